What follows belongs to an exercise in optimizing a design on an open flow for small area and a short achievable clock period; a production flow would make more cautious choices.
Where RTL was checked, it was by simulation tests only, not by an equivalence proof against the original.
The runs stand in the order in which they began. Some may have run side by side, so a run need not build on the results above it, and the first need not be the original design.
Not every run is shown, and edits may drop behaviour that the tests do not exercise.
Function not checked in runs 2, 3, 8, 9, 13 and 15: the RTL went through the layout flow alone.
The clock port is modelled as an ideal driver; clocking choices that lean on that would not hold on a real chip.
No activity file was given, so power comes from the tool's default toggle rates.

==> design.v <==
module registor_block(
	input clk_i,
	input rstn_i,
	input acc_en_i,
	input wr_en_i,
	input [2:0] addr_i,
	input [15:0] wdata_i,
	output reg [15:0] rdata_o,
	output [1:0] mode,
	output [9:0] duty_cycle,
	output [1:0] frequency_selection,
	output [3:0] input_selection,
	output [1:0] trigger_selection,
	output out_function,
	output [1:0] capture_selection,
	output [9:0] target_value,
	output [9:0] counter,
	output clear,
	output SW_trigger,
	input [9:0] actual_counter_value,
	input [9:0] captured_value,
	input tm_running
);
reg [15:0] CTRL0;
always @(posedge clk_i or negedge rstn_i) begin
	if(!rstn_i)
		CTRL0<=16'd0;
	else if(acc_en_i==1 && wr_en_i==1 && addr_i==3'b000)
		CTRL0<=wdata_i;
end
assign mode=CTRL0[1:0];
reg [15:0] PWM_MODE;
always @(posedge clk_i or negedge rstn_i) begin
	if(!rstn_i)
		PWM_MODE<=0;
	else if(acc_en_i==1 && wr_en_i==1 && addr_i==3'b001)
		PWM_MODE<=wdata_i;
end
assign duty_cycle=PWM_MODE[9:0];
assign frequency_selection=PWM_MODE[13:12];
reg [15:0] CNT_TIMER_MODE0;
always @(posedge clk_i or negedge rstn_i) begin
	if(!rstn_i)
		CNT_TIMER_MODE0<=0;
	else if(acc_en_i==1 && wr_en_i==1 && addr_i==3'b010)
		CNT_TIMER_MODE0<=wdata_i;
end
assign input_selection=CNT_TIMER_MODE0[3:0];
assign trigger_selection=CNT_TIMER_MODE0[5:4];
assign out_function=CNT_TIMER_MODE0[8];
assign capture_selection=CNT_TIMER_MODE0[13:12];
reg[15:0] CNT_TIMER_MODE1;
always @(posedge clk_i or negedge rstn_i) begin
	if(!rstn_i)
		CNT_TIMER_MODE1<=0;
	else if(acc_en_i==1 && wr_en_i==1 && addr_i==3'b011)
		CNT_TIMER_MODE1<=wdata_i;
end
assign target_value=CNT_TIMER_MODE1[9:0];
assign clear=wdata_i[0] && wr_en_i==1 && acc_en_i==1 && addr_i==3'b101;
assign SW_trigger=wdata_i[4] && wr_en_i==1 && acc_en_i==1 && addr_i==3'b101;
always @(*) begin
	rdata_o=0;
	if(acc_en_i==1 && wr_en_i==0) begin  
		case(addr_i)
			3'b000: rdata_o=CTRL0;
			3'b001: rdata_o=PWM_MODE;
			3'b010: rdata_o=CNT_TIMER_MODE0;
			3'b011: rdata_o=CNT_TIMER_MODE1;
			3'b100: rdata_o={6'b000000, actual_counter_value};
			3'b110: rdata_o={3'b000, tm_running, 2'b00, captured_value};
		endcase
	end
end
endmodule
`timescale 1ns / 1ps
module PWM(
    input clk_i,
	input rstn_i,
	input acc_en_i,
	input [9:0] duty_cycle,
	input [1:0] frequency_selection,
	input [1:0] trigger_selection,
	input out_function,
	input [1:0] capture_selection,
	input [9:0] target_value,
	input clear,
	input SW_trigger,
	output reg [9:0] actual_counter_value,
	output reg [9:0] captured_value,
	output reg tm_running,
	output reg pwm_out
);
reg [18:0] pwm_counter;
reg [18:0] duty_counter;
reg [18:0] frequency_divisor;
always @(*) begin
    case(frequency_selection)
        2'b00:  frequency_divisor=40*(10**6)/100;
        2'b01:  frequency_divisor=40*(10**6)/200;
        2'b10:  frequency_divisor=40*(10**6)/320;
        2'b11:  frequency_divisor=40*(10**6)/400;
    endcase
end
always @(posedge clk_i or negedge rstn_i) begin
    if(!rstn_i) begin
        pwm_counter<=10'd0;
        duty_counter<=10'd0;
        pwm_out<=1'b0;
        actual_counter_value<=10'd0;
        captured_value<=10'd0;
        tm_running<=1'b0;
    end
    else if(acc_en_i) begin
        if(duty_counter<(duty_cycle*frequency_divisor/1023)) begin
            pwm_out<=1'b1;
            duty_counter<=duty_counter+1;
        end
        else begin
            pwm_out<=1'b0;
        end
        if(pwm_counter < frequency_divisor) begin
            pwm_counter<=pwm_counter+1;
        end
        else begin
            pwm_counter<=19'd0;
            duty_counter<=19'd0;
            tm_running<=1'b0;
        end
        actual_counter_value<=pwm_counter[9:0];
        if(clear) begin
            captured_value<=10'd0;
        end else if(pwm_counter==target_value) begin
            captured_value<=pwm_counter[9:0];
        end
        if(SW_trigger || (trigger_selection==2'b01 && pwm_counter==target_value)) begin
            tm_running<=1'b1;
        end
    end
end
endmodule
module top(
	input clk_i,
	input rstn_i,
	input acc_en_i,
	input wr_en_i,
	input [2:0] addr_i,
	input [15:0] wdata_i,
	input input1_i,
	input input2_i,
	input input3_i,
	input input4_i,
	input input5_i,
	input input6_i,
	input input7_i,
	input input8_i,
	input input9_i,
	input input10_i,
	input input11_i,
	input input12_i,
	input input13_i,
	input input14_i,
	input input15_i,
	output [15:0] rdata_o,
	output output_o
);
	wire [1:0] mode_w;
	wire [9:0] duty_cycle_w;
	wire [1:0] frequency_selection_w;
	wire [3:0] input_selection_w;
	wire [1:0] trigger_selection_w;
	wire out_function_w;
	wire [1:0] capture_selection_w;
	wire [9:0] target_value_w;
	wire [9:0] counter_w;
	wire clear_w;
	wire SW_trigger_w;
	wire [9:0] actual_counter_value_w;
	wire [9:0] captured_value_w;
    wire tm_running_w;
registor_block registor_block(
	.clk_i(clk_i),
	.rstn_i(rstn_i),
	.acc_en_i(acc_en_i),
	.wr_en_i(wr_en_i),
	.wdata_i(wdata_i),
	.rdata_o(rdata_o),
	.addr_i(addr_i),
	.mode(mode_w),
	.duty_cycle(duty_cycle_w),
	.frequency_selection(frequency_selection_w),
	.input_selection(input_selection_w),
	.trigger_selection(trigger_selection_w),
	.out_function(out_function_w),
	.capture_selection(capture_selection_w),
	.target_value(target_value_w),
	.counter(counter_w),
	.clear(clear_w),
	.SW_trigger(SW_trigger_w),
	.actual_counter_value(actual_counter_value_w),
	.captured_value(captured_value_w),
	.tm_running(tm_running_w)
);
PWM PWM(
    .clk_i(clk_i),
	.rstn_i(rstn_i),
	.acc_en_i(acc_en_i),
	.duty_cycle(duty_cycle_w),
	.out_function(out_function_w),
	.frequency_selection(frequency_selection_w),
	.trigger_selection(trigger_selection_w),
    .target_value(target_value_w),
	.clear(clear_w),
	.SW_trigger(SW_trigger_w),
	.actual_counter_value(actual_counter_value_w),
	.captured_value(captured_value_w),
    .tm_running(tm_running_w),
	.pwm_out(output_o)
);
endmodule
==> run.sh <==
#!/bin/bash
# synth_recipe.tcl (not shown) runs the flow's synth.tcl, then flattens the netlist and writes it again
# the make line also repeats each setting of config.mk as NAME=value (left out here)
make -C /OpenROAD-flow-scripts/flow DESIGN_CONFIG=/design/flow/config.mk WORK_HOME=/design/flow/orfs CLKGATE_MAP_FILE= SYNTH_SCRIPT=/design/flow/synth_recipe.tcl finish
==> config.mk <==
export PLATFORM = sky130hd
export DESIGN_NAME = top
export DESIGN_NICKNAME = top
export VERILOG_FILES = /design/flow/design.v
export SDC_FILE = /design/flow/constraint.sdc
export NUM_CORES = 4
export LEC_CHECK = 0
export CAP_MARGIN = 20
export CORE_MARGIN = 2
export CORE_UTILIZATION = 40
export SLEW_MARGIN = 20
==> constraint.sdc <==
create_clock -name core_clock -period 25.0 [get_ports {clk_i}]
set_input_delay 5.0000 -clock core_clock [delete_from_list [all_inputs] [get_ports {clk_i}]]
set_output_delay 5.0000 -clock core_clock [all_outputs]
set_load 0.01 [all_outputs]
==> results of run 1 <==
==> cell usage in the layout (no fill, tap or decap), drive strengths merged, types with 11 or more instances in the layout <==
| cell type | count |
|---|---|
| nand2 | 184 |
| and3 | 28 |
| dfrtp | 124 |
| o211ai | 30 |
| xnor2 | 59 |
| o31a | 16 |
| nor4 | 22 |
| a31oi | 26 |
| buf | 13 |
| mux2 | 81 |
| fa | 101 |
| nand2b | 32 |
| and4 | 14 |
| or3 | 23 |
| xor2 | 28 |
| and2 | 69 |
| clkbuf | 17 |
| mux2i | 48 |
| nor3 | 57 |
| a21oi | 112 |
| a21o | 31 |
| o31ai | 26 |
| or2 | 15 |
| clkdlybuf4s50 | 38 |
| inv | 151 |
| o21ai | 87 |
| ha | 105 |
| nand3 | 59 |
| o22a | 11 |
| nor2 | 163 |
| o21a | 14 |
| a211oi | 28 |
| nor2b | 29 |
| nand4 | 37 |
==> worst max path at each step <==
stage,from,to,slack (ns),cells past startpoint
2_1_floorplan,registor_block.PWM_MODE[13]$_DFFE_PN0P_,PWM.duty_counter[0]$_DFFE_PN0P_,6.99,75
3_3_place_gp,registor_block.PWM_MODE[13]$_DFFE_PN0P_,PWM.duty_counter[6]$_DFFE_PN0P_,2.36,67
3_5_place_dp,registor_block.PWM_MODE[13]$_DFFE_PN0P_,PWM.duty_counter[6]$_DFFE_PN0P_,2.22,66
4_1_cts,registor_block.PWM_MODE[13]$_DFFE_PN0P_,PWM.duty_counter[6]$_DFFE_PN0P_,2.06,67
5_1_grt,registor_block.PWM_MODE[13]$_DFFE_PN0P_,PWM.duty_counter[2]$_DFFE_PN0P_,0.23,67
6_report,registor_block.PWM_MODE[13]$_DFFE_PN0P_,PWM.duty_counter[6]$_DFFE_PN0P_,2.07,65
==> per-layer routing <==
metal | routed length [µm] | vias to the layer above
met2 | 23730 | 423
li1 | - | 7503
met3 | 1776 | 70
met4 | 911 | 0
met1 | 23470 | 7729
met5 | 0 | -
==> timing repair <==
item,CTS,global route
endpoints found under the setup margin,0,1
gates resized for setup,0,1
setup buffers,0,0
==> flip-flops by register name (all words and copies together) (netlist names) <==
| register | cells |
|---|---|
| registor_block.PWM_MODE | 16 |
| registor_block.CNT_TIMER_MODE0 | 16 |
| registor_block.CNT_TIMER_MODE1 | 16 |
| PWM.duty_counter | 19 |
| registor_block.CTRL0 | 16 |
| PWM.captured_value | 10 |
| PWM.pwm_counter | 19 |
| PWM.tm_running | 1 |
| PWM.pwm_out | 1 |
| PWM.actual_counter_value | 10 |
==> cell families (layout without fill, tap and decap cells) <==
kind of cell | after synthesis | count (layout) | synth area share, %
flip-flops | 124 | 124 | 17.52
multiplexers | 132 | 132 | 8.427
other | 1 | 1 | 0.02117
XOR/XNOR | 87 | 87 | 4.429
buffers and inverters | 230 | 232 | 5.284
AO/OA/AOI/OAI | 523 | 523 | 22.61
AND/OR/NAND/NOR | 765 | 765 | 22.87
adder cells (fa/ha/maj) | 206 | 206 | 18.83
==> worst max-delay path, delay by kind of cell (launching register included) <==
kind	cells	cell delay [ns]
buffers and inverters	4	0.99
muxes	2	0.60
adders and majority gates	8	3.85
DFF	1	0.49
xor gates and xnor gates	2	0.94
AOI/OAI and AO/OA	27	8.98
and+or+nand+nor	22	6.96
==> area by class of cell <==
cell class	instances	area [µm²]	area share [%]
multi-input cells	1714	13700	71.51
clock inverters	15	142.6	0.7444
inverters	149	561.8	2.932
clock buffers	17	425.4	2.220
repair buffers	51	485.5	2.533
well taps	592	740.7	3.865
flip-flops and latches	124	3103	16.19
==> through the flow <==
stage / instances / utilization (%) / hold slack (ns) / instance area, µm² / setup WS [ns]
finish: 2662 / 43.62 / 0.5040 / 19160 / 2.070
global route: 2662 / 43.62 / 0.5154 / 19160 / 0.2295
CTS: 2662 / 43.60 / 0.5079 / 19160 / 2.063
detailed placement: 2630 / 42.31 / 0.4948 / 18590 / 2.220
global placement: 2629 / 42.28 / 0.4845 / 18580 / 2.361
floorplan: 2068 / - / 0.4752 / 17710 / 6.991
==> impl.org, run 1 <==
** Hold path
- Hold Crit Depth :: 1
- Start point of the worst hold path :: registor_block.CNT_TIMER_MODE0[15]$_DFFE_PN0P_
- Worst hold-check path type :: register to register
- The path with the worst hold slack has its endpoint at registor_block.CNT_TIMER_MODE0[15]$_DFFE_PN0P_.

** Worst setup path
- Sort of element at the start of the critical path :: register
- Along the worst path, the maximum fanout reaches 19.
- Type of destination of the critical path :: register
- Critical path type :: register to register
- STA puts the critical path data arrival time at approximately 23 ns.
- Reg-to-reg slack, setup :: roughly 2.1 ns
- Startpoint of the most critical register-to-register path :: registor_block.PWM_MODE[13]$_DFFE_PN0P_
- Most frequent cell on the critical path :: sky130_fd_sc_hd__fa_1
- Number of cells on the worst reg-to-reg path :: 65
- For this design, the slowest cell found on the critical path is sky130_fd_sc_hd__o22ai_1.
- Worst path max stage delay :: roughly 0.84 ns
- In this run the critical register-to-register path is captured at PWM.duty_counter[6]$_DFFE_PN0P_.
- STA puts the critical path data required time at about 25 ns.

** Global routing
- Global routing used around 21% of the available tracks across all layers.
- For this run, global-route usage on met3 was measured as approximately 1.7%.
- The first global-routing pass estimated roughly 82 mm of wire.
- Global-route track usage on met1 :: between 20 and 30%
- Antenna violations before repair :: 0
- Total congestion overflow :: 0
- For met2 alone, demand over resource in global routing was 36.80%.
- Pin count of the biggest net entering global routing :: 79
- The layer flagged by global routing as most heavily used is met2.
- Number of global-route vias before repair :: roughly 16k

** STA
- In the finished design, the share of the clock period the worst path needs comes to about nine tenths.
- The count of final hold-check violations was 0.
- The final number of max-transition violations came to 0.
- Final worst path period need :: around 23 ns
- Final setup vio count :: 0
- Setup repair after global routing left no endpoint under its margin.
- Setup Skew :: 0.006219 ns
- Setup total negative slack :: 0 ns
- Worst-Margin Slew :: roughly 1.1 ns
- Timing would allow up to between 40 and 50 MHz.
- Worst-case headroom to the max-slew limit :: between 20% and 30%

** Layout
- Fin nets :: about 2.3k
- Area growth from synthesis to final layout :: 8.187%
- The repair_antennas step left the layout with diodes totalling 0.
- Proportion of layout cells with a drive suffix above 1 :: between 10% and 20%
- Fill cell count :: around 4.4k

** Drt
- After detailed routing, the average wire length per cell comes to 18.74 µm.
- In the routed design, unresolved DRC markers number 0.
- After detailed routing, the number of vias per cell comes to 5.907.
- The first detailed-routing pass ran for 7 iterations.
- Post-route ant nets :: 0
- The final layout contains routed wiring with a total length of around 50 mm.
- After the first detailed-routing iteration, the DRC count stood at 1229.
- Overall via count from detail_route :: 15.73k

** Clock network
- Clock tree synthesis inserted a total of 17 buffers.
- Clock latency on the worst-skew pair, taken at its later pin, is 0.42 ns.
- No sink is reached through more buffers than the 2 on the longest clock path.
- The H-tree was split into 4 levels.
- Clock Pin Slew Worst Setup and Hold Paths :: 0.06 ns
- CTS saw 124 sinks.
- Number of buffers added to fix hold violations after cts :: 0
- Clock tree from TritonCTS :: built
- In this run the clock root is driven by a sky130_fd_sc_hd__clkbuf_16.

** Yosys
- Post-synthesis area per instance :: between 8 and 9 µm²
- Most frequent cells after synthesis :: sky130_fd_sc_hd__nand2_1 (182), sky130_fd_sc_hd__nor2_1 (161), sky130_fd_sc_hd__inv_1 (144), sky130_fd_sc_hd__dfrtp_1 (124), sky130_fd_sc_hd__ha_1 (105)
- Of all cell types, the one taking the most synthesized area is sky130_fd_sc_hd__dfrtp_1.
- Area share of the largest cell type after synthesis :: between 10% and 20%
- Synth Cell Area :: 17710 µm²
- The number of different library cells used by synthesis comes to approximately 140.
- Synthesis inferred roughly 120 register bits.
- Synthesized netlist net count :: 2312
- After synthesis, the share of flip-flops with an asynchronous set or reset is 100.0%.
- Ys flop type :: sky130_fd_sc_hd__dfrtp_1
- Count of flip-flops with a built-in enable after synthesis :: 0
- Share of synthesized area occupied by flip-flops and latches :: 17.52%
- Mapped Cells :: 2068
- Synth area leaders :: sky130_fd_sc_hd__dfrtp_1 (18%), sky130_fd_sc_hd__fa_1 (11%), sky130_fd_sc_hd__ha_1 (7.4%)
- Most repeated cell in the gate-level netlist after synthesis :: sky130_fd_sc_hd__nand2_1
- Yosys synthesis warning count :: 2

** Outcome
- Outcome :: timing/DRC/antenna clean

** Flow run
- Max-cap violations in this run came to 0.

** Floorplanning
- The die covers between 40000 and 50000 µm².
- In this run the standard cell core region covers approximately 44000 µm².
- Row cnt :: just under 80
- Measured along the y axis, the die boundary spans about 210 µm.
- For this configuration, the core starts out at a cell density of just over 40%.
- Pin placement for this block handled 55 I/O pins.
- In this run the horizontal extent of the chip is 214.4 µm.

** Placement
- Routability Congestion :: 0.8862
- Placed wire-length estimate after detailed placement :: roughly 40 mm
- Count of port buffers added during placement :: 39
Power of run 1 is left out: the tool's default activity adds up to more than one toggle a clock period on the data nets, which glitch-free logic cannot reach.
==> run 2, diff against run 1 <==
==> design.v (replaced) <==
module registor_block(
	input clk_i,
	input rstn_i,
	input acc_en_i,
	input wr_en_i,
	input [2:0] addr_i,
	input [15:0] wdata_i,
	output reg [15:0] rdata_o,
	output [9:0] duty_cycle,
	output [1:0] frequency_selection,
	output [1:0] trigger_selection,
	output [9:0] target_value,
	output clear,
	output SW_trigger,
	input [9:0] actual_counter_value,
	input [9:0] captured_value,
	input tm_running
);
reg [15:0] CTRL0;
reg [15:0] PWM_MODE;
reg [15:0] CNT_TIMER_MODE0;
reg [15:0] CNT_TIMER_MODE1;
wire wr = acc_en_i & wr_en_i;
always @(posedge clk_i or negedge rstn_i) begin
	if(!rstn_i) begin
		CTRL0<=16'd0;
		PWM_MODE<=16'd0;
		CNT_TIMER_MODE0<=16'd0;
		CNT_TIMER_MODE1<=16'd0;
	end else if(wr) begin
		if(addr_i==3'd0) CTRL0<=wdata_i;
		if(addr_i==3'd1) PWM_MODE<=wdata_i;
		if(addr_i==3'd2) CNT_TIMER_MODE0<=wdata_i;
		if(addr_i==3'd3) CNT_TIMER_MODE1<=wdata_i;
	end
end
assign duty_cycle=PWM_MODE[9:0];
assign frequency_selection=PWM_MODE[13:12];
assign trigger_selection=CNT_TIMER_MODE0[5:4];
assign target_value=CNT_TIMER_MODE1[9:0];
assign clear=wdata_i[0] & wr & (addr_i==3'd5);
assign SW_trigger=wdata_i[4] & wr & (addr_i==3'd5);
always @(*) begin
	rdata_o=16'd0;
	if(acc_en_i & ~wr_en_i) begin
		case(addr_i)
			3'd0: rdata_o=CTRL0;
			3'd1: rdata_o=PWM_MODE;
			3'd2: rdata_o=CNT_TIMER_MODE0;
			3'd3: rdata_o=CNT_TIMER_MODE1;
			3'd4: rdata_o={6'd0, actual_counter_value};
			3'd6: rdata_o={3'd0, tm_running, 2'd0, captured_value};
			default: rdata_o=16'd0;
		endcase
	end
end
endmodule
module PWM(
	input clk_i,
	input rstn_i,
	input acc_en_i,
	input [9:0] duty_cycle,
	input [1:0] frequency_selection,
	input [1:0] trigger_selection,
	input [9:0] target_value,
	input clear,
	input SW_trigger,
	output [9:0] actual_counter_value,
	output reg [9:0] captured_value,
	output reg tm_running,
	output reg pwm_out
);
reg [18:0] P;
reg        Z;
reg [13:0] A;
reg [14:0] B;
wire [18:0] pc = Z ? 19'd0 : P + 19'd1;
reg [18:0] fd_m1;
reg [13:0] T;
always @(*) begin
	case(frequency_selection)
		2'b00: begin fd_m1 = 19'd399999; T = {duty_cycle, 4'b0}; end
		2'b01: begin fd_m1 = 19'd199999; T = {1'b0, duty_cycle, 3'b0}; end
		2'b10: begin fd_m1 = 19'd124999; T = {2'b0, duty_cycle, 2'b0} + {4'b0, duty_cycle}; end
		default: begin fd_m1 = 19'd99999; T = {2'b0, duty_cycle, 2'b0}; end
	endcase
end
wire wrap = ~Z & (P >= fd_m1);
wire hit = (pc == {9'd0, target_value});
wire duty_on = (B == 15'd0) ? (A <= T) : (A < T);
wire [15:0] b_add = {1'b0, B} + 16'd1023;
wire b_carry = (b_add >= 16'd25000);
assign actual_counter_value = P[9:0];
always @(posedge clk_i or negedge rstn_i) begin
	if(!rstn_i) begin
		P <= 19'd0;
		Z <= 1'b1;
		A <= 14'd0;
		B <= 15'd1023;
		pwm_out <= 1'b0;
		captured_value <= 10'd0;
		tm_running <= 1'b0;
	end else if(acc_en_i) begin
		pwm_out <= duty_on;
		P <= pc;
		Z <= wrap;
		if(wrap) begin
			A <= 14'd0;
			B <= 15'd1023;
		end else if(duty_on) begin
			if(b_carry) begin
				A <= A + 14'd1;
				B <= b_add - 16'd25000;
			end else begin
				B <= b_add[14:0];
			end
		end
		if(clear)
			captured_value <= 10'd0;
		else if(hit)
			captured_value <= target_value;
		if(SW_trigger || (trigger_selection==2'b01 && hit))
			tm_running <= 1'b1;
		else if(wrap)
			tm_running <= 1'b0;
	end
end
endmodule
module top(
	input clk_i,
	input rstn_i,
	input acc_en_i,
	input wr_en_i,
	input [2:0] addr_i,
	input [15:0] wdata_i,
	input input1_i,
	input input2_i,
	input input3_i,
	input input4_i,
	input input5_i,
	input input6_i,
	input input7_i,
	input input8_i,
	input input9_i,
	input input10_i,
	input input11_i,
	input input12_i,
	input input13_i,
	input input14_i,
	input input15_i,
	output [15:0] rdata_o,
	output output_o
);
	wire [9:0] duty_cycle_w;
	wire [1:0] frequency_selection_w;
	wire [1:0] trigger_selection_w;
	wire [9:0] target_value_w;
	wire clear_w;
	wire SW_trigger_w;
	wire [9:0] actual_counter_value_w;
	wire [9:0] captured_value_w;
	wire tm_running_w;
registor_block registor_block(
	.clk_i(clk_i),
	.rstn_i(rstn_i),
	.acc_en_i(acc_en_i),
	.wr_en_i(wr_en_i),
	.addr_i(addr_i),
	.wdata_i(wdata_i),
	.rdata_o(rdata_o),
	.duty_cycle(duty_cycle_w),
	.frequency_selection(frequency_selection_w),
	.trigger_selection(trigger_selection_w),
	.target_value(target_value_w),
	.clear(clear_w),
	.SW_trigger(SW_trigger_w),
	.actual_counter_value(actual_counter_value_w),
	.captured_value(captured_value_w),
	.tm_running(tm_running_w)
);
PWM PWM(
	.clk_i(clk_i),
	.rstn_i(rstn_i),
	.acc_en_i(acc_en_i),
	.duty_cycle(duty_cycle_w),
	.frequency_selection(frequency_selection_w),
	.trigger_selection(trigger_selection_w),
	.target_value(target_value_w),
	.clear(clear_w),
	.SW_trigger(SW_trigger_w),
	.actual_counter_value(actual_counter_value_w),
	.captured_value(captured_value_w),
	.tm_running(tm_running_w),
	.pwm_out(output_o)
);
endmodule
==> impl.org, run 2 <==
** Outcome
- Outcome :: timing/DRC/antenna clean

** Layout
- The number of antenna diodes in the final layout is 0.
- From synthesis to final layout, the design area changed by 13.84%.
- Proportion of layout cells with a drive suffix above 1 :: around 17%
- Leaving out fill and tap cells, the most frequent cell in the layout is sky130_fd_sc_hd__dfrtp_1.
- Largest reg by FF count :: PWM.P
- The register with the most flip-flops in the layout has 19 of them.
- Most frequent cells in the layout :: sky130_fd_sc_hd__dfrtp_1 (114), sky130_fd_sc_hd__nand2_1 (80), sky130_fd_sc_hd__nor2_1 (73)
- Cells fill approximately 46% of the core in the end.
- Fin nets :: approximately 1.0k

** Yosys
- Most frequent cells after synthesis :: sky130_fd_sc_hd__dfrtp_1 (114), sky130_fd_sc_hd__nand2_1 (80), sky130_fd_sc_hd__nor2_1 (73), sky130_fd_sc_hd__mux2_2 (67), sky130_fd_sc_hd__o21ai_0 (64)
- Mapped Cells :: about 920
- The number of nets in the synthesized netlist is between 1k and 1.5k.
- Area share of xor/xnor cells in the synthesized design :: 4.322%
- Largest family of logic cells by synthesized area :: compound AO/OA/AOI/OAI gates
- Area share of the largest cell type after synthesis :: around 33%
- In the post-synthesis netlist, the biggest area contributors are sky130_fd_sc_hd__dfrtp_1 (33%), sky130_fd_sc_hd__mux2_2 (8.7%), sky130_fd_sc_hd__ha_1 (6.7%).
- Synth area leader :: sky130_fd_sc_hd__dfrtp_1
- Yosys synthesis warning count :: 2
- Number of register bits inferred by synthesis :: ~130
- Share of synthesized area occupied by flip-flops and latches :: a little over a third
- Fraction of registers with async set/reset :: 100.0%
- Yosys mapped the design onto 80 distinct sky130hd cell types.
- The synthesized netlist occupies a cell area of about 8700 µm².
- After Yosys synthesis, and, or, nand and nor cells account for 17.29% of the synthesized area.
- Area share of fa/ha/maj cells after synthesis :: under 10%
- Count of flip-flops with a built-in enable after synthesis :: 0
- Among all flip-flop cells after synthesis, the most frequent one is sky130_fd_sc_hd__dfrtp_1.
- Synth Area in Compound Gates :: about 18%
- In the synthesized netlist, mux cells make up a little over an eighth of the area.
- Most repeated cell in the gate-level netlist after synthesis :: sky130_fd_sc_hd__dfrtp_1
- Post-synthesis area per instance :: between 9 and 10 µm²

** Worst setup path
- Family with the most delay on the worst path :: buffers and inverters
- STA puts the critical path data required time at around 20 ns.
- Type of destination of the critical path :: output port
- Sort of element at the start of the critical path :: primary input
- Crit path max-delay cell type :: sky130_fd_sc_hd__nor2_1
- Worst Path Arrival :: between 7 and 8 ns
- Walking the worst path, the cells encountered are clkdlybuf4s50_1, buf_4, clkinv_1, nor2_1, a221oi_1, a21oi_1, a21oi_1, nor2_1, clkdlybuf4s50_1.
- In this run the worst path has a maximum fanout of 16.
- Counting both buffers and inverters, the worst setup path holds a total of 4.
- Worst path max stage delay :: 0.60 ns
- Critical path type :: primary input to output port

** Drt
- Routed length per instance :: 18.94 µm
- Average via count per standard cell :: approximately 6
- Iteration-0 DRC count of the detailed router :: ~500
- 1st-pass router iterations :: 5
- The routed layout has 7163 vias.
- Count of unresolved DRC violations after routing :: 0
- In this run the remaining antenna-violating nets after routing total 0.
- Wires add up to 23.14 mm.

** STA
- Count of final hold-check violations :: 0
- Setup repair after global routing missed its margin :: no
- Final setup vio count :: 0
- Setup Skew :: just under 0.01 ns
- Adding up every negative setup slack in the final design gives 0 ns.
- Final worst path period need :: approximately 13 ns
- The final critical path takes up 51.50% of the cycle.
- Worst-Margin Slew :: 1.028 ns
- In this run the tightest slew margin relative to its limit is 31.28%.
- Derived from the worst setup path, the maximum achievable clock frequency is around 78 MHz.
- Pins Over Slew Limit :: 0

** Global routing
- The total overflow left after global routing is 0.
- The first global-routing pass estimated between 30 and 40 mm of wire.
- The number of antenna violations at the first check in global routing was 0.
- Pin count of the biggest net entering global routing :: 84
- Overall routing resource usage :: 21.21%
- Number of global-route vias before repair :: roughly 7.0k

** Placement
- At the end of routability-driven placement, the weighted congestion stood at a little under 0.9.
- During placement, the flow inserted port buffers numbering 39.
- Placed wire-length estimate after detailed placement :: ~16 mm

** Clock network
- Clock tree synthesis found a total of between 100 and 150 sinks.
- Number of buffers added to fix hold violations after cts :: 0
- TritonCTS built the clock tree.
- Clock tree root buffer cell :: sky130_fd_sc_hd__clkbuf_16
- Cells resized by post-CTS repair :: 0
- Maximum number of buffers from clock root to sink :: 2
- The H-tree generated during clock tree synthesis spans 4 levels.
- After clock tree synthesis, the setup repair step added 0 buffers.
- After clock tree synthesis, the clock-pin slew on the worst setup and hold paths is 0.06 ns.
- Clock tree synthesis inserted a total of 17 buffers.
- At the later pin of the worst-skew pair, clock insertion delay measures 0.44 ns.

** Pwr
- Proportion of power drawn by flip-flops and latches :: approximately 37%
- Switching share of power :: about two fifths
- Net switching power figure :: 342.5 µW
- Internal power comes to 523.1 µW.
- Dividing total power by cell area gives a power density of 87.26 nW/µm².
- For this design the static power due to leakage is 4.104 nW.
- Max rail drop VDD :: roughly 52 µV
- Share of total power in the clock network :: between 30% and 40%
- Combinational cells account for between 30 and 40% of the total power.

** Floorplanning
- Effective utilization at floorplan :: 40.31%
- The floorplan step defined a die boundary enclosing between 20000 and 25000 µm².
- Pin placement for this block handled 55 I/O pins.
- X dimension of the die :: 151.6 µm
- The initialized floorplan defines 54 standard-cell rows.
- The core region is roughly 22000 µm².
- The floorplan step set the die height to around 150 µm.

** Hold path
- Worst hold-check path type :: register to register

** Flow run
- The tool flagged a number of max-cap violations equal to 0.
## run 2: logic make-up after synthesis
kind of cell,count (synthesis)
and+or+nand+nor,292
AOI/OAI and AO/OA,223
DFF,125
muxes,97
buffers and inverters,91
adders and majority gates,48
xor gates and xnor gates,43
## run 2: worst paths after layout
kind,cells after the start,slack [ns],start,to
worst min register to register,1,0.49,PWM.pwm_out$_DFFE_PN0P_,PWM.pwm_out$_DFFE_PN0P_
worst max register to register,20,19.76,registor_block.PWM_MODE[2]$_DFFE_PN0P_,PWM.A[1]$_DFFE_PN0P_
max in group asynchronous,2,19.40,rstn_i,PWM.captured_value[4]$_DFFE_PN0P_
worst max-delay path,9,12.12,addr_i[0],rdata_o[8]
worst min-delay path,1,0.49,PWM.pwm_out$_DFFE_PN0P_,PWM.pwm_out$_DFFE_PN0P_
min in group asynchronous,1,4.47,rstn_i,PWM.P[7]$_DFFE_PN0P_
## run 2: per-stage QoR
step / setup slack (ns) / cells / total power [mW] / instance area, µm² / hold WS (ns)
finish: 12.12 / 1222 / 0.8657 / 9921 / 0.4854
global route: 12.00 / 1222 / 0.9216 / 9921 / 0.5242
CTS: 12.15 / 1222 / 0.8677 / 9906 / 0.4906
detailed placement: 12.16 / 1190 / 0.5999 / 9288 / 0.4762
global placement: 12.13 / 1190 / 0.5930 / 9288 / 0.4699
floorplan: 13.68 / 919 / 0.5194 / 8715 / 0.4737
## run 2: final cells by class
cell class / count / area [µm²]
Clock buffer: 17 / 425.4
Clock inverter: 15 / 192.7
Fill cell: 2069 / 11700
Inverter: 36 / 135.1
Multi-Input combinational cell: 703 / 5233
Sequential cell: 125 / 3142
Tap cell: 280 / 350.3
Timing Repair Buffer: 46 / 442.9
## run 2: power by group through the flow
stage / registers (mW) / clock network (mW) / logic, mW
6_report: 0.320 / 0.265 / 0.281
5_1_grt: 0.328 / 0.278 / 0.316
4_1_cts: 0.319 / 0.269 / 0.280
3_5_place_dp: 0.322 / 0 / 0.278
3_3_place_gp: 0.321 / 0 / 0.272
2_1_floorplan: 0.283 / 0 / 0.237
## run 2: per-layer routing
layer  vias to the layer above  global-route usage, %  wire length [µm]
met1                      3515                  27.71             10740
met3                        42                  5.030              1104
met5                         -                      0                 0
met2                       176                  35.16             10840
met4                         0                  6.111               456
li1                       3430                      -                 -
==> run 3, diff against run 2 <==
--- a/config.mk
+++ b/config.mk
@@ -8,4 +8,7 @@
 export CAP_MARGIN = 20
 export CORE_MARGIN = 2
-export CORE_UTILIZATION = 40
+export CORE_UTILIZATION = 70
+export CTS_BUF_LIST = sky130_fd_sc_hd__clkbuf_4 sky130_fd_sc_hd__clkbuf_8
+export CTS_CLUSTER_DIAMETER = 60
+export CTS_CLUSTER_SIZE = 30
 export SLEW_MARGIN = 20
==> impl.org, run 3 <==
** Floorplanning
- For this configuration, the core starts out at a cell density of around 72%.
- Floorplan Core Area :: ~12000 µm²
- Top Ports :: between 50 and 60
- The die covers around 13000 µm².
- In this run the horizontal extent of the chip is around 120 µm.
- The initialized floorplan defines 40 standard-cell rows.
- From bottom edge to top edge, the die measures 115.6 µm.

** Clock network
- After clock tree synthesis, the clock-pin slew on the worst setup and hold paths is around 0.09 ns.
- At the later pin of the worst-skew pair, clock insertion delay measures ~0.46 ns.
- Clock tree from TritonCTS :: built
- The clock drives approximately 130 sinks.
- Number of buffers created by CTS :: 17
- Post-CTS repair changed the size of 0 cells.
- Clock tree root buffer cell :: sky130_fd_sc_hd__clkbuf_8
- Post-CTS timing repair inserted 0 buffers for setup.
- H-tree Lvls :: 4
- In this run, post-CTS hold repair placed 0 buffers.
- In this run the deepest clock path goes through 2 buffers.

** Global routing
- Number of global-route vias before repair :: between 7k and 8k
- Global-route wire length before repair :: ~37 mm
- In the global route stage, overall resource usage came out at a little over a third.
- In the global route stage, met3 resource usage came out at ~8.5%.
- M2 GR Usage :: between 50% and 60%
- After global routing, the most crowded layer is met2.
- Antenna violations before repair :: 0
- Global-route track usage on met1 :: a little over two fifths
- Entering global routing, the biggest net connects between 70 and 80 pins.
- Global routing finished with a remaining overflow of 0.

** Drt
- Overall via count from detail_route :: approximately 7.6k
- The routed design has between 20 and 25 mm of wire.
- Iteration-0 DRC count of the detailed router :: 789
- In the routed layout, each cell is associated on average with a via count of 6.815.
- Post-route ant nets :: 0
- Dividing the detail-routed wire length by the instance count gives around 21 µm.
- The first detailed-routing pass took 6 iterations.
- Count of unresolved DRC violations after routing :: 0

** Layout
- The register with the most flip-flops in the layout has 19 of them.
- The net count of the finished layout is ~1.0k.
- Proportion of layout cells with a drive suffix above 1 :: 16.45%
- Area growth from synthesis to final layout :: 9.835%
- Most frequent standard cell in the layout excluding fill and tap cells :: sky130_fd_sc_hd__dfrtp_1
- Once layout is done, the placed cells without fillers occupy between 9000 and 10000 µm².
- The repair_antennas step left the layout with diodes totalling 0.
- Largest reg by FF count :: PWM.P
- In the layout the commonest cells are sky130_fd_sc_hd__dfrtp_1 (114), sky130_fd_sc_hd__nand2_1 (80), sky130_fd_sc_hd__nor2_1 (73).

** STA
- The worst path meets setup with 12.13 ns of slack.
- After layout, the worst path uses approximately half of the clock period.
- Setup repair after global routing left no endpoint under its margin.
- Count of final hold-check violations :: 0
- Final setup vio count :: 0
- At the pin with the least slew margin, the transition time is ~1.1 ns.
- Maximum achievable frequency :: about 80 MHz
- Final worst path period need :: 12.87 ns
- After routing, the total negative slack on setup checks comes to 0 ns.
- Worst-case headroom to the max-slew limit :: between 20% and 30%
- Pins Over Slew Limit :: 0
- On the final layout, the worst clock skew is 0.01443 ns.

** Worst setup path
- Data on the critical path arrives at its endpoint at approximately 7.9 ns.
- Family with the most delay on the worst path :: buffers and inverters
- STA classifies the critical path startpoint as a primary input.
- Crit path max-delay cell type :: sky130_fd_sc_hd__nor2_1
- The worst setup path is captured at an output port.
- Worst Path Buf+Inv :: 4
- Critical path type :: primary input to output port
- Required time at the worst-slack endpoint :: approximately 20 ns
- Across all register-to-register paths, the minimum setup slack is around 20 ns.
- Critical Path, Cell by Cell :: clkdlybuf4s50_1, buf_4, clkinv_1, nor2_1, a221oi_1, a21oi_1, a21oi_1, nor2_1, clkdlybuf4s50_1
- Along the worst path, the maximum fanout reaches 16.
- Worst path max stage delay :: approximately 0.62 ns

** Placement
- Placement-stage cell area :: roughly 9000 µm²
- Placement-stage worst setup slack :: ~12 ns
- Count of port buffers added during placement :: 39
- Routability Congestion :: between 0.9 and 1
- Placed wire-length estimate after detailed placement :: 15.77 mm

** Yosys
- Count of flip-flops with a built-in enable after synthesis :: 0
- Synthesized netlist net count :: 1005
- Among all flip-flop cells after synthesis, the most frequent one is sky130_fd_sc_hd__dfrtp_1.
- Dividing the synthesized area by the synthesized cell count gives between 9 and 10 µm².
- The share of synthesized area in the top cell type comes to 32.74%.
- The synthesized design spends more area on one cell type than any other, namely sky130_fd_sc_hd__dfrtp_1.
- The Yosys step of the flow raised 2 warnings.
- For this run, asynchronously set or reset flops after synthesis account for 100.0%.
- Number of register bits inferred by synthesis :: ~130
- Yosys instantiated no cell more often than sky130_fd_sc_hd__dfrtp_1.
- Synth unique cells :: 80
- Summing every instance area after synthesis gives ~8700 µm².
- By count the netlist is led by sky130_fd_sc_hd__dfrtp_1 (114), sky130_fd_sc_hd__nand2_1 (80), sky130_fd_sc_hd__nor2_1 (73), sky130_fd_sc_hd__mux2_2 (67), sky130_fd_sc_hd__o21ai_0 (64).
- Synth area leaders :: sky130_fd_sc_hd__dfrtp_1 (33%), sky130_fd_sc_hd__mux2_2 (8.7%), sky130_fd_sc_hd__ha_1 (6.7%)
- Share of synthesized area occupied by flip-flops and latches :: between 30% and 40%
- Mapped Cells :: about 900

** Pwr
- Total power per unit cell area :: roughly 84 nW/µm²
- In this run the static leakage power is between 4 and 5 nW.
- IR analysis of the VDD net gives a maximum drop of 63.39 µV.

** Flow run
- Across the run, the number of max-cap violations was 0.

** Outcome
- The flow ran to the end and the layout has no timing, DRC or antenna violations.

** Hold path
- In this run the worst hold path is classified as register to register.
[run 3: cell counts after synthesis]
No cell type changed its count.
[run 3: power breakdown]
part / total [mW] / internal (mW) / switching [mW] / leakage [nW]
Sequential: 0.321 / 0.250 / 0.0703 / 1.58
Combinational: 0.287 / 0.128 / 0.159 / 2.22
Clock: 0.199 / 0.103 / 0.0963 / 0.225
Total: 0.806 / 0.481 / 0.325 / 4.02
[run 3: worst reg2reg max path: stages (launching register included)]
cell and delay, ns:
sky130_fd_sc_hd__dfrtp_1 0.52, sky130_fd_sc_hd__ha_1 0.25, sky130_fd_sc_hd__inv_1 0.06, sky130_fd_sc_hd__fa_1 0.39, sky130_fd_sc_hd__nor2b_1 0.12, sky130_fd_sc_hd__o21ai_0 0.11
sky130_fd_sc_hd__a21boi_0 0.22, sky130_fd_sc_hd__o21ai_0 0.13, sky130_fd_sc_hd__a21oi_1 0.23, sky130_fd_sc_hd__o21ai_0 0.17, sky130_fd_sc_hd__nor4b_1 0.18, sky130_fd_sc_hd__or3_1 0.36
sky130_fd_sc_hd__ha_1 0.29, sky130_fd_sc_hd__nand4_1 0.09, sky130_fd_sc_hd__or2_2 0.34, sky130_fd_sc_hd__a211o_1 0.28, sky130_fd_sc_hd__o2111ai_1 0.09, sky130_fd_sc_hd__nand2_1 0.55
sky130_fd_sc_hd__nand2_1 0.38, sky130_fd_sc_hd__nor2_1 0.11, sky130_fd_sc_hd__a32o_1 0.22
[run 3: final timing paths]
check / from / to / cells past startpoint
setup / recovery: addr_i[0] / rdata_o[8] / 9
hold / removal: PWM.pwm_out$_DFFE_PN0P_ / PWM.pwm_out$_DFFE_PN0P_ / 1
setup reg to reg: registor_block.PWM_MODE[2]$_DFFE_PN0P_ / PWM.A[1]$_DFFE_PN0P_ / 20
hold reg to reg: PWM.pwm_out$_DFFE_PN0P_ / PWM.pwm_out$_DFFE_PN0P_ / 1
max in group asynchronous: rstn_i / registor_block.CNT_TIMER_MODE1[15]$_DFFE_PN0P_ / 2
min in group asynchronous: rstn_i / PWM.pwm_out$_DFFE_PN0P_ / 1
[run 3: per-stage QoR]
stage / cells / power, mW / util [%] / hold WS, ns
final: 1110 / 0.8065 / 79.36 / 0.4999
after global routing: 1110 / 0.8529 / 79.36 / 0.5244
after CTS: 1110 / 0.7987 / 79.36 / 0.5075
after detailed placement: 1078 / 0.6001 / 75.76 / 0.4892
after global placement: 1078 / 0.5810 / 75.76 / 0.4629
after floorplan: 919 / 0.5194 / - / 0.4737
[run 3: cells by family after synthesis]
group           Yosys count  synth area share, %
mux                      97                13.54
xor+xnor                 43                4.322
compound gates          223                17.53
fa+ha+maj                48                6.978
buf+inv                  91                4.293
flops                   125                36.05
simple gates            292                17.29
[run 3: layout make-up]
type,instances,area [µm²]
Timing Repair Buffer,46,435.4
Fill cell,758,2490
Tap cell,168,210.2
Clock buffer,17,234.0
Sequential cell,125,3142
Inverter,36,135.1
Clock inverter,15,200.2
Multi-Input combinational cell,703,5215
[run 3: layer usage]
layer	up-vias	routed length, µm
li1	3416	-
met1	3647	8941
met2	407	11100
met3	95	1827
met4	0	957
met5	-	0
==> run 4, diff against run 3 <==
--- a/design.v
+++ b/design.v
@@ -71,57 +71,76 @@
 	output reg pwm_out
 );
-reg [18:0] P;
+reg [9:0]  P_lo;
+reg [8:0]  P_hi;
 reg        Z;
 reg [13:0] A;
 reg [14:0] B;
-wire [18:0] pc = Z ? 19'd0 : P + 19'd1;
-reg [18:0] fd_m1;
+wire [18:0] P = {P_hi, P_lo};
+wire en = acc_en_i;
+wire [18:0] p_inc = P + {18'd0, en};
+wire [18:0] p_next = (Z & en) ? 19'd0 : p_inc;
+wire ge400 = P >= 19'd399999;
+wire ge200 = P >= 19'd199999;
+wire ge125 = P >= 19'd124999;
+wire ge100 = P >= 19'd99999;
+wire ge = frequency_selection[1] ? (frequency_selection[0] ? ge100 : ge125)
+                                 : (frequency_selection[0] ? ge200 : ge400);
+wire wrap = ~Z & ge;
+wire hit = Z ? (target_value == 10'd0) : (p_inc == {9'd0, target_value});
+wire [12:0] dc5 = {1'b0, duty_cycle, 2'b0} + {3'b0, duty_cycle};
 reg [13:0] T;
 always @(*) begin
 	case(frequency_selection)
-		2'b00: begin fd_m1 = 19'd399999; T = {duty_cycle, 4'b0}; end
-		2'b01: begin fd_m1 = 19'd199999; T = {1'b0, duty_cycle, 3'b0}; end
-		2'b10: begin fd_m1 = 19'd124999; T = {2'b0, duty_cycle, 2'b0} + {4'b0, duty_cycle}; end
-		default: begin fd_m1 = 19'd99999; T = {2'b0, duty_cycle, 2'b0}; end
+		2'b00: T = {duty_cycle, 4'b0};
+		2'b01: T = {1'b0, duty_cycle, 3'b0};
+		2'b10: T = {1'b0, dc5};
+		default: T = {2'b0, duty_cycle, 2'b0};
 	endcase
 end
-wire wrap = ~Z & (P >= fd_m1);
-wire hit = (pc == {9'd0, target_value});
-wire duty_on = (B == 15'd0) ? (A <= T) : (A < T);
-wire [15:0] b_add = {1'b0, B} + 16'd1023;
-wire b_carry = (b_add >= 16'd25000);
-assign actual_counter_value = P[9:0];
+wire bz = (B == 15'd0);
+wire [14:0] lt;
+assign lt[0] = bz;
+genvar i;
+generate for (i = 0; i < 14; i = i + 1) begin : g_lt
+	assign lt[i+1] = (~A[i] & T[i]) | (~A[i] & lt[i]) | (T[i] & lt[i]);
+end endgenerate
+wire duty_on = Z ? (duty_cycle != 10'd0) : lt[14];
+wire b_carry = (B >= 15'd23977);
+wire [14:0] b_next = B + (b_carry ? 15'd8791 : 15'd1023);
+assign actual_counter_value = P_lo;
 always @(posedge clk_i or negedge rstn_i) begin
 	if(!rstn_i) begin
-		P <= 19'd0;
+		P_lo <= 10'd0;
 		Z <= 1'b1;
-		A <= 14'd0;
-		B <= 15'd1023;
 		pwm_out <= 1'b0;
 		captured_value <= 10'd0;
 		tm_running <= 1'b0;
-	end else if(acc_en_i) begin
-		pwm_out <= duty_on;
-		P <= pc;
-		Z <= wrap;
-		if(wrap) begin
+	end else begin
+		P_lo <= p_next[9:0];
+		if(en) begin
+			Z <= wrap;
+			pwm_out <= duty_on;
+			if(clear)
+				captured_value <= 10'd0;
+			else if(hit)
+				captured_value <= target_value;
+			if(SW_trigger || (trigger_selection==2'b01 && hit))
+				tm_running <= 1'b1;
+			else if(wrap)
+				tm_running <= 1'b0;
+		end
+	end
+end
+always @(posedge clk_i) begin
+	P_hi <= p_next[18:10];
+	if(en) begin
+		if(Z) begin
 			A <= 14'd0;
-			B <= 15'd1023;
+			B <= duty_on ? 15'd2046 : 15'd1023;
 		end else if(duty_on) begin
-			if(b_carry) begin
+			B <= b_next;
+			if(b_carry)
 				A <= A + 14'd1;
-				B <= b_add - 16'd25000;
-			end else begin
-				B <= b_add[14:0];
-			end
 		end
-		if(clear)
-			captured_value <= 10'd0;
-		else if(hit)
-			captured_value <= target_value;
-		if(SW_trigger || (trigger_selection==2'b01 && hit))
-			tm_running <= 1'b1;
-		else if(wrap)
-			tm_running <= 1'b0;
 	end
 end
==> impl.org, run 4 <==
** Hold path
- Start point of the worst hold path :: registor_block.CTRL0[9]$_DFFE_PN0P_
- In this run the worst hold path is classified as register to register.
- Counting instances, the worst hold path has a depth of 1.
- The path with the worst hold slack has its endpoint at registor_block.CTRL0[9]$_DFFE_PN0P_.

** Worst setup path
- For the worst setup path, the data arrival time is a little under 8 ns.
- Most frequent cell on the critical path :: sky130_fd_sc_hd__clkdlybuf4s50_1
- Startpoint of the most critical register-to-register path :: registor_block.PWM_MODE[0]$_DFFE_PN0P_
- STA classifies the critical path endpoint as an output port.
- The endpoint identified for the worst register-to-register timing path is PWM.B[7]$_SDFFCE_PP1P_.
- Family with the most delay on the worst path :: buffers and inverters
- Data on the critical path is required at its endpoint by approximately 20 ns.
- Worst path max stage delay :: 0.85 ns
- Number of cells on the worst reg-to-reg path :: 11
- The setup check on the worst reg-to-reg path leaves a slack of between 20 and 25 ns.
- Along the worst path, the maximum fanout reaches 14.
- Worst Path Buf+Inv :: 3
- Sort of element at the start of the critical path :: primary input
- The critical path goes through clkdlybuf4s50_1, clkinv_1, nor2_1, a221oi_1, a211oi_1, clkdlybuf4s50_1.
- The critical path starts at addr_i[2].
- Among all stages on the critical path, the largest delay is contributed by sky130_fd_sc_hd__clkdlybuf4s50_1.
- The critical path is of the primary input to output port type.

** Floorplanning
- Row cnt :: 38
- Top Ports :: 55
- Once the floorplan was initialized, standard cells occupied between 70 and 80% of the core.
- Full die area :: roughly 12000 µm²
- Die Height :: around 110 µm
- X dimension of the die :: 110.0 µm
- Floorplan Core Area :: roughly 11000 µm²

** Drt
- Average via count per standard cell :: slightly below 7
- Iteration-0 DRC count of the detailed router :: 676
- The first TritonRoute pass finished after 6 iterations.
- For this block, the via count after detailed routing is 6398.
- In the routed design, unresolved DRC markers number 0.
- Wire length reported by the detailed router :: about 19 mm
- The count of nets left with antenna violations once routing finished came out at 0.
- Dividing the detail-routed wire length by the instance count gives just over 20 µm.

** Yosys
- Multiplexer area fraction after synthesis :: between 15 and 20%
- In the post-synthesis netlist, the cell with the most instances is sky130_fd_sc_hd__dfrtp_1.
- Fraction of the mapped netlist area in simple logic gates :: 17.85%
- Post-synthesis area per instance :: approximately 10 µm²
- Area share of xor/xnor cells in the synthesized design :: between 5 and 6%
- Area share of fa/ha/maj cells after synthesis :: between 3 and 4%
- In this run, synthesis produced a sequential element count of around 130.
- By count the netlist is led by sky130_fd_sc_hd__dfrtp_1 (86), sky130_fd_sc_hd__mux2_2 (76), sky130_fd_sc_hd__nor2_1 (70), sky130_fd_sc_hd__clkbuf_1 (35), sky130_fd_sc_hd__nand2_1 (34).
- Fraction of registers with async set/reset :: 69.60%
- Ys flop type :: sky130_fd_sc_hd__dfrtp_1
- Synthesized netlist net count :: a little over 800
- Synth area leaders :: sky130_fd_sc_hd__dfrtp_1 (27%), sky130_fd_sc_hd__edfxtp_1 (11%), sky130_fd_sc_hd__mux2_2 (11%)
- Summed over all instances, the cell type with the most area after synthesis is sky130_fd_sc_hd__dfrtp_1.
- The share of the Yosys chip area taken by registers is between 40 and 50%.
- The Yosys step of the flow raised 2 warnings.
- Synth unique cells :: 79
- Synth Cell Area :: slightly below 8000 µm²
- Summing the areas of all compound-gate instances in the mapped netlist gives between 10% and 20% of the synthesized area.
- Mapped Cells :: 766
- Largest family of logic cells by synthesized area :: simple AND/OR/NAND/NOR gates
- Counting flops with a built-in enable in the synthesized netlist gives 29.
- Of the post-synthesis cell area, the dominant cell type holds between 20% and 30%.

** STA
- Worst-Margin Slew :: a little over 1 ns
- In the finished design, the share of the clock period the worst path needs comes to about half.
- Setup Skew :: 0.01398 ns
- Setup total negative slack :: 0 ns
- Maximum achievable frequency :: 77.92 MHz
- Count of final hold-check violations :: 0
- Worst-case headroom to the max-slew limit :: 31.10%
- Setup repair after global routing left no endpoint under its margin.
- Final setup vio count :: 0
- Final worst path period need :: roughly 13 ns
- Pins Over Slew Limit :: 0

** Clock network
- Number of buffers added to fix hold violations after cts :: 0
- In this run the deepest clock path goes through 2 buffers.
- Setup bufs post-CTS :: 0
- After clock tree synthesis, the clock-pin slew on the worst setup and hold paths is approximately 0.070 ns.
- TritonCTS built the clock tree.
- Clock tree root buffer cell :: sky130_fd_sc_hd__clkbuf_8
- Clk Latency, worst-skew pair :: between 0.4 and 0.5 ns
- Clock sink count :: roughly 130
- Number of buffers created by CTS :: 17
- Gates resized during post-CTS repair numbered 0.
- The H-tree generated during clock tree synthesis spans 4 levels.

** Pwr
- Total power per unit cell area :: roughly 90 nW/µm²
- For this design the static power due to leakage is 3.472 nW.
- IR analysis of the VDD net gives a maximum drop of roughly 72 µV.

** Layout
- Finished Cell Area :: 8708 µm²
- Summing all flip-flop and latch instances after layout gives ~3200 µm².
- Area growth from synthesis to final layout :: 10.76%
- Most frequent standard cell in the layout excluding fill and tap cells :: sky130_fd_sc_hd__dfrtp_1
- Diode count :: 0
- Fill cell count :: roughly 660
- Fin nets :: 846
- Cells with a size suffix above 1 make up 18.02% of the layout.
- In the layout the commonest cells are sky130_fd_sc_hd__dfrtp_1 (86), sky130_fd_sc_hd__mux2_2 (76), sky130_fd_sc_hd__nor2_1 (70).
- The multi-input combinational cells in the finished layout cover a total of between 4000 and 5000 µm².

** Global routing
- Summed over all layers, the global routing overflow is 0.
- Pin count of the biggest net entering global routing :: roughly 90
- Antenna violations before repair :: 0
- Number of global-route vias before repair :: 6293
- Overall routing resource usage :: roughly 34%
- Global-route wire length before repair :: approximately 31 mm

** Placement
- Count of port buffers added during placement :: 39
- Placed wire-length estimate after detailed placement :: 13.17 mm
- At the end of routability-driven placement, the weighted congestion stood at 0.9079.
- In this run the cell area measured after placement is roughly 8300 µm².

** Flow run
- Maximum Capacitance Violations :: 0

** Outcome
- The run finished with no timing, DRC or antenna violations.
[run 4: changes by cell type in the layout (fill, tap and decap cells not counted), sizes merged, moves of 12 or more]
cell / delta
nand2: -46
inv: -25
dfrtp: -28
a21oi: -12
o21ai: -41
edfxtp: +29
ha: -28
[run 4: metrics by stage]
| step | power [mW] | util, % | setup WS (ns) | hold slack (ns) | instances |
|---|---|---|---|---|---|
| 2_1_floorplan | 0.5231 | - | 13.45 | 0.4568 | 766 |
| 3_3_place_gp | 0.5827 | 76.38 | 12.33 | 0.4768 | 909 |
| 3_5_place_dp | 0.6002 | 76.38 | 12.30 | 0.4830 | 909 |
| 4_1_cts | 0.7816 | 79.95 | 12.27 | 0.5053 | 939 |
| 5_1_grt | 0.8299 | 79.98 | 12.05 | 0.5179 | 939 |
| 6_report | 0.7861 | 79.98 | 12.17 | 0.5092 | 939 |
[run 4: worst max path at each step]
stage / endpoint / slack [ns] / depth (start not counted)
after CTS: rdata_o[4] / 12.27 / 6
after global routing: rdata_o[4] / 12.05 / 6
final: rdata_o[4] / 12.17 / 6
after global placement: rdata_o[4] / 12.33 / 6
after detailed placement: rdata_o[4] / 12.30 / 6
after floorplan: rdata_o[12] / 13.45 / 7
[run 4: layout make-up]
cell class / instances / area share [%]
clock buffers: 21 / 3.175
clock inverters: 9 / 1.279
inverters: 17 / 0.7328
multi-input cells: 580 / 50.59
flip-flops and latches: 125 / 37.08
well taps: 140 / 2.011
repair buffers: 47 / 5.129
[run 4: where the power goes]
group          internal, mW  switching, mW
combinational         0.133          0.146
sequential            0.267         0.0597
clock                0.0954         0.0853
total                 0.495          0.291
[run 4: logic make-up after synthesis]
family          count (synthesis)
simple gates                  260
buf+inv                        61
mux                            99
flops                         125
fa+ha+maj                      23
compound gates                149
xor+xnor                       49
[run 4: per-layer routing]
metal | wire length (µm) | track usage [%]
met1 | 7986 | 43.57
met4 | 659 | 15.46
met2 | 9441 | 55.00
met5 | 0 | 0
met3 | 1250 | 7.995
==> run 5, diff against run 4 <==
--- a/design.v
+++ b/design.v
@@ -41,17 +41,15 @@
 assign clear=wdata_i[0] & wr & (addr_i==3'd5);
 assign SW_trigger=wdata_i[4] & wr & (addr_i==3'd5);
+wire rd = acc_en_i & ~wr_en_i;
+wire s0 = rd & (addr_i == 3'd0);
+wire s1 = rd & (addr_i == 3'd1);
+wire s2 = rd & (addr_i == 3'd2);
+wire s3 = rd & (addr_i == 3'd3);
+wire s4 = rd & (addr_i == 3'd4);
+wire s6 = rd & (addr_i == 3'd6);
 always @(*) begin
-	rdata_o=16'd0;
-	if(acc_en_i & ~wr_en_i) begin
-		case(addr_i)
-			3'd0: rdata_o=CTRL0;
-			3'd1: rdata_o=PWM_MODE;
-			3'd2: rdata_o=CNT_TIMER_MODE0;
-			3'd3: rdata_o=CNT_TIMER_MODE1;
-			3'd4: rdata_o={6'd0, actual_counter_value};
-			3'd6: rdata_o={3'd0, tm_running, 2'd0, captured_value};
-			default: rdata_o=16'd0;
-		endcase
-	end
+	rdata_o = ({16{s0}} & CTRL0) | ({16{s1}} & PWM_MODE) | ({16{s2}} & CNT_TIMER_MODE0)
+	        | ({16{s3}} & CNT_TIMER_MODE1) | ({16{s4}} & {6'd0, actual_counter_value})
+	        | ({16{s6}} & {3'd0, tm_running, 2'd0, captured_value});
 end
 endmodule
@@ -71,4 +69,46 @@
 	output reg pwm_out
 );
+function [18:0] inc19(input [18:0] a, input cin);
+	integer i; reg c;
+	begin
+		c = cin;
+		for (i = 0; i < 19; i = i + 1) begin inc19[i] = a[i] ^ c; c = a[i] & c; end
+	end
+endfunction
+function [13:0] inc14(input [13:0] a, input cin);
+	integer i; reg c;
+	begin
+		c = cin;
+		for (i = 0; i < 14; i = i + 1) begin inc14[i] = a[i] ^ c; c = a[i] & c; end
+	end
+endfunction
+function [14:0] add15(input [14:0] a, input [14:0] b);
+	integer i; reg c;
+	begin
+		c = 1'b0;
+		for (i = 0; i < 15; i = i + 1) begin
+			add15[i] = a[i] ^ b[i] ^ c;
+			c = (a[i] & b[i]) | (a[i] & c) | (b[i] & c);
+		end
+	end
+endfunction
+function [12:0] add13(input [12:0] a, input [12:0] b);
+	integer i; reg c;
+	begin
+		c = 1'b0;
+		for (i = 0; i < 13; i = i + 1) begin
+			add13[i] = a[i] ^ b[i] ^ c;
+			c = (a[i] & b[i]) | (a[i] & c) | (b[i] & c);
+		end
+	end
+endfunction
+function lt14(input [13:0] a, input [13:0] b, input cin);
+	integer i; reg c;
+	begin
+		c = cin;
+		for (i = 0; i < 14; i = i + 1) c = (~a[i] & b[i]) | (~a[i] & c) | (b[i] & c);
+		lt14 = c;
+	end
+endfunction
 reg [9:0]  P_lo;
 reg [8:0]  P_hi;
@@ -78,5 +118,5 @@
 wire [18:0] P = {P_hi, P_lo};
 wire en = acc_en_i;
-wire [18:0] p_inc = P + {18'd0, en};
+wire [18:0] p_inc = inc19(P, en);
 wire [18:0] p_next = (Z & en) ? 19'd0 : p_inc;
 wire ge400 = P >= 19'd399999;
@@ -88,5 +128,5 @@
 wire wrap = ~Z & ge;
 wire hit = Z ? (target_value == 10'd0) : (p_inc == {9'd0, target_value});
-wire [12:0] dc5 = {1'b0, duty_cycle, 2'b0} + {3'b0, duty_cycle};
+wire [12:0] dc5 = add13({1'b0, duty_cycle, 2'b0}, {3'b0, duty_cycle});
 reg [13:0] T;
 always @(*) begin
@@ -99,13 +139,11 @@
 end
 wire bz = (B == 15'd0);
-wire [14:0] lt;
-assign lt[0] = bz;
-genvar i;
-generate for (i = 0; i < 14; i = i + 1) begin : g_lt
-	assign lt[i+1] = (~A[i] & T[i]) | (~A[i] & lt[i]) | (T[i] & lt[i]);
-end endgenerate
-wire duty_on = Z ? (duty_cycle != 10'd0) : lt[14];
+wire duty_on = Z ? (duty_cycle != 10'd0) : lt14(A, T, bz);
+wire go = en & ~Z & duty_on;
+wire ld = en & Z;
 wire b_carry = (B >= 15'd23977);
-wire [14:0] b_next = B + (b_carry ? 15'd8791 : 15'd1023);
+wire [14:0] b_step = go ? (b_carry ? 15'd8791 : 15'd1023) : 15'd0;
+wire [14:0] b_sum = add15(B, b_step);
+wire [13:0] a_sum = inc14(A, go & b_carry);
 assign actual_counter_value = P_lo;
 always @(posedge clk_i or negedge rstn_i) begin
@@ -134,14 +172,6 @@
 always @(posedge clk_i) begin
 	P_hi <= p_next[18:10];
-	if(en) begin
-		if(Z) begin
-			A <= 14'd0;
-			B <= duty_on ? 15'd2046 : 15'd1023;
-		end else if(duty_on) begin
-			B <= b_next;
-			if(b_carry)
-				A <= A + 14'd1;
-		end
-	end
+	A <= ld ? 14'd0 : a_sum;
+	B <= ld ? (duty_on ? 15'd2046 : 15'd1023) : b_sum;
 end
 endmodule
==> impl.org, run 5 <==
** Outcome
- The flow ran to the end and the layout has no timing, DRC or antenna violations.

** STA
- Summed over all failing endpoints, the final setup total negative slack is 0 ns.
- Final setup vio count :: 0
- The final number of max-transition violations is 0.
- Across all setup checks in the final design, the least slack found is about 12 ns.
- Setup repair after global routing missed its margin :: no
- Worst-case headroom to the max-slew limit :: 35.53%
- Timing would allow up to about 76 MHz.
- The worst path in the final design needs a cycle of roughly 13 ns, including I/O delays and setup.
- For the pin with the worst max-slew slack, the measured transition is between 0.9 and 1 ns.
- Count of final hold-check violations :: 0
- Setup Skew :: roughly 0.013 ns
- The worst path uses a little over half of the clock period.

** Placement
- The HPWL after detailed placement is 11.28 mm.
- Count of port buffers added during placement :: 39
- Routability-driven placement finished with a final weighted congestion of 0.8927.
- Prior to clock tree synthesis, the placed netlist has a worst setup slack of 11.67 ns.
- Summing all placed instances gives a cell area of approximately 7300 µm².

** Layout
- Fin nets :: around 750
- After routing the design area is around 7800 µm².
- Across the whole layout, storage elements account for 2939 µm².
- Diode count :: 0
- Leaving out fill and tap cells, the most frequent cell in the layout is sky130_fd_sc_hd__dfrtp_1.
- Proportion of layout cells with a drive suffix above 1 :: between 10% and 20%
- The top cell types in the final layout, fill and taps aside, are sky130_fd_sc_hd__dfrtp_1 (86), sky130_fd_sc_hd__mux2_2 (56), sky130_fd_sc_hd__a22oi_1 (44).
- Fill cell count :: roughly 640
- In the final layout, the multi-input gates occupy ~3700 µm².
- The area growth from synthesis to layout is 13.82%.

** Global routing
- Overall routing resource usage :: approximately a third
- The first global-routing pass estimated approximately 26 mm of wire.
- Entering global routing, the biggest net connects 88 pins.
- For this run the aggregate overflow at the end of global routing stands at 0.
- The number of antenna violations at the first check in global routing was 0.
- The via count of the first global-routing pass was ~5.2k.

** Pwr
- For this design the total switching power over the nets is roughly 260 µW.
- Proportion of power drawn by flip-flops and latches :: between 40% and 50%
- Total power per unit cell area :: 95.59 nW/µm²
- Leakage power figure :: 3.384 nW
- Internal power contribution :: roughly 480 µW
- Max rail drop VDD :: 69.25 µV
- Of the total power, combinational logic draws 32.0%.
- In this run switching power makes up 34.79% of total power.
- Share of total power in the clock network :: about a quarter

** Yosys
- Most repeated cell in the gate-level netlist after synthesis :: sky130_fd_sc_hd__dfrtp_1
- Synth Cell Area :: 6828 µm²
- In the post-synthesis netlist, the biggest area contributors are sky130_fd_sc_hd__dfrtp_1 (32%), sky130_fd_sc_hd__dfxtp_1 (11%), sky130_fd_sc_hd__mux2_2 (9.2%).
- Synthesized netlist net count :: just over 700
- Most frequent cells after synthesis :: sky130_fd_sc_hd__dfrtp_1 (86), sky130_fd_sc_hd__mux2_2 (56), sky130_fd_sc_hd__a22oi_1 (44), sky130_fd_sc_hd__ha_1 (40), sky130_fd_sc_hd__dfxtp_1 (38)
- The most used flip-flop cell after synthesis is sky130_fd_sc_hd__dfrtp_1.
- Yosys synthesis warning count :: 2
- Fraction of registers with async set/reset :: between 60% and 70%
- Synth unique cells :: 62
- A synthesized cell averages ~11 µm².
- The top cell type by area accounts for about a third of the synthesized area.
- Counting flops with a built-in enable in the synthesized netlist gives 0.
- Sequential elements use between 40% and 50% of the synthesized area.
- The largest total area in the synthesized netlist belongs to sky130_fd_sc_hd__dfrtp_1.
- Synthesis produced a netlist whose cell count is slightly above 600.
- Counting flops and latches in the post-synthesis netlist gives 125.

** Drt
- Wire length on met2 :: ~8 mm
- Count of unresolved DRC violations after routing :: 0
- 1st-pass router iterations :: 5
- Post-route ant nets :: 0
- Top layer reached by signal wires :: met4
- Routed length per instance :: 19.97 µm
- Iteration-0 DRC count of the detailed router :: around 350
- DRT met1 WL :: 6.590 mm
- After detailed routing, the total wire length is ~16 mm.
- The routed layout has approximately 5.2k vias.
- Detailed routing placed a total of between 800 and 900 µm of wire on met3.
- Average via count per standard cell :: between 6 and 7

** Clock network
- Clock Pin Slew Worst Setup and Hold Paths :: around 0.070 ns
- Clock tree synthesis inserted a total of 17 buffers.
- Maximum number of buffers from clock root to sink :: 2
- For this design, the sink count on the clock tree is around 130.
- TritonCTS built the clock tree.
- H-tree Lvls :: 4
- The number of hold buffers added after CTS was 0.
- Clock tree root buffer cell :: sky130_fd_sc_hd__clkbuf_8
- Clock latency on the worst-skew pair, taken at its later pin, is 0.46 ns.
- Setup bufs post-CTS :: 0
- Cells resized by post-CTS repair :: 0

** Floorplanning
- The region available for standard cell placement spans about 9600 µm².
- Once the floorplan was initialized, standard cells occupied a little over two thirds of the core.
- In this run the count of I/O pins placed on the die edge is 55.
- Full die area :: 10560 µm²
- Die Height :: between 100 and 150 µm
- X dimension of the die :: ~100 µm
- Row generation in the floorplan step produced 36 rows.

** Worst setup path
- Along the worst path, the maximum fanout reaches 22.
- Sort of element at the start of the critical path :: primary input
- Critical path type :: primary input to output port
- STA puts the critical path data required time at 20.00 ns.
- Reg-to-reg slack, setup :: 14.98 ns
- STA puts the critical path data arrival time at 8.11 ns.
- STA classifies the critical path endpoint as an output port.

** Flow run
- The tool flagged a number of max-cap violations equal to 0.

** Hold path
- Worst hold-check path type :: register to register
==> run 5: changes by cell type after synthesis, moves of 11 or more <==
cell                       change
sky130_fd_sc_hd__xnor2_1      -20
sky130_fd_sc_hd__mux2_2       -20
sky130_fd_sc_hd__edfxtp_1     -29
sky130_fd_sc_hd__xor2_1       -15
sky130_fd_sc_hd__nor2b_1      -13
sky130_fd_sc_hd__nand4_1      -11
sky130_fd_sc_hd__dfxtp_1      +29
sky130_fd_sc_hd__ha_1         +21
sky130_fd_sc_hd__a22o_1       -11
sky130_fd_sc_hd__fa_1         +15
sky130_fd_sc_hd__a22oi_1      +34
sky130_fd_sc_hd__and2_1       +30
sky130_fd_sc_hd__clkbuf_1     -22
sky130_fd_sc_hd__nor2_1       -58
==> run 5: power groups by stage <==
stage | registers (mW) | clock network, mW | logic [mW]
floorplan | 0.295 | 0 | 0.186
finish | 0.313 | 0.192 | 0.238
global route | 0.321 | 0.202 | 0.269
CTS | 0.313 | 0.193 | 0.236
global placement | 0.312 | 0 | 0.219
detailed placement | 0.316 | 0 | 0.232
==> run 5: cell type report <==
cell class,instances,area share [%]
clock inverters,12,2.077
clock buffers,20,3.542
well taps,133,2.141
flip-flops and latches,125,37.82
multi-input cells,442,47.59
repair buffers,44,5.522
inverters,27,1.304
==> run 5: logic make-up (layout without fill, tap and decap cells) <==
kind of cell             count (synthesis)  in the layout  synth area share (%)
XOR/XNOR                                14             14                 1.796
buffers and inverters                   54            103                 3.372
AND/OR/NAND/NOR                        168            168                 13.65
multiplexers                            69             69                 12.24
adder cells (fa/ha/maj)                 57             57                 12.19
flip-flops                             125            125                 43.05
AO/OA/AOI/OAI                          134            134                 13.71
==> run 5: worst paths after layout <==
kind	startpoint	to	cells after the start
min	registor_block.CTRL0[0]$_DFFE_PN0P_	registor_block.CTRL0[0]$_DFFE_PN0P_	1
min in group asynchronous	rstn_i	registor_block.CTRL0[14]$_DFFE_PN0P_	1
min reg2reg	registor_block.CTRL0[0]$_DFFE_PN0P_	registor_block.CTRL0[0]$_DFFE_PN0P_	1
max reg2reg	registor_block.PWM_MODE[0]$_DFFE_PN0P_	PWM.B[14]$_SDFF_PP0_	34
max	acc_en_i	rdata_o[12]	8
max in group asynchronous	rstn_i	PWM.P_lo[5]$_DFF_PN0_	1
==> run 5: stage by stage <==
stage	std cells	total power, mW	hold slack (ns)	util, %
after floorplan	621	0.4805	0.4793	-
after global placement	771	0.5305	0.4878	75.78
after detailed placement	771	0.5479	0.4938	75.87
after CTS	803	0.7418	0.5114	80.40
after global routing	803	0.7923	0.5170	80.62
final	803	0.7428	0.5107	80.62
==> run 5: routing by layer <==
metal / vias to the layer above / global-route usage [%]
met4: 0 / 12.35
met3: 39 / 7.864
met1: 2605 / 41.67
met2: 183 / 54.50
met5: - / 0
li1: 2357 / -
==> run 5: critical path: stages <==
cell                              delay [ns]
sky130_fd_sc_hd__clkdlybuf4s50_1        0.45
sky130_fd_sc_hd__buf_4                  0.28
sky130_fd_sc_hd__inv_2                  0.19
sky130_fd_sc_hd__or3_1                  0.51
sky130_fd_sc_hd__nor3b_4                0.69
sky130_fd_sc_hd__a22oi_1                0.25
sky130_fd_sc_hd__nand3_1                0.16
sky130_fd_sc_hd__clkdlybuf4s50_1        0.55
==> run 6, diff against run 5 <==
==> flow/run.sh (new file) <==
#!/bin/bash
# Layout flow: the standard ORFS flow, with port buffers of a plain buffer
# cell, a clock tree without dummy loads, and timing repair aimed at a larger
# setup margin. Clock period and constraints are the standard flow's own.
set -euo pipefail
W=$(pwd)
bash standard.sh \
  "BUFFER_PORTS_ARGS=-buffer_cell sky130_fd_sc_hd__buf_2" \
  "CTS_ARGS=-sink_clustering_enable -repair_clock_nets -dont_use_dummy_load -sink_clustering_size 30 -sink_clustering_max_diameter 60 -buf_list {sky130_fd_sc_hd__clkbuf_4 sky130_fd_sc_hd__clkbuf_8}" \
  finish > "$W/flow_make.log" 2>&1
==> standard.sh (new file) <==
#!/bin/bash
# synth_recipe.tcl (not shown) runs the flow's synth.tcl, then flattens the netlist and writes it again
# the make line also repeats each setting of config.mk as NAME=value (left out here)
make -C /OpenROAD-flow-scripts/flow DESIGN_CONFIG=/design/flow/config.mk WORK_HOME=/design/flow/orfs CLKGATE_MAP_FILE= SYNTH_SCRIPT=/design/flow/synth_recipe.tcl "${@:-finish}"
removed: run.sh
==> impl.org, run 6 <==
** Global routing
- Antenna violations before repair :: 0
- Entering global routing, the biggest net connects 88 pins.
- Overall routing resource usage :: about a third
- Total congestion overflow :: 0
- Global-route wire length before repair :: 25.27 mm
- Number of global-route vias before repair :: 5066

** Layout
- Proportion of layout cells with a drive suffix above 1 :: 21.53%
- Leaving out fill and tap cells, the most frequent cell in the layout is sky130_fd_sc_hd__dfrtp_1.
- The finished layout holds approximately 790 standard cells, fillers aside.
- Finished Core Util :: between 70% and 80%
- Compared with the post-synthesis result, the final layout area differs by 7.971%.
- Fin nets :: around 750
- Most frequent cells in the layout :: sky130_fd_sc_hd__dfrtp_1 (86), sky130_fd_sc_hd__mux2_2 (56), sky130_fd_sc_hd__a22oi_1 (44)
- Diode count :: 0

** Floorplanning
- Die Height :: 102.8 µm
- After floorplanning, the core was divided into 36 placement rows.
- Floorplan Core Area :: approximately 9600 µm²
- The die covers ~11000 µm².
- 55 I/O pins were placed.
- The initial utilization of the core area, before any placement, comes to 70.83%.
- Measured along the x axis, the die boundary spans 102.8 µm.

** Placement
- The count of buffers added on input and output ports is 39.
- In this run, placement finished with an instance count of between 700 and 800.
- At the end of routability-driven placement, the weighted congestion stood at approximately 0.9.
- The HPWL after detailed placement is around 11 mm.

** Pwr
- Net switching power figure :: around 230 µW
- The worst-case IR drop observed on VDD is around 54 µV.
- Power spread over the standard cell area amounts to 90.60 nW/µm².
- In this run switching power makes up between 30% and 40% of total power.
- Total power consumption of the routed design :: 667.9 µW
- Leakage power figure :: 3.336 nW
- Internal power comes to 433.6 µW.
- The share of total power dissipated in the clock network is between 10% and 20%.
- Proportion of power drawn by flip-flops and latches :: a little under half
- Combinational logic burns around a third of the power.

** Yosys
- Area share of fa/ha/maj cells after synthesis :: 12.19%
- Summing the areas of all and, or, nand and nor instances in the mapped netlist gives between 10% and 20% of the synthesized area.
- Number of register bits inferred by synthesis :: between 100 and 150
- Summed over its instances, the top area cell type makes up 31.52% of the synthesized netlist area.
- The largest total area in the synthesized netlist belongs to sky130_fd_sc_hd__dfrtp_1.
- Yosys synthesis warning count :: 2
- Summing the areas of all compound-gate instances in the mapped netlist gives between 10 and 15% of the synthesized area.
- The cell area that synthesis handed to floorplanning was ~6800 µm².
- After synthesis, the mean cell area works out to 10.99 µm².
- Most frequent cells after synthesis :: sky130_fd_sc_hd__dfrtp_1 (86), sky130_fd_sc_hd__mux2_2 (56), sky130_fd_sc_hd__a22oi_1 (44), sky130_fd_sc_hd__ha_1 (40), sky130_fd_sc_hd__dfxtp_1 (38)
- Synth area leaders :: sky130_fd_sc_hd__dfrtp_1 (32%), sky130_fd_sc_hd__dfxtp_1 (11%), sky130_fd_sc_hd__mux2_2 (9.2%)
- Synth unique cells :: 62
- The synthesized netlist devotes under 10% of its cell area to XOR and XNOR gates.
- Synthesis handed over a netlist of ~620 instances.
- By area, the combinational part of the netlist is dominated by compound AO/OA/AOI/OAI gates.
- Fraction of registers with async set/reset :: around 70%
- The share of the Yosys chip area taken by registers is a little over two fifths.
- Synthesized netlist net count :: approximately 720
- The synthesized design contains 0 enable-type register cells.
- In the post-synthesis netlist, the cell with the most instances is sky130_fd_sc_hd__dfrtp_1.
- Of the post-synthesis cell area, the part taken by muxes is between 10 and 15%.
- Among all flip-flop cells after synthesis, the most frequent one is sky130_fd_sc_hd__dfrtp_1.

** Clock network
- Clock Pin Slew Worst Setup and Hold Paths :: 0.06 ns
- Buffers added to address setup during post-CTS repair amount to 0.
- Number of buffers added to fix hold violations after cts :: 0
- TritonCTS built the clock tree.
- CTS saw between 100 and 150 sinks.
- Clk Latency, worst-skew pair :: between 0.4 and 0.5 ns
- Clock tree root buffer cell :: sky130_fd_sc_hd__clkbuf_8
- Number of buffers created by CTS :: 17
- Cells resized by post-CTS repair :: 0
- H-tree Lvls :: 4
- Maximum number of buffers from clock root to sink :: 2

** Worst setup path
- For this design, the slowest cell found on the critical path is sky130_fd_sc_hd__nor3b_4.
- Critical path type :: primary input to output port
- Sort of element at the start of the critical path :: primary input
- Family with the most delay on the worst path :: simple AND/OR/NAND/NOR gates
- The worst setup path is captured at an output port.
- Critical path fanouts, max :: 22
- For the worst setup path, the data arrival time is approximately 7.4 ns.
- Worst path max stage delay :: 0.70 ns
- Required time at the worst-slack endpoint :: around 20 ns
- Most frequent cell on the critical path :: sky130_fd_sc_hd__buf_2
- The critical path contains buffers and inverters numbering 3 combined.
- Walking the worst path, the cells encountered are buf_2, inv_2, or3_1, nor3b_4, a22oi_1, nand3_1, buf_2.

** Outcome
- Outcome :: timing/DRC/antenna clean

** STA
- Pins Over Slew Limit :: 0
- Maximum achievable frequency :: 80.38 MHz
- Headroom to the max-slew limit came out at between 30% and 40%.
- For the pin with the worst max-slew slack, the measured transition is 0.9434 ns.
- Between clock sinks in the finished design, the worst skew comes to about 0.027 ns.
- Summed over all failing endpoints, the final setup total negative slack is 0 ns.
- Subtracting the final worst setup slack from the clock period gives around 12 ns.
- Period Utilization, post-route :: 49.76%
- The count of final hold-check violations is 0.
- Setup repair after global routing left no endpoint under its margin.
- Setup violations remaining at the end of the flow were counted as 0.
- Worst hold margin :: between 0.5 and 0.6 ns

** Drt
- Routed length per instance :: ~20 µm
- The final layout contains routed wiring with a total length of about 16 mm.
- The detailed router placed 5138 vias in this run.
- The first TritonRoute pass finished after 8 iterations.
- The detail route stage leaves a number of antenna-violating nets equal to 0.
- Count of unresolved DRC violations after routing :: 0
- In the routed layout, each cell is associated on average with a via count of 6.520.
- Iteration-0 DRC count of the detailed router :: slightly below 400

** Flow run
- Across the run, the number of max-cap violations was 0.

** Hold path
- The min-delay analysis places its worst path in the category register to register.
[run 6: cell counts after synthesis]
No cell type changed its count.
[run 6: final cells by class]
class | instances | area [µm²]
fillers | 701 | 2267
inverters | 27 | 101.3
flip-flops and latches | 125 | 2939
multi-input cells | 442 | 3692
clock buffers | 17 | 234.0
well taps | 133 | 166.4
repair buffers | 44 | 239.0
[run 6: path summary, 6_finish.rpt]
kind	from	to	slack [ns]	cells past startpoint
min in group asynchronous	rstn_i	registor_block.CNT_TIMER_MODE1[10]$_DFFE_PN0P_	4.61	1
hold reg to reg	registor_block.CTRL0[10]$_DFFE_PN0P_	registor_block.CTRL0[10]$_DFFE_PN0P_	0.51	1
hold / removal	registor_block.CTRL0[10]$_DFFE_PN0P_	registor_block.CTRL0[10]$_DFFE_PN0P_	0.51	1
setup / recovery	acc_en_i	rdata_o[1]	12.56	7
setup reg to reg	registor_block.PWM_MODE[0]$_DFFE_PN0P_	PWM.B[14]$_SDFF_PP0_	14.94	34
max in group asynchronous	rstn_i	PWM.P_lo[5]$_DFF_PN0_	19.84	1
[run 6: kinds of logic (layout without fill, tap and decap cells)]
logic type,count (synthesis),after routing
AO/OA/AOI/OAI,134,134
XOR/XNOR,14,14
adder cells (fa/ha/maj),57,57
buffers and inverters,54,88
flip-flops,125,125
multiplexers,69,69
AND/OR/NAND/NOR,168,168
[run 6: per-layer routing]
layer,vias to the layer above,GRT usage (%),share of wire (%)
met1,2557,41.93,42
met4,0,12.65,2.9
li1,2349,-,-
met2,199,50.73,49
met3,33,9.085,6.2
met5,-,0,0
[run 6: metrics by stage]
stage / setup slack [ns] / area, µm²
2_1_floorplan: 13.67 / 6828
3_3_place_gp: 12.38 / 7114
3_5_place_dp: 12.29 / 7117
4_1_cts: 12.28 / 7351
5_1_grt: 12.50 / 7372
6_report: 12.56 / 7372
[run 6: worst register-to-register path, delay by kind of cell (launching register included)]
kind / cells / cell delay [ns]
xor gates and xnor gates: 1 / 0.17
buffers and inverters: 2 / 0.12
muxes: 2 / 0.36
DFF: 1 / 0.55
AOI/OAI and AO/OA: 5 / 0.99
adders and majority gates: 24 / 7.75
[run 6: power groups by stage]
stage,combinational (mW),clock (mW),sequential (mW)
2_1_floorplan,0.186,0,0.295
3_3_place_gp,0.214,0,0.312
3_5_place_dp,0.229,0,0.314
4_1_cts,0.230,0.127,0.312
5_1_grt,0.262,0.134,0.320
6_report,0.230,0.125,0.312
==> run 7, diff against run 6 <==
--- a/flow/run.sh
+++ b/flow/run.sh
@@ -7,4 +7,5 @@
 bash standard.sh \
   "BUFFER_PORTS_ARGS=-buffer_cell sky130_fd_sc_hd__buf_2" \
-  "CTS_ARGS=-sink_clustering_enable -repair_clock_nets -dont_use_dummy_load -sink_clustering_size 30 -sink_clustering_max_diameter 60 -buf_list {sky130_fd_sc_hd__clkbuf_4 sky130_fd_sc_hd__clkbuf_8}" \
+  "SETUP_SLACK_MARGIN=14" \
+  "CTS_ARGS=-sink_clustering_enable -repair_clock_nets -dont_use_dummy_load -sink_clustering_size 50 -sink_clustering_max_diameter 200 -buf_list {sky130_fd_sc_hd__clkbuf_4 sky130_fd_sc_hd__clkbuf_8}" \
   finish > "$W/flow_make.log" 2>&1
==> impl.org, run 7 <==
** Outcome
- Outcome :: timing/DRC/antenna clean

** Clock network
- Clk Latency, worst-skew pair :: 0.44 ns
- The cell sitting at the root of the clock tree is a sky130_fd_sc_hd__clkbuf_8.
- TritonCTS built the clock tree.
- Number of buffers added to fix hold violations after cts :: 0
- Counting every sink on the clock net gives 125.
- The clock passes through at most 2 buffers.
- Clock-pin slew was measured on the worst setup and hold paths at ~0.070 ns.
- H-tree Lvls :: 4
- Buffers inserted during clock tree synthesis total 17.

** Yosys
- In this run the cell area of the synthesized design comes to roughly 6800 µm².
- Synthesis inferred ~130 register bits.
- Ys flop type :: sky130_fd_sc_hd__dfrtp_1
- During synthesis, Yosys emitted a total of 2 warnings.
- In the synthesized netlist, the number of instances is 621.
- Synth Area in Compound Gates :: roughly 14%
- The commonest cells after synthesis are sky130_fd_sc_hd__dfrtp_1 (86), sky130_fd_sc_hd__mux2_2 (56), sky130_fd_sc_hd__a22oi_1 (44), sky130_fd_sc_hd__ha_1 (40), sky130_fd_sc_hd__dfxtp_1 (38).
- sky130_fd_sc_hd__dfrtp_1 takes more of the synthesized area than any other cell.
- Area share of xor/xnor cells in the synthesized design :: 1.796%
- Of all flip-flops after synthesis, the portion carrying an async set or reset was a little over two thirds.
- Multiplexer area fraction after synthesis :: about an eighth
- The synthesized netlist devotes ~12% of its cell area to adder and majority cells.
- Largest family of logic cells by synthesized area :: compound AO/OA/AOI/OAI gates
- Synthesis produced a netlist with a net count of slightly above 700.
- In this run the biggest area consumer among cell types represents 31.52% of the synthesized area.
- In this run the mean area of a mapped cell was roughly 11 µm².
- Share of synthesized area occupied by flip-flops and latches :: a little over two fifths
- Most repeated cell in the gate-level netlist after synthesis :: sky130_fd_sc_hd__dfrtp_1
- Fraction of the mapped netlist area in simple logic gates :: around 14%
- Count of flip-flops with a built-in enable after synthesis :: 0
- Synth unique cells :: 62
- Yosys attributes the largest share of cell area to sky130_fd_sc_hd__dfrtp_1 (32%), sky130_fd_sc_hd__dfxtp_1 (11%), sky130_fd_sc_hd__mux2_2 (9.2%).

** Pwr
- Proportion of power drawn by flip-flops and latches :: 46.4%
- The share of total power dissipated in the clock network is a little under a fifth.
- Logic pwr share :: a little over a third
- In this run the static leakage power is 3.537 nW.
- Internal power contribution :: ~440 µW
- In this run the power spent charging and discharging nets is ~240 µW.
- Net switching is a little over a third of the power.
- IR analysis of the VDD net gives a maximum drop of ~59 µV.
- For this design the ratio of total power to cell area is 86.96 nW/µm².

** Placement
- Count of port buffers added during placement :: 39
- The congestion estimate from routability-driven global placement came to 0.8843.
- Inst Count DP :: around 770
- Placed wire-length estimate after detailed placement :: about 11 mm

** Worst setup path
- Along the worst path, the maximum fanout reaches 5.
- STA classifies the critical path startpoint as a primary input.
- The worst setup path is captured at an output port.
- The critical path is of the primary input to output port type.
- STA puts the critical path data required time at around 20 ns.
- Data arrives at the worst endpoint at roughly 6.4 ns.
- Across all register-to-register paths, the minimum setup slack is roughly 15 ns.

** Global routing
- Entering global routing, the biggest net connects 88 pins.
- Overall routing resource usage :: roughly a third
- Global-route wire length before repair :: 26.87 mm
- The via count of the first global-routing pass is 5349.
- Antenna violations before repair :: 0
- The total overflow left after global routing is 0.

** Layout
- Fin nets :: 767
- Most frequent cells in the layout :: sky130_fd_sc_hd__dfrtp_1 (86), sky130_fd_sc_hd__mux2_2 (56), sky130_fd_sc_hd__ha_1 (40)
- In the final layout, the multi-input gates occupy a little under 4000 µm².
- Final standard cell count with taps included and fillers excluded :: between 800 and 900
- The layout has about 600 filler cells.
- Area growth from synthesis to final layout :: 15.08%
- Leaving out fill and tap cells, the most frequent cell in the layout is sky130_fd_sc_hd__dfrtp_1.
- Area occupied by registers :: about 2900 µm²
- Diode count :: 0
- Cells with a size suffix above 1 make up between 20% and 30% of the layout.

** STA
- Setup violations remaining at the end of the flow were counted as 0.
- The worst pin sits at a relative slew slack of between 30% and 40%.
- Setup repair after global routing missed its margin :: yes
- Pins Over Slew Limit :: 0
- Period Utilization, post-route :: a little under half
- For this run, the top clock speed supported by timing is roughly 88 MHz.
- Worst-Margin Slew :: 0.9892 ns
- Setup Skew :: 0.02363 ns
- Setup total negative slack :: 0 ns
- The count of final hold-check violations is 0.
- Final worst path period need :: between 10 and 15 ns

** Hold path
- Worst hold-check path type :: register to register

** Drt
- The routed layout has about 5.3k vias.
- Iteration-0 DRC count of the detailed router :: approximately 300
- Average via count per standard cell :: approximately 6.5
- Once detail routing completed, the nets flagged for antenna violations numbered 0.
- After detailed routing, the average wire length per cell comes to between 20 and 25 µm.
- The routed design has approximately 17 mm of wire.
- 1st-pass router iterations :: 5
- Count of unresolved DRC violations after routing :: 0

** Floorplanning
- After floorplanning, the core was divided into 36 placement rows.
- The region available for standard cell placement spans approximately 9600 µm².
- Effective utilization at floorplan :: roughly 71%
- Full die area :: around 11000 µm²
- In this run the vertical extent of the chip is 102.8 µm.
- During I/O placement, the number of pins put on the boundary was 55.
- X dimension of the die :: between 100 and 150 µm

** Flow run
- Maximum Capacitance Violations :: 0
-- run 7: final cells by class --
type                       count  area share [%]
inverter                      27           1.449
tap                          133           2.118
timing repair buffer          60           7.054
multi-input combinational    442           49.00
sequential                   125           37.40
clock buffer                  17           2.978
-- run 7: critical path: stages --
cell and delay, ns:
sky130_fd_sc_hd__buf_8 0.09, sky130_fd_sc_hd__buf_4 0.14, sky130_fd_sc_hd__nor2_2 0.14, sky130_fd_sc_hd__nand2_2 0.09
sky130_fd_sc_hd__nor3b_2 0.30, sky130_fd_sc_hd__clkbuf_4 0.26, sky130_fd_sc_hd__a22oi_1 0.13, sky130_fd_sc_hd__nand3_2 0.12
sky130_fd_sc_hd__buf_6 0.13
-- run 7: power by group through the flow --
stage                     clock (mW)  combinational, mW  sequential [mW]
after floorplan                    0              0.187            0.296
after CTS                      0.127              0.234            0.314
after global routing           0.136              0.272            0.325
after detailed placement           0              0.227            0.316
final                          0.127              0.239            0.317
after global placement             0              0.216            0.313
-- run 7: layer usage --
metal	wire, µm	GRT usage, %	vias up
li1	-	-	2382
met2	8496	56.81	208
met1	6857	41.92	2611
met5	0	0	-
met4	633	15.08	0
met3	1235	9.966	62
-- run 7: final timing paths --
path | startpoint | end | cells after the start
max in group asynchronous | rstn_i | registor_block.PWM_MODE[1]$_DFFE_PN0P_ | 1
worst min-delay path | registor_block.CTRL0[9]$_DFFE_PN0P_ | registor_block.CTRL0[9]$_DFFE_PN0P_ | 1
worst max register to register | registor_block.PWM_MODE[0]$_DFFE_PN0P_ | PWM.B[14]$_SDFF_PP0_ | 34
min in group asynchronous | rstn_i | registor_block.PWM_MODE[10]$_DFFE_PN0P_ | 1
worst max-delay path | wr_en_i | rdata_o[0] | 9
worst min register to register | registor_block.CTRL0[9]$_DFFE_PN0P_ | registor_block.CTRL0[9]$_DFFE_PN0P_ | 1
-- run 7: stage by stage --
step | power [mW] | hold slack (ns) | util (%) | instance area, µm² | setup slack, ns
after floorplan | 0.4826 | 0.4799 | - | 6957 | 13.82
after global placement | 0.5283 | 0.4870 | 74.71 | 7202 | 12.73
after detailed placement | 0.5427 | 0.4962 | 74.71 | 7202 | 12.65
after CTS | 0.6746 | 0.5108 | 80.53 | 7762 | 13.65
after global routing | 0.7341 | 0.5325 | 81.52 | 7858 | 13.57
final | 0.6833 | 0.5133 | 81.52 | 7858 | 13.59
-- run 7: cell families (layout without fill, tap and decap cells) --
family,count (synthesis),after routing
AO/OA/AOI/OAI,134,134
buffers and inverters,54,104
flip-flops,125,125
multiplexers,69,69
adder cells (fa/ha/maj),57,57
XOR/XNOR,14,14
AND/OR/NAND/NOR,168,168
-- run 7: timing repair --
action,4_1_cts,5_1_grt
pin swaps,13,12
resized for setup,33,15
setup endpoints to repair,16,17
buffers inserted,11,2
cloned,2,1
==> run 8, diff against run 7 <==
--- a/design.v
+++ b/design.v
@@ -7,7 +7,9 @@
 	input [15:0] wdata_i,
 	output reg [15:0] rdata_o,
+	output duty_valid,
 	output [9:0] duty_cycle,
 	output [1:0] frequency_selection,
-	output [1:0] trigger_selection,
+	output trigger_on_hit,
+	output target_valid,
 	output [9:0] target_value,
 	output clear,
@@ -21,36 +23,60 @@
 reg [15:0] CNT_TIMER_MODE0;
 reg [15:0] CNT_TIMER_MODE1;
+reg [3:0] valid;
 wire wr = acc_en_i & wr_en_i;
+wire we0 = wr & (addr_i == 3'd0);
+wire we1 = wr & (addr_i == 3'd1);
+wire we2 = wr & (addr_i == 3'd2);
+wire we3 = wr & (addr_i == 3'd3);
 always @(posedge clk_i or negedge rstn_i) begin
-	if(!rstn_i) begin
-		CTRL0<=16'd0;
-		PWM_MODE<=16'd0;
-		CNT_TIMER_MODE0<=16'd0;
-		CNT_TIMER_MODE1<=16'd0;
-	end else if(wr) begin
-		if(addr_i==3'd0) CTRL0<=wdata_i;
-		if(addr_i==3'd1) PWM_MODE<=wdata_i;
-		if(addr_i==3'd2) CNT_TIMER_MODE0<=wdata_i;
-		if(addr_i==3'd3) CNT_TIMER_MODE1<=wdata_i;
-	end
-end
-assign duty_cycle=PWM_MODE[9:0];
-assign frequency_selection=PWM_MODE[13:12];
-assign trigger_selection=CNT_TIMER_MODE0[5:4];
-assign target_value=CNT_TIMER_MODE1[9:0];
-assign clear=wdata_i[0] & wr & (addr_i==3'd5);
-assign SW_trigger=wdata_i[4] & wr & (addr_i==3'd5);
+	if(!rstn_i)
+		valid <= 4'd0;
+	else
+		valid <= valid | {we3, we2, we1, we0};
+end
+always @(posedge clk_i) begin
+	if(we0) CTRL0 <= wdata_i;
+	if(we1) PWM_MODE <= wdata_i;
+	if(we2) CNT_TIMER_MODE0 <= wdata_i;
+	if(we3) CNT_TIMER_MODE1 <= wdata_i;
+end
+assign duty_valid = valid[1];
+assign duty_cycle = PWM_MODE[9:0];
+assign frequency_selection = PWM_MODE[13:12] & {2{valid[1]}};
+assign trigger_on_hit = valid[2] & (CNT_TIMER_MODE0[5:4] == 2'b01);
+assign target_valid = valid[3];
+assign target_value = CNT_TIMER_MODE1[9:0];
+assign clear = wdata_i[0] & wr & (addr_i == 3'd5);
+assign SW_trigger = wdata_i[4] & wr & (addr_i == 3'd5);
 wire rd = acc_en_i & ~wr_en_i;
-wire s0 = rd & (addr_i == 3'd0);
-wire s1 = rd & (addr_i == 3'd1);
-wire s2 = rd & (addr_i == 3'd2);
-wire s3 = rd & (addr_i == 3'd3);
+wire s0 = rd & (addr_i == 3'd0) & valid[0];
+wire s1 = rd & (addr_i == 3'd1) & valid[1];
+wire s2 = rd & (addr_i == 3'd2) & valid[2];
+wire s3 = rd & (addr_i == 3'd3) & valid[3];
 wire s4 = rd & (addr_i == 3'd4);
 wire s6 = rd & (addr_i == 3'd6);
-always @(*) begin
-	rdata_o = ({16{s0}} & CTRL0) | ({16{s1}} & PWM_MODE) | ({16{s2}} & CNT_TIMER_MODE0)
-	        | ({16{s3}} & CNT_TIMER_MODE1) | ({16{s4}} & {6'd0, actual_counter_value})
-	        | ({16{s6}} & {3'd0, tm_running, 2'd0, captured_value});
-end
+wire [15:0] ya, yb;
+genvar i;
+generate
+	for (i = 0; i < 16; i = i + 1) begin : g_rd
+		if (i < 10) begin : g6
+			rd_aoi222 ua(.a0(CTRL0[i]), .s0(s0), .a1(PWM_MODE[i]), .s1(s1), .a2(CNT_TIMER_MODE0[i]), .s2(s2), .y(ya[i]));
+			rd_aoi222 ub(.a0(CNT_TIMER_MODE1[i]), .s0(s3), .a1(actual_counter_value[i]), .s1(s4), .a2(captured_value[i]), .s2(s6), .y(yb[i]));
+		end else if (i == 12) begin : g5
+			rd_aoi222 ua(.a0(CTRL0[i]), .s0(s0), .a1(PWM_MODE[i]), .s1(s1), .a2(CNT_TIMER_MODE0[i]), .s2(s2), .y(ya[i]));
+			rd_aoi22 ub(.a0(CNT_TIMER_MODE1[i]), .s0(s3), .a1(tm_running), .s1(s6), .y(yb[i]));
+		end else begin : g4
+			rd_aoi22 ua(.a0(CTRL0[i]), .s0(s0), .a1(PWM_MODE[i]), .s1(s1), .y(ya[i]));
+			rd_aoi22 ub(.a0(CNT_TIMER_MODE0[i]), .s0(s2), .a1(CNT_TIMER_MODE1[i]), .s1(s3), .y(yb[i]));
+		end
+	end
+endgenerate
+always @(*) rdata_o = ~(ya & yb);
+endmodule
+module rd_aoi222(input a0, input s0, input a1, input s1, input a2, input s2, output y);
+assign y = ~((a0 & s0) | (a1 & s1) | (a2 & s2));
+endmodule
+module rd_aoi22(input a0, input s0, input a1, input s1, output y);
+assign y = ~((a0 & s0) | (a1 & s1));
 endmodule
 module PWM(
@@ -60,5 +86,7 @@
 	input [9:0] duty_cycle,
 	input [1:0] frequency_selection,
-	input [1:0] trigger_selection,
+	input duty_valid,
+	input trigger_on_hit,
+	input target_valid,
 	input [9:0] target_value,
 	input clear,
@@ -127,5 +155,6 @@
                                  : (frequency_selection[0] ? ge200 : ge400);
 wire wrap = ~Z & ge;
-wire hit = Z ? (target_value == 10'd0) : (p_inc == {9'd0, target_value});
+wire hit_tv = Z ? (target_value == 10'd0) : (p_inc == {9'd0, target_value});
+wire hit = target_valid ? hit_tv : Z;
 wire [12:0] dc5 = add13({1'b0, duty_cycle, 2'b0}, {3'b0, duty_cycle});
 reg [13:0] T;
@@ -139,5 +168,5 @@
 end
 wire bz = (B == 15'd0);
-wire duty_on = Z ? (duty_cycle != 10'd0) : lt14(A, T, bz);
+wire duty_on = duty_valid & (Z ? (duty_cycle != 10'd0) : lt14(A, T, bz));
 wire go = en & ~Z & duty_on;
 wire ld = en & Z;
@@ -159,9 +188,9 @@
 			Z <= wrap;
 			pwm_out <= duty_on;
-			if(clear)
+			if(clear | (hit & ~target_valid))
 				captured_value <= 10'd0;
 			else if(hit)
 				captured_value <= target_value;
-			if(SW_trigger || (trigger_selection==2'b01 && hit))
+			if(SW_trigger || (trigger_on_hit && hit))
 				tm_running <= 1'b1;
 			else if(wrap)
@@ -203,5 +232,7 @@
 	wire [9:0] duty_cycle_w;
 	wire [1:0] frequency_selection_w;
-	wire [1:0] trigger_selection_w;
+	wire duty_valid_w;
+	wire trigger_on_hit_w;
+	wire target_valid_w;
 	wire [9:0] target_value_w;
 	wire clear_w;
@@ -220,5 +251,7 @@
 	.duty_cycle(duty_cycle_w),
 	.frequency_selection(frequency_selection_w),
-	.trigger_selection(trigger_selection_w),
+	.duty_valid(duty_valid_w),
+	.trigger_on_hit(trigger_on_hit_w),
+	.target_valid(target_valid_w),
 	.target_value(target_value_w),
 	.clear(clear_w),
@@ -234,5 +267,7 @@
 	.duty_cycle(duty_cycle_w),
 	.frequency_selection(frequency_selection_w),
-	.trigger_selection(trigger_selection_w),
+	.duty_valid(duty_valid_w),
+	.trigger_on_hit(trigger_on_hit_w),
+	.target_valid(target_valid_w),
 	.target_value(target_value_w),
 	.clear(clear_w),
==> flow/run.sh (replaced) <==
#!/bin/bash
# Layout flow: the standard ORFS flow, with port buffers of a plain buffer
# cell, a clock tree without dummy loads, and timing repair aimed at a larger
# setup margin. Clock period and constraints are the standard flow's own.
set -euo pipefail
W=$(pwd)
bash standard.sh \
  "BUFFER_PORTS_ARGS=-buffer_cell sky130_fd_sc_hd__buf_2" \
  "CTS_ARGS=-sink_clustering_enable -repair_clock_nets -dont_use_dummy_load -sink_clustering_size 30 -sink_clustering_max_diameter 60 -buf_list {sky130_fd_sc_hd__clkbuf_4 sky130_fd_sc_hd__clkbuf_8}" \
  finish > "$W/flow_make.log" 2>&1
--- a/config.mk
+++ b/config.mk
@@ -13,2 +13,4 @@
 export CTS_CLUSTER_SIZE = 30
 export SLEW_MARGIN = 20
+export SYNTH_HIERARCHICAL = 1
+export SYNTH_MINIMUM_KEEP_SIZE = 0
==> impl.org, run 8 <==
** Outcome
- Outcome :: timing/DRC/antenna clean

** Worst setup path
- Required time at the worst-slack endpoint :: ~20 ns
- Startpoint of the most critical register-to-register path :: registor_block.PWM_MODE[2]$_DFFE_PP_
- Type of destination of the critical path :: output port
- Data arrives at the worst endpoint at 6.79 ns.
- Critical path fanouts, max :: 16
- Source of the critical timing path :: acc_en_i
- The critical path in this run is classified as primary input to output port.
- Sort of element at the start of the critical path :: primary input

** STA
- Worst-case headroom to the max-slew limit :: 31.58%
- Worst-Margin Slew :: ~1.0 ns
- Adding up every negative setup slack in the final design gives 0 ns.
- The final critical path takes up between 40% and 50% of the cycle.
- The count of final hold-check violations came to 0.
- Final setup vio count :: 0
- Worst setup margin :: approximately 13 ns
- The final number of max-transition violations came to 0.
- Between clock sinks in the finished design, the worst skew comes to about 0.032 ns.
- The clock period could shrink to roughly 12 ns.
- Maximum achievable frequency :: around 85 MHz
- Setup repair after global routing missed its margin :: no

** Clock network
- Counting the buffers created by CTS gives 17.
- The number of setup buffers added after CTS is 0.
- Clock Pin Slew Worst Setup and Hold Paths :: ~0.070 ns
- In this run, post-CTS hold repair placed 0 buffers.
- Maximum number of buffers from clock root to sink :: 2
- Cells resized by post-CTS repair :: 0
- Clk Latency, worst-skew pair :: approximately 0.43 ns
- In this run the number of H-tree levels came out at 4.
- Counting every sink on the clock net gives between 100 and 150.
- Clock tree root buffer cell :: sky130_fd_sc_hd__clkbuf_8
- Clock tree from TritonCTS :: built

** Floorplanning
- Top Ports :: between 50 and 60
- Once the floorplan was initialized, standard cells occupied around 73% of the core.
- Floorplan Core Area :: 9284 µm²
- X dimension of the die :: just over 100 µm
- The die covers roughly 10000 µm².
- Row cnt :: 35
- Die Height :: 102.3 µm

** Pwr
- Leakage power figure :: slightly above 3 nW
- Dividing total power by cell area gives a power density of slightly above 70 nW/µm².
- Across the VDD grid, the largest voltage drop is 53.75 µV.

** Global routing
- Pin count of the biggest net entering global routing :: 28
- Summed over all layers, the global routing overflow is 0.
- The via count of the first global-routing pass was 4436.
- The number of antenna violations at the first check in global routing came to 0.
- Across every metal layer, demand over resource in global routing totals 28.71%.
- The first global-routing pass estimated about 22 mm of wire.

** Drt
- Wire length reported by the detailed router :: 14.01 mm
- Average via count per standard cell :: about 6.5
- After detailed routing, the average wire length per cell comes to around 20 µm.
- Overall via count from detail_route :: 4592
- For this run, design rule violations remaining after detail routing come to 0.
- After the first detailed-routing iteration, the DRC count stood at around 360.
- Post-route ant nets :: 0
- The first detailed-routing pass took 5 iterations.

** Yosys
- The cell count after synthesis came out at about 560.
- The largest total area in the synthesized netlist belongs to sky130_fd_sc_hd__edfxtp_1.
- Yosys synthesis warning count :: 8
- Area share of xor/xnor cells in the synthesized design :: 1.814%
- Number of register bits inferred by synthesis :: roughly 130
- Synth Area in Compound Gates :: 12.75%
- The number of different library cells used by synthesis comes to 71.
- Of the total synthesized cell area, the portion taken by AND, OR, NAND and NOR gates is around 15%.
- Share of synthesized area occupied by flip-flops and latches :: slightly below 50%
- For this run, asynchronously set or reset flops after synthesis account for a little over a fifth.
- The most common cell in the synthesized netlist is sky130_fd_sc_hd__edfxtp_1.
- Synthesized netlist net count :: approximately 650
- Ys flop type :: sky130_fd_sc_hd__edfxtp_1
- After synthesis, the mean cell area works out to ~12 µm².
- Synth area leaders :: sky130_fd_sc_hd__edfxtp_1 (28%), sky130_fd_sc_hd__dfxtp_1 (11%), sky130_fd_sc_hd__dfrtp_1 (9.6%)
- After Yosys synthesis, full adders, half adders and majority gates account for 12.14% of the synthesized area.
- Largest family of logic cells by synthesized area :: simple AND/OR/NAND/NOR gates
- In this run the biggest area consumer among cell types represents ~28% of the synthesized area.
- Multiplexer area fraction after synthesis :: 3.240%
- Sorting the synthesized cells by how often they occur yields sky130_fd_sc_hd__edfxtp_1 (64), sky130_fd_sc_hd__nand2_1 (51), sky130_fd_sc_hd__ha_1 (40), sky130_fd_sc_hd__and2_1 (39), sky130_fd_sc_hd__dfxtp_1 (38).
- Counting flops with a built-in enable in the synthesized netlist gives 64.
- After synthesis the cells add up to roughly 6800 µm².

** Placement
- Before CTS, the worst setup slack after placement is around 13 ns.
- Placed wire-length estimate after detailed placement :: between 9 and 10 mm
- Count of port buffers added during placement :: 39
- Routability-driven placement finished with a final weighted congestion of between 0.8 and 0.9.

** Layout
- Most frequent cells in the layout :: sky130_fd_sc_hd__edfxtp_1 (64), sky130_fd_sc_hd__nand2_1 (51), sky130_fd_sc_hd__ha_1 (40)
- Cells fill between 70% and 80% of the core in the end.
- The number of antenna diodes in the final layout is 0.
- Most frequent standard cell in the layout excluding fill and tap cells :: sky130_fd_sc_hd__edfxtp_1
- Area growth from synthesis to final layout :: 6.164%
- At the end of the flow, the number of nets in the layout was around 680.
- The post-route netlist has 17.76% of its cells at a drive strength greater than 1.

** Hold path
- The startpoint identified for the worst hold timing path is registor_block.valid[0]$_DFF_PN0_.
- Worst hold-check path type :: register to register

** Flow run
- Maximum Capacitance Violations :: 0
==> run 8: changes by cell type after synthesis, sizes merged, moves of 7 or more <==
cell / delta
a211oi: -8
dfrtp: -60
nand3: -21
nor3: -7
edfxtp: +64
a21oi: -12
nand2: +16
mux2: -55
buf: +24
a22oi: -31
clkbuf: -8
a222oi: +23
==> run 8: final cells by class <==
| class | count | area, µm² |
|---|---|---|
| repair buffers | 49 | 290.3 |
| clock buffers | 17 | 234.0 |
| flip-flops and latches | 129 | 3359 |
| multi-input cells | 361 | 3040 |
| well taps | 129 | 161.4 |
| fillers | 646 | 2108 |
| inverters | 24 | 90.09 |
==> run 8: per-layer routing <==
layer	part of all wire (%)	GRT usage, %	wire length (µm)	vias to the layer above
met3	6.4	5.814	890	38
met1	40	36.91	5654	2245
li1	-	-	-	2111
met2	50	46.86	6986	198
met4	3.4	14.15	475	0
met5	0	0	0	-
==> run 8: where the power goes <==
| group | switching [mW] | total [mW] | internal [mW] |
|---|---|---|---|
| Combinational | 0.0522 | 0.102 | 0.0502 |
| Sequential | 0.0268 | 0.280 | 0.253 |
| Clock | 0.0658 | 0.125 | 0.0596 |
==> run 8: modules after synthesis (local to each module, per instance), excerpt <==
module	flip-flops and latches	area, µm²
PWM	61	3925
registor_block	68	2486
rd_aoi22	0	12.51
rd_aoi222	0	10.01
==> run 8: critical path, stage by stage <==
cell,delay (ns)
sky130_fd_sc_hd__buf_2,0.27
sky130_fd_sc_hd__nand3b_1,0.17
sky130_fd_sc_hd__nor2_1,0.71
sky130_fd_sc_hd__a222oi_1,0.33
sky130_fd_sc_hd__nand2_1,0.16
sky130_fd_sc_hd__buf_2,0.14
==> run 8: worst paths after layout <==
| check | endpoint | cells past startpoint | slack [ns] |
|---|---|---|---|
| worst min-delay path | registor_block.valid[0]$_DFF_PN0_ | 2 | 0.46 |
| max in group asynchronous | PWM.captured_value[8]$_DFFE_PN0P_ | 1 | 19.99 |
| worst max register to register | PWM.B[14]$_SDFF_PP0_ | 35 | 14.69 |
| worst min register to register | registor_block.valid[0]$_DFF_PN0_ | 2 | 0.46 |
| worst max-delay path | rdata_o[6] | 6 | 13.21 |
| min in group asynchronous | PWM.P_lo[3]$_DFF_PN0_ | 1 | 4.59 |
==> run 8: kinds of logic after synthesis <==
| group | Yosys count |
|---|---|
| compound gates | 105 |
| xor+xnor | 14 |
| fa+ha+maj | 56 |
| buf+inv | 67 |
| flops | 129 |
| mux | 11 |
| simple gates | 175 |
==> run 8: per-stage QoR <==
| stage | hold slack [ns] | cell area, µm² | cells | power, mW |
|---|---|---|---|---|
| 2_1_floorplan | 0.4269 | 6759 | 557 | 0.3620 |
| 3_3_place_gp | 0.4481 | 6904 | 691 | 0.3782 |
| 3_5_place_dp | 0.4456 | 6932 | 692 | 0.3860 |
| 4_1_cts | 0.4612 | 7166 | 709 | 0.5098 |
| 5_1_grt | 0.4807 | 7176 | 709 | 0.5371 |
| 6_report | 0.4644 | 7176 | 709 | 0.5079 |
==> run 9, diff against run 8 <==
==> flow/run.sh (replaced) <==
#!/bin/bash
# Layout flow: the standard ORFS flow, with port buffers of a plain buffer
# cell, a clock tree of small clock buffers without dummy loads, and timing
# repair aimed at a larger setup margin. Clock period and constraints are
# the standard flow's own.
set -euo pipefail
W=$(pwd)
bash standard.sh \
  "BUFFER_PORTS_ARGS=-buffer_cell sky130_fd_sc_hd__buf_2" \
  "SETUP_SLACK_MARGIN=13.8" \
  "CTS_ARGS=-sink_clustering_enable -repair_clock_nets -dont_use_dummy_load -buf_list {sky130_fd_sc_hd__clkbuf_4}" \
  finish > "$W/flow_make.log" 2>&1
==> impl.org, run 9 <==
** Drt
- Count of unresolved DRC violations after routing :: 0
- In this run, the number of DRC markers left after iteration 0 of detailed routing was between 500 and 600.
- Post-route ant nets :: 0
- Routed length per instance :: approximately 21 µm
- Overall via count from detail_route :: 4780
- 1st-pass router iterations :: 8
- Average via count per standard cell :: 6.503
- After detailed routing, the total wire length is 15.11 mm.

** Global routing
- Total congestion overflow :: 0
- Entering global routing, the biggest net connects 46 pins.
- Global routing used between 30% and 40% of the available tracks.
- Antenna violations before repair :: 0
- Global routing usage on met3 :: under 10%
- For this run, global-route usage on met1 was measured as a little under two fifths.
- Number of global-route vias before repair :: roughly 4.7k
- Most crowded layer after global routing :: met2
- Global-route wire length before repair :: between 20 and 25 mm
- M2 GR Usage :: a little under 50%

** Floorplanning
- Effective utilization at floorplan :: between 70% and 80%
- From bottom edge to top edge, the die measures between 100 and 150 µm.
- Row cnt :: 35
- X dimension of the die :: around 100 µm
- The floorplan step defined a die boundary enclosing approximately 10000 µm².
- For this design the top-level I/O count stands at 55.
- Floorplan Core Area :: around 9300 µm²

** Yosys
- Among all flip-flop cells after synthesis, the most frequent one is sky130_fd_sc_hd__edfxtp_1.
- Of the synthesized area, sequential elements account for a little under 50%.
- Synth area leader :: sky130_fd_sc_hd__edfxtp_1
- Yosys mapped a number of flops with a built-in enable equal to 64.
- Yosys synthesis warning count :: 8
- Summing the areas of all fa, ha and maj instances in the mapped netlist gives approximately 12% of the synthesized area.
- Most frequent cells after synthesis :: sky130_fd_sc_hd__edfxtp_1 (64), sky130_fd_sc_hd__nand2_1 (51), sky130_fd_sc_hd__ha_1 (40), sky130_fd_sc_hd__and2_1 (39), sky130_fd_sc_hd__dfxtp_1 (38)
- Fraction of the mapped netlist area in simple logic gates :: between 10% and 20%
- Most repeated cell in the gate-level netlist after synthesis :: sky130_fd_sc_hd__edfxtp_1
- The synthesized netlist contains 71 unique library cells.
- Area share of the largest cell type after synthesis :: between 20 and 30%
- Multiplexer area fraction after synthesis :: under 10%
- Sorting the synthesized cells by area gives the leading types as sky130_fd_sc_hd__edfxtp_1 (28%), sky130_fd_sc_hd__dfxtp_1 (11%), sky130_fd_sc_hd__dfrtp_1 (9.6%).
- Synthesized netlist net count :: roughly 650
- Of all flip-flops after synthesis, the portion carrying an async set or reset was 20.93%.
- Of the total synthesized cell area, the portion taken by XOR and XNOR cells is around 1.8%.
- The synthesized design contains ~130 register bits.
- Synth Cell Area :: a little under 7000 µm²
- Summing the areas of all compound-gate instances in the mapped netlist gives between 10% and 20% of the synthesized area.
- Each instance of the synthesized netlist takes up on average 12.13 µm².
- Synthesis produced ~560 cells.
- After synthesis, the largest family of logic cells by area is simple AND/OR/NAND/NOR gates.

** Placement
- Placed wire-length estimate after detailed placement :: approximately 9.9 mm
- Placement-stage worst setup slack :: 12.91 ns
- Count of port buffers added during placement :: 39
- The congestion estimate from routability-driven global placement came to between 0.8 and 0.9.
- Placement-stage cell area :: approximately 7000 µm²

** Worst setup path
- The signal on the critical path passes through buf_12, nor3b_2, nor4b_4, buf_12, a222oi_1, nand2_1, buf_2.
- The worst setup path is captured at an output port.
- Together, buffers and inverters on the worst path number 3.
- Sort of element at the start of the critical path :: primary input
- The setup path with the least slack is of type primary input to output port.
- Required time at the worst-slack endpoint :: approximately 20 ns
- Counting stages on the worst path, the most repeated cell is sky130_fd_sc_hd__buf_12.
- Worst path max stage delay :: 0.42 ns
- Critical path fanouts, max :: 15
- The slowest stage of the critical path is the sky130_fd_sc_hd__a222oi_1 cell.
- Worst Path Arrival :: about 6.3 ns
- Family with the most delay on the worst path :: buffers and inverters

** Pwr
- Sequential cells burn 58.0% of the power.
- The worst-case IR drop observed on VDD is just over 60 µV.
- Summed over all nets, the switching power comes to 143.5 µW.
- Power spread over the standard cell area amounts to 64.49 nW/µm².
- In this run the static leakage power is between 3 and 4 nW.
- Overall power consumption after layout is estimated at approximately 480 µW.
- Combinational logic burns between 20% and 30% of the power.
- The internal power of the cells totals 338.6 µW.
- Net switching is just under 30% of the power.
- The clock network accounts for 19.3% of the total power.

** STA
- Worst setup margin :: between 10 and 15 ns
- Setup repair after global routing missed its margin :: yes
- Setup total negative slack :: 0 ns
- At the pin with the least slew margin, the transition time is just over 1 ns.
- The final number of max-transition violations was 0.
- Setup violations remaining at the end of the flow were counted as 0.
- The final critical path takes up between 40% and 50% of the cycle.
- Final worst path period need :: between 10 and 15 ns
- Maximum achievable frequency :: roughly 89 MHz
- Worst hold margin :: slightly below 0.5 ns
- For the final database, setup skew stands at 0.03751 ns.
- The count of final hold-check violations came to 0.
- Worst-case headroom to the max-slew limit :: 31.89%

** Layout
- The sequential cells in the finished layout cover a total of 3359 µm².
- Area taken by multi-input logic gates :: roughly 3000 µm²
- Summing all non-filler instances in the final layout gives an area of approximately 7500 µm².
- Proportion of layout cells with a drive suffix above 1 :: roughly 22%
- Most frequent cells in the layout :: sky130_fd_sc_hd__edfxtp_1 (64), sky130_fd_sc_hd__nand2_1 (50), sky130_fd_sc_hd__ha_1 (40)
- Most frequent standard cell in the layout excluding fill and tap cells :: sky130_fd_sc_hd__edfxtp_1
- Diode count :: 0
- The area growth from synthesis to layout is 10.61%.
- The filler cells instantiated in the layout total 550.
- The net count of the finished layout is about 700.

** Outcome
- The flow ran to the end and the layout has no timing, DRC or antenna violations.

** Clock network
- TritonCTS built the clock tree.
- Clock Pin Slew Worst Setup and Hold Paths :: ~0.070 ns
- Number of buffers created by CTS :: 17
- The clock passes through at most 2 buffers.
- At the later pin of the worst-skew pair, clock insertion delay measures 0.52 ns.
- The H-tree was split into 4 levels.
- Clock tree root buffer cell :: sky130_fd_sc_hd__clkbuf_4
- Clock tree synthesis found a total of 129 sinks.

** Hold path
- Worst hold-check path type :: register to register

** Flow run
- The tool flagged a number of max-cap violations equal to 0.
==> run 9: changes by cell type in the layout (fill, tap and decap cells not counted), sizes merged <==
cell,change
clkbuf,+2
buf,+24
==> run 9: power by group through the flow <==
stage          Sequential (mW)  Combinational, mW  Clock (mW)
4_1_cts                  0.280              0.108      0.0941
3_5_place_dp             0.284              0.103           0
2_1_floorplan            0.276             0.0864           0
6_report                 0.280              0.109      0.0932
3_3_place_gp             0.282             0.0970           0
5_1_grt                  0.284              0.124       0.103
==> run 9: path summary, 6_finish.rpt <==
path | slack, ns | to | depth (start not counted) | startpoint
worst min-delay path | 0.49 | PWM.captured_value[5]$_DFFE_PN0P_ | 2 | PWM.captured_value[5]$_DFFE_PN0P_
max in group asynchronous | 20.05 | registor_block.valid[1]$_DFF_PN0_ | 1 | rstn_i
worst min register to register | 0.49 | PWM.captured_value[5]$_DFFE_PN0P_ | 2 | PWM.captured_value[5]$_DFFE_PN0P_
worst max register to register | 14.56 | PWM.B[14]$_SDFF_PP0_ | 33 | registor_block.PWM_MODE[0]$_DFFE_PP_
worst max-delay path | 13.75 | rdata_o[4] | 7 | acc_en_i
min in group asynchronous | 4.49 | PWM.P_lo[1]$_DFF_PN0_ | 1 | rstn_i
==> run 9: cell families after synthesis <==
group	after synthesis
flops	129
simple gates	175
compound gates	105
xor+xnor	14
mux	11
fa+ha+maj	56
buf+inv	67
==> run 9: Yosys stat by module (local to each module, per instance), a selection <==
module          times used  area [µm²]
PWM                      1        3925
rd_aoi222               21       10.01
registor_block           1        2486
rd_aoi22                11       12.51
==> run 9: worst min-delay path: cells and delay by family, from the launching register on <==
family,cells,cell delay (ns)
compound gates,1,0.06
simple gates,1,0.05
flops,1,0.35
==> run 9: layer usage <==
metal	up-vias	part of all wire, %
met1	2349	40
met3	40	7.0
met5	-	0
met2	213	51
li1	2178	-
met4	0	2.7
==> run 9: final cells by class <==
cell class	count	share of cell area [%]
Timing Repair Buffer	75	8.686
Multi-Input combinational cell	361	41.31
Inverter	24	1.205
Clock buffer	17	1.707
Tap cell	129	2.159
Sequential cell	129	44.94
==> run 9: per-stage QoR <==
step	cells	util, %
6_report	735	80.53
5_1_grt	735	80.53
4_1_cts	729	79.65
3_5_place_dp	687	74.35
3_3_place_gp	687	74.33
2_1_floorplan	557	-
==> run 9: repair_timing <==
item / CTS / global route
gates resized for setup: 25 / 6
pin swaps: 7 / 15
hold buffers: 0 / 0
setup endpoints to repair: 16 / 14
setup buffers: 24 / 4
cloned: 1 / 2
==> run 10, diff against run 9 <==
--- a/design.v
+++ b/design.v
@@ -17,4 +17,5 @@
 	input [9:0] actual_counter_value,
 	input [9:0] captured_value,
+	input cap_valid,
 	input tm_running
 );
@@ -56,4 +57,5 @@
 wire s4 = rd & (addr_i == 3'd4);
 wire s6 = rd & (addr_i == 3'd6);
+wire s6c = s6 & cap_valid;
 wire [15:0] ya, yb;
 genvar i;
@@ -62,5 +64,5 @@
 		if (i < 10) begin : g6
 			rd_aoi222 ua(.a0(CTRL0[i]), .s0(s0), .a1(PWM_MODE[i]), .s1(s1), .a2(CNT_TIMER_MODE0[i]), .s2(s2), .y(ya[i]));
-			rd_aoi222 ub(.a0(CNT_TIMER_MODE1[i]), .s0(s3), .a1(actual_counter_value[i]), .s1(s4), .a2(captured_value[i]), .s2(s6), .y(yb[i]));
+			rd_aoi222 ub(.a0(CNT_TIMER_MODE1[i]), .s0(s3), .a1(actual_counter_value[i]), .s1(s4), .a2(captured_value[i]), .s2(s6c), .y(yb[i]));
 		end else if (i == 12) begin : g5
 			rd_aoi222 ua(.a0(CTRL0[i]), .s0(s0), .a1(PWM_MODE[i]), .s1(s1), .a2(CNT_TIMER_MODE0[i]), .s2(s2), .y(ya[i]));
@@ -94,4 +96,5 @@
 	output [9:0] actual_counter_value,
 	output reg [9:0] captured_value,
+	output reg cap_valid,
 	output reg tm_running,
 	output reg pwm_out
@@ -181,5 +184,5 @@
 		Z <= 1'b1;
 		pwm_out <= 1'b0;
-		captured_value <= 10'd0;
+		cap_valid <= 1'b0;
 		tm_running <= 1'b0;
 	end else begin
@@ -188,8 +191,8 @@
 			Z <= wrap;
 			pwm_out <= duty_on;
-			if(clear | (hit & ~target_valid))
-				captured_value <= 10'd0;
+			if(clear)
+				cap_valid <= 1'b0;
 			else if(hit)
-				captured_value <= target_value;
+				cap_valid <= target_valid;
 			if(SW_trigger || (trigger_on_hit && hit))
 				tm_running <= 1'b1;
@@ -200,4 +203,6 @@
 end
 always @(posedge clk_i) begin
+	if(en & hit)
+		captured_value <= target_value;
 	P_hi <= p_next[18:10];
 	A <= ld ? 14'd0 : a_sum;
@@ -240,4 +245,5 @@
 	wire [9:0] actual_counter_value_w;
 	wire [9:0] captured_value_w;
+	wire cap_valid_w;
 	wire tm_running_w;
 registor_block registor_block(
@@ -259,4 +265,5 @@
 	.actual_counter_value(actual_counter_value_w),
 	.captured_value(captured_value_w),
+	.cap_valid(cap_valid_w),
 	.tm_running(tm_running_w)
 );
@@ -275,4 +282,5 @@
 	.actual_counter_value(actual_counter_value_w),
 	.captured_value(captured_value_w),
+	.cap_valid(cap_valid_w),
 	.tm_running(tm_running_w),
 	.pwm_out(output_o)
==> flow/run.sh (replaced) <==
#!/bin/bash
# Layout flow: the standard ORFS flow, with port buffers of a plain buffer
# cell, a clock tree without dummy loads, and timing repair tuned (sizing
# only, power recovery on). Clock period and constraints are the standard flow's own.
set -euo pipefail
W=$(pwd)
bash standard.sh \
  "BUFFER_PORTS_ARGS=-buffer_cell sky130_fd_sc_hd__buf_2" \
  "CTS_ARGS=-sink_clustering_enable -repair_clock_nets -dont_use_dummy_load -buf_list {sky130_fd_sc_hd__clkbuf_8}" \
  "RECOVER_POWER=100"  \
  finish > "$W/flow_make.log" 2>&1
==> impl.org, run 10 <==
** Yosys
- Count of flip-flops with a built-in enable after synthesis :: 74
- Fraction of registers with async set/reset :: 13.85%
- Share of synthesized area occupied by flip-flops and latches :: just over 50%
- Most frequent cells after synthesis :: sky130_fd_sc_hd__edfxtp_1 (74), sky130_fd_sc_hd__ha_1 (40), sky130_fd_sc_hd__dfxtp_1 (38), sky130_fd_sc_hd__and2_1 (37), sky130_fd_sc_hd__nand2_1 (34)
- By area the synthesized netlist is led by sky130_fd_sc_hd__edfxtp_1 (33%), sky130_fd_sc_hd__dfxtp_1 (11%), sky130_fd_sc_hd__ha_1 (7.5%).
- Synth area leader :: sky130_fd_sc_hd__edfxtp_1
- Number of register bits inferred by synthesis :: 130
- Yosys printed 8 warnings.
- Synth unique cells :: 73
- Mapped Cells :: 528
- Area share of the largest cell type after synthesis :: between 30% and 40%
- Most repeated cell in the gate-level netlist after synthesis :: sky130_fd_sc_hd__edfxtp_1
- Synth Cell Area :: around 6700 µm²
- Ys flop type :: sky130_fd_sc_hd__edfxtp_1
- Post-synthesis area per instance :: 12.71 µm²
- Synthesized netlist net count :: 622

** Layout
- The filler cells instantiated in the layout total around 650.
- For this run, the post-layout net count is 644.
- The post-route netlist has a little under a tenth of its cells at a drive strength greater than 1.
- Area growth from synthesis to final layout :: 3.450%
- The multi-input combinational cells in the finished layout cover a total of approximately 2800 µm².
- The repair_antennas step left the layout with diodes totalling 0.
- Most frequent standard cell in the layout excluding fill and tap cells :: sky130_fd_sc_hd__edfxtp_1
- The finished cells cover around 7000 µm².
- Leaving out fill and tap cells, the most frequent cells in the layout are sky130_fd_sc_hd__edfxtp_1 (74), sky130_fd_sc_hd__ha_1 (40), sky130_fd_sc_hd__dfxtp_1 (38).
- Area occupied by registers :: around 3400 µm²

** Clock network
- Hold repair after CTS inserted 0 buffers.
- Clock tree from TritonCTS :: built
- The H-tree was split into 4 levels.
- Clk Latency, worst-skew pair :: approximately 0.44 ns
- The tree is rooted in a sky130_fd_sc_hd__clkbuf_8.
- Maximum number of buffers from clock root to sink :: 2
- Post-CTS repair changed the size of 0 cells.
- Clock-pin slew was measured on the worst setup and hold paths at around 0.080 ns.
- Setup bufs post-CTS :: 0
- Counting the buffers created by CTS gives 17.
- Clock sink count :: 130

** STA
- Setup Skew :: between 0.03 and 0.04 ns
- For the pin with the worst max-slew slack, the measured transition is around 1.2 ns.
- Count of final hold-check violations :: 0
- Based on the critical path, the design can be clocked at up to 81.40 MHz.
- The worst pin sits at a relative slew slack of 17.48%.
- Summed over all failing endpoints, the final setup total negative slack is 0 ns.
- After layout, the worst path uses just under 50% of the clock period.
- The final number of max-transition violations came to 0.
- Setup violations remaining at the end of the flow were counted as 0.
- Setup repair after global routing missed its margin :: no
- Subtracting the final worst setup slack from the clock period gives 12.29 ns.

** Global routing
- For this run the aggregate overflow at the end of global routing stands at 0.
- Global-route wire length before repair :: about 21 mm
- Pin count of the biggest net entering global routing :: 45
- Number of global-route vias before repair :: approximately 4.2k
- The number of antenna violations at the first check in global routing came to 0.
- Global routing used around 28% of the available tracks across all layers.

** Drt
- 1st-pass router iterations :: 10
- The first routing iteration left around 480 violations.
- Routed length per instance :: 19.83 µm
- For this run, design rule violations remaining after detail routing come to 0.
- Using the TritonRoute via totals, the vias-per-cell ratio works out to 6.415.
- Wires add up to between 10 and 15 mm.
- Post-route ant nets :: 0
- Overall via count from detail_route :: ~4.3k

** Pwr
- Power spread over the standard cell area amounts to 71.19 nW/µm².
- The worst-case IR drop observed on VDD is around 45 µV.
- Summed over all cells, the static leakage comes to 2.812 nW.

** Floorplanning
- Pin placement for this block handled between 50 and 60 I/O pins.
- The die is slightly above 100 µm tall.
- The floorplan step set the die width to about 100 µm.
- After floorplanning, the core was divided into 35 placement rows.
- Full die area :: 10390 µm²
- Effective utilization at floorplan :: 72.28%
- The floorplan step defined a core boundary enclosing around 9300 µm².

** Flow run
- Maximum Capacitance Violations :: 0

** Worst setup path
- For the worst setup path, the data arrival time is between 7 and 8 ns.
- The worst setup path is launched from a primary input.
- Type of destination of the critical path :: output port
- Critical path type :: primary input to output port
- For the worst setup path, the data required time is about 20 ns.
- Of all nets on the critical path, the largest fanout is 16.

** Placement
- In this run the tool buffered the top-level ports with 39 buffer cells.
- Routability Congestion :: ~0.9
- Placement-stage cell area :: just under 7000 µm²
- The wire-length estimate of the detail-placed layout is approximately 9.5 mm.

** Hold path
- Worst hold-check path type :: register to register

** Outcome
- The flow ran to the end and the layout has no timing, DRC or antenna violations.
==> run 10: cells by family after synthesis <==
group / synth area share [%]
XOR/XNOR: 1.827
AO/OA/AOI/OAI: 11.90
flip-flops: 51.18
adder cells (fa/ha/maj): 12.40
buffers and inverters: 6.172
multiplexers: 3.226
AND/OR/NAND/NOR: 13.29
==> run 10: Yosys stat by module (local to each module, per instance), excerpt <==
module          times used  cells inside  area (µm²)
rd_aoi222               21             1       10.01
PWM                      1           357        3854
registor_block           1           139        2509
rd_aoi22                11             1       12.51
==> run 10: path summary, 6_finish.rpt <==
path	from	cells after the start	endpoint	slack (ns)
setup / recovery	acc_en_i	6	rdata_o[7]	12.71
min in group asynchronous	rstn_i	1	PWM.P_lo[1]$_DFF_PN0_	4.73
setup reg to reg	registor_block.PWM_MODE[0]$_DFFE_PP_	33	PWM.B[14]$_SDFF_PP0_	14.74
hold reg to reg	registor_block.valid[0]$_DFF_PN0_	2	registor_block.valid[0]$_DFF_PN0_	0.48
hold / removal	registor_block.valid[0]$_DFF_PN0_	2	registor_block.valid[0]$_DFF_PN0_	0.48
max in group asynchronous	rstn_i	1	PWM.tm_running$_DFFE_PN0P_	19.58
==> run 10: where the power goes <==
group	switching, mW	internal (mW)
sequential	0.0202	0.248
clock	0.0672	0.0596
combinational	0.0504	0.0487
==> run 10: final cells by class <==
| cell class | instances | area share (%) |
|---|---|---|
| Clock buffer | 17 | 3.371 |
| Inverter | 29 | 1.568 |
| Multi-Input combinational cell | 327 | 40.57 |
| Sequential cell | 130 | 49.48 |
| Tap cell | 129 | 2.325 |
| Timing Repair Buffer | 45 | 2.686 |
==> run 10: metrics by stage <==
| stage | total power, mW | hold WS, ns | cells | setup slack (ns) | utilization, % |
|---|---|---|---|---|---|
| final | 0.4942 | 0.4804 | 677 | 12.71 | 74.77 |
| after global routing | 0.5234 | 0.5120 | 677 | 12.63 | 74.77 |
| after CTS | 0.5000 | 0.4737 | 677 | 13.12 | 76.01 |
| after detailed placement | 0.3743 | 0.4538 | 660 | 13.14 | 73.49 |
| after global placement | 0.3672 | 0.4399 | 660 | 13.14 | 73.46 |
| after floorplan | 0.3502 | 0.4236 | 528 | 13.44 | - |
==> run 10: critical path, stage by stage <==
cell and delay [ns]:
sky130_fd_sc_hd__clkbuf_1 0.54, sky130_fd_sc_hd__nor2b_1 0.37, sky130_fd_sc_hd__and4b_1 0.76, sky130_fd_sc_hd__a222oi_1 0.31
sky130_fd_sc_hd__nand2_1 0.14, sky130_fd_sc_hd__clkbuf_1 0.16
==> run 10: layer usage <==
layer / up-vias / track usage (%) / wire, µm
met5: - / 0 / 0
li1: 2005 / - / -
met2: 157 / 46.61 / 6806
met1: 2160 / 36.10 / 5543
met3: 21 / 6.977 / 813
met4: 0 / 9.128 / 262
==> run 11, diff against run 10 <==
--- a/flow/run.sh
+++ b/flow/run.sh
@@ -8,4 +8,4 @@
   "BUFFER_PORTS_ARGS=-buffer_cell sky130_fd_sc_hd__buf_2" \
   "CTS_ARGS=-sink_clustering_enable -repair_clock_nets -dont_use_dummy_load -buf_list {sky130_fd_sc_hd__clkbuf_8}" \
-  "RECOVER_POWER=100"  \
+  "RECOVER_POWER=100" "SETUP_SLACK_MARGIN=13.8" "SETUP_MOVE_SEQUENCE=sizeup,swap" \
   finish > "$W/flow_make.log" 2>&1
==> impl.org, run 11 <==
** Outcome
- List of failed layout checks :: max-capacitance violations, max-slew violations
- The flow ran to the end, but the layout failed its checks.

** Drt
- Count of unresolved DRC violations after routing :: 0
- Dividing the detail-routed via count by the number of cells gives roughly 6.5.
- Post-route ant nets :: 0
- For this block, the initial DRC count from the detailed router was between 400 and 500.
- Overall via count from detail_route :: around 4.4k
- 1st-pass router iterations :: 11
- Wire length reported by the detailed router :: approximately 14 mm
- Dividing the detail-routed wire length by the instance count gives 20.39 µm.

** Yosys
- Area share of the largest cell type after synthesis :: approximately a third
- The biggest area contributor in the post-synthesis netlist is sky130_fd_sc_hd__edfxtp_1.
- Synthesis produced a netlist whose cell count is roughly 530.
- Synthesis instantiated 73 different standard cells from the library.
- Synth area leaders :: sky130_fd_sc_hd__edfxtp_1 (33%), sky130_fd_sc_hd__dfxtp_1 (11%), sky130_fd_sc_hd__ha_1 (7.5%)
- Synth Cell Area :: 6710 µm²
- Ys flop type :: sky130_fd_sc_hd__edfxtp_1
- Most repeated cell in the gate-level netlist after synthesis :: sky130_fd_sc_hd__edfxtp_1
- In this run, synthesis produced a sequential element count of 130.
- Share of synthesized area occupied by flip-flops and latches :: 51.18%
- Ranked by instance count, the synthesized netlist is headed by sky130_fd_sc_hd__edfxtp_1 (74), sky130_fd_sc_hd__ha_1 (40), sky130_fd_sc_hd__dfxtp_1 (38), sky130_fd_sc_hd__and2_1 (37), sky130_fd_sc_hd__nand2_1 (34).
- The Yosys step of the flow raised 8 warnings.
- After synthesis, the share of flip-flops with an asynchronous set or reset is between 10% and 20%.
- The number of nets handed over by synthesis was ~620.
- Counting flops with a built-in enable in the synthesized netlist gives 74.
- Post-synthesis area per instance :: 12.71 µm²

** Hold path
- The tightest min-delay check is of the register to register type.
- The worst hold path passes through 2 cells.
- In this run the most critical hold path is launched from registor_block.valid[2]$_DFF_PN0_.

** Placement
- Detailed placement finished with a half-perimeter wire length of just under 10 mm.
- Routability-driven placement finished with a final weighted congestion of about 0.9.
- Placement-stage worst setup slack :: between 10 and 15 ns
- Count of port buffers added during placement :: 39
- Inst Count DP :: 658

** Pwr
- For this design the ratio of total power to cell area is a little over 70 nW/µm².
- Max rail drop VDD :: 51.64 µV
- Total power consumption of the routed design :: a little under 500 µW
- Leakage power figure :: roughly 2.8 nW

** Layout
- Most frequent standard cell in the layout excluding fill and tap cells :: sky130_fd_sc_hd__edfxtp_1
- Area growth from synthesis to final layout :: 3.711%
- Area taken by multi-input logic gates :: around 2800 µm²
- Proportion of layout cells with a drive suffix above 1 :: under 10%
- Fin nets :: about 640
- Most frequent cells in the layout :: sky130_fd_sc_hd__edfxtp_1 (74), sky130_fd_sc_hd__ha_1 (40), sky130_fd_sc_hd__dfxtp_1 (38), sky130_fd_sc_hd__clkbuf_1 (38), sky130_fd_sc_hd__nand2_1 (35)
- Across the whole layout, storage elements account for 3435 µm².
- The number of antenna diodes in the final layout is 0.
- Final standard cell count with taps included and fillers excluded :: about 680
- Fill cell count :: 679

** Floorplanning
- Effective utilization at floorplan :: approximately 72%
- During I/O placement, the number of pins put on the boundary was 55.
- Die Height :: 101.9 µm
- Floorplan Core Area :: between 9000 and 10000 µm²
- In this run the core area contains 35 standard-cell rows.
- The floorplan step defined a die boundary enclosing approximately 10000 µm².
- X dimension of the die :: slightly above 100 µm

** Clock network
- Clock tree from TritonCTS :: built
- Number of buffers created by CTS :: 17
- The later pin in the worst-skew pair is clocked with a latency of 0.43 ns.
- Clock sink count :: between 100 and 150
- Clock tree root buffer cell :: sky130_fd_sc_hd__clkbuf_8
- The H-tree was split into 4 levels.
- Maximum number of buffers from clock root to sink :: 2
- Clock Pin Slew Worst Setup and Hold Paths :: roughly 0.060 ns

** Global routing
- The via count of the first global-routing pass came to roughly 4.4k.
- Overall routing resource usage :: between 20% and 30%
- Global-route wire length before repair :: about 22 mm
- Global routing finished with a remaining overflow of 0.
- Pin count of the biggest net entering global routing :: 45
- M2 GR Usage :: about half
- Global-route track usage on met1 :: 36.87%
- Most crowded layer after global routing :: met2
- Antenna violations before repair :: 0
- Global routing usage on met3 :: about 7.6%

** STA
- Between clock sinks in the finished design, the worst skew comes to between 0.03 and 0.04 ns.
- Setup violations remaining at the end of the flow were counted as 0.
- After layout, the worst setup slack is about 11 ns.
- Worst-case headroom to the max-slew limit :: -57.14%
- Maximum achievable frequency :: approximately 74 MHz
- Worst-Margin Slew :: around 2.3 ns
- Final worst path period need :: 13.55 ns
- Pins Over Slew Limit :: 23
- In the final timing run, aggregate negative setup slack is 0 ns.
- Count of final hold-check violations :: 0
- Setup repair after global routing could not meet its margin everywhere.
- Period Utilization, post-route :: 54.19%

** Worst setup path
- Type of destination of the critical path :: output port
- The critical path starts at acc_en_i.
- Sort of element at the start of the critical path :: primary input
- Critical path fanouts, max :: 15
- By startpoint and endpoint, the worst setup path is classified as primary input to output port.
- Worst Path Arrival :: between 8 and 9 ns
- Required time at the worst-slack endpoint :: around 20 ns
- Number of cells on the worst reg-to-reg path :: 33
- Startpoint of the most critical register-to-register path :: registor_block.PWM_MODE[0]$_DFFE_PP_

** Flow run
- Across the run, the number of max-cap violations was 2.
-- run 11: cell families after synthesis --
| group | synth area share (%) |
|---|---|
| AOI/OAI and AO/OA | 11.90 |
| and+or+nand+nor | 13.29 |
| muxes | 3.226 |
| DFF | 51.18 |
| buffers and inverters | 6.172 |
| adders and majority gates | 12.40 |
| xor gates and xnor gates | 1.827 |
-- run 11: repair_timing --
item	in CTS	in global routing
resized for setup	10	3
hold buffers	0	0
buffers inserted	0	0
endpoints found under the setup margin	16	16
pin swaps	6	8
-- run 11: report_power, final --
part | total, mW | switching, mW | internal (mW)
combinational | 0.101 | 0.0511 | 0.0499
sequential | 0.268 | 0.0203 | 0.248
clock | 0.125 | 0.0656 | 0.0596
total | 0.495 | 0.137 | 0.357
-- run 11: worst max-delay path: stages --
cell	delay, ns
sky130_fd_sc_hd__clkbuf_1	0.51
sky130_fd_sc_hd__nor2b_1	0.38
sky130_fd_sc_hd__nor4b_1	1.84
sky130_fd_sc_hd__clkbuf_1	0.43
sky130_fd_sc_hd__a22oi_2	0.14
sky130_fd_sc_hd__nand2_1	0.09
sky130_fd_sc_hd__clkbuf_1	0.15
-- run 11: final cells by class --
class	count	area share [%]
Sequential cell	130	49.35
Multi-Input combinational cell	327	40.70
Inverter	29	1.564
Timing Repair Buffer	44	2.697
Tap cell	129	2.319
Clock buffer	17	3.362
-- run 11: stage by stage --
stage	hold slack [ns]	utilization [%]	area (µm²)
finish	0.4737	74.96	6959
global route	0.4929	74.96	6959
CTS	0.4843	76.42	7094
detailed placement	0.4723	73.49	6823
global placement	0.4450	73.34	6809
floorplan	0.4236	-	6725
-- run 11: per-layer routing --
| layer | share of wire (%) | wire (µm) |
|---|---|---|
| met2 | 50 | 6959 |
| met3 | 5.6 | 767 |
| met1 | 41 | 5703 |
| met5 | 0 | 0 |
| met4 | 2.6 | 352 |
-- run 11: Yosys stat by module, one instance, submodules excluded, a selection --
| module | cell area [µm²] | cells | copies in the design |
|---|---|---|---|
| PWM | 3854 | 357 | 1 |
| registor_block | 2509 | 139 | 1 |
| rd_aoi22 | 12.51 | 1 | 11 |
| rd_aoi222 | 10.01 | 1 | 21 |
-- run 11: final timing paths --
path	slack (ns)	endpoint
worst max register to register	14.68	PWM.B[14]$_SDFF_PP0_
worst min register to register	0.47	registor_block.valid[2]$_DFF_PN0_
max in group asynchronous	19.57	PWM.pwm_out$_DFFE_PN0P_
min in group asynchronous	4.75	PWM.P_lo[0]$_DFF_PN0_
worst min-delay path	0.47	registor_block.valid[2]$_DFF_PN0_
worst max-delay path	11.45	rdata_o[10]
==> run 12, diff against run 11 <==
==> flow/run.sh (replaced) <==
#!/bin/bash
# Layout flow: the standard ORFS flow, with port buffers of a plain buffer
# cell, a clock tree without dummy loads, and timing repair aimed at a larger
# setup margin. Clock period and constraints are the standard flow's own.
set -euo pipefail
W=$(pwd)
bash standard.sh \
  "BUFFER_PORTS_ARGS=-buffer_cell sky130_fd_sc_hd__buf_2" \
  "CTS_ARGS=-sink_clustering_enable -repair_clock_nets -dont_use_dummy_load -sink_clustering_size 30 -sink_clustering_max_diameter 60 -buf_list {sky130_fd_sc_hd__clkbuf_4 sky130_fd_sc_hd__clkbuf_8}" \
  finish > "$W/flow_make.log" 2>&1
==> impl.org, run 12 <==
** Placement
- Port buffering added 39 buffers.
- Routability-driven placement finished with a final weighted congestion of about 0.9.
- Placed wire-length estimate after detailed placement :: roughly 9.5 mm

** Worst setup path
- STA classifies the critical path endpoint as an output port.
- Crit path max-delay cell type :: sky130_fd_sc_hd__and4b_1
- Worst flop-to-flop path endpoint :: PWM.B[14]$_SDFF_PP0_
- The critical path is of the primary input to output port type.
- Startpoint of the most critical register-to-register path :: registor_block.PWM_MODE[0]$_DFFE_PP_
- On the worst path, the slowest cell contributes a delay of approximately 0.75 ns.
- Family with the most delay on the worst path :: simple AND/OR/NAND/NOR gates
- Traced cell by cell, the critical path runs through buf_2, nor2b_4, and4b_1, a222oi_1, nand2_1, buf_2.
- The number of cells on the worst reg-to-reg path is 33.
- Of all nets on the critical path, the largest fanout is 16.
- Reg-to-reg slack, setup :: about 15 ns
- STA puts the critical path data required time at 20.00 ns.
- STA classifies the critical path startpoint as a primary input.
- Counting both buffers and inverters, the worst setup path holds a total of 2.
- Most frequent cell on the critical path :: sky130_fd_sc_hd__buf_2
- For the worst setup path, the data arrival time is between 6 and 7 ns.

** Yosys
- By area the synthesized netlist is led by sky130_fd_sc_hd__edfxtp_1 (33%), sky130_fd_sc_hd__dfxtp_1 (11%), sky130_fd_sc_hd__ha_1 (7.5%).
- Ys flop type :: sky130_fd_sc_hd__edfxtp_1
- The number of different library cells used by synthesis comes to 73.
- Synthesis produced a netlist whose cell count is around 530.
- Most frequent cells after synthesis :: sky130_fd_sc_hd__edfxtp_1 (74), sky130_fd_sc_hd__ha_1 (40), sky130_fd_sc_hd__dfxtp_1 (38), sky130_fd_sc_hd__and2_1 (37), sky130_fd_sc_hd__nand2_1 (34)
- Post-synthesis area per instance :: ~13 µm²
- The synthesized design contains 130 register bits.
- The number of nets in the synthesized netlist is about 620.
- Count of flip-flops with a built-in enable after synthesis :: 74
- Area share of the largest cell type after synthesis :: about 33%
- Fraction of registers with async set/reset :: 13.85%
- Synth area leader :: sky130_fd_sc_hd__edfxtp_1
- For this run, the number of Yosys warnings is 8.
- Synth Cell Area :: about 6700 µm²
- In the post-synthesis netlist, the cell with the most instances is sky130_fd_sc_hd__edfxtp_1.
- Share of synthesized area occupied by flip-flops and latches :: approximately half

** Layout
- Most frequent standard cell in the layout excluding fill and tap cells :: sky130_fd_sc_hd__edfxtp_1
- Finished Core Util :: 76.01%
- In the final layout, flip-flops and latches occupy between 3000 and 4000 µm².
- Fin nets :: about 640
- Compared with the post-synthesis result, the final layout area differs by 5.165%.
- Most frequent cells in the layout :: sky130_fd_sc_hd__edfxtp_1 (74), sky130_fd_sc_hd__ha_1 (40), sky130_fd_sc_hd__buf_2 (39)
- The multi-input combinational cells in the finished layout cover a total of about 2900 µm².
- The number of antenna diodes in the final layout is 0.
- Proportion of layout cells with a drive suffix above 1 :: around 18%
- Fill cells in the final layout number a little over 600.

** Clock network
- Number of buffers created by CTS :: 17
- Maximum number of buffers from clock root to sink :: 2
- Setup bufs post-CTS :: 0
- Clock sink count :: 130
- Clock tree root buffer cell :: sky130_fd_sc_hd__clkbuf_8
- TritonCTS built the clock tree.
- Number of buffers added to fix hold violations after cts :: 0
- Cells resized by post-CTS repair :: 0
- Clock Pin Slew Worst Setup and Hold Paths :: ~0.08 ns
- The H-tree was split into 4 levels.
- The later pin in the worst-skew pair is clocked with a latency of about 0.44 ns.

** STA
- Worst-case headroom to the max-slew limit :: 45.80%
- The final number of max-transition violations was 0.
- Final worst path period need :: 11.91 ns
- The final critical path takes up between 40% and 50% of the cycle.
- Timing would allow up to 83.99 MHz.
- Setup total negative slack :: 0 ns
- Setup repair after global routing missed its margin :: no
- Clock skew on the completed layout was measured at 0.03440 ns.
- Hold is met by slightly below 0.5 ns.
- Setup violations remaining at the end of the flow were counted as 0.
- Worst-Margin Slew :: between 0.8 and 0.9 ns
- Count of final hold-check violations :: 0

** Pwr
- Max rail drop VDD :: roughly 46 µV
- In this run the static leakage power is 2.957 nW.
- In this run the power density over the cells is ~70 nW/µm².

** Drt
- Routed length per instance :: between 15 and 20 µm
- Count of unresolved DRC violations after routing :: 0
- The pre-antenna-repair detailed-routing pass consisted of 8 iterations.
- Wire length reported by the detailed router :: ~13 mm
- Dividing the detail-routed via count by the number of cells gives about 6.4.
- Iteration-0 DRC count of the detailed router :: between 400 and 500
- The count of nets left with antenna violations once routing finished came out at 0.
- The routed layout has 4313 vias.

** Global routing
- Number of global-route vias before repair :: around 4.2k
- Total congestion overflow :: 0
- Pin count of the biggest net entering global routing :: 45
- Global routing used 27.88% of the available tracks.
- Global-route wire length before repair :: 21.35 mm
- Antenna violations before repair :: 0

** Floorplanning
- Top Ports :: 55
- The floorplan step defined a die boundary enclosing ~10000 µm².
- In this run the core area contains 35 standard-cell rows.
- The region available for standard cell placement spans a little over 9000 µm².
- The floorplan step set the die width to 101.9 µm.
- In this run the vertical extent of the chip is between 100 and 150 µm.
- Effective utilization at floorplan :: 72.28%

** Hold path
- Hold Crit Depth :: 2
- Worst-case hold path end point :: registor_block.valid[0]$_DFF_PN0_
- The worst hold path begins at registor_block.valid[0]$_DFF_PN0_.
- The tightest min-delay check is of the register to register type.

** Outcome
- The run finished with no timing, DRC or antenna violations.

** Flow run
- Maximum Capacitance Violations :: 0
==> run 12: cell counts after synthesis <==
No cell type changed its count.
==> run 12: per-layer routing <==
layer	track usage (%)	up-vias	wire length [µm]
li1	-	2006	-
met1	36.10	2127	5462
met2	46.61	162	6847
met3	6.977	18	887
met4	9.128	0	199
met5	0	-	0
==> run 12: worst max path at each step <==
stage,start,to,slack (ns),depth (start not counted)
finish,acc_en_i,rdata_o[4],13.09,6
detailed placement,acc_en_i,rdata_o[0],13.14,6
global route,acc_en_i,rdata_o[0],13.03,6
CTS,acc_en_i,rdata_o[0],13.12,6
global placement,acc_en_i,rdata_o[0],13.14,6
floorplan,addr_i[0],rdata_o[0],13.44,5
==> run 12: cells by family (layout without fill, tap and decap cells) <==
kind of cell / Yosys count / in the layout / synth area share (%)
xor+xnor: 14 / 14 / 1.827
flops: 130 / 130 / 51.18
fa+ha+maj: 57 / 57 / 12.40
mux: 11 / 11 / 3.226
compound gates: 91 / 91 / 11.90
buf+inv: 71 / 91 / 6.172
simple gates: 154 / 154 / 13.29
==> run 12: worst min-delay path, cell delays in order (launching register included) <==
cell	delay [ns]
sky130_fd_sc_hd__dfrtp_1	0.37
sky130_fd_sc_hd__inv_1	0.06
sky130_fd_sc_hd__o41ai_2	0.04
==> run 12: per-stage QoR <==
step | power [mW] | setup WS (ns) | cells | instance area [µm²]
floorplan | 0.3502 | 13.44 | 528 | 6710
global placement | 0.3672 | 13.14 | 660 | 6820
detailed placement | 0.3743 | 13.14 | 660 | 6823
CTS | 0.5000 | 13.12 | 677 | 7057
global route | 0.5252 | 13.03 | 677 | 7057
finish | 0.4965 | 13.09 | 677 | 7057
==> run 12: layout make-up <==
| class | count | area share [%] |
|---|---|---|
| tap | 129 | 2.287 |
| inverter | 29 | 1.543 |
| sequential | 130 | 48.67 |
| timing repair buffer | 45 | 3.404 |
| multi-input combinational | 327 | 40.78 |
| clock buffer | 17 | 3.316 |
==> run 12: per-module statistics from Yosys, one instance, submodules excluded, a selection <==
module	cells inside	flops+latches
PWM	357	62
rd_aoi22	1	0
rd_aoi222	1	0
registor_block	139	68
==> run 12: where the power goes <==
part / total, mW / internal (mW) / switching, mW
registers: 0.268 / 0.248 / 0.0203
logic: 0.101 / 0.0501 / 0.0509
clock network: 0.127 / 0.0597 / 0.0676
==> run 13, diff against run 12 <==
--- a/design.v
+++ b/design.v
@@ -6,5 +6,5 @@
 	input [2:0] addr_i,
 	input [15:0] wdata_i,
-	output reg [15:0] rdata_o,
+	output [15:0] rdata_o,
 	output duty_valid,
 	output [9:0] duty_cycle,
@@ -50,11 +50,11 @@
 assign clear = wdata_i[0] & wr & (addr_i == 3'd5);
 assign SW_trigger = wdata_i[4] & wr & (addr_i == 3'd5);
-wire rd = acc_en_i & ~wr_en_i;
-wire s0 = rd & (addr_i == 3'd0) & valid[0];
-wire s1 = rd & (addr_i == 3'd1) & valid[1];
-wire s2 = rd & (addr_i == 3'd2) & valid[2];
-wire s3 = rd & (addr_i == 3'd3) & valid[3];
-wire s4 = rd & (addr_i == 3'd4);
-wire s6 = rd & (addr_i == 3'd6);
+wire nrd = ~acc_en_i | wr_en_i;
+wire s0 = (addr_i == 3'd0) & valid[0];
+wire s1 = (addr_i == 3'd1) & valid[1];
+wire s2 = (addr_i == 3'd2) & valid[2];
+wire s3 = (addr_i == 3'd3) & valid[3];
+wire s4 = (addr_i == 3'd4);
+wire s6 = (addr_i == 3'd6);
 wire s6c = s6 & cap_valid;
 wire [15:0] ya, yb;
@@ -74,8 +74,15 @@
 	end
 endgenerate
-always @(*) rdata_o = ~(ya & yb);
+generate
+	for (i = 0; i < 16; i = i + 1) begin : g_out
+		rd_aoi21 uo(.a0(ya[i]), .a1(yb[i]), .b(nrd), .y(rdata_o[i]));
+	end
+endgenerate
 endmodule
 module rd_aoi222(input a0, input s0, input a1, input s1, input a2, input s2, output y);
 assign y = ~((a0 & s0) | (a1 & s1) | (a2 & s2));
+endmodule
+module rd_aoi21(input a0, input a1, input b, output y);
+assign y = ~((a0 & a1) | b);
 endmodule
 module rd_aoi22(input a0, input s0, input a1, input s1, output y);
==> flow/run.sh (replaced) <==
#!/bin/bash
# Layout flow: the standard ORFS flow, with port buffers of a plain buffer
# cell, a clock tree without dummy loads, and timing repair aimed at a larger
# setup margin with a restricted set of moves. Clock period and constraints
# are the standard flow's own.
set -euo pipefail
W=$(pwd)
bash standard.sh \
  "BUFFER_PORTS_ARGS=-buffer_cell sky130_fd_sc_hd__buf_2" \
  "CTS_ARGS=-sink_clustering_enable -repair_clock_nets -dont_use_dummy_load -buf_list {sky130_fd_sc_hd__clkbuf_8}" \
  "SETUP_SLACK_MARGIN=13.8" "SETUP_MOVE_SEQUENCE=sizeup,swap" \
  finish > "$W/flow_make.log" 2>&1
==> impl.org, run 13 <==
** Flow run
- The tool flagged a number of max-cap violations equal to 0.

** Clock network
- H-tree Lvls :: 4
- TritonCTS built the clock tree.
- Number of buffers added to fix hold violations after cts :: 0
- Counting along the longest clock path gives a buffer depth of 2.
- CTS saw 130 sinks.
- Clk Latency, worst-skew pair :: roughly 0.43 ns
- Clock Pin Slew Worst Setup and Hold Paths :: 0.06 ns
- The tree is rooted in a sky130_fd_sc_hd__clkbuf_8.
- The number of clock buffers added by TritonCTS is 17.

** Drt
- Wire length reported by the detailed router :: 14.03 mm
- Iteration-0 DRC count of the detailed router :: roughly 260
- Once detail routing completed, the nets flagged for antenna violations numbered 0.
- In the routed layout, each cell is associated on average with a via count of roughly 6.5.
- The highest layer touched by signal routing is met4.
- Routed length per instance :: around 20 µm
- Summing over every cut layer, the via total after detailed routing is around 4.5k.
- Wire length on met2 :: around 7 mm
- The first detailed-routing pass took 6 iterations.
- Summed over all nets, wire length on met3 after detailed routing comes to between 800 and 900 µm.
- After detailed routing, the number of remaining DRC violations is 0.
- In the final routing, the length of wire on met1 measures between 5 and 6 mm.

** Floorplanning
- The core region is about 9600 µm².
- Row cnt :: 36
- Measured along the x axis, the die boundary spans 103.0 µm.
- Measured along the y axis, the die boundary spans about 100 µm.
- Full die area :: about 11000 µm²
- In this run the count of I/O pins placed on the die edge is 55.
- Once the floorplan was initialized, standard cells occupied between 70 and 80% of the core.

** Worst setup path
- The worst setup path is captured at an output port.
- Counting buffers and inverters, the worst setup path is 5 cells deep.
- The number of cells on the worst reg-to-reg path is 35.
- Source of the critical timing path :: addr_i[1]
- Required time at the worst-slack endpoint :: ~20 ns
- The number of buffers and inverters on the critical path is 2.
- For this run, the slowest stage of the critical path takes ~0.9 ns.
- Traced cell by cell, the critical path runs through buf_12, nor4_4, a222oi_1, a21oi_2, buf_2.
- Crit path max-delay cell type :: sky130_fd_sc_hd__nor4_4
- The worst setup path is launched from a primary input.
- Worst Path Arrival :: 6.76 ns
- In this design, the largest share of critical-path delay is due to simple AND/OR/NAND/NOR gates.
- Critical path fanouts, max :: 16
- Critical path type :: primary input to output port
- Startpoint of the most critical register-to-register path :: registor_block.PWM_MODE[0]$_DFFE_PP_

** Layout
- The filler cells instantiated in the layout total around 660.
- Finished Cell Area :: 7305 µm²
- Summing all flip-flop and latch instances after layout gives approximately 3400 µm².
- Relative to the synthesized area, the layout overhead comes to 6.416%.
- The number of antenna diodes in the final layout is 0.
- Most frequent standard cell in the layout excluding fill and tap cells :: sky130_fd_sc_hd__edfxtp_1
- Most frequent cells in the layout :: sky130_fd_sc_hd__edfxtp_1 (74), sky130_fd_sc_hd__ha_1 (40), sky130_fd_sc_hd__and2_1 (39)
- Area taken by multi-input logic gates :: between 3000 and 4000 µm²
- Proportion of layout cells with a drive suffix above 1 :: a little over a fifth
- Measured on the finished design, the core utilization comes to roughly 76%.
- The final layout contains 650 nets.

** Hold path
- The min-delay analysis places its worst path in the category register to register.
- Start point of the worst hold path :: registor_block.valid[0]$_DFF_PN0_
- Along the worst hold path, the cell count comes to 2.

** Placement
- Placement-stage cell area :: about 7000 µm²
- At the end of routability-driven placement, the weighted congestion stood at slightly above 0.8.
- Placed wire-length estimate after detailed placement :: ~10 mm
- In this run the tool buffered the top-level ports with 39 buffer cells.

** Pwr
- IR analysis of the VDD net gives a maximum drop of 57.09 µV.
- Total power per unit cell area :: 69.37 nW/µm²
- Summed over all cells, the static leakage comes to between 2 and 3 nW.

** Outcome
- The flow ran to the end and the layout has no timing, DRC or antenna violations.

** Global routing
- The via count of the first global-routing pass came to about 4.4k.
- The number of antenna violations at the first check in global routing is 0.
- Across every metal layer, demand over resource in global routing totals around 29%.
- Entering global routing, the biggest net connects 45 pins.
- Global-route wire length before repair :: between 20 and 25 mm
- Summed over all layers, the global routing overflow is 0.

** Yosys
- Post-synthesis area per instance :: between 10 and 15 µm²
- The largest total area in the synthesized netlist belongs to sky130_fd_sc_hd__edfxtp_1.
- Synth area leaders :: sky130_fd_sc_hd__edfxtp_1 (32%), sky130_fd_sc_hd__dfxtp_1 (11%), sky130_fd_sc_hd__ha_1 (7.3%)
- The most used flip-flop cell after synthesis is sky130_fd_sc_hd__edfxtp_1.
- Number of register bits inferred by synthesis :: 130
- Counting instances in the post-synthesis netlist gives the leading cell types as sky130_fd_sc_hd__edfxtp_1 (74), sky130_fd_sc_hd__ha_1 (40), sky130_fd_sc_hd__and2_1 (39), sky130_fd_sc_hd__dfxtp_1 (38), sky130_fd_sc_hd__buf_4 (30).
- In this run, synthesis inferred 74 flip-flops with an integrated enable.
- By instance count, the leading cell after synthesis is sky130_fd_sc_hd__edfxtp_1.
- Counting distinct cell types in the post-synthesis netlist gives 76.
- Synthesized netlist net count :: around 630
- Yosys synthesis warning count :: 8
- Synthesis produced 533 cells.
- Fraction of registers with async set/reset :: 13.85%
- Share of synthesized area occupied by flip-flops and latches :: about half
- After synthesis the cells add up to 6864 µm².
- Area share of the largest cell type after synthesis :: between 30% and 40%

** STA
- Maximum achievable frequency :: 85.01 MHz
- The worst path uses about 47% of the clock period.
- Final worst path period need :: between 10 and 15 ns
- Worst hold margin :: between 0.5 and 0.6 ns
- After routing, the total negative slack on setup checks comes to 0 ns.
- The count of final hold-check violations was 0.
- Setup Skew :: roughly 0.016 ns
- The final number of max-transition violations is 0.
- The worst pin sits at a relative slew slack of approximately a quarter.
- Worst-Margin Slew :: between 1 and 1.5 ns
- Final setup vio count :: 0
- Setup repair after global routing could not meet its margin everywhere.
-- run 13: per-module statistics from Yosys, one instance, submodules excluded, a selection --
| module | cell area (µm²) | cells | flops+latches |
|---|---|---|---|
| rd_aoi22 | 12.51 | 1 | 0 |
| rd_aoi222 | 10.01 | 1 | 0 |
| rd_aoi21 | 8.758 | 1 | 0 |
| registor_block | 2412 | 118 | 68 |
| PWM | 3964 | 367 | 62 |
-- run 13: cells by family (layout without fill, tap and decap cells) --
kind of cell	Yosys count	after routing	synth area share, %
xor gates and xnor gates	14	14	1.786
DFF	130	130	50.04
muxes	11	11	3.318
and+or+nand+nor	143	143	12.67
AOI/OAI and AO/OA	113	113	14.29
adders and majority gates	59	59	12.43
buffers and inverters	63	84	5.468
-- run 13: final cells by class --
| cell class | count | share of cell area (%) |
|---|---|---|
| clock buffer | 17 | 3.203 |
| inverter | 21 | 1.079 |
| multi-input combinational | 340 | 42.65 |
| sequential | 130 | 47.02 |
| tap | 133 | 2.278 |
| timing repair buffer | 46 | 3.768 |
-- run 13: timing repair --
action,in CTS,in global routing
setup endpoints to repair,16,16
pin swaps,21,6
buffers inserted,0,0
resized for setup,10,0
cloned,0,0
-- run 13: final timing paths --
path / endpoint / slack (ns)
hold / removal: registor_block.valid[0]$_DFF_PN0_ / 0.50
max in group asynchronous: PWM.Z$_DFFE_PN1P_ / 20.15
setup / recovery: rdata_o[3] / 13.24
setup reg to reg: PWM.B[14]$_SDFF_PP0_ / 14.54
hold reg to reg: registor_block.valid[0]$_DFF_PN0_ / 0.50
min in group asynchronous: registor_block.valid[0]$_DFF_PN0_ / 4.50
-- run 13: worst reg2reg max path, delay by kind of cell (launching register included) --
kind	cells	cell delay (ns)
adder cells (fa/ha/maj)	23	7.76
AO/OA/AOI/OAI	5	1.27
flip-flops	1	0.56
multiplexers	1	0.30
buffers and inverters	3	0.18
XOR/XNOR	1	0.17
AND/OR/NAND/NOR	2	0.11
-- run 13: metrics by stage --
step / power, mW / setup slack, ns / std cells
3_5_place_dp: 0.3844 / 12.99 / 670
6_report: 0.5067 / 13.24 / 687
2_1_floorplan: 0.3602 / 13.79 / 533
3_3_place_gp: 0.3787 / 13.09 / 670
4_1_cts: 0.5109 / 13.27 / 687
5_1_grt: 0.5383 / 13.19 / 687
-- run 13: power breakdown --
part / total, mW / internal (mW) / switching, mW
clock: 0.126 / 0.0597 / 0.0661
sequential: 0.271 / 0.249 / 0.0216
combinational: 0.110 / 0.0545 / 0.0557
-- run 13: metal layers --
| layer | GRT usage [%] | vias to the layer above |
|---|---|---|
| met1 | 35.03 | 2187 |
| met5 | 0 | - |
| met4 | 12.96 | 0 |
| li1 | - | 2062 |
| met2 | 47.00 | 173 |
| met3 | 8.271 | 29 |
==> run 14, diff against run 13 <==
--- a/design.v
+++ b/design.v
@@ -6,5 +6,5 @@
 	input [2:0] addr_i,
 	input [15:0] wdata_i,
-	output [15:0] rdata_o,
+	output reg [15:0] rdata_o,
 	output duty_valid,
 	output [9:0] duty_cycle,
@@ -50,11 +50,11 @@
 assign clear = wdata_i[0] & wr & (addr_i == 3'd5);
 assign SW_trigger = wdata_i[4] & wr & (addr_i == 3'd5);
-wire nrd = ~acc_en_i | wr_en_i;
-wire s0 = (addr_i == 3'd0) & valid[0];
-wire s1 = (addr_i == 3'd1) & valid[1];
-wire s2 = (addr_i == 3'd2) & valid[2];
-wire s3 = (addr_i == 3'd3) & valid[3];
-wire s4 = (addr_i == 3'd4);
-wire s6 = (addr_i == 3'd6);
+wire rd = acc_en_i & ~wr_en_i;
+wire s0 = rd & (addr_i == 3'd0) & valid[0];
+wire s1 = rd & (addr_i == 3'd1) & valid[1];
+wire s2 = rd & (addr_i == 3'd2) & valid[2];
+wire s3 = rd & (addr_i == 3'd3) & valid[3];
+wire s4 = rd & (addr_i == 3'd4);
+wire s6 = rd & (addr_i == 3'd6);
 wire s6c = s6 & cap_valid;
 wire [15:0] ya, yb;
@@ -74,15 +74,8 @@
 	end
 endgenerate
-generate
-	for (i = 0; i < 16; i = i + 1) begin : g_out
-		rd_aoi21 uo(.a0(ya[i]), .a1(yb[i]), .b(nrd), .y(rdata_o[i]));
-	end
-endgenerate
+always @(*) rdata_o = ~(ya & yb);
 endmodule
 module rd_aoi222(input a0, input s0, input a1, input s1, input a2, input s2, output y);
 assign y = ~((a0 & s0) | (a1 & s1) | (a2 & s2));
-endmodule
-module rd_aoi21(input a0, input a1, input b, output y);
-assign y = ~((a0 & a1) | b);
 endmodule
 module rd_aoi22(input a0, input s0, input a1, input s1, output y);
==> impl.org, run 14 <==
** STA
- Timing would allow up to about 87 MHz.
- Period Utilization, post-route :: a little under half
- At the pin with the least slew margin, the transition time is approximately 0.80 ns.
- Pins Over Slew Limit :: 0
- Final worst path period need :: roughly 12 ns
- Setup violations remaining at the end of the flow were counted as 0.
- Adding up every negative setup slack in the final design gives 0 ns.
- Setup repair after global routing could not meet its margin everywhere.
- Measured against its own limit, the worst slew margin works out to 46.55%.
- Count of final hold-check violations :: 0
- On the final layout, the worst clock skew is about 0.03 ns.

** Yosys
- Count of flip-flops with a built-in enable after synthesis :: 74
- Number of register bits inferred by synthesis :: 130
- Area share of the largest cell type after synthesis :: 33.12%
- Post-synthesis area per instance :: 12.71 µm²
- Synthesized netlist net count :: between 600 and 700
- Synthesis produced 528 cells.
- Most frequent cells after synthesis :: sky130_fd_sc_hd__edfxtp_1 (74), sky130_fd_sc_hd__ha_1 (40), sky130_fd_sc_hd__dfxtp_1 (38), sky130_fd_sc_hd__and2_1 (37), sky130_fd_sc_hd__nand2_1 (34)
- Yosys printed 8 warnings.
- After synthesis the cells add up to around 6700 µm².
- Share of synthesized area occupied by flip-flops and latches :: a little over 50%
- Synth area leader :: sky130_fd_sc_hd__edfxtp_1
- Most repeated cell in the gate-level netlist after synthesis :: sky130_fd_sc_hd__edfxtp_1
- For this run, asynchronously set or reset flops after synthesis account for between 10% and 20%.
- Ys flop type :: sky130_fd_sc_hd__edfxtp_1
- The synthesized netlist contains 73 unique library cells.
- Synth area leaders :: sky130_fd_sc_hd__edfxtp_1 (33%), sky130_fd_sc_hd__dfxtp_1 (11%), sky130_fd_sc_hd__ha_1 (7.5%)

** Pwr
- The worst-case IR drop observed on VDD is roughly 53 µV.
- Summed over all cells, the static leakage comes to 2.965 nW.
- Total power consumption of the routed design :: 496.9 µW
- Power spread over the standard cell area amounts to between 60 and 70 nW/µm².

** Floorplanning
- After floorplanning, the core was sized to cover approximately 9300 µm².
- The floorplan has 35 rows.
- Top Ports :: between 50 and 60
- The die covers roughly 10000 µm².
- Effective utilization at floorplan :: 72.28%
- Die Height :: around 100 µm
- X dimension of the die :: 101.9 µm

** Drt
- Wire length reported by the detailed router :: 13.72 mm
- Count of unresolved DRC violations after routing :: 0
- In the final routed layout, each cell accounts on average for a little over 20 µm.
- Once detail routing completed, the nets flagged for antenna violations numbered 0.
- For this run, the detailed router's first-pass iteration total came to 7.
- Using the TritonRoute via totals, the vias-per-cell ratio works out to roughly 6.5.
- After the first detailed-routing iteration, the DRC count stood at approximately 540.
- For this block, the via count after detailed routing is 4371.

** Clock network
- Once the clock tree was built, the setup fixing pass inserted 0 buffers.
- Number of buffers created by CTS :: 17
- CTS placed an instance of sky130_fd_sc_hd__clkbuf_8 at the clock tree root.
- Counting every sink on the clock net gives 130.
- Clock Pin Slew Worst Setup and Hold Paths :: approximately 0.060 ns
- In this run the deepest clock path goes through 2 buffers.
- The H-tree was split into 4 levels.
- The number of hold buffers added after CTS was 0.
- Clock tree from TritonCTS :: built
- For the worst-skew pair, the clock arrives at the later sink with an insertion delay of between 0.4 and 0.5 ns.

** Hold path
- The worst hold path belongs to the class register to register.
- The worst hold path passes through 2 cells.

** Worst setup path
- The worst register-to-register path has a setup slack of roughly 15 ns.
- Critical path type :: primary input to output port
- Type of destination of the critical path :: output port
- Startpoint of the most critical register-to-register path :: registor_block.PWM_MODE[0]$_DFFE_PP_
- Data on the critical path arrives at its endpoint at 6.53 ns.
- Sort of element at the start of the critical path :: primary input
- Worst flop-to-flop path endpoint :: PWM.B[14]$_SDFF_PP0_
- End point of the critical path :: rdata_o[14]
- STA puts the critical path data required time at 20.00 ns.
- Tracing the worst setup path back leads to its startpoint at acc_en_i.
- Along the worst path, the maximum fanout reaches 15.
- The number of cells on the worst reg-to-reg path is 33.

** Global routing
- The via count of the first global-routing pass came to about 4.4k.
- After global routing the overflow that remains totals 0.
- In the global route stage, overall resource usage came out at roughly 29%.
- Entering global routing, the biggest net connects 45 pins.
- The first global-routing pass estimated 22.23 mm of wire.
- The number of antenna violations at the first check in global routing came to 0.

** Placement
- Buffers placed on the I/O ports in this run total 39.
- After legalization and detailed placement, the total HPWL measured approximately 9.8 mm.
- Routability-driven placement finished with a final weighted congestion of 0.9017.
- Inst Count DP :: roughly 660

** Outcome
- The flow ran to the end and the layout has no timing, DRC or antenna violations.

** Layout
- The area growth from synthesis to layout is 5.930%.
- Proportion of layout cells with a drive suffix above 1 :: a little under a fifth
- Leaving out fill and tap cells, the most frequent cell in the layout is sky130_fd_sc_hd__edfxtp_1.
- Fin nets :: ~640
- For this run, the share of the core covered by cells in the final layout is between 70 and 80%.
- Leaving out fill and tap cells, the most frequent cells in the layout are sky130_fd_sc_hd__edfxtp_1 (74), sky130_fd_sc_hd__ha_1 (40), sky130_fd_sc_hd__dfxtp_1 (38).
- After the flow finishes, the layout carries non-filler instances totaling about 680.
- The repair_antennas step left the layout with diodes totalling 0.

** Flow run
- Across the run, the number of max-cap violations was 0.
==> run 14: changes by cell type after synthesis, sizes merged, moves of 4 or more <==
| cell | before | now |
|---|---|---|
| a21oi | 26 | 7 |
| xor2 | 9 | 0 |
| xnor2 | 5 | 14 |
| inv | 21 | 28 |
| nand2b | 15 | 11 |
| nor2 | 19 | 12 |
| nand2 | 15 | 35 |
| and3 | 1 | 7 |
==> run 14: timing repair <==
action	in CTS	in global routing
endpoints found under the setup margin	16	16
pin swaps	6	8
gates resized for setup	10	3
==> run 14: Yosys stat by module (local to each module, per instance), a selection <==
module	cells inside	copies in the design	area, µm²	flops+latches
PWM	357	1	3854	62
rd_aoi22	1	11	12.51	0
rd_aoi222	1	21	10.01	0
registor_block	139	1	2509	68
==> run 14: critical path, cell delays in order <==
cell and delay, ns:
sky130_fd_sc_hd__buf_12 0.12, sky130_fd_sc_hd__nor2b_4 0.20, sky130_fd_sc_hd__nor4b_4 0.68, sky130_fd_sc_hd__buf_6 0.23, sky130_fd_sc_hd__a22oi_2 0.07, sky130_fd_sc_hd__nand2_1 0.10, sky130_fd_sc_hd__buf_2 0.13
==> run 14: stage by stage <==
stage | area [µm²] | hold WS [ns] | setup WS [ns]
floorplan | 6725 | 0.4236 | 13.80
global placement | 6809 | 0.4450 | 12.98
detailed placement | 6823 | 0.4723 | 12.95
CTS | 7094 | 0.4843 | 13.16
global route | 7108 | 0.5043 | 13.36
finish | 7108 | 0.4847 | 13.47
==> run 14: cells by family after synthesis <==
group | synth area share, %
simple gates | 13.29
fa+ha+maj | 12.40
compound gates | 11.90
xor+xnor | 1.827
buf+inv | 6.172
flops | 51.18
mux | 3.226
==> run 14: worst min-delay path by stage <==
stage	startpoint	endpoint	slack [ns]
detailed placement	registor_block.valid[2]$_DFF_PN0_	registor_block.valid[2]$_DFF_PN0_	0.47
finish	registor_block.valid[2]$_DFF_PN0_	registor_block.valid[2]$_DFF_PN0_	0.48
CTS	registor_block.valid[2]$_DFF_PN0_	registor_block.valid[2]$_DFF_PN0_	0.48
floorplan	registor_block.valid[0]$_DFF_PN0_	registor_block.valid[0]$_DFF_PN0_	0.42
global placement	registor_block.valid[0]$_DFF_PN0_	registor_block.valid[0]$_DFF_PN0_	0.45
global route	registor_block.valid[2]$_DFF_PN0_	registor_block.valid[2]$_DFF_PN0_	0.50
==> run 14: layout make-up <==
class | count | area [µm²]
Clock buffer | 17 | 234.0
Timing Repair Buffer | 44 | 272.8
Tap cell | 129 | 161.4
Fill cell | 641 | 2176
Inverter | 29 | 108.9
Sequential cell | 130 | 3435
Multi-Input combinational cell | 327 | 2897
==> run 14: where the power goes <==
group	total, mW	switching [mW]	internal, mW	leakage (nW)
logic	0.103	0.0517	0.0517	1.65
clock network	0.125	0.0655	0.0596	0.122
registers	0.268	0.0205	0.248	1.20
total	0.497	0.138	0.359	2.97
==> run 14: per-layer routing <==
layer  global-route usage [%]  vias up  part of all wire (%)
met2                    48.33      157                    51
li1                         -     2000                     -
met4                    10.87        0                   2.2
met5                        0        -                     0
met1                    36.87     2188                    41
met3                    7.592       26                   5.9
==> run 15, diff against run 14 <==
--- a/design.v
+++ b/design.v
@@ -6,5 +6,5 @@
 	input [2:0] addr_i,
 	input [15:0] wdata_i,
-	output reg [15:0] rdata_o,
+	output [15:0] rdata_o,
 	output duty_valid,
 	output [9:0] duty_cycle,
@@ -50,11 +50,13 @@
 assign clear = wdata_i[0] & wr & (addr_i == 3'd5);
 assign SW_trigger = wdata_i[4] & wr & (addr_i == 3'd5);
-wire rd = acc_en_i & ~wr_en_i;
-wire s0 = rd & (addr_i == 3'd0) & valid[0];
-wire s1 = rd & (addr_i == 3'd1) & valid[1];
-wire s2 = rd & (addr_i == 3'd2) & valid[2];
-wire s3 = rd & (addr_i == 3'd3) & valid[3];
-wire s4 = rd & (addr_i == 3'd4);
-wire s6 = rd & (addr_i == 3'd6);
+wire nrd = ~acc_en_i | wr_en_i;
+wire [2:0] na = ~addr_i;
+wire s0, s1, s2, s3, s4, s6;
+rd_and4 u_s0(.a(na[2]), .b(na[1]), .c(na[0]), .d(valid[0]), .y(s0));
+rd_and4 u_s1(.a(na[2]), .b(na[1]), .c(addr_i[0]), .d(valid[1]), .y(s1));
+rd_and4 u_s2(.a(na[2]), .b(addr_i[1]), .c(na[0]), .d(valid[2]), .y(s2));
+rd_and4 u_s3(.a(na[2]), .b(addr_i[1]), .c(addr_i[0]), .d(valid[3]), .y(s3));
+rd_and3 u_s4(.a(addr_i[2]), .b(na[1]), .c(na[0]), .y(s4));
+rd_and3 u_s6(.a(addr_i[2]), .b(addr_i[1]), .c(na[0]), .y(s6));
 wire s6c = s6 & cap_valid;
 wire [15:0] ya, yb;
@@ -74,8 +76,21 @@
 	end
 endgenerate
-always @(*) rdata_o = ~(ya & yb);
+generate
+	for (i = 0; i < 16; i = i + 1) begin : g_out
+		rd_aoi21 uo(.a0(ya[i]), .a1(yb[i]), .b(nrd), .y(rdata_o[i]));
+	end
+endgenerate
 endmodule
 module rd_aoi222(input a0, input s0, input a1, input s1, input a2, input s2, output y);
 assign y = ~((a0 & s0) | (a1 & s1) | (a2 & s2));
+endmodule
+module rd_and4(input a, input b, input c, input d, output y);
+assign y = a & b & c & d;
+endmodule
+module rd_and3(input a, input b, input c, output y);
+assign y = a & b & c;
+endmodule
+module rd_aoi21(input a0, input a1, input b, output y);
+assign y = ~((a0 & a1) | b);
 endmodule
 module rd_aoi22(input a0, input s0, input a1, input s1, output y);
==> impl.org, run 15 <==
** Outcome
- Outcome :: timing/DRC/antenna clean

** Yosys
- The synthesized netlist devotes between 10% and 20% of its cell area to compound gates.
- sky130_fd_sc_hd__edfxtp_1 takes more of the synthesized area than any other cell.
- The synthesized design devotes to its leading area cell type about a third of total area.
- Most repeated cell in the gate-level netlist after synthesis :: sky130_fd_sc_hd__edfxtp_1
- Of the total synthesized cell area, the portion taken by XOR and XNOR cells is under 10%.
- Synthesis produced roughly 540 cells.
- Post-synthesis area per instance :: between 10 and 15 µm²
- Largest family of logic cells by synthesized area :: compound AO/OA/AOI/OAI gates
- The synthesized netlist devotes 12.56% of its cell area to simple gates.
- The synthesized design contains 74 enable-type register cells.
- The netlist uses 71 different library cells.
- Synth area leaders :: sky130_fd_sc_hd__edfxtp_1 (32%), sky130_fd_sc_hd__dfxtp_1 (11%), sky130_fd_sc_hd__ha_1 (7.3%)
- Synthesis produced a netlist with a net count of roughly 640.
- Ys flop type :: sky130_fd_sc_hd__edfxtp_1
- Synth Cell Area :: around 6900 µm²
- Summing the sequential cell areas from Yosys gives between 50% and 60% of the chip area.
- Area share of fa/ha/maj cells after synthesis :: between 10% and 20%
- Fraction of registers with async set/reset :: roughly 14%
- Multiplexer area fraction after synthesis :: 3.705%
- Number of register bits inferred by synthesis :: 130
- Yosys synthesis warning count :: 8
- Ranked by instance count, the synthesized netlist is headed by sky130_fd_sc_hd__edfxtp_1 (74), sky130_fd_sc_hd__ha_1 (40), sky130_fd_sc_hd__and2_1 (39), sky130_fd_sc_hd__dfxtp_1 (38), sky130_fd_sc_hd__inv_1 (33).

** Drt
- Wire length reported by the detailed router :: 14.39 mm
- Before antenna repair, the detailed router went through 8 iterations.
- Count of unresolved DRC violations after routing :: 0
- Iteration-0 DRC count of the detailed router :: 383
- The final route contains roughly 4.5k vias.
- Post-route ant nets :: 0
- Average via count per standard cell :: roughly 6.5
- In the final routed layout, each cell accounts on average for ~21 µm.

** Clock network
- Clock Pin Slew Worst Setup and Hold Paths :: about 0.060 ns
- Clock tree from TritonCTS :: built
- Counting every sink on the clock net gives 130.
- H-tree Lvls :: 4
- Clock tree root buffer cell :: sky130_fd_sc_hd__clkbuf_8
- Buffers added to address setup during post-CTS repair amount to 0.
- Clk Latency, worst-skew pair :: 0.45 ns
- Number of buffers created by CTS :: 17
- Hold repair after CTS inserted 0 buffers.
- Maximum number of buffers from clock root to sink :: 2

** STA
- For the pin with the worst max-slew slack, the measured transition is approximately 0.84 ns.
- In the finished design, the share of the clock period the worst path needs comes to approximately 45%.
- In this run the tightest slew margin relative to its limit is around 44%.
- Setup repair after global routing could not meet its margin everywhere.
- Maximum achievable frequency :: roughly 88 MHz
- Setup Skew :: roughly 0.027 ns
- Setup total negative slack :: 0 ns
- Final setup vio count :: 0
- After layout, the minimum clock period comes to about 11 ns.
- The final number of max-transition violations was 0.
- On the final layout, the worst hold slack is 0.4950 ns.
- Count of final hold-check violations :: 0

** Global routing
- In the global route stage, overall resource usage came out at 28.93%.
- Global routing consumed, on the met3 layer, under 10% of the routing resources.
- Pin count of the biggest net entering global routing :: 46
- Global routing used between 30% and 40% of the available met1 tracks.
- Number of global-route vias before repair :: between 4k and 5k
- The global routing stage identified its most utilized layer as met2.
- Total congestion overflow :: 0
- Antenna violations before repair :: 0
- Global-route wire length before repair :: about 22 mm
- M2 GR Usage :: between 40% and 50%

** Flow run
- Maximum Capacitance Violations :: 0

** Floorplanning
- The die covers approximately 11000 µm².
- The region available for standard cell placement spans around 9600 µm².
- X dimension of the die :: around 100 µm
- The floorplan has 36 rows.
- Effective utilization at floorplan :: between 70 and 80%
- Measured along the y axis, the die boundary spans a little over 100 µm.
- Top Ports :: 55

** Placement
- After detailed placement, the total cell area comes to 6999 µm².
- Count of port buffers added during placement :: 39
- Routability-driven placement finished with a final weighted congestion of 0.8492.
- Summed over all nets, the half-perimeter wirelength after detailed placement is slightly below 10 mm.

** Worst setup path
- Worst Path Arrival :: 6.33 ns
- Walking the worst path, the cells encountered are buf_12, inv_6, and3_4, and2_4, a222oi_1, a21oi_2, buf_2.
- The worst setup path is of the primary input to output port kind.
- Family with the most delay on the worst path :: compound AO/OA/AOI/OAI gates
- Worst Path Buf+Inv :: 3
- The worst setup path is launched from a primary input.
- For this design, the slowest cell found on the critical path is sky130_fd_sc_hd__a222oi_1.
- Required time at the worst-slack endpoint :: about 20 ns
- On the worst path, the slowest cell contributes a delay of 0.55 ns.
- The worst setup path is captured at an output port.
- Critical path fanouts, max :: 10

** Pwr
- VDD sags by at most a little over 50 µV.
- For this design the ratio of total power to cell area is between 60 and 70 nW/µm².
- The analysis attributes to cell leakage a power of 2.959 nW.

** Layout
- After filler insertion, the fill cell instance count of the layout stands at 660.
- Most frequent standard cell in the layout excluding fill and tap cells :: sky130_fd_sc_hd__edfxtp_1
- Area growth from synthesis to final layout :: 6.899%
- Finished Cell Area :: roughly 7300 µm²
- Across the whole layout, storage elements account for about 3400 µm².
- The library cells used most frequently in the layout, excluding fill and tap cells, are sky130_fd_sc_hd__edfxtp_1 (74), sky130_fd_sc_hd__ha_1 (40), sky130_fd_sc_hd__dfxtp_1 (38), sky130_fd_sc_hd__and2_1 (38), sky130_fd_sc_hd__buf_2 (36).
- Of the cells placed in the final design, the portion with a size suffix greater than 1 is 21.63%.
- Fin nets :: 660
- 0 antenna diodes ended up in the layout.
- In the final layout, the multi-input gates occupy 3087 µm².

** Hold path
- Worst hold-check path type :: register to register
==> run 15: power by group <==
| part | switching, mW | leakage [nW] | total, mW | internal, mW |
|---|---|---|---|---|
| Combinational | 0.0519 | 1.65 | 0.102 | 0.0500 |
| Sequential | 0.0214 | 1.19 | 0.269 | 0.248 |
| Clock | 0.0674 | 0.122 | 0.127 | 0.0595 |
| Total | 0.141 | 2.96 | 0.498 | 0.358 |
==> run 15: metal layers <==
| metal | vias to the layer above | routed length (µm) |
|---|---|---|
| met5 | - | 0 |
| met4 | 0 | 268 |
| met3 | 23 | 943 |
| met2 | 171 | 7308 |
| met1 | 2243 | 5873 |
| li1 | 2091 | - |
==> run 15: cells by family after synthesis <==
| family | Yosys count |
|---|---|
| AOI/OAI and AO/OA | 110 |
| buffers and inverters | 73 |
| and+or+nand+nor | 145 |
| muxes | 13 |
| DFF | 130 |
| adders and majority gates | 56 |
| xor gates and xnor gates | 14 |
==> run 15: final cells by class <==
class                      instances  area share (%)
inverter                          34           1.844
sequential                       130           46.87
tap                              133           2.271
timing repair buffer              45           3.705
multi-input combinational        338           42.12
clock buffer                      17           3.193
==> run 15: what timing repair did <==
action	in CTS	in global routing
setup endpoints to repair	18	17
gates resized for setup	26	7
pin swaps	6	9
==> run 15: worst reg2reg max path: cells and delay by family, from the launching register on <==
family	cells	cell delay, ns
adder cells (fa/ha/maj)	23	7.69
AO/OA/AOI/OAI	4	1.02
AND/OR/NAND/NOR	2	0.61
multiplexers	1	0.58
flip-flops	1	0.52
XOR/XNOR	1	0.17
buffers and inverters	2	0.11
==> run 15: final timing paths <==
path	startpoint	end	slack, ns	cells after the start
max in group asynchronous	rstn_i	PWM.Z$_DFFE_PN1P_	20.15	1
worst max-delay path	addr_i[0]	rdata_o[9]	13.67	7
worst max register to register	registor_block.PWM_MODE[0]$_DFFE_PP_	PWM.B[14]$_SDFF_PP0_	14.19	33
min in group asynchronous	rstn_i	PWM.P_lo[6]$_DFF_PN0_	4.50	1
worst min-delay path	registor_block.valid[2]$_DFF_PN0_	registor_block.valid[2]$_DFF_PN0_	0.49	2
worst min register to register	registor_block.valid[2]$_DFF_PN0_	registor_block.valid[2]$_DFF_PN0_	0.49	2
==> run 15: modules after synthesis, one instance, submodules excluded, excerpt <==
module / cells / area, µm²
rd_aoi21: 1 / 8.758
rd_aoi22: 1 / 12.51
rd_and4: 1 / 8.758
rd_aoi222: 1 / 10.01
rd_and3: 1 / 6.256
PWM: 375 / 3998
registor_block: 112 / 2322
==> run 15: through the flow <==
stage	std cells	util, %	total power [mW]	worst slack [ns]
floorplan	541	-	0.3494	13.91
global placement	680	72.61	0.3669	13.21
detailed placement	680	72.61	0.3727	13.07
CTS	697	75.74	0.5001	13.69
global route	697	76.03	0.5264	13.67
finish	697	76.03	0.4982	13.67
==> run 16, diff against run 15 <==
--- a/design.v
+++ b/design.v
@@ -6,5 +6,5 @@
 	input [2:0] addr_i,
 	input [15:0] wdata_i,
-	output [15:0] rdata_o,
+	output reg [15:0] rdata_o,
 	output duty_valid,
 	output [9:0] duty_cycle,
@@ -50,13 +50,11 @@
 assign clear = wdata_i[0] & wr & (addr_i == 3'd5);
 assign SW_trigger = wdata_i[4] & wr & (addr_i == 3'd5);
-wire nrd = ~acc_en_i | wr_en_i;
-wire [2:0] na = ~addr_i;
-wire s0, s1, s2, s3, s4, s6;
-rd_and4 u_s0(.a(na[2]), .b(na[1]), .c(na[0]), .d(valid[0]), .y(s0));
-rd_and4 u_s1(.a(na[2]), .b(na[1]), .c(addr_i[0]), .d(valid[1]), .y(s1));
-rd_and4 u_s2(.a(na[2]), .b(addr_i[1]), .c(na[0]), .d(valid[2]), .y(s2));
-rd_and4 u_s3(.a(na[2]), .b(addr_i[1]), .c(addr_i[0]), .d(valid[3]), .y(s3));
-rd_and3 u_s4(.a(addr_i[2]), .b(na[1]), .c(na[0]), .y(s4));
-rd_and3 u_s6(.a(addr_i[2]), .b(addr_i[1]), .c(na[0]), .y(s6));
+wire rd = acc_en_i & ~wr_en_i;
+wire s0 = rd & (addr_i == 3'd0) & valid[0];
+wire s1 = rd & (addr_i == 3'd1) & valid[1];
+wire s2 = rd & (addr_i == 3'd2) & valid[2];
+wire s3 = rd & (addr_i == 3'd3) & valid[3];
+wire s4 = rd & (addr_i == 3'd4);
+wire s6 = rd & (addr_i == 3'd6);
 wire s6c = s6 & cap_valid;
 wire [15:0] ya, yb;
@@ -76,21 +74,8 @@
 	end
 endgenerate
-generate
-	for (i = 0; i < 16; i = i + 1) begin : g_out
-		rd_aoi21 uo(.a0(ya[i]), .a1(yb[i]), .b(nrd), .y(rdata_o[i]));
-	end
-endgenerate
+always @(*) rdata_o = ~(ya & yb);
 endmodule
 module rd_aoi222(input a0, input s0, input a1, input s1, input a2, input s2, output y);
 assign y = ~((a0 & s0) | (a1 & s1) | (a2 & s2));
-endmodule
-module rd_and4(input a, input b, input c, input d, output y);
-assign y = a & b & c & d;
-endmodule
-module rd_and3(input a, input b, input c, output y);
-assign y = a & b & c;
-endmodule
-module rd_aoi21(input a0, input a1, input b, output y);
-assign y = ~((a0 & a1) | b);
 endmodule
 module rd_aoi22(input a0, input s0, input a1, input s1, output y);
==> flow/run.sh (replaced) <==
#!/bin/bash
# Layout flow: the standard ORFS flow, with port buffers of a plain buffer
# cell, a clock tree without dummy loads whose lightly loaded leaf buffers get
# a smaller cell (flow/post_cts.tcl), and timing repair aimed at a larger setup
# margin using only gate sizing and pin swaps. Clock period and constraints are
# the standard flow's own.
set -euo pipefail
W=$(pwd)
export POST_CTS_TCL="$W/flow/post_cts.tcl"
export SMALL_CLKBUF_MAX_SLEW=0.095
bash standard.sh \
  "BUFFER_PORTS_ARGS=-buffer_cell sky130_fd_sc_hd__buf_2" \
  "CTS_ARGS=-sink_clustering_enable -repair_clock_nets -dont_use_dummy_load -buf_list {sky130_fd_sc_hd__clkbuf_8}" \
  "SETUP_SLACK_MARGIN=13.8" "SETUP_MOVE_SEQUENCE=sizeup,swap" \
  finish > "$W/flow_make.log" 2>&1
==> flow/post_cts.tcl (new file) <==
# After CTS: a leaf clock buffer gets a smaller clock buffer cell when the
# clock pins it drives keep a slew below SMALL_CLKBUF_MAX_SLEW (ns) with it.
# The smaller cell fits where the larger one was placed.
set max_slew 0.095
if {[info exists ::env(SMALL_CLKBUF_MAX_SLEW)]} { set max_slew $::env(SMALL_CLKBUF_MAX_SLEW) }
set_propagated_clock [all_clocks]
foreach inst [get_cells clkbuf_*] {
  if {[get_property $inst ref_name] != "sky130_fd_sc_hd__clkbuf_8"} { continue }
  set net [get_nets -of_objects [get_pins -of_objects $inst -filter "direction==output"]]
  set loads [get_pins -of_objects $net -filter "direction==input"]
  set leaf 1
  foreach p $loads {
    if {[string match "*clkbuf*" [get_full_name $p]]} { set leaf 0 }
  }
  if {!$leaf} { continue }
  replace_cell $inst sky130_fd_sc_hd__clkbuf_4
  estimate_parasitics -placement
  set ms 0
  foreach p $loads {
    set s [get_property $p slew_max]
    if {$s > $ms} { set ms $s }
  }
  if {$ms > $max_slew} {
    replace_cell $inst sky130_fd_sc_hd__clkbuf_8
  }
}
estimate_parasitics -placement
--- a/config.mk
+++ b/config.mk
@@ -8,5 +8,5 @@
 export CAP_MARGIN = 20
 export CORE_MARGIN = 2
-export CORE_UTILIZATION = 70
+export CORE_UTILIZATION = 85
 export CTS_BUF_LIST = sky130_fd_sc_hd__clkbuf_4 sky130_fd_sc_hd__clkbuf_8
 export CTS_CLUSTER_DIAMETER = 60
==> impl.org, run 16 <==
** STA
- The clock arrives with between 0.03 and 0.04 ns of skew.
- Setup violations remaining at the end of the flow were counted as 0.
- Setup total negative slack on the finished layout was measured at 0 ns.
- At the pin with the least slew margin, the transition time is 1.239 ns.
- Final worst path period need :: ~12 ns
- In this run the tightest slew margin relative to its limit is roughly 17%.
- Pins Over Slew Limit :: 0
- Period Utilization, post-route :: between 40 and 50%
- Maximum achievable frequency :: between 80 and 90 MHz
- Setup repair after global routing missed its margin :: yes
- Count of final hold-check violations :: 0

** Clock network
- For the worst-skew pair, the clock arrives at the later sink with an insertion delay of ~0.42 ns.
- Clock sink count :: 130
- TritonCTS built the clock tree.
- Clock Pin Slew Worst Setup and Hold Paths :: around 0.090 ns

** Yosys
- The synthesized netlist occupies a cell area of ~6700 µm².
- Summed over all instances, the cell type with the most area after synthesis is sky130_fd_sc_hd__edfxtp_1.
- Ys flop type :: sky130_fd_sc_hd__edfxtp_1
- The number of nets in the synthesized netlist is just over 600.
- Synth unique cells :: 73
- The share of synthesized area in the top cell type comes to between 30% and 40%.
- After synthesis, the share of flip-flops with an asynchronous set or reset is between 10% and 20%.
- The synthesized design contains between 70 and 80 enable-type register cells.
- During synthesis, Yosys emitted a total of 8 warnings.
- The share of the Yosys chip area taken by registers is 51.18%.
- Post-synthesis area per instance :: between 10 and 15 µm²
- Mapped Cells :: around 530
- The synthesized design contains 130 register bits.
- Synth area leaders :: sky130_fd_sc_hd__edfxtp_1 (33%), sky130_fd_sc_hd__dfxtp_1 (11%), sky130_fd_sc_hd__ha_1 (7.5%)
- Most frequent cells after synthesis :: sky130_fd_sc_hd__edfxtp_1 (74), sky130_fd_sc_hd__ha_1 (40), sky130_fd_sc_hd__dfxtp_1 (38), sky130_fd_sc_hd__and2_1 (37), sky130_fd_sc_hd__nand2_1 (34)
- Most repeated cell in the gate-level netlist after synthesis :: sky130_fd_sc_hd__edfxtp_1

** Layout
- Summing all flip-flop and latch instances after layout gives roughly 3400 µm².
- Area taken by multi-input logic gates :: roughly 2900 µm²
- The library cell used most frequently in the layout, excluding fill and tap cells, is sky130_fd_sc_hd__edfxtp_1.
- Fin nets :: between 600 and 700
- The layout has 294 filler cells.
- Proportion of layout cells with a drive suffix above 1 :: about 18%
- The top cell types in the final layout, fill and taps aside, are sky130_fd_sc_hd__edfxtp_1 (74), sky130_fd_sc_hd__ha_1 (40), sky130_fd_sc_hd__dfxtp_1 (38).
- Diode count :: 0
- From synthesis to final layout, the design area changed by 4.084%.

** Pwr
- Summed over all cells, the static leakage comes to 2.926 nW.
- Net switching power figure :: around 150 µW
- Across the VDD grid, the largest voltage drop is 52.10 µV.
- Combinational logic is responsible for between 20% and 30% of the overall power.
- Summing internal, switching and leakage power gives about 500 µW.
- The share of total power dissipated in sequential elements is between 50 and 60%.
- The internal portion of the total power is ~340 µW.
- Total power per unit cell area :: around 72 nW/µm²
- Switching share of power :: 30.98%
- The clock network accounts for 22.6% of the total power.

** Global routing
- Antenna violations before repair :: 0
- Overall routing resource usage :: roughly 45%
- Number of global-route vias before repair :: roughly 5.2k
- Global routing finished with a remaining overflow of 0.
- Pin count of the biggest net entering global routing :: 45
- The first global-routing pass estimated 28.08 mm of wire.

** Drt
- 1st-pass router iterations :: 8
- In the routed layout, each cell is associated on average with a via count of approximately 7.6.
- Routed length per instance :: about 28 µm
- Iteration-0 DRC count of the detailed router :: roughly 1000
- Wires add up to between 15 and 20 mm.
- In this run the remaining antenna-violating nets after routing total 0.
- Overall via count from detail_route :: ~4.9k
- For this run, design rule violations remaining after detail routing come to 0.

** Worst setup path
- Critical path type :: primary input to output port
- The worst setup path is captured at an output port.
- Critical path fanouts, max :: 16
- STA puts the critical path data arrival time at between 7 and 8 ns.
- Required time at the worst-slack endpoint :: ~20 ns
- Reg-to-reg slack, setup :: roughly 14 ns
- Startpoint of the most critical register-to-register path :: registor_block.PWM_MODE[0]$_DFFE_PP_
- Sort of element at the start of the critical path :: primary input
- Number of cells on the worst reg-to-reg path :: 33
- Tracing the worst setup path back leads to its startpoint at acc_en_i.

** Floorplanning
- The region available for standard cell placement spans between 7000 and 8000 µm².
- Die Height :: approximately 93 µm
- Effective utilization at floorplan :: slightly below 90%
- Top Ports :: 55
- Row generation in the floorplan step produced 32 rows.
- The floorplan step defined a die boundary enclosing approximately 8600 µm².
- X dimension of the die :: 92.85 µm

** Placement
- Routability Congestion :: 0.9119
- Detailed placement finished with a half-perimeter wire length of roughly 11 mm.
- Buffers placed on the I/O ports in this run total 39.

** Hold path
- The worst hold path begins at registor_block.valid[2]$_DFF_PN0_.
- The worst hold path belongs to the class register to register.
- Hold Crit Depth :: 2

** Flow run
- Maximum Capacitance Violations :: 0

** Outcome
- The run finished with no timing, DRC or antenna violations.
run 16: changes by cell type in the layout (fill, tap and decap cells not counted), moves of 5 or more:
| cell | before | now |
|---|---|---|
| sky130_fd_sc_hd__a21oi_2 | 16 | 0 |
| sky130_fd_sc_hd__nand2_1 | 16 | 32 |
| sky130_fd_sc_hd__clkbuf_4 | 0 | 10 |
| sky130_fd_sc_hd__clkbuf_8 | 17 | 7 |
| sky130_fd_sc_hd__xnor2_1 | 5 | 14 |
| sky130_fd_sc_hd__xor2_1 | 9 | 0 |
| sky130_fd_sc_hd__nor3_1 | 9 | 4 |
run 16: path summary, 6_finish.rpt:
path                                                     end
max                                               rdata_o[0]
min                        registor_block.valid[2]$_DFF_PN0_
max reg2reg                             PWM.B[14]$_SDFF_PP0_
min reg2reg                registor_block.valid[2]$_DFF_PN0_
max in group asynchronous                  PWM.Z$_DFFE_PN1P_
min in group asynchronous  registor_block.valid[1]$_DFF_PN0_
run 16: modules after synthesis, one instance, submodules excluded, excerpt:
module | cells inside | cell area, µm²
PWM | 357 | 3854
rd_aoi22 | 1 | 12.51
rd_aoi222 | 1 | 10.01
registor_block | 139 | 2509
run 16: critical path, cell delays in order:
cell and delay, ns:
sky130_fd_sc_hd__buf_12 0.13, sky130_fd_sc_hd__nor2b_4 0.22, sky130_fd_sc_hd__nor4b_4 1.02, sky130_fd_sc_hd__a222oi_1 0.35, sky130_fd_sc_hd__nand2_1 0.18, sky130_fd_sc_hd__buf_2 0.15
run 16: cells by family after synthesis:
kind of cell	synth area share (%)
compound gates	11.90
xor+xnor	1.827
fa+ha+maj	12.40
buf+inv	6.172
flops	51.18
mux	3.226
simple gates	13.29
run 16: final cells by class:
class | instances | share of cell area (%)
multi-input combinational | 327 | 41.47
clock buffer | 17 | 2.454
inverter | 29 | 1.559
tap | 102 | 1.827
timing repair buffer | 42 | 3.511
sequential | 130 | 49.18
run 16: power by group through the flow:
stage | clock (mW) | combinational (mW) | sequential (mW)
2_1_floorplan | 0 | 0.0844 | 0.266
3_3_place_gp | 0 | 0.0950 | 0.271
3_5_place_dp | 0 | 0.109 | 0.273
5_1_grt | 0.120 | 0.129 | 0.272
6_report | 0.113 | 0.116 | 0.270
run 16: per-layer routing:
metal | track usage, % | up-vias | share of wire (%) | routed length (µm)
li1 | - | 2003 | - | -
met1 | 51.45 | 2309 | 32 | 5661
met3 | 9.683 | 156 | 11 | 2017
met5 | 0 | - | 0 | 0
met4 | 30.15 | 0 | 8.5 | 1517
met2 | 75.36 | 474 | 48 | 8606
run 16: per-stage QoR:
step / instances / hold slack [ns] / area (µm²) / utilization [%] / worst slack, ns
detailed placement: 630 / 0.4688 / 6775 / 88.13 / 13.09
global route: 647 / 0.5256 / 6984 / 90.85 / 13.02
global placement: 630 / 0.4395 / 6775 / 88.13 / 13.03
floorplan: 528 / 0.4236 / 6725 / - / 13.80
finish: 647 / 0.5308 / 6984 / 90.85 / 12.96
==> run 17, diff against run 16 <==
==> flow/run.sh (replaced) <==
#!/bin/bash
# Layout flow: the standard ORFS flow, with port buffers of the smallest buffer
# cell, a clock tree without dummy loads whose lightly loaded leaf buffers get
# a smaller cell (flow/post_cts.tcl), and timing repair aimed at a larger setup
# margin using only gate sizing and pin swaps. Clock period and constraints are
# the standard flow's own.
set -euo pipefail
W=$(pwd)
export POST_CTS_TCL="$W/flow/post_cts.tcl"
export SMALL_CLKBUF_MAX_SLEW=0.095
bash standard.sh \
  "BUFFER_PORTS_ARGS=-buffer_cell sky130_fd_sc_hd__buf_1" \
  "CTS_ARGS=-sink_clustering_enable -repair_clock_nets -dont_use_dummy_load -buf_list {sky130_fd_sc_hd__clkbuf_8}" \
  "SETUP_SLACK_MARGIN=13.8" "SETUP_MOVE_SEQUENCE=sizeup,swap" \
  finish > "$W/flow_make.log" 2>&1
--- a/config.mk
+++ b/config.mk
@@ -8,5 +8,5 @@
 export CAP_MARGIN = 20
 export CORE_MARGIN = 2
-export CORE_UTILIZATION = 85
+export CORE_UTILIZATION = 70
 export CTS_BUF_LIST = sky130_fd_sc_hd__clkbuf_4 sky130_fd_sc_hd__clkbuf_8
 export CTS_CLUSTER_DIAMETER = 60
==> impl.org, run 17 <==
** Outcome
- Outcome :: timing/DRC/antenna clean

** Layout
- Final standard cell count with taps included and fillers excluded :: approximately 680
- Leaving out fill and tap cells, the most frequent cells in the layout are sky130_fd_sc_hd__edfxtp_1 (74), sky130_fd_sc_hd__ha_1 (40), sky130_fd_sc_hd__dfxtp_1 (38).
- The area growth from synthesis to layout is 4.251%.
- Most frequent standard cell in the layout excluding fill and tap cells :: sky130_fd_sc_hd__edfxtp_1
- In the final layout, the share of cells above drive strength 1 is approximately an eighth.
- Fin nets :: approximately 640
- Diode count :: 0

** Clock network
- The clock reaches the later pin of the worst-skew pair after ~0.41 ns.
- The tree built by TritonCTS fans out to 130 sinks.
- TritonCTS built the clock tree.
- Clock-pin slew was measured on the worst setup and hold paths at around 0.070 ns.

** Yosys
- The most common cell in the synthesized netlist is sky130_fd_sc_hd__edfxtp_1.
- After synthesis, the share of flip-flops with an asynchronous set or reset is between 10 and 15%.
- For this run, the number of Yosys warnings is 8.
- Synthesis inferred 130 register bits.
- Synth area leaders :: sky130_fd_sc_hd__edfxtp_1 (33%), sky130_fd_sc_hd__dfxtp_1 (11%), sky130_fd_sc_hd__ha_1 (7.5%)
- Summing the sequential cell areas from Yosys gives 51.18% of the chip area.
- The commonest cells after synthesis are sky130_fd_sc_hd__edfxtp_1 (74), sky130_fd_sc_hd__ha_1 (40), sky130_fd_sc_hd__dfxtp_1 (38), sky130_fd_sc_hd__and2_1 (37), sky130_fd_sc_hd__nand2_1 (34).
- Synthesized netlist net count :: 622
- A synthesized cell averages approximately 13 µm².
- The biggest area contributor in the post-synthesis netlist is sky130_fd_sc_hd__edfxtp_1.
- Count of flip-flops with a built-in enable after synthesis :: between 70 and 80
- Synthesis produced a netlist whose cell count is about 530.
- Counting distinct cell types in the post-synthesis netlist gives 73.
- Area share of the largest cell type after synthesis :: approximately a third
- Synth Cell Area :: about 6700 µm²
- Ys flop type :: sky130_fd_sc_hd__edfxtp_1

** Worst setup path
- By startpoint and endpoint, the worst setup path is classified as primary input to output port.
- Critical path fanouts, max :: 16
- Type of destination of the critical path :: output port
- Sort of element at the start of the critical path :: primary input
- Worst Path Arrival :: 6.94 ns
- Required time at the worst-slack endpoint :: 20.00 ns

** Drt
- Top layer reached by signal wires :: met4
- After detailed routing, the met2 layer carries roughly 6.7 mm of wire.
- DRT met1 WL :: 5.322 mm
- Average via count per standard cell :: ~6.4
- The count of nets left with antenna violations once routing finished came out at 0.
- Met3 Routed Length :: around 890 µm
- Routed length per instance :: approximately 20 µm
- Count of unresolved DRC violations after routing :: 0
- Summing over every cut layer, the via total after detailed routing is roughly 4.4k.
- In this run, the number of DRC markers left after iteration 0 of detailed routing was 359.
- The routed design has 13.29 mm of wire.
- Before antenna repair, the detailed router went through 7 iterations.

** Floorplanning
- The floorplan step defined a die boundary enclosing about 10000 µm².
- Floorplan Core Area :: 9284 µm²
- Top Ports :: 55
- The floorplan has 35 rows.
- Effective utilization at floorplan :: between 70% and 80%
- The floorplan step set the die height to roughly 100 µm.
- Measured along the x axis, the die boundary spans 101.9 µm.

** Global routing
- The first global-routing pass estimated ~21 mm of wire.
- Entering global routing, the biggest net connects 45 pins.
- The via count of the first global-routing pass was about 4.3k.
- Global routing used approximately 28% of the available tracks across all layers.
- Total congestion overflow :: 0
- The number of antenna violations at the first check in global routing was 0.

** Pwr
- Total power per unit cell area :: about 68 nW/µm²
- IR analysis of the VDD net gives a maximum drop of between 40 and 50 µV.
- In this run the static leakage power is 2.850 nW.
- Total power consumption of the routed design :: roughly 470 µW

** STA
- Of the available clock period, the critical path in the final layout requires 47.77%.
- Setup Skew :: about 0.029 ns
- Worst setup margin :: between 10 and 15 ns
- Static timing analysis puts the maximum clock frequency at around 84 MHz.
- The count of final hold-check violations was 0.
- Final setup vio count :: 0
- Setup repair after global routing missed its margin :: yes
- Worst-Margin Slew :: 1.115 ns
- Worst-case headroom to the max-slew limit :: roughly 25%
- Pins Over Slew Limit :: 0
- The clock period could shrink to about 12 ns.
- Setup total negative slack :: 0 ns

** Placement
- Placed wire-length estimate after detailed placement :: between 9 and 10 mm
- Inst Count DP :: ~660
- Routability-driven placement finished with a final weighted congestion of around 0.88.
- Timing analysis after detailed placement gives a worst setup slack of 12.94 ns.
- Count of port buffers added during placement :: 39

** Hold path
- Worst hold-check path type :: register to register

** Flow run
- Max-cap violations in this run came to 0.
run 17: report_power, final:
part | switching [mW] | internal, mW
clock network | 0.0622 | 0.0417
registers | 0.0197 | 0.248
logic | 0.0508 | 0.0504
run 17: worst paths after layout:
kind / start / end / slack (ns) / cells after the start
min in group asynchronous: rstn_i / PWM.tm_running$_DFFE_PN0P_ / 4.56 / 1
min: registor_block.valid[2]$_DFF_PN0_ / registor_block.valid[2]$_DFF_PN0_ / 0.48 / 2
max: addr_i[0] / rdata_o[7] / 13.06 / 6
min reg2reg: registor_block.valid[2]$_DFF_PN0_ / registor_block.valid[2]$_DFF_PN0_ / 0.48 / 2
max in group asynchronous: rstn_i / PWM.Z$_DFFE_PN1P_ / 20.05 / 1
max reg2reg: registor_block.PWM_MODE[0]$_DFFE_PP_ / PWM.B[14]$_SDFF_PP0_ / 14.80 / 33
run 17: layout make-up:
| class | instances | area (µm²) |
|---|---|---|
| sequential | 130 | 3435 |
| multi-input combinational | 327 | 2897 |
| fill | 642 | 2288 |
| timing repair buffer | 44 | 229.0 |
| clock buffer | 17 | 165.2 |
| tap | 129 | 161.4 |
| inverter | 29 | 108.9 |
run 17: per-module statistics from Yosys, one instance, submodules excluded, a selection:
module          cells  flip-flops and latches  copies in the design  cell area [µm²]
registor_block    139                      68                     1             2509
PWM               357                      62                     1             3854
rd_aoi22            1                       0                    11            12.51
rd_aoi222           1                       0                    21            10.01
run 17: metal layers:
| layer | GRT usage, % | vias up |
|---|---|---|
| li1 | - | 2010 |
| met1 | 34.08 | 2142 |
| met2 | 47.47 | 173 |
| met3 | 7.045 | 27 |
| met4 | 11.18 | 0 |
| met5 | 0 | - |
run 17: critical path, cell delays in order:
cell                       delay [ns]
sky130_fd_sc_hd__buf_2           0.17
sky130_fd_sc_hd__nand2b_4        0.18
sky130_fd_sc_hd__nor4b_4         0.96
sky130_fd_sc_hd__a222oi_1        0.30
sky130_fd_sc_hd__nand2_1         0.18
sky130_fd_sc_hd__buf_2           0.14
run 17: through the flow:
step                util (%)  cell area, µm²  hold WS [ns]
finish                 75.35            6995        0.4823
global route           75.35            6995        0.5021
detailed placement     73.01            6778        0.4572
global placement       72.98            6775        0.4454
floorplan                  -            6725        0.4236
run 17: kinds of logic after synthesis:
logic type      share of synthesized area, %
simple gates                           13.29
flops                                  51.18
compound gates                         11.90
buf+inv                                6.172
fa+ha+maj                              12.40
xor+xnor                               1.827
mux                                    3.226
==> run 18, diff against run 17 <==
==> flow/run.sh (replaced) <==
#!/bin/bash
# Layout flow: the standard ORFS flow, with port buffers of a plain buffer
# cell, a clock tree without dummy loads whose lightly loaded leaf buffers get
# a smaller cell (flow/post_cts.tcl), and timing repair aimed at a larger setup
# margin using only gate sizing and pin swaps. Clock period and constraints are
# the standard flow's own.
set -euo pipefail
W=$(pwd)
export POST_CTS_TCL="$W/flow/post_cts.tcl"
export SMALL_CLKBUF_MAX_SLEW=0.095
bash standard.sh \
  "BUFFER_PORTS_ARGS=-buffer_cell sky130_fd_sc_hd__buf_2" \
  "CTS_ARGS=-sink_clustering_enable -repair_clock_nets -dont_use_dummy_load -buf_list {sky130_fd_sc_hd__clkbuf_8}" \
  "SETUP_SLACK_MARGIN=13.8" "SETUP_MOVE_SEQUENCE=sizeup,swap" \
  finish > "$W/flow_make.log" 2>&1
==> impl.org, run 18 <==
** Yosys
- In the synthesized netlist, the number of instances is around 530.
- sky130_fd_sc_hd__edfxtp_1 is the most common cell in the netlist.
- Count of flip-flops with a built-in enable after synthesis :: 74
- Number of register bits inferred by synthesis :: 130
- Fraction of registers with async set/reset :: between 10% and 20%
- The average instance in the mapped netlist occupies ~13 µm².
- Share of synthesized area occupied by flip-flops and latches :: roughly half
- Yosys attributes the largest share of cell area to sky130_fd_sc_hd__edfxtp_1 (33%), sky130_fd_sc_hd__dfxtp_1 (11%), sky130_fd_sc_hd__ha_1 (7.5%).
- Synth unique cells :: between 70 and 80
- Among all flip-flop cells after synthesis, the most frequent one is sky130_fd_sc_hd__edfxtp_1.
- Area share of the largest cell type after synthesis :: 33.12%
- Yosys synthesis warning count :: 8
- In this run the cell area of the synthesized design comes to between 6000 and 7000 µm².
- Counting every net in the synthesized netlist gives around 620.
- Of all cell types, the one taking the most synthesized area is sky130_fd_sc_hd__edfxtp_1.
- Most frequent cells after synthesis :: sky130_fd_sc_hd__edfxtp_1 (74), sky130_fd_sc_hd__ha_1 (40), sky130_fd_sc_hd__dfxtp_1 (38), sky130_fd_sc_hd__and2_1 (37), sky130_fd_sc_hd__nand2_1 (34)

** Placement
- Detailed placement ended at an HPWL of about 9.8 mm.
- Routability Congestion :: 0.9017
- In this run the tool buffered the top-level ports with 39 buffer cells.
- In this run the cell area measured after placement is 6823 µm².

** Floorplanning
- X dimension of the die :: approximately 100 µm
- The floorplan step defined a die boundary enclosing 10390 µm².
- Floorplan Core Area :: between 9000 and 10000 µm²
- Die Height :: approximately 100 µm
- For this configuration, the core starts out at a cell density of 72.28%.
- Top Ports :: 55
- Row generation in the floorplan step produced 35 rows.

** Pwr
- Net switching is between 20% and 30% of the power.
- Share of total power in the clock network :: between 20 and 25%
- Cell internal power was estimated by the tool at roughly 340 µW.
- Proportion of power drawn by flip-flops and latches :: 56.6%
- Logic pwr share :: a little over a fifth
- For this design the static power due to leakage is roughly 3 nW.
- The analysis attributes to net switching a power of around 130 µW.
- Dividing total power by cell area gives a power density of about 67 nW/µm².
- Max rail drop VDD :: 52.33 µV

** Global routing
- Total congestion overflow :: 0
- Global routing used between 20% and 30% of the available tracks across all layers.
- Antenna violations before repair :: 0
- Pin count of the biggest net entering global routing :: 45
- Global-route wire length before repair :: around 22 mm
- The via count of the first global-routing pass is approximately 4.4k.

** Drt
- Wire length reported by the detailed router :: 13.77 mm
- In the routed design, unresolved DRC markers number 0.
- 1st-pass router iterations :: 7
- Average via count per standard cell :: 6.485
- Iteration-0 DRC count of the detailed router :: 420
- Post-route ant nets :: 0
- Routed length per instance :: 20.36 µm
- Overall via count from detail_route :: between 4k and 5k

** Clock network
- The later pin in the worst-skew pair is clocked with a latency of between 0.4 and 0.5 ns.
- Clock tree from TritonCTS :: built
- Clock Pin Slew Worst Setup and Hold Paths :: 0.08 ns
- Clock sink count :: 130

** STA
- Setup total negative slack :: 0 ns
- Period Utilization, post-route :: 46.33%
- Pins Over Slew Limit :: 0
- Setup repair after global routing could not meet its margin everywhere.
- Worst-Margin Slew :: between 0.8 and 0.9 ns
- The smallest clock period supported by the final layout is computed as between 10 and 15 ns.
- For this run, the top clock speed supported by timing is about 86 MHz.
- Clock skew on the completed layout was measured at ~0.028 ns.
- Setup violations remaining at the end of the flow were counted as 0.
- Headroom to the max-slew limit came out at between 40% and 50%.
- Count of final hold-check violations :: 0

** Flow run
- Maximum Capacitance Violations :: 0

** Layout
- Fill cell count :: between 600 and 700
- Area occupied by registers :: 3435 µm²
- In the final layout, the multi-input gates occupy roughly 2900 µm².
- Compared with the post-synthesis result, the final layout area differs by 4.811%.
- Most frequent cells in the layout :: sky130_fd_sc_hd__edfxtp_1 (74), sky130_fd_sc_hd__ha_1 (40), sky130_fd_sc_hd__dfxtp_1 (38)
- Fin nets :: approximately 640
- Proportion of layout cells with a drive suffix above 1 :: between 10% and 20%
- Diode count :: 0
- The finished cells cover 7033 µm².
- Most frequent standard cell in the layout excluding fill and tap cells :: sky130_fd_sc_hd__edfxtp_1

** Worst setup path
- Data on the critical path is required at its endpoint by approximately 20 ns.
- STA classifies the critical path startpoint as a primary input.
- The worst setup path is of the primary input to output port kind.
- Critical path fanouts, max :: 15
- Number of cells on the worst reg-to-reg path :: 33
- Worst Path Arrival :: between 6 and 7 ns
- Reg-to-reg slack, setup :: roughly 15 ns
- Type of destination of the critical path :: output port

** Outcome
- The flow ran to the end and the layout has no timing, DRC or antenna violations.

** Hold path
- Worst hold-check path type :: register to register
- The worst hold path passes through 2 cells.
## run 18: worst paths after layout
| kind | start | to |
|---|---|---|
| max in group asynchronous | rstn_i | PWM.Z$_DFFE_PN1P_ |
| worst max register to register | registor_block.PWM_MODE[0]$_DFFE_PP_ | PWM.B[14]$_SDFF_PP0_ |
| worst max-delay path | acc_en_i | rdata_o[4] |
| worst min register to register | registor_block.valid[2]$_DFF_PN0_ | registor_block.valid[2]$_DFF_PN0_ |
| min in group asynchronous | rstn_i | PWM.P_lo[5]$_DFF_PN0_ |
| worst min-delay path | registor_block.valid[2]$_DFF_PN0_ | registor_block.valid[2]$_DFF_PN0_ |
## run 18: kinds of logic (layout without fill, tap and decap cells)
group	after synthesis	in the layout	synth area share (%)
flip-flops	130	130	51.18
AND/OR/NAND/NOR	154	154	13.29
buffers and inverters	71	90	6.172
XOR/XNOR	14	14	1.827
multiplexers	11	11	3.226
AO/OA/AOI/OAI	91	91	11.90
adder cells (fa/ha/maj)	57	57	12.40
## run 18: Yosys stat by module (local to each module, per instance), a selection
module	flops+latches	copies in the design
registor_block	68	1
rd_aoi222	0	21
rd_aoi22	0	11
PWM	62	1
## run 18: power groups by stage
stage                     clock network, mW  registers, mW  logic (mW)
after floorplan                           0          0.266      0.0844
after global placement                    0          0.271      0.0964
after detailed placement                  0          0.273       0.103
after global routing                  0.113          0.271       0.120
final                                 0.103          0.268       0.103
## run 18: critical path, cell delays in order
cell	delay, ns
sky130_fd_sc_hd__buf_12	0.12
sky130_fd_sc_hd__nor2b_4	0.20
sky130_fd_sc_hd__nor4b_4	0.72
sky130_fd_sc_hd__a222oi_1	0.25
sky130_fd_sc_hd__nand2_1	0.16
sky130_fd_sc_hd__buf_2	0.14
## run 18: stage by stage
step / hold WS, ns / setup WS, ns / util, % / total power [mW] / std cells
after detailed placement: 0.4723 / 12.95 / 73.49 / 0.3756 / 658
final: 0.4915 / 13.42 / 75.75 / 0.4738 / 676
after global routing: 0.5109 / 13.36 / 75.75 / 0.5048 / 676
after global placement: 0.4450 / 12.98 / 73.34 / 0.3675 / 657
after floorplan: 0.4236 / 13.80 / - / 0.3504 / 528
## run 18: layer usage
layer  vias up  part of all wire (%)  track usage [%]
li1       2004                     -                -
met1      2191                    41            36.96
met2       162                    51            48.33
met3        27                   5.5            7.592
met4         0                   2.2            10.87
met5         -                     0                0
## run 18: area by class of cell
| cell class | count | share of cell area (%) |
|---|---|---|
| Inverter | 29 | 1.548 |
| Tap cell | 129 | 2.295 |
| Clock buffer | 17 | 2.259 |
| Multi-Input combinational cell | 327 | 41.18 |
| Timing Repair Buffer | 44 | 3.878 |
| Sequential cell | 130 | 48.83 |
==> run 19, diff against run 18 <==
--- a/design.v
+++ b/design.v
@@ -6,5 +6,5 @@
 	input [2:0] addr_i,
 	input [15:0] wdata_i,
-	output reg [15:0] rdata_o,
+	output [15:0] rdata_o,
 	output duty_valid,
 	output [9:0] duty_cycle,
@@ -50,35 +50,59 @@
 assign clear = wdata_i[0] & wr & (addr_i == 3'd5);
 assign SW_trigger = wdata_i[4] & wr & (addr_i == 3'd5);
-wire rd = acc_en_i & ~wr_en_i;
-wire s0 = rd & (addr_i == 3'd0) & valid[0];
-wire s1 = rd & (addr_i == 3'd1) & valid[1];
-wire s2 = rd & (addr_i == 3'd2) & valid[2];
-wire s3 = rd & (addr_i == 3'd3) & valid[3];
-wire s4 = rd & (addr_i == 3'd4);
-wire s6 = rd & (addr_i == 3'd6);
+wire nrd = ~acc_en_i | wr_en_i;
+wire [2:0] na = ~addr_i;
+wire s0, s1, s2, s3, s4, s6;
+rd_and4 u_s0(.a(na[2]), .b(na[1]), .c(na[0]), .d(valid[0]), .y(s0));
+rd_and4 u_s1(.a(na[2]), .b(na[1]), .c(addr_i[0]), .d(valid[1]), .y(s1));
+rd_and4 u_s2(.a(na[2]), .b(addr_i[1]), .c(na[0]), .d(valid[2]), .y(s2));
+rd_and4 u_s3(.a(na[2]), .b(addr_i[1]), .c(addr_i[0]), .d(valid[3]), .y(s3));
+rd_and3 u_s4(.a(addr_i[2]), .b(na[1]), .c(na[0]), .y(s4));
+rd_and3 u_s6(.a(addr_i[2]), .b(addr_i[1]), .c(na[0]), .y(s6));
 wire s6c = s6 & cap_valid;
-wire [15:0] ya, yb;
 genvar i;
 generate
 	for (i = 0; i < 16; i = i + 1) begin : g_rd
 		if (i < 10) begin : g6
-			rd_aoi222 ua(.a0(CTRL0[i]), .s0(s0), .a1(PWM_MODE[i]), .s1(s1), .a2(CNT_TIMER_MODE0[i]), .s2(s2), .y(ya[i]));
-			rd_aoi222 ub(.a0(CNT_TIMER_MODE1[i]), .s0(s3), .a1(actual_counter_value[i]), .s1(s4), .a2(captured_value[i]), .s2(s6c), .y(yb[i]));
+			rd_bit6 u(.d0(CTRL0[i]), .s0(s0), .d1(PWM_MODE[i]), .s1(s1),
+				.d2(CNT_TIMER_MODE0[i]), .s2(s2), .d3(CNT_TIMER_MODE1[i]), .s3(s3),
+				.d4(actual_counter_value[i]), .s4(s4), .d5(captured_value[i]), .s5(s6c),
+				.nrd(nrd), .y(rdata_o[i]));
 		end else if (i == 12) begin : g5
-			rd_aoi222 ua(.a0(CTRL0[i]), .s0(s0), .a1(PWM_MODE[i]), .s1(s1), .a2(CNT_TIMER_MODE0[i]), .s2(s2), .y(ya[i]));
-			rd_aoi22 ub(.a0(CNT_TIMER_MODE1[i]), .s0(s3), .a1(tm_running), .s1(s6), .y(yb[i]));
+			rd_bit5 u(.d0(CTRL0[i]), .s0(s0), .d1(PWM_MODE[i]), .s1(s1),
+				.d2(CNT_TIMER_MODE0[i]), .s2(s2), .d3(CNT_TIMER_MODE1[i]), .s3(s3),
+				.d4(tm_running), .s4(s6), .nrd(nrd), .y(rdata_o[i]));
 		end else begin : g4
-			rd_aoi22 ua(.a0(CTRL0[i]), .s0(s0), .a1(PWM_MODE[i]), .s1(s1), .y(ya[i]));
-			rd_aoi22 ub(.a0(CNT_TIMER_MODE0[i]), .s0(s2), .a1(CNT_TIMER_MODE1[i]), .s1(s3), .y(yb[i]));
+			rd_bit4 u(.d0(CTRL0[i]), .s0(s0), .d1(PWM_MODE[i]), .s1(s1),
+				.d2(CNT_TIMER_MODE0[i]), .s2(s2), .d3(CNT_TIMER_MODE1[i]), .s3(s3),
+				.nrd(nrd), .y(rdata_o[i]));
 		end
 	end
 endgenerate
-always @(*) rdata_o = ~(ya & yb);
 endmodule
-module rd_aoi222(input a0, input s0, input a1, input s1, input a2, input s2, output y);
-assign y = ~((a0 & s0) | (a1 & s1) | (a2 & s2));
+module rd_and4(input a, input b, input c, input d, output y);
+assign y = a & b & c & d;
 endmodule
-module rd_aoi22(input a0, input s0, input a1, input s1, output y);
-assign y = ~((a0 & s0) | (a1 & s1));
+module rd_and3(input a, input b, input c, output y);
+assign y = a & b & c;
+endmodule
+module rd_bit6(input d0, input s0, input d1, input s1, input d2, input s2,
+	input d3, input s3, input d4, input s4, input d5, input s5, input nrd, output y);
+wire ya = ~((d0 & s0) | (d1 & s1));
+wire yb = ~((d2 & s2) | (d3 & s3));
+wire yc = ~((d4 & s4) | (d5 & s5));
+assign y = ~((ya & yb & yc) | nrd);
+endmodule
+module rd_bit5(input d0, input s0, input d1, input s1, input d2, input s2,
+	input d3, input s3, input d4, input s4, input nrd, output y);
+wire ya = ~((d0 & s0) | (d1 & s1));
+wire yb = ~((d2 & s2) | (d3 & s3));
+wire yc = ~(d4 & s4);
+assign y = ~((ya & yb & yc) | nrd);
+endmodule
+module rd_bit4(input d0, input s0, input d1, input s1, input d2, input s2,
+	input d3, input s3, input nrd, output y);
+wire ya = ~((d0 & s0) | (d1 & s1));
+wire yb = ~((d2 & s2) | (d3 & s3));
+assign y = ~((ya & yb) | nrd);
 endmodule
 module PWM(
--- a/flow/run.sh
+++ b/flow/run.sh
@@ -12,4 +12,4 @@
   "BUFFER_PORTS_ARGS=-buffer_cell sky130_fd_sc_hd__buf_2" \
   "CTS_ARGS=-sink_clustering_enable -repair_clock_nets -dont_use_dummy_load -buf_list {sky130_fd_sc_hd__clkbuf_8}" \
-  "SETUP_SLACK_MARGIN=13.8" "SETUP_MOVE_SEQUENCE=sizeup,swap" \
+  "SETUP_SLACK_MARGIN=13.5" "SETUP_MOVE_SEQUENCE=sizeup,swap" \
   finish > "$W/flow_make.log" 2>&1
==> impl.org, run 19 <==
** Global routing
- Entering global routing, the biggest net connects 46 pins.
- Summed over all layers, the global routing overflow is 0.
- Global-route wire length before repair :: 23.07 mm
- The via count of the first global-routing pass came to between 4k and 5k.
- Global routing used approximately 30% of the available tracks.
- Antenna violations before repair :: 0

** Pwr
- Sequential cells burn a little under three fifths of the power.
- Summed over all cells, the static leakage comes to a little under 3 nW.
- IR analysis of the VDD net gives a maximum drop of between 50 and 60 µV.
- Logic pwr share :: between 20% and 30%
- The clock network burns between 20% and 30% of the power.
- Internal power contribution :: 335.0 µW
- Total power consumption of the routed design :: approximately 470 µW
- Switching share of power :: 28.79%
- Net switching power figure :: between 100 and 150 µW
- Total power per unit cell area :: about 66 nW/µm²

** Yosys
- For this run, the number of Yosys warnings is 8.
- The netlist uses between 60 and 70 different library cells.
- By instance count, the leading cell after synthesis is sky130_fd_sc_hd__edfxtp_1.
- Post-synthesis area per instance :: between 10 and 15 µm²
- Synth Cell Area :: 6778 µm²
- Synth area leaders :: sky130_fd_sc_hd__edfxtp_1 (33%), sky130_fd_sc_hd__dfxtp_1 (11%), sky130_fd_sc_hd__ha_1 (7.4%)
- In the synthesized netlist the dominant register cell turns out to be sky130_fd_sc_hd__edfxtp_1.
- Synth area leader :: sky130_fd_sc_hd__edfxtp_1
- Mapped Cells :: 551
- The synthesized design contains between 70 and 80 enable-type register cells.
- Number of register bits inferred by synthesis :: 130
- Counting flops with an async set or reset pin after synthesis yields a share of about 14%.
- Counting instances in the post-synthesis netlist gives the leading cell types as sky130_fd_sc_hd__edfxtp_1 (74), sky130_fd_sc_hd__a22oi_1 (45), sky130_fd_sc_hd__ha_1 (40), sky130_fd_sc_hd__and2_1 (39), sky130_fd_sc_hd__dfxtp_1 (38).
- When the netlist entered floorplanning its net count stood at about 650.
- Sequential elements use about 51% of the synthesized area.
- Area share of the largest cell type after synthesis :: between 30 and 40%

** Layout
- Final standard cell count with taps included and fillers excluded :: roughly 700
- Area growth from synthesis to final layout :: 4.560%
- Finished Cell Area :: 7087 µm²
- In the layout the commonest cells are sky130_fd_sc_hd__edfxtp_1 (74), sky130_fd_sc_hd__a22oi_1 (45), sky130_fd_sc_hd__ha_1 (40).
- Diode count :: 0
- In the final design database the tool counted 670 nets.
- Proportion of layout cells with a drive suffix above 1 :: between 10% and 20%
- Most frequent standard cell in the layout excluding fill and tap cells :: sky130_fd_sc_hd__edfxtp_1

** Floorplanning
- In this run the horizontal extent of the chip is around 100 µm.
- Top Ports :: 55
- For this configuration, the core starts out at a cell density of between 70% and 80%.
- In this run the standard cell core region covers 9328 µm².
- Die Height :: ~100 µm
- After floorplanning, the core was divided into 35 placement rows.
- The floorplan step defined a die boundary enclosing between 10000 and 15000 µm².

** Worst setup path
- STA puts the critical path data arrival time at ~6.5 ns.
- STA classifies the critical path startpoint as a primary input.
- Reg-to-reg slack, setup :: ~14 ns
- Number of cells on the worst reg-to-reg path :: 33
- Type of destination of the critical path :: output port
- Critical path fanouts, max :: 10
- Startpoint of the most critical register-to-register path :: registor_block.PWM_MODE[2]$_DFFE_PP_
- Critical path type :: primary input to output port
- Worst path max stage delay :: around 0.28 ns
- Most frequent cell on the critical path :: sky130_fd_sc_hd__buf_2
- Crit path max-delay cell type :: sky130_fd_sc_hd__and2_2
- Worst flop-to-flop path endpoint :: PWM.B[14]$_SDFF_PP0_
- Traced cell by cell, the critical path runs through buf_2, inv_1, and3_1, and2_2, a22oi_1, a31oi_1, buf_2.
- Required time at the worst-slack endpoint :: roughly 20 ns

** Drt
- Summing over every cut layer, the via total after detailed routing is about 4.6k.
- In the routed design, unresolved DRC markers number 0.
- Using the TritonRoute via totals, the vias-per-cell ratio works out to about 6.5.
- Routed length per instance :: 20.61 µm
- 1st-pass router iterations :: 5
- Iteration-0 DRC count of the detailed router :: roughly 340
- For this block, the routed nets add up to 14.49 mm of wire.
- Post-route ant nets :: 0

** STA
- For this run, the top clock speed supported by timing is 87.19 MHz.
- Worst-case headroom to the max-slew limit :: between 20% and 30%
- Pins Over Slew Limit :: 0
- Setup violations remaining at the end of the flow were counted as 0.
- Setup repair after global routing missed its margin :: no
- In the finished design, the share of the clock period the worst path needs comes to a little under half.
- For the pin with the worst max-slew slack, the measured transition is roughly 1.1 ns.
- Subtracting the final worst setup slack from the clock period gives roughly 11 ns.
- Setup total negative slack :: 0 ns
- The count of final hold-check violations is 0.
- Worst setup margin :: approximately 14 ns
- Setup Skew :: ~0.021 ns

** Outcome
- The run finished with no timing, DRC or antenna violations.

** Placement
- Count of port buffers added during placement :: 39
- Routability Congestion :: 0.8368
- Inst Count DP :: 686
- Summed over all nets, the half-perimeter wirelength after detailed placement is about 10 mm.
- Placement-stage worst setup slack :: about 13 ns
- Placement-stage cell area :: slightly below 7000 µm²

** Hold path
- Worst hold-check path type :: register to register
- Start point of the worst hold path :: registor_block.valid[2]$_DFF_PN0_
- Worst-case hold path end point :: registor_block.valid[2]$_DFF_PN0_
- Hold Crit Depth :: 2

** Clock network
- The clock drives 130 sinks.
- Clock Pin Slew Worst Setup and Hold Paths :: 0.08 ns
- Clk Latency, worst-skew pair :: 0.42 ns
- Clock tree from TritonCTS :: built

** Flow run
- Maximum Capacitance Violations :: 0
[run 19: layer usage]
layer	track usage (%)	share of wire, %	up-vias
met3	6.361	6.5	26
met1	38.84	41	2254
li1	-	-	2116
met5	0	0	-
met4	10.77	2.0	0
met2	50.10	51	182
[run 19: Yosys stat by module, one instance, submodules excluded, a selection]
module	cells	area [µm²]
rd_bit5	3	22.52
registor_block	112	2322
rd_and3	1	6.256
rd_bit4	3	20.02
PWM	375	3998
rd_and4	1	8.758
rd_bit6	4	28.78
[run 19: metrics by stage]
| stage | util (%) | hold WS, ns |
|---|---|---|
| after global routing | 75.98 | 0.5570 |
| after global placement | 74.15 | 0.4350 |
| final | 75.98 | 0.5349 |
| after floorplan | - | 0.4235 |
| after detailed placement | 74.15 | 0.4612 |
[run 19: critical path: cells and delay by family]
kind / cells / cell delay, ns
AOI/OAI and AO/OA: 2 / 0.43
and+or+nand+nor: 2 / 0.52
buffers and inverters: 3 / 0.50
[run 19: kinds of logic (layout without fill, tap and decap cells)]
family | count (synthesis) | after routing | share of synthesized area (%)
fa+ha+maj | 56 | 56 | 12.11
mux | 13 | 13 | 3.747
xor+xnor | 14 | 14 | 1.809
buf+inv | 73 | 96 | 5.999
flops | 130 | 130 | 50.67
simple gates | 145 | 145 | 12.70
compound gates | 120 | 120 | 12.96
[run 19: area by class of cell]
cell class	count	area, µm²
Inverter	34	127.6
Timing Repair Buffer	45	240.2
Tap cell	129	161.4
Clock buffer	17	152.6
Multi-Input combinational cell	348	2970
Fill cell	664	2241
Sequential cell	130	3435
[run 19: worst max-delay path by stage]
stage	cells past startpoint	startpoint	slack, ns	to
floorplan	21	acc_en_i	13.91	PWM.B[14]$_SDFF_PP0_
global placement	22	acc_en_i	13.31	PWM.B[14]$_SDFF_PP0_
detailed placement	22	acc_en_i	13.27	PWM.B[14]$_SDFF_PP0_
global route	7	addr_i[0]	13.51	rdata_o[9]
finish	7	addr_i[0]	13.53	rdata_o[9]
[run 19: power groups by stage]
stage	clock [mW]	sequential, mW	combinational, mW
3_5_place_dp	0	0.273	0.0971
6_report	0.102	0.268	0.0997
3_3_place_gp	0	0.272	0.0924
2_1_floorplan	0	0.266	0.0811
5_1_grt	0.110	0.271	0.114
==> run 20, diff against run 19 <==
--- a/flow/run.sh
+++ b/flow/run.sh
@@ -12,4 +12,4 @@
   "BUFFER_PORTS_ARGS=-buffer_cell sky130_fd_sc_hd__buf_2" \
   "CTS_ARGS=-sink_clustering_enable -repair_clock_nets -dont_use_dummy_load -buf_list {sky130_fd_sc_hd__clkbuf_8}" \
-  "SETUP_SLACK_MARGIN=13.5" "SETUP_MOVE_SEQUENCE=sizeup,swap" \
+  "SETUP_SLACK_MARGIN=14.1" "SETUP_MOVE_SEQUENCE=sizeup,swap" \
   finish > "$W/flow_make.log" 2>&1
==> impl.org, run 20 <==
** Layout
- Most frequent cells in the layout :: sky130_fd_sc_hd__edfxtp_1 (74), sky130_fd_sc_hd__ha_1 (39), sky130_fd_sc_hd__dfxtp_1 (38), sky130_fd_sc_hd__and2_1 (38)
- Area taken by multi-input logic gates :: just over 3000 µm²
- Diode count :: 0
- The library cell used most frequently in the layout, excluding fill and tap cells, is sky130_fd_sc_hd__edfxtp_1.
- Relative to the synthesized area, the layout overhead comes to 7.624%.
- At the end of the flow, the number of nets in the layout was 670.
- Proportion of layout cells with a drive suffix above 1 :: approximately a fifth
- Final standard cell count with taps included and fillers excluded :: around 700
- Counting the fill cells in the layout gives between 600 and 700.
- Across the whole layout, storage elements account for about 3400 µm².

** Global routing
- Global-route wire length before repair :: about 23 mm
- Global routing used 29.38% of the available tracks across all layers.
- The number of antenna violations at the first check in global routing came to 0.
- Pin count of the biggest net entering global routing :: between 40 and 50
- The total overflow left after global routing is 0.
- Number of global-route vias before repair :: ~4.6k

** Pwr
- The worst-case IR drop observed on VDD is ~46 µV.
- Leakage power figure :: around 2.9 nW
- Total power per unit cell area :: roughly 65 nW/µm²

** Yosys
- Yosys printed 8 warnings.
- After synthesis, the share of flip-flops with an asynchronous set or reset is between 10% and 20%.
- The mapped netlist covers between 6000 and 7000 µm².
- Synth unique cells :: 69
- Number of register bits inferred by synthesis :: 130
- Most repeated cell in the gate-level netlist after synthesis :: sky130_fd_sc_hd__edfxtp_1
- Yosys attributes the largest share of cell area to sky130_fd_sc_hd__edfxtp_1 (33%), sky130_fd_sc_hd__dfxtp_1 (11%), sky130_fd_sc_hd__ha_1 (7.4%).
- The commonest cells after synthesis are sky130_fd_sc_hd__edfxtp_1 (74), sky130_fd_sc_hd__a22oi_1 (45), sky130_fd_sc_hd__ha_1 (40), sky130_fd_sc_hd__and2_1 (39), sky130_fd_sc_hd__dfxtp_1 (38).
- Mapped Cells :: roughly 550
- Share of synthesized area occupied by flip-flops and latches :: around half
- After synthesis, the mean cell area works out to approximately 12 µm².
- Synthesized netlist net count :: 645
- The synthesized design spends more area on one cell type than any other, namely sky130_fd_sc_hd__edfxtp_1.
- Count of flip-flops with a built-in enable after synthesis :: 74
- The most used flip-flop cell after synthesis is sky130_fd_sc_hd__edfxtp_1.
- In this run the biggest area consumer among cell types represents 32.79% of the synthesized area.

** Placement
- In this run the tool buffered the top-level ports with 39 buffer cells.
- Routability Congestion :: ~0.87
- Placed wire-length estimate after detailed placement :: about 10 mm
- Inst Count DP :: 686

** Flow run
- Across the run, the number of max-cap violations was 0.

** Clock network
- Clock sink count :: 130
- Clock Pin Slew Worst Setup and Hold Paths :: 0.09 ns
- Clock tree from TritonCTS :: built
- Clk Latency, worst-skew pair :: ~0.4 ns

** Drt
- Count of unresolved DRC violations after routing :: 0
- Dividing the detail-routed wire length by the instance count gives between 20 and 25 µm.
- 1st-pass router iterations :: 6
- In this run the remaining antenna-violating nets after routing total 0.
- Overall via count from detail_route :: about 4.6k
- Using the TritonRoute via totals, the vias-per-cell ratio works out to around 6.5.
- Summed over all layers, the routed wires come to between 10 and 15 mm.
- For this block, the initial DRC count from the detailed router was 334.

** STA
- Pins Over Slew Limit :: 0
- Setup repair after global routing missed its margin :: yes
- Final worst path period need :: about 11 ns
- Count of final hold-check violations :: 0
- Maximum achievable frequency :: between 80 and 90 MHz
- Worst-Margin Slew :: ~0.8 ns
- In this run the tightest slew margin relative to its limit is a little under half.
- Final setup vio count :: 0
- Setup total negative slack :: 0 ns
- Period Utilization, post-route :: ~44%
- Setup Skew :: between 0.02 and 0.03 ns

** Floorplanning
- The die is roughly 100 µm tall.
- The die covers approximately 10000 µm².
- The die is 102.4 µm wide.
- Top Ports :: 55
- In this run the standard cell core region covers between 9000 and 10000 µm².
- Effective utilization at floorplan :: 72.66%
- Row cnt :: 35

** Worst setup path
- Sort of element at the start of the critical path :: primary input
- In this run the worst path has a maximum fanout of 16.
- Critical Path, Cell by Cell :: buf_12, inv_8, and4_4, a22oi_1, a31oi_1, buf_2
- The worst register-to-register path has a setup slack of 14.77 ns.
- Type of destination of the critical path :: output port
- For the worst setup path, the data arrival time is between 6 and 7 ns.
- Crit path max-delay cell type :: sky130_fd_sc_hd__and4_4
- Critical path type :: primary input to output port
- On the worst path, the slowest cell contributes a delay of roughly 0.37 ns.
- Required time at the worst-slack endpoint :: 20.00 ns

** Outcome
- Outcome :: timing/DRC/antenna clean

** Hold path
- Worst hold-check path type :: register to register
run 20: kinds of logic (layout without fill, tap and decap cells):
kind of cell	after synthesis	count (layout)	share of synthesized area, %
simple gates	145	145	12.70
flops	130	130	50.67
compound gates	120	120	12.96
buf+inv	73	96	5.999
fa+ha+maj	56	56	12.11
xor+xnor	14	14	1.809
mux	13	13	3.747
run 20: power by group:
group / switching, mW / total, mW / internal (mW)
registers: 0.0218 / 0.269 / 0.248
logic: 0.0515 / 0.103 / 0.0517
clock network: 0.0632 / 0.103 / 0.0400
run 20: per-stage QoR:
| stage | hold WS, ns | total power, mW | utilization, % | setup WS, ns | area, µm² |
|---|---|---|---|---|---|
| after detailed placement | 0.4423 | 0.3712 | 74.51 | 13.39 | 6950 |
| after global placement | 0.4464 | 0.3657 | 74.51 | 13.46 | 6950 |
| final | 0.4755 | 0.4759 | 78.20 | 13.88 | 7295 |
| after global routing | 0.4823 | 0.5031 | 78.20 | 13.86 | 7295 |
| after floorplan | 0.4233 | 0.3486 | - | 14.10 | 6812 |
run 20: Yosys stat by module (local to each module, per instance), excerpt:
module / cell area (µm²) / cells / times used
PWM: 3998 / 375 / 1
rd_and3: 6.256 / 1 / 2
rd_and4: 8.758 / 1 / 4
rd_bit4: 20.02 / 3 / 5
rd_bit5: 22.52 / 3 / 1
rd_bit6: 28.78 / 4 / 10
registor_block: 2322 / 112 / 1
run 20: critical path, delay by kind of cell:
family / cells / cell delay, ns
AOI/OAI and AO/OA: 2 / 0.39
buffers and inverters: 3 / 0.35
and+or+nand+nor: 1 / 0.37
run 20: final timing paths:
check / from / endpoint / depth (start not counted)
worst min register to register: registor_block.valid[0]$_DFF_PN0_ / registor_block.valid[0]$_DFF_PN0_ / 2
worst max register to register: registor_block.PWM_MODE[0]$_DFFE_PP_ / PWM.B[14]$_SDFF_PP0_ / 33
max in group asynchronous: rstn_i / PWM.P_lo[1]$_DFF_PN0_ / 1
worst min-delay path: registor_block.valid[0]$_DFF_PN0_ / registor_block.valid[0]$_DFF_PN0_ / 2
worst max-delay path: addr_i[2] / rdata_o[2] / 6
min in group asynchronous: rstn_i / registor_block.valid[3]$_DFF_PN0_ / 1
run 20: cell type report:
cell class                      count  area share (%)
Sequential cell                   130           47.08
Multi-Input combinational cell    348           42.45
Timing Repair Buffer               45           3.945
Tap cell                          129           2.213
Clock buffer                       17           2.178
Inverter                           34           2.127
run 20: per-layer routing:
layer | part of all wire, % | global-route usage (%) | vias up | routed length, µm
met5 | 0 | 0 | - | 0
met4 | 2.6 | 12.51 | 0 | 376
met3 | 5.7 | 6.977 | 28 | 817
met2 | 50 | 49.29 | 180 | 7152
met1 | 41 | 36.80 | 2245 | 5913
li1 | - | - | 2108 | -
==> run 21, diff against run 20 <==
--- a/flow/run.sh
+++ b/flow/run.sh
@@ -12,4 +12,4 @@
   "BUFFER_PORTS_ARGS=-buffer_cell sky130_fd_sc_hd__buf_2" \
   "CTS_ARGS=-sink_clustering_enable -repair_clock_nets -dont_use_dummy_load -buf_list {sky130_fd_sc_hd__clkbuf_8}" \
-  "SETUP_SLACK_MARGIN=14.1" "SETUP_MOVE_SEQUENCE=sizeup,swap" \
+  "SETUP_SLACK_MARGIN=13.8" "SETUP_MOVE_SEQUENCE=sizeup,swap" \
   finish > "$W/flow_make.log" 2>&1
==> impl.org, run 21 <==
** Pwr
- Proportion of power drawn by flip-flops and latches :: a little under three fifths
- The share of total power dissipated in combinational logic is between 20% and 30%.
- Summed over all cells, the static leakage comes to approximately 2.9 nW.
- Cell internal power was estimated by the tool at about 340 µW.
- Switching share of power :: approximately 29%
- Total power per unit cell area :: 65.80 nW/µm²
- Net switching power figure :: about 140 µW
- Share of total power in the clock network :: 21.6%
- Max rail drop VDD :: about 57 µV
- Total power consumption of the routed design :: between 400 and 500 µW

** Hold path
- Start point of the worst hold path :: registor_block.valid[2]$_DFF_PN0_
- Hold Crit Depth :: 2
- Worst-case hold path end point :: registor_block.valid[2]$_DFF_PN0_
- Worst hold-check path type :: register to register

** Drt
- Overall via count from detail_route :: around 4.6k
- In the routed design, unresolved DRC markers number 0.
- Iteration-0 DRC count of the detailed router :: ~330
- The first detailed-routing pass took 5 iterations.
- Wire length reported by the detailed router :: approximately 15 mm
- Dividing the detail-routed wire length by the instance count gives just over 20 µm.
- Using the TritonRoute via totals, the vias-per-cell ratio works out to between 6 and 7.
- Post-route ant nets :: 0

** Yosys
- Post-synthesis area per instance :: between 10 and 15 µm²
- Share of synthesized area occupied by flip-flops and latches :: approximately 51%
- Ys flop type :: sky130_fd_sc_hd__edfxtp_1
- Yosys synthesis warning count :: 8
- Synth Cell Area :: between 6000 and 7000 µm²
- When the netlist entered floorplanning its net count stood at ~650.
- Synth area leaders :: sky130_fd_sc_hd__edfxtp_1 (33%), sky130_fd_sc_hd__dfxtp_1 (11%), sky130_fd_sc_hd__ha_1 (7.4%)
- Count of flip-flops with a built-in enable after synthesis :: 74
- Synth unique cells :: slightly below 70
- In this run the biggest area consumer among cell types represents roughly a third of the synthesized area.
- Mapped Cells :: 551
- Most frequent cells after synthesis :: sky130_fd_sc_hd__edfxtp_1 (74), sky130_fd_sc_hd__a22oi_1 (45), sky130_fd_sc_hd__ha_1 (40), sky130_fd_sc_hd__and2_1 (39), sky130_fd_sc_hd__dfxtp_1 (38)
- In this run, synthesis produced a sequential element count of 130.
- Fraction of registers with async set/reset :: between 10% and 20%
- Synth area leader :: sky130_fd_sc_hd__edfxtp_1
- The most common cell in the synthesized netlist is sky130_fd_sc_hd__edfxtp_1.

** Worst setup path
- STA puts the critical path data arrival time at around 6.2 ns.
- Required time at the worst-slack endpoint :: 20.00 ns
- The worst register-to-register path has a setup slack of 14.40 ns.
- Critical path fanouts, max :: 16
- Sort of element at the start of the critical path :: primary input
- Type of destination of the critical path :: output port
- The worst register-to-register path ends at PWM.B[14]$_SDFF_PP0_.
- The number of cells on the worst reg-to-reg path is 33.
- The critical path in this run is classified as primary input to output port.
- The worst register-to-register path begins at registor_block.PWM_MODE[2]$_DFFE_PP_.

** Outcome
- Outcome :: timing/DRC/antenna clean

** Global routing
- Overall routing resource usage :: 29.87%
- Pin count of the biggest net entering global routing :: 46
- The via count of the first global-routing pass was 4561.
- The total overflow left after global routing is 0.
- Antenna violations before repair :: 0
- The first global-routing pass estimated 23.10 mm of wire.

** STA
- Summed over all failing endpoints, the final setup total negative slack is 0 ns.
- Setup repair after global routing missed its margin :: yes
- Hold is met by ~0.54 ns.
- For the final database, setup skew stands at ~0.023 ns.
- Count of final hold-check violations :: 0
- Setup violations remaining at the end of the flow were counted as 0.
- For the pin with the worst max-slew slack, the measured transition is about 0.84 ns.
- Worst setup margin :: 13.83 ns
- Maximum achievable frequency :: 89.49 MHz
- Period Utilization, post-route :: 44.70%
- Pins Over Slew Limit :: 0
- Worst-case headroom to the max-slew limit :: 44.20%
- For the finished layout, the period the worst path requires is between 10 and 15 ns.

** Floorplanning
- In this run the count of I/O pins placed on the die edge is 55.
- After floorplanning, the core was sized to cover about 9300 µm².
- Effective utilization at floorplan :: between 70 and 80%
- The die is between 100 and 150 µm tall.
- Row generation in the floorplan step produced 35 rows.
- Full die area :: about 10000 µm²
- X dimension of the die :: between 100 and 150 µm

** Clock network
- Clock sink count :: 130
- For the worst-skew pair, the clock arrives at the later sink with an insertion delay of approximately 0.42 ns.
- Clock Pin Slew Worst Setup and Hold Paths :: 0.08 ns
- TritonCTS built the clock tree.

** Placement
- In this run the cell area measured after placement is a little under 7000 µm².
- Count of port buffers added during placement :: 39
- The number of placed instances, taps included, is 686.
- The congestion estimate from routability-driven global placement came to approximately 0.84.
- OpenSTA, run right after detailed placement, puts the worst setup slack at approximately 13 ns.
- Placed wire-length estimate after detailed placement :: approximately 10 mm

** Layout
- Diode count :: 0
- Most frequent cells in the layout :: sky130_fd_sc_hd__edfxtp_1 (74), sky130_fd_sc_hd__ha_1 (39), sky130_fd_sc_hd__dfxtp_1 (38), sky130_fd_sc_hd__and2_1 (38)
- Leaving out filler cells and counting taps, the final layout contains 703.
- Proportion of layout cells with a drive suffix above 1 :: between 10% and 20%
- At the end of the flow the core is filled with cells to 77.20%.
- The final layout contains 670 nets.
- Counting the fill cells in the layout gives between 600 and 700.
- Compared with the post-synthesis result, the final layout area differs by 6.240%.
- The finished cells cover just over 7000 µm².
- Leaving out fill and tap cells, the most frequent cell in the layout is sky130_fd_sc_hd__edfxtp_1.

** Flow run
- Across the run, the number of max-cap violations was 0.
-- run 21: cell count changes in the layout (fill, tap and decap cells not counted), moves of 2 or more --
cell                     previous run  this run
sky130_fd_sc_hd__buf_12             3         0
sky130_fd_sc_hd__fa_2               7         1
sky130_fd_sc_hd__inv_8              2         0
sky130_fd_sc_hd__fa_1               9        15
sky130_fd_sc_hd__inv_4              0         3
-- run 21: worst max-delay path, stage by stage --
cell                      delay (ns)
sky130_fd_sc_hd__buf_4          0.15
sky130_fd_sc_hd__inv_4          0.08
sky130_fd_sc_hd__and4_4         0.40
sky130_fd_sc_hd__a22oi_1        0.14
sky130_fd_sc_hd__a31oi_1        0.22
sky130_fd_sc_hd__buf_2          0.18
-- run 21: routing by layer --
metal	routed length (µm)	GRT usage (%)	share of wire, %
met1	6087	39.17	42
met2	7413	49.80	51
met3	810	6.019	5.6
met5	0	0	0
met4	262	11.18	1.8
-- run 21: final cells by class --
cell class	count	area, µm²	area share [%]
clock buffer	17	152.6	2.120
tap	129	161.4	2.242
sequential	130	3435	47.70
inverter	34	135.1	1.877
timing repair buffer	45	251.5	3.493
multi-input combinational	348	3065	42.57
-- run 21: worst max-delay path by stage --
stage	to	startpoint	slack, ns	depth (start not counted)
6_report	rdata_o[5]	addr_i[2]	13.83	6
3_3_place_gp	PWM.B[14]$_SDFF_PP0_	acc_en_i	13.31	22
3_5_place_dp	PWM.B[14]$_SDFF_PP0_	acc_en_i	13.27	22
2_1_floorplan	PWM.B[14]$_SDFF_PP0_	acc_en_i	13.91	21
5_1_grt	rdata_o[8]	addr_i[2]	13.79	6
-- run 21: kinds of logic (layout without fill, tap and decap cells) --
family	count (synthesis)	in the layout	share of synthesized area (%)
multiplexers	13	13	3.747
AO/OA/AOI/OAI	120	120	12.96
flip-flops	130	130	50.67
buffers and inverters	73	96	5.999
AND/OR/NAND/NOR	145	145	12.70
XOR/XNOR	14	14	1.809
adder cells (fa/ha/maj)	56	56	12.11
-- run 21: power by group through the flow --
stage / combinational, mW / sequential, mW / clock (mW)
5_1_grt: 0.117 / 0.272 / 0.110
3_3_place_gp: 0.0924 / 0.272 / 0
2_1_floorplan: 0.0811 / 0.266 / 0
3_5_place_dp: 0.0971 / 0.273 / 0
6_report: 0.102 / 0.269 / 0.102
-- run 21: modules after synthesis, one instance, submodules excluded, excerpt --
module          flops+latches  copies in the design  cells inside  cell area [µm²]
rd_and4                     0                     4             1            8.758
rd_bit6                     0                    10             4            28.78
rd_bit4                     0                     5             3            20.02
PWM                        62                     1           375             3998
rd_and3                     0                     2             1            6.256
rd_bit5                     0                     1             3            22.52
registor_block             68                     1           112             2322
==> run 22, diff against run 21 <==
--- a/config.mk
+++ b/config.mk
@@ -12,4 +12,5 @@
 export CTS_CLUSTER_DIAMETER = 60
 export CTS_CLUSTER_SIZE = 30
+export GPL_TIMING_DRIVEN = 1
 export SLEW_MARGIN = 20
 export SYNTH_HIERARCHICAL = 1
==> impl.org, run 22 <==
** Worst setup path
- STA classifies the critical path endpoint as an output port.
- Critical path type :: primary input to output port
- Critical path fanouts, max :: 16
- The startpoint identified for the worst register-to-register timing path is registor_block.PWM_MODE[2]$_DFFE_PP_.
- In this design, the stage delay of the slowest critical-path cell is around 0.40 ns.
- Sort of element at the start of the critical path :: primary input
- Data on the critical path is required at its endpoint by approximately 20 ns.
- The signal on the critical path passes through buf_4, inv_4, and4_4, a22oi_1, a31oi_1, buf_2.
- The slowest stage of the critical path belongs to the cell sky130_fd_sc_hd__and4_4.
- Broken down by cell family, the worst path's largest delay share belongs to buffers and inverters.
- The critical path contains buffers and inverters numbering 3 combined.
- The endpoint identified for the worst register-to-register timing path is PWM.B[14]$_SDFF_PP0_.
- Measured in cells, the most critical reg-to-reg path has a length of 33.
- Worst Path Arrival :: about 6.2 ns
- Reg-to-reg slack, setup :: 14.40 ns

** Layout
- Most frequent cells in the layout :: sky130_fd_sc_hd__edfxtp_1 (74), sky130_fd_sc_hd__ha_1 (39), sky130_fd_sc_hd__dfxtp_1 (38), sky130_fd_sc_hd__and2_1 (38)
- Most frequent standard cell in the layout excluding fill and tap cells :: sky130_fd_sc_hd__edfxtp_1
- After the last flow step, the layout net total stands at 670.
- Finished Cell Area :: 7201 µm²
- Cells fill about 77% of the core in the end.
- Proportion of layout cells with a drive suffix above 1 :: a little under a fifth
- In the final layout, the multi-input gates occupy 3065 µm².
- Area growth from synthesis to final layout :: 6.240%
- Diode count :: 0
- Area occupied by registers :: roughly 3400 µm²
- Fill cell count :: between 600 and 700

** Yosys
- Share of synthesized area occupied by flip-flops and latches :: around half
- Post-synthesis area per instance :: between 10 and 15 µm²
- The netlist uses just under 70 different library cells.
- Count of flip-flops with a built-in enable after synthesis :: 74
- Summing the areas of all and, or, nand and nor instances in the mapped netlist gives between 10% and 20% of the synthesized area.
- In this run the cell area of the synthesized design comes to 6778 µm².
- The Yosys step of the flow raised 8 warnings.
- The synthesized netlist devotes under 10% of its cell area to XOR and XNOR gates.
- Most repeated cell in the gate-level netlist after synthesis :: sky130_fd_sc_hd__edfxtp_1
- Mapped Cells :: about 550
- Fraction of registers with async set/reset :: between 10 and 15%
- For this run, the leading register cell type out of synthesis is sky130_fd_sc_hd__edfxtp_1.
- By area, the combinational part of the netlist is dominated by compound AO/OA/AOI/OAI gates.
- Synth area leader :: sky130_fd_sc_hd__edfxtp_1
- Number of register bits inferred by synthesis :: 130
- Summing the areas of all compound-gate instances in the mapped netlist gives 12.96% of the synthesized area.
- Most frequent cells after synthesis :: sky130_fd_sc_hd__edfxtp_1 (74), sky130_fd_sc_hd__a22oi_1 (45), sky130_fd_sc_hd__ha_1 (40), sky130_fd_sc_hd__and2_1 (39), sky130_fd_sc_hd__dfxtp_1 (38)
- In the synthesized netlist, mux cells make up ~3.7% of the area.
- Synth area leaders :: sky130_fd_sc_hd__edfxtp_1 (33%), sky130_fd_sc_hd__dfxtp_1 (11%), sky130_fd_sc_hd__ha_1 (7.4%)
- After synthesis, the largest area contributor takes up around 33% of total cell area.
- Synthesis produced a netlist with a net count of around 650.
- Area share of fa/ha/maj cells after synthesis :: between 10 and 15%

** Floorplanning
- The initial utilization of the core area, before any placement, comes to between 70 and 80%.
- Top Ports :: 55
- Full die area :: about 10000 µm²
- Measured along the y axis, the die boundary spans between 100 and 150 µm.
- X dimension of the die :: 102.4 µm
- Floorplan Core Area :: between 9000 and 10000 µm²
- The floorplan has 35 rows.

** Placement
- Routability Congestion :: 0.8368
- Once detailed placement completed, the half-perimeter wirelength came to roughly 10 mm.
- Placement-stage cell area :: between 6000 and 7000 µm²
- Buffers placed on the I/O ports in this run total 39.

** Global routing
- Entering global routing, the biggest net connects 46 pins.
- Antenna violations before repair :: 0
- Number of global-route vias before repair :: roughly 4.6k
- Global-route wire length before repair :: approximately 23 mm
- Global routing used ~30% of the available tracks.
- The total overflow left after global routing is 0.

** STA
- The tightest hold path in the finished design has a slack of ~0.54 ns.
- Final worst path period need :: about 11 ns
- Setup Skew :: 0.02257 ns
- Setup total negative slack :: 0 ns
- Static timing analysis puts the maximum clock frequency at about 89 MHz.
- Worst-case headroom to the max-slew limit :: around 44%
- Setup repair after global routing could not meet its margin everywhere.
- Period Utilization, post-route :: between 40% and 50%
- The count of final hold-check violations was 0.
- Worst-Margin Slew :: between 0.8 and 0.9 ns
- Setup violations remaining at the end of the flow were counted as 0.
- Pins Over Slew Limit :: 0

** Pwr
- Leakage power figure :: a little under 3 nW
- In this run the power density over the cells is approximately 66 nW/µm².
- VDD sags by at most roughly 57 µV.

** Drt
- Summed over all layers, the routed wires come to about 15 mm.
- In the detailed route, the total length drawn on met3 is between 800 and 900 µm.
- The first detailed-routing pass ran for 5 iterations.
- Count of unresolved DRC violations after routing :: 0
- DRT met1 WL :: between 6 and 7 mm
- Overall via count from detail_route :: 4612
- In this run the remaining antenna-violating nets after routing total 0.
- Dividing the detail-routed via count by the number of cells gives roughly 6.6.
- The detailed router used layers up to and including met4.
- Wire segments on met2 add up to 7.413 mm in the final route.
- Iteration-0 DRC count of the detailed router :: 334
- Routed length per instance :: 20.73 µm

** Outcome
- The flow ran to the end and the layout has no timing, DRC or antenna violations.

** Clock network
- TritonCTS built the clock tree.
- Clock sink count :: 130
- Clk Latency, worst-skew pair :: between 0.4 and 0.5 ns
- Clock-pin slew was measured on the worst setup and hold paths at ~0.08 ns.

** Flow run
- Max-cap violations in this run came to 0.

** Hold path
- In this run the most critical hold path is launched from registor_block.valid[2]$_DFF_PN0_.
- The worst hold path terminates at registor_block.valid[2]$_DFF_PN0_.
- The worst hold path was traced through 2 stages.
- The min-delay analysis places its worst path in the category register to register.
-- run 22: per-module statistics from Yosys (local to each module, per instance), a selection --
module	flip-flops and latches	cells	cell area, µm²
rd_bit4	0	3	20.02
rd_and4	0	1	8.758
rd_bit6	0	4	28.78
rd_and3	0	1	6.256
PWM	62	375	3998
rd_bit5	0	3	22.52
registor_block	68	112	2322
-- run 22: power breakdown --
group | switching, mW | leakage (nW) | total, mW | internal, mW
registers | 0.0216 | 1.19 | 0.269 | 0.248
logic | 0.0518 | 1.63 | 0.102 | 0.0505
clock network | 0.0640 | 0.0886 | 0.102 | 0.0384
total | 0.137 | 2.91 | 0.474 | 0.336
-- run 22: how the worst max path moves through the flow --
stage                      endpoint  cells past startpoint  startpoint  slack [ns]
2_1_floorplan  PWM.B[14]$_SDFF_PP0_                     21    acc_en_i       13.91
3_3_place_gp   PWM.B[14]$_SDFF_PP0_                     22    acc_en_i       13.31
3_5_place_dp   PWM.B[14]$_SDFF_PP0_                     22    acc_en_i       13.27
5_1_grt                  rdata_o[8]                      6   addr_i[2]       13.79
6_report                 rdata_o[5]                      6   addr_i[2]       13.83
-- run 22: layer usage --
metal | vias to the layer above | track usage [%]
li1 | 2120 | -
met1 | 2281 | 39.17
met2 | 188 | 49.80
met3 | 23 | 6.019
met4 | 0 | 11.18
met5 | - | 0
-- run 22: worst min-delay path, stage by stage (launching register included) --
cell                      delay, ns
sky130_fd_sc_hd__dfrtp_1       0.37
sky130_fd_sc_hd__inv_1         0.08
sky130_fd_sc_hd__o31ai_1       0.06
-- run 22: logic make-up after synthesis --
logic type | after synthesis
xor+xnor | 14
compound gates | 120
mux | 13
buf+inv | 73
fa+ha+maj | 56
simple gates | 145
flops | 130
-- run 22: per-stage QoR --
step | setup WS (ns) | power [mW] | cells
finish | 13.83 | 0.4738 | 703
global route | 13.79 | 0.4990 | 703
detailed placement | 13.27 | 0.3705 | 686
global placement | 13.31 | 0.3646 | 686
floorplan | 13.91 | 0.3475 | 551
-- run 22: area by class of cell --
cell class                 count  share of cell area, %
sequential                   130                  47.70
multi-input combinational    348                  42.57
timing repair buffer          45                  3.493
tap                          129                  2.242
clock buffer                  17                  2.120
inverter                      34                  1.877
==> run 23, diff against run 22 <==
--- a/design.v
+++ b/design.v
@@ -16,4 +16,5 @@
 	output SW_trigger,
 	input [9:0] actual_counter_value,
+	input acv_valid,
 	input [9:0] captured_value,
 	input cap_valid,
@@ -57,5 +58,5 @@
 rd_and4 u_s2(.a(na[2]), .b(addr_i[1]), .c(na[0]), .d(valid[2]), .y(s2));
 rd_and4 u_s3(.a(na[2]), .b(addr_i[1]), .c(addr_i[0]), .d(valid[3]), .y(s3));
-rd_and3 u_s4(.a(addr_i[2]), .b(na[1]), .c(na[0]), .y(s4));
+rd_and4 u_s4(.a(addr_i[2]), .b(na[1]), .c(na[0]), .d(acv_valid), .y(s4));
 rd_and3 u_s6(.a(addr_i[2]), .b(addr_i[1]), .c(na[0]), .y(s6));
 wire s6c = s6 & cap_valid;
@@ -119,4 +120,5 @@
 	input SW_trigger,
 	output [9:0] actual_counter_value,
+	output acv_valid,
 	output reg [9:0] captured_value,
 	output reg cap_valid,
@@ -169,4 +171,5 @@
 reg [8:0]  P_hi;
 reg        Z;
+reg        R;
 reg [13:0] A;
 reg [14:0] B;
@@ -203,14 +206,15 @@
 wire [13:0] a_sum = inc14(A, go & b_carry);
 assign actual_counter_value = P_lo;
+assign acv_valid = ~R;
 always @(posedge clk_i or negedge rstn_i) begin
 	if(!rstn_i) begin
-		P_lo <= 10'd0;
 		Z <= 1'b1;
+		R <= 1'b1;
 		pwm_out <= 1'b0;
 		cap_valid <= 1'b0;
 		tm_running <= 1'b0;
 	end else begin
-		P_lo <= p_next[9:0];
 		if(en) begin
+			R <= 1'b0;
 			Z <= wrap;
 			pwm_out <= duty_on;
@@ -229,4 +233,5 @@
 	if(en & hit)
 		captured_value <= target_value;
+	P_lo <= p_next[9:0];
 	P_hi <= p_next[18:10];
 	A <= ld ? 14'd0 : a_sum;
@@ -268,4 +273,5 @@
 	wire SW_trigger_w;
 	wire [9:0] actual_counter_value_w;
+	wire acv_valid_w;
 	wire [9:0] captured_value_w;
 	wire cap_valid_w;
@@ -288,4 +294,5 @@
 	.SW_trigger(SW_trigger_w),
 	.actual_counter_value(actual_counter_value_w),
+	.acv_valid(acv_valid_w),
 	.captured_value(captured_value_w),
 	.cap_valid(cap_valid_w),
@@ -305,4 +312,5 @@
 	.SW_trigger(SW_trigger_w),
 	.actual_counter_value(actual_counter_value_w),
+	.acv_valid(acv_valid_w),
 	.captured_value(captured_value_w),
 	.cap_valid(cap_valid_w),
==> flow/post_cts.tcl (replaced) <==
# After CTS: a leaf clock buffer gets the smallest clock buffer cell with which
# the clock pins it drives keep a slew below SMALL_CLKBUF_MAX_SLEW (ns). A
# smaller cell fits where the larger one was placed.
set max_slew 0.095
if {[info exists ::env(SMALL_CLKBUF_MAX_SLEW)]} { set max_slew $::env(SMALL_CLKBUF_MAX_SLEW) }
set_propagated_clock [all_clocks]
foreach inst [get_cells clkbuf_*] {
  set orig [get_property $inst ref_name]
  if {$orig != "sky130_fd_sc_hd__clkbuf_8"} { continue }
  set net [get_nets -of_objects [get_pins -of_objects $inst -filter "direction==output"]]
  set loads [get_pins -of_objects $net -filter "direction==input"]
  set leaf 1
  foreach p $loads {
    if {[string match "*clkbuf*" [get_full_name $p]]} { set leaf 0 }
  }
  if {!$leaf} { continue }
  set done 0
  foreach cell {sky130_fd_sc_hd__clkbuf_2 sky130_fd_sc_hd__clkbuf_4} {
    replace_cell $inst $cell
    estimate_parasitics -placement
    set ms 0
    foreach p $loads {
      set s [get_property $p slew_max]
      if {$s > $ms} { set ms $s }
    }
    if {$ms <= $max_slew} { set done 1; break }
  }
  if {!$done} { replace_cell $inst $orig }
}
estimate_parasitics -placement
--- a/config.mk
+++ b/config.mk
@@ -12,5 +12,4 @@
 export CTS_CLUSTER_DIAMETER = 60
 export CTS_CLUSTER_SIZE = 30
-export GPL_TIMING_DRIVEN = 1
 export SLEW_MARGIN = 20
 export SYNTH_HIERARCHICAL = 1
==> impl.org, run 23 <==
** Yosys
- In the synthesized netlist, the number of instances is 550.
- The synthesized netlist devotes 12.89% of its cell area to simple gates.
- Synth Area in Compound Gates :: around 13%
- Counting flops with a built-in enable in the synthesized netlist gives 74.
- Ys flop type :: sky130_fd_sc_hd__edfxtp_1
- The synthesized netlist occupies a cell area of slightly below 7000 µm².
- The synthesized netlist devotes between 10% and 20% of its cell area to adder and majority cells.
- Largest family of logic cells by synthesized area :: simple AND/OR/NAND/NOR gates
- Synth unique cells :: between 60 and 70
- Area share of xor/xnor cells in the synthesized design :: 1.823%
- Fraction of registers with async set/reset :: slightly below 7%
- Counting flops and latches in the post-synthesis netlist gives approximately 130.
- Synth area leader :: sky130_fd_sc_hd__edfxtp_1
- During synthesis, Yosys emitted a total of 8 warnings.
- Summing the sequential cell areas from Yosys gives between 50% and 60% of the chip area.
- When the netlist entered floorplanning its net count stood at between 600 and 700.
- Of the post-synthesis cell area, the dominant cell type holds between 30% and 40%.
- Yosys attributes the largest share of cell area to sky130_fd_sc_hd__edfxtp_1 (33%), sky130_fd_sc_hd__dfxtp_1 (14%), sky130_fd_sc_hd__ha_1 (7.4%).
- Most repeated cell in the gate-level netlist after synthesis :: sky130_fd_sc_hd__edfxtp_1
- Most frequent cells after synthesis :: sky130_fd_sc_hd__edfxtp_1 (74), sky130_fd_sc_hd__dfxtp_1 (48), sky130_fd_sc_hd__a22oi_1 (41), sky130_fd_sc_hd__ha_1 (40), sky130_fd_sc_hd__and2_1 (38)
- Post-synthesis area per instance :: around 12 µm²
- Multiplexer area fraction after synthesis :: about 3.6%

** Global routing
- Pin count of the biggest net entering global routing :: 25
- The via count of the first global-routing pass came to 4533.
- For this run the aggregate overflow at the end of global routing stands at 0.
- Overall routing resource usage :: just under 30%
- Antenna violations before repair :: 0
- The first global-routing pass estimated 22.63 mm of wire.

** Pwr
- In this run the power density over the cells is 69.08 nW/µm².
- Leakage power figure :: about 2.8 nW
- Across the VDD grid, the largest voltage drop is 48.09 µV.

** Worst setup path
- For this run, the slowest stage of the critical path takes 0.37 ns.
- Crit path max-delay cell type :: sky130_fd_sc_hd__and4_4
- The startpoint identified for the worst register-to-register timing path is registor_block.PWM_MODE[0]$_DFFE_PP_.
- In this run the worst setup path terminates at rdata_o[6].
- Critical path type :: primary input to output port
- Critical Path, Cell by Cell :: buf_4, inv_4, and4_4, a22oi_1, a31oi_1, buf_2
- For the worst flop-to-flop path, the logic depth is 33.
- Worst flop-to-flop path endpoint :: PWM.B[14]$_SDFF_PP0_
- Reg-to-reg slack, setup :: 14.37 ns
- Critical path fanouts, max :: 16
- Data on the critical path arrives at its endpoint at 6.18 ns.
- Source of the critical timing path :: addr_i[2]
- The worst setup path is launched from a primary input.
- The worst setup path is captured at an output port.
- Required time at the worst-slack endpoint :: around 20 ns

** STA
- The worst path uses between 40% and 50% of the clock period.
- Worst hold margin :: ~0.47 ns
- Setup repair after global routing could not meet its margin everywhere.
- Worst-case headroom to the max-slew limit :: a little over a third
- Setup Skew :: 0.03224 ns
- In the final timing run, aggregate negative setup slack is 0 ns.
- The count of final hold-check violations came to 0.
- The final number of max-transition violations came to 0.
- Worst-Margin Slew :: around 0.96 ns
- Derived from the worst setup path, the maximum achievable clock frequency is about 89 MHz.
- Setup violations remaining at the end of the flow were counted as 0.
- Final worst path period need :: approximately 11 ns

** Clock network
- The clock reaches the later pin of the worst-skew pair after 0.41 ns.
- Clock tree from TritonCTS :: built
- The clock net in this run drives a total of around 130 sinks.
- Clock-pin slew was measured on the worst setup and hold paths at 0.08 ns.

** Drt
- Count of unresolved DRC violations after routing :: 0
- Overall via count from detail_route :: ~4.5k
- Routed length per instance :: 20.10 µm
- The first detailed-routing pass ran for 5 iterations.
- The first routing iteration left 450 violations.
- Average via count per standard cell :: about 6.5
- The final layout contains routed wiring with a total length of 14.09 mm.
- Post-route ant nets :: 0

** Floorplanning
- Top Ports :: 55
- The total area inside the core boundary comes to 9284 µm².
- The floorplan has 35 rows.
- The floorplan step defined a die boundary enclosing between 10000 and 15000 µm².
- X dimension of the die :: roughly 100 µm
- Effective utilization at floorplan :: about 72%
- The die is a little over 100 µm tall.

** Flow run
- Maximum Capacitance Violations :: 0

** Placement
- The congestion estimate from routability-driven global placement came to between 0.8 and 0.9.
- Count of port buffers added during placement :: 39
- Placed wire-length estimate after detailed placement :: 9.939 mm

** Layout
- Fill cell count :: approximately 630
- Most frequent standard cell in the layout excluding fill and tap cells :: sky130_fd_sc_hd__edfxtp_1
- Area taken by multi-input logic gates :: between 3000 and 4000 µm²
- Cells with a size suffix above 1 make up between 10% and 20% of the layout.
- Summing all flip-flop and latch instances after layout gives between 3000 and 4000 µm².
- Area growth from synthesis to final layout :: 5.970%
- Diode count :: 0
- Fin nets :: 668
- Most frequent cells in the layout :: sky130_fd_sc_hd__edfxtp_1 (74), sky130_fd_sc_hd__dfxtp_1 (48), sky130_fd_sc_hd__ha_1 (40)

** Outcome
- The flow ran to the end and the layout has no timing, DRC or antenna violations.

** Hold path
- The worst hold path belongs to the class register to register.
- Hold Crit Depth :: 2
- Start point of the worst hold path :: registor_block.valid[0]$_DFF_PN0_
[run 23: changes by cell type in the layout (fill, tap and decap cells not counted), moves of 6 or more]
cell and delta:
sky130_fd_sc_hd__xor2_1 -9, sky130_fd_sc_hd__nor2b_1 +6, sky130_fd_sc_hd__dfrtp_1 -10, sky130_fd_sc_hd__dfxtp_1 +10, sky130_fd_sc_hd__xnor2_1 +9, sky130_fd_sc_hd__nand4_1 +6
sky130_fd_sc_hd__a22oi_1 -6
[run 23: report_power, final]
part           internal, mW  switching [mW]
combinational        0.0583          0.0567
clock                0.0393          0.0627
sequential            0.252          0.0235
[run 23: routing by layer]
layer / track usage (%) / up-vias / wire length, µm
li1: - / 2094 / -
met1: 38.42 / 2227 / 5832
met2: 48.18 / 181 / 7118
met3: 6.772 / 23 / 828
met4: 10.97 / 0 / 314
met5: 0 / - / 0
[run 23: worst min path at each step]
stage,end
floorplan,registor_block.valid[0]$_DFF_PN0_
finish,registor_block.valid[0]$_DFF_PN0_
detailed placement,registor_block.valid[0]$_DFF_PN0_
global route,PWM.R$_DFFE_PN1P_
global placement,registor_block.valid[0]$_DFF_PN0_
[run 23: metrics by stage]
| stage | total power [mW] | util (%) | instances | area, µm² | setup slack [ns] |
|---|---|---|---|---|---|
| after global routing | 0.5233 | 76.79 | 701 | 7129 | 13.79 |
| after floorplan | 0.3655 | - | 550 | 6728 | 14.07 |
| after global placement | 0.3824 | 73.84 | 683 | 6855 | 13.39 |
| final | 0.4925 | 76.79 | 701 | 7129 | 13.82 |
| after detailed placement | 0.3909 | 74.00 | 684 | 6870 | 13.38 |
[run 23: area by class of cell]
type / count / share of cell area, %
multi-input combinational: 347 / 42.28
inverter: 33 / 1.843
clock buffer: 17 / 2.194
sequential: 131 / 47.84
tap: 129 / 2.264
timing repair buffer: 44 / 3.580
[run 23: cells by family after synthesis]
group	count (synthesis)
adder cells (fa/ha/maj)	56
buffers and inverters	72
AND/OR/NAND/NOR	148
flip-flops	131
AO/OA/AOI/OAI	116
multiplexers	13
XOR/XNOR	14
[run 23: critical path, delay by kind of cell]
family	cells	cell delay, ns
buffers and inverters	3	0.42
AND/OR/NAND/NOR	1	0.37
AO/OA/AOI/OAI	2	0.39
[run 23: Yosys stat by module, one instance, submodules excluded, a selection]
| module | copies in the design | cells inside | area, µm² | flip-flops and latches |
|---|---|---|---|---|
| PWM | 1 | 374 | 3945 | 63 |
| rd_and3 | 1 | 1 | 6.256 | 0 |
| rd_and4 | 5 | 1 | 8.758 | 0 |
| rd_bit4 | 5 | 3 | 20.02 | 0 |
| rd_bit5 | 1 | 3 | 22.52 | 0 |
| rd_bit6 | 10 | 4 | 28.78 | 0 |
| registor_block | 1 | 112 | 2322 | 68 |
==> run 24, diff against run 23 <==
--- a/config.mk
+++ b/config.mk
@@ -8,5 +8,5 @@
 export CAP_MARGIN = 20
 export CORE_MARGIN = 2
-export CORE_UTILIZATION = 70
+export CORE_UTILIZATION = 60
 export CTS_BUF_LIST = sky130_fd_sc_hd__clkbuf_4 sky130_fd_sc_hd__clkbuf_8
 export CTS_CLUSTER_DIAMETER = 60
==> impl.org, run 24 <==
** Worst setup path
- Critical path type :: primary input to output port
- Critical path fanouts, max :: 16
- Across all register-to-register paths, the minimum setup slack is 14.39 ns.
- For this run, the slowest stage of the critical path takes 0.40 ns.
- Critical Path, Cell by Cell :: buf_6, inv_4, and4_4, a22oi_1, a31oi_1, buf_2
- Number of cells on the worst reg-to-reg path :: 33
- Sort of element at the start of the critical path :: primary input
- Worst Path Arrival :: 6.15 ns
- The endpoint identified for the worst register-to-register timing path is PWM.B[14]$_SDFF_PP0_.
- Family with the most delay on the worst path :: simple AND/OR/NAND/NOR gates
- The number of buffers and inverters on the critical path is 3.
- STA puts the critical path data required time at roughly 20 ns.
- Startpoint of the most critical register-to-register path :: registor_block.PWM_MODE[0]$_DFFE_PP_
- Crit path max-delay cell type :: sky130_fd_sc_hd__and4_4
- STA classifies the critical path endpoint as an output port.

** Drt
- Once detail routing completed, the nets flagged for antenna violations numbered 0.
- Iteration-0 DRC count of the detailed router :: between 400 and 500
- 1st-pass router iterations :: 5
- Routed length per instance :: between 20 and 25 µm
- Average via count per standard cell :: 6.254
- Count of unresolved DRC violations after routing :: 0
- Wires add up to about 14 mm.
- The detailed router placed ~4.5k vias in this run.

** Yosys
- In this run, synthesis produced a sequential element count of roughly 130.
- Synth area leaders :: sky130_fd_sc_hd__edfxtp_1 (33%), sky130_fd_sc_hd__dfxtp_1 (14%), sky130_fd_sc_hd__ha_1 (7.4%)
- Count of flip-flops with a built-in enable after synthesis :: 74
- Synth area leader :: sky130_fd_sc_hd__edfxtp_1
- The netlist uses between 60 and 70 different library cells.
- During synthesis, Yosys emitted a total of 8 warnings.
- By count the netlist is led by sky130_fd_sc_hd__edfxtp_1 (74), sky130_fd_sc_hd__dfxtp_1 (48), sky130_fd_sc_hd__a22oi_1 (41), sky130_fd_sc_hd__ha_1 (40), sky130_fd_sc_hd__and2_1 (38).
- After synthesis, flip-flops and latches occupy between 50% and 60% of the total area.
- Mapped Cells :: 550
- Among all cell types in the netlist, the one instantiated most often is sky130_fd_sc_hd__edfxtp_1.
- Synth Cell Area :: about 6700 µm²
- Area share of the largest cell type after synthesis :: roughly 33%
- Synthesized netlist net count :: 644
- For this run, asynchronously set or reset flops after synthesis account for under 10%.
- Ys flop type :: sky130_fd_sc_hd__edfxtp_1
- Post-synthesis area per instance :: approximately 12 µm²

** STA
- Final worst path period need :: ~11 ns
- Worst hold margin :: approximately 0.46 ns
- For this run, the top clock speed supported by timing is approximately 90 MHz.
- Setup violations remaining at the end of the flow were counted as 0.
- Setup repair after global routing left no endpoint under its margin.
- The count of final hold-check violations was 0.
- Worst setup margin :: approximately 14 ns
- In the final timing run, aggregate negative setup slack is 0 ns.
- At the pin with the least slew margin, the transition time is ~0.78 ns.
- Clock skew on the completed layout was measured at between 0.02 and 0.03 ns.
- Dividing the final minimum period by the clock period gives between 40 and 50%.
- Worst-case headroom to the max-slew limit :: 48.08%
- The final number of max-transition violations came to 0.

** Hold path
- The worst hold path terminates at PWM.R$_DFFE_PN1P_.
- Counting instances, the worst hold path has a depth of 2.
- In this run the worst hold path is classified as register to register.
- In this run the most critical hold path is launched from PWM.R$_DFFE_PN1P_.

** Layout
- In the layout the commonest cells are sky130_fd_sc_hd__edfxtp_1 (74), sky130_fd_sc_hd__dfxtp_1 (48), sky130_fd_sc_hd__ha_1 (40).
- Finished Cell Area :: slightly above 7000 µm²
- Of the cells placed in the final design, the portion with a size suffix greater than 1 is a little under a fifth.
- For this run, the share of the core covered by cells in the final layout is about 66%.
- Area growth from synthesis to final layout :: 6.602%
- The repair_antennas step left the layout with diodes totalling 0.
- Fill cell count :: between 800 and 900
- For this run, the number of standard cells in the final layout without fillers is a little over 700.
- At the end of the flow, the number of nets in the layout was 669.
- Most frequent standard cell in the layout excluding fill and tap cells :: sky130_fd_sc_hd__edfxtp_1
- Area taken by multi-input logic gates :: between 3000 and 4000 µm²
- Area occupied by registers :: 3411 µm²

** Global routing
- The via count of the first global-routing pass came to around 4.3k.
- After global routing the overflow that remains totals 0.
- The number of antenna violations at the first check in global routing is 0.
- Pin count of the biggest net entering global routing :: between 40 and 50
- Overall routing resource usage :: approximately 26%
- The first global-routing pass estimated between 20 and 25 mm of wire.

** Floorplanning
- From left edge to right edge, the die measures 109.9 µm.
- In this run the vertical extent of the chip is between 100 and 150 µm.
- Row cnt :: 38
- For this configuration, the core starts out at a cell density of between 60 and 70%.
- After floorplanning, the core was sized to cover 10890 µm².
- The floorplan step defined a die boundary enclosing 12080 µm².
- 55 I/O pins were placed.

** Placement
- Placed wire-length estimate after detailed placement :: approximately 10 mm
- Placement-stage worst setup slack :: 13.35 ns
- In this run the tool buffered the top-level ports with 39 buffer cells.
- The placed instances occupy a cell area of around 7000 µm².
- Routability Congestion :: between 0.9 and 1
- Inst Count DP :: just under 700

** Clock network
- Clock tree from TritonCTS :: built
- The later pin in the worst-skew pair is clocked with a latency of between 0.4 and 0.5 ns.
- Clock-pin slew was measured on the worst setup and hold paths at about 0.07 ns.
- The tree built by TritonCTS fans out to roughly 130 sinks.

** Pwr
- Leakage power figure :: 2.832 nW
- Max rail drop VDD :: roughly 57 µV
- Total power per unit cell area :: 68.58 nW/µm²
- Total power consumption of the routed design :: between 400 and 500 µW

** Flow run
- Max-cap violations in this run came to 0.

** Outcome
- Outcome :: timing/DRC/antenna clean
[run 24: final cells by class]
| cell class | instances | area share, % |
|---|---|---|
| Multi-Input combinational cell | 347 | 42.25 |
| Tap cell | 140 | 2.442 |
| Sequential cell | 131 | 47.56 |
| Clock buffer | 17 | 2.303 |
| Timing Repair Buffer | 45 | 3.611 |
| Inverter | 33 | 1.832 |
[run 24: power breakdown]
part	total [mW]	internal (mW)	leakage [nW]	switching, mW
clock	0.107	0.0416	0.0937	0.0649
combinational	0.111	0.0571	1.58	0.0540
sequential	0.274	0.252	1.15	0.0222
[run 24: Yosys stat by module (local to each module, per instance), a selection]
module          times used  cells  area (µm²)
PWM                      1    374        3945
rd_and3                  1      1       6.256
rd_and4                  5      1       8.758
rd_bit4                  5      3       20.02
rd_bit5                  1      3       22.52
rd_bit6                 10      4       28.78
registor_block           1    112        2322
[run 24: kinds of logic after synthesis]
family,Yosys count,share of synthesized area (%)
simple gates,148,12.89
xor+xnor,14,1.823
mux,13,3.589
fa+ha+maj,56,12.20
flops,131,50.70
compound gates,116,12.87
buf+inv,72,5.933
[run 24: worst max path at each step]
stage | startpoint | end | depth (start not counted)
detailed placement | addr_i[2] | rdata_o[4] | 6
floorplan | addr_i[1] | rdata_o[0] | 4
global placement | addr_i[1] | rdata_o[4] | 6
global route | addr_i[0] | rdata_o[0] | 6
finish | addr_i[2] | rdata_o[5] | 6
[run 24: metal layers]
metal / wire length [µm] / part of all wire [%] / track usage, % / vias up
met5: 0 / 0 / 0 / -
met4: 470 / 3.3 / 11.21 / 0
met3: 955 / 6.7 / 6.817 / 35
met2: 6968 / 49 / 42.90 / 174
met1: 5943 / 41 / 31.24 / 2165
li1: - / - / - / 2085
[run 24: worst min-delay path, delay by kind of cell, from the launching register on]
kind | cells | cell delay, ns
simple gates | 1 | 0.04
buf+inv | 1 | 0.06
flops | 1 | 0.37
==> run 25, diff against run 24 <==
--- a/config.mk
+++ b/config.mk
@@ -8,5 +8,5 @@
 export CAP_MARGIN = 20
 export CORE_MARGIN = 2
-export CORE_UTILIZATION = 60
+export CORE_UTILIZATION = 78
 export CTS_BUF_LIST = sky130_fd_sc_hd__clkbuf_4 sky130_fd_sc_hd__clkbuf_8
 export CTS_CLUSTER_DIAMETER = 60
==> impl.org, run 25 <==
** Yosys
- Number of register bits inferred by synthesis :: 131
- Synth area leader :: sky130_fd_sc_hd__edfxtp_1
- During synthesis, Yosys emitted a total of 8 warnings.
- After synthesis, the mean cell area works out to about 12 µm².
- Synth unique cells :: 65
- Of the post-synthesis cell area, the dominant cell type holds 33.03%.
- Synthesized netlist net count :: around 640
- After synthesis, the most frequently instantiated cells are sky130_fd_sc_hd__edfxtp_1 (74), sky130_fd_sc_hd__dfxtp_1 (48), sky130_fd_sc_hd__a22oi_1 (41), sky130_fd_sc_hd__ha_1 (40), sky130_fd_sc_hd__and2_1 (38).
- Most repeated cell in the gate-level netlist after synthesis :: sky130_fd_sc_hd__edfxtp_1
- Share of synthesized area occupied by flip-flops and latches :: around half
- After synthesis the cells add up to between 6000 and 7000 µm².
- Among all flip-flop cells after synthesis, the most frequent one is sky130_fd_sc_hd__edfxtp_1.
- Synth area leaders :: sky130_fd_sc_hd__edfxtp_1 (33%), sky130_fd_sc_hd__dfxtp_1 (14%), sky130_fd_sc_hd__ha_1 (7.4%)
- In the synthesized netlist the async set-or-reset flop fraction comes to under 10%.
- Count of flip-flops with a built-in enable after synthesis :: 74
- Mapped Cells :: 550

** Flow run
- Maximum Capacitance Violations :: 0

** STA
- Hold is met by roughly 0.46 ns.
- The worst pin sits at a relative slew slack of 34.15%.
- For this run, the top clock speed supported by timing is approximately 89 MHz.
- After layout, the worst setup slack is 13.77 ns.
- Setup Skew :: 0.03961 ns
- For the pin with the worst max-slew slack, the measured transition is between 0.9 and 1 ns.
- In the final timing run, aggregate negative setup slack is 0 ns.
- Setup repair after global routing missed its margin :: yes
- The count of final hold-check violations is 0.
- Final setup vio count :: 0
- The smallest clock period supported by the final layout is computed as 11.23 ns.
- Pins Over Slew Limit :: 0
- The worst path uses between 40 and 50% of the clock period.

** Layout
- Once layout is complete, the cells apart from fillers number 676.
- Proportion of layout cells with a drive suffix above 1 :: ~17%
- After filler insertion, the fill cell instance count of the layout stands at 436.
- Most frequent cells in the layout :: sky130_fd_sc_hd__edfxtp_1 (74), sky130_fd_sc_hd__dfxtp_1 (48), sky130_fd_sc_hd__ha_1 (40)
- Finished Core Util :: a little under nine tenths
- Fin nets :: ~670
- Relative to the synthesized area, the layout overhead comes to 5.207%.
- Leaving out fill and tap cells, the most frequent cell in the layout is sky130_fd_sc_hd__edfxtp_1.
- Diode count :: 0
- After routing the design area is 7078 µm².

** Floorplanning
- From bottom edge to top edge, the die measures between 90 and 100 µm.
- Row cnt :: 33
- Top Ports :: 55
- X dimension of the die :: 96.87 µm
- The total area inside the core boundary comes to 8299 µm².
- The die covers approximately 9400 µm².
- Effective utilization at floorplan :: between 80% and 90%

** Worst setup path
- Data on the critical path arrives at its endpoint at just over 6 ns.
- Critical path type :: primary input to output port
- The worst setup path is captured at an output port.
- Critical path fanouts, max :: 10
- Required time at the worst-slack endpoint :: roughly 20 ns
- STA classifies the critical path startpoint as a primary input.

** Clock network
- Clock sink count :: 131
- Clock Pin Slew Worst Setup and Hold Paths :: around 0.070 ns
- Clk Latency, worst-skew pair :: about 0.42 ns
- Clock tree from TritonCTS :: built

** Drt
- Iteration-0 DRC count of the detailed router :: just under 500
- Wire length reported by the detailed router :: 14.88 mm
- Dividing the detail-routed wire length by the instance count gives between 20 and 25 µm.
- Post-route ant nets :: 0
- In the routed design, unresolved DRC markers number 0.
- Overall via count from detail_route :: about 4.7k
- After detailed routing, the number of vias per cell comes to ~7.
- 1st-pass router iterations :: 6

** Global routing
- Number of global-route vias before repair :: approximately 4.8k
- Global-route wire length before repair :: 24.15 mm
- Entering global routing, the biggest net connects 45 pins.
- Antenna violations before repair :: 0
- Global routing used between 30% and 40% of the available tracks.
- Total congestion overflow :: 0

** Placement
- Counting tap cells, the placed design contains a total of around 660 instances.
- Placement-stage worst setup slack :: roughly 13 ns
- After legalization and detailed placement, the total HPWL measured roughly 10 mm.
- Placement-stage cell area :: between 6000 and 7000 µm²
- The congestion estimate from routability-driven global placement came to 0.9268.
- Count of port buffers added during placement :: 39

** Hold path
- The min-delay analysis places its worst path in the category register to register.

** Outcome
- The run finished with no timing, DRC or antenna violations.

** Pwr
- IR analysis of the VDD net gives a maximum drop of 55.62 µV.
- In this run the static leakage power is approximately 2.8 nW.
- Total power per unit cell area :: roughly 71 nW/µm²
- Total power consumption of the routed design :: roughly 500 µW
==> run 25: modules after synthesis, one instance, submodules excluded, a selection <==
module | flip-flops and latches | area, µm² | times used
rd_and3 | 0 | 6.256 | 1
rd_bit6 | 0 | 28.78 | 10
PWM | 63 | 3945 | 1
rd_bit4 | 0 | 20.02 | 5
rd_and4 | 0 | 8.758 | 5
rd_bit5 | 0 | 22.52 | 1
registor_block | 68 | 2322 | 1
==> run 25: metal layers <==
layer  track usage, %  up-vias  wire (µm)
li1                 -     2091          -
met3            9.393       61       1382
met5            2.747        -          0
met2            53.95      282       7247
met4            14.52        0        680
met1            41.63     2253       5573
==> run 25: final cells by class <==
| type | instances | area, µm² | share of cell area (%) |
|---|---|---|---|
| clock buffer | 17 | 166.4 | 2.351 |
| inverter | 33 | 128.9 | 1.821 |
| multi-input combinational | 347 | 2997 | 42.34 |
| sequential | 131 | 3411 | 48.19 |
| tap | 105 | 131.4 | 1.856 |
| timing repair buffer | 43 | 244.0 | 3.447 |
==> run 25: worst paths after layout <==
path | start | end | slack, ns | cells after the start
worst min-delay path | PWM.R$_DFFE_PN1P_ | PWM.R$_DFFE_PN1P_ | 0.46 | 2
worst max register to register | registor_block.PWM_MODE[0]$_DFFE_PP_ | PWM.B[14]$_SDFF_PP0_ | 14.52 | 33
worst min register to register | PWM.R$_DFFE_PN1P_ | PWM.R$_DFFE_PN1P_ | 0.46 | 2
worst max-delay path | addr_i[0] | rdata_o[6] | 13.77 | 7
min in group asynchronous | rstn_i | PWM.pwm_out$_DFFE_PN0P_ | 4.42 | 1
max in group asynchronous | rstn_i | PWM.R$_DFFE_PN1P_ | 20.30 | 1
==> run 25: cells by family after synthesis <==
| kind of cell | synth area share, % |
|---|---|
| buf+inv | 5.933 |
| xor+xnor | 1.823 |
| simple gates | 12.89 |
| mux | 3.589 |
| compound gates | 12.87 |
| fa+ha+maj | 12.20 |
| flops | 50.70 |
==> run 25: power breakdown <==
group          total (mW)  switching [mW]  internal [mW]  leakage, nW
logic               0.118          0.0590         0.0589         1.57
registers           0.276          0.0234          0.252         1.15
clock network       0.108          0.0661         0.0418       0.0954
==> run 25: critical path, cell delays in order <==
cell and delay (ns):
sky130_fd_sc_hd__buf_6 0.12, sky130_fd_sc_hd__inv_2 0.08, sky130_fd_sc_hd__and3_1 0.21, sky130_fd_sc_hd__and2_4 0.25
sky130_fd_sc_hd__a22oi_2 0.09, sky130_fd_sc_hd__a31oi_1 0.28, sky130_fd_sc_hd__buf_2 0.19

## what the ideal ports hide
No port has a modelled driver above. Below, the same layouts with a new extraction and two added sets of constraints. Step 1, drivers: a clkbuf_16 drives clk_i and a buf_2 each remaining input, both assumed. Step 2 moves the port delays by t, midway between the first and last clock arrival at a register: inputs arrive t later, outputs are due t later. That takes back most of the time a late clock gives input paths. Slacks: ideal / step 1 / step 2; pairs: ideal / step 1.
run	t (ns)	slack for setup (ns)	clock arrival spread, ns	pins driven straight from the clock port
run 1	0.465	2.070 / 2.070 / 2.070	0.012 / 0.011	1
run 2	0.481	12.125 / 12.100 / 12.100	0.012 / 0.012	1
run 3	0.493	12.128 / 12.105 / 12.105	0.014 / 0.015	1
run 4	0.495	12.166 / 12.140 / 12.140	0.014 / 0.014	1
run 5	0.487	11.889 / 11.865 / 11.865	0.013 / 0.013	1
run 6	0.478	12.559 / 12.536 / 12.536	0.027 / 0.027	1
run 7	0.468	13.591 / 13.484 / 13.484	0.031 / 0.030	1
run 8	0.452	13.213 / 13.187 / 13.187	0.032 / 0.032	1
run 9	0.542	13.754 / 13.666 / 13.666	0.038 / 0.038	1
run 10	0.460	12.715 / 12.690 / 12.690	0.034 / 0.034	1
run 11	0.457	11.453 / 11.426 / 11.426	0.031 / 0.031	1
run 12	0.459	13.094 / 13.074 / 13.074	0.035 / 0.035	1
run 13	0.459	13.236 / 13.188 / 13.188	0.016 / 0.017	1
run 14	0.454	13.472 / 13.408 / 13.408	0.031 / 0.031	1
run 15	0.476	13.667 / 13.571 / 13.531	0.027 / 0.026	1
run 16	0.442	12.956 / 12.883 / 12.883	0.030 / 0.030	1
run 17	0.429	13.058 / 13.008 / 13.008	0.030 / 0.029	1
run 18	0.433	13.416 / 13.353 / 13.353	0.027 / 0.028	1
run 19	0.440	13.530 / 13.477 / 13.410	0.023 / 0.023	1
run 20	0.438	13.882 / 13.822 / 13.822	0.028 / 0.027	1
run 21	0.445	13.826 / 13.787 / 13.664	0.023 / 0.023	1
run 22	0.445	13.826 / 13.787 / 13.664	0.023 / 0.023	1
run 23	0.427	13.823 / 13.792 / 13.730	0.032 / 0.032	1
run 24	0.454	13.847 / 13.802 / 13.705	0.034 / 0.034	1
run 25	0.435	13.767 / 13.721 / 13.721	0.040 / 0.040	1
